Background: an optimization exercise with open tools, aiming at small area. Do not read the settings as production practice. Where RTL was checked, it was by simulation tests only, not by an equivalence proof against the original. Order is by start time. A run may have started before the one above it ended, and the first run may already hold edits. Some runs may be left out. An edit can pass the tests and still lose a function that they never use. No functional check of the RTL was part of run 6. The clock cells of runs 10 to 17 come from the design's own scripts or RTL, not from TritonCTS. The clock port is modelled as an ideal driver, which makes a skipped or thinned clock tree look cheaper than it is; a real chip needs a root buffer or a tree. Power is estimated from default activity; no workload was simulated.

[flow/design.v]
`timescale 1ns / 1ps
module shifternew(
    input rstn,
    input [31:0] in0,
    input pclk,
    input fifo_empty,
    output reg tx,
    output reg fifo_rd_en,
    output reg [1:0] curState,
    output reg [6:0] reqcounter,
    output reg reqcounter_trig,
    output reg trig_out,
    output reg [8:0] bitcounter
    );
    parameter IDLE = 2'b00;
    parameter SYNC = 2'b01;
    parameter SEND = 2'b10;
    parameter WAIT = 2'b11;
    reg [7:0] counter;
    reg [35:0] curData;
    reg [1:0] nxtState;
    reg requested;
    reg data_req;
    reg [3:0] parity_bits;
    always@(posedge pclk) begin
        if(rstn == 1'b0) begin
            trig_out <= 1'b0;
            counter <= 8'b0;
        end else begin
            if(counter == 8'd49) begin 
                trig_out <= 1'b1;
                counter <= 8'b0;
            end else begin 
                trig_out <= 1'b0;
                counter <= counter + 1;
            end
        end
    end
    always@(posedge pclk) begin
        if(rstn == 1'b0) begin 
            bitcounter <= 9'b0;
        end else begin 
            if((trig_out == 1'b1) && (curState != IDLE)) begin
                if(bitcounter == 9'd344) begin 
                    bitcounter <= 9'b0;
                end else begin 
                    bitcounter <= bitcounter + 1;
                end
            end
        end
    end
    always@(posedge pclk) begin
        if(rstn == 1'b0) begin 
            reqcounter <= 7'b0;
        end else begin 
            if(curState == IDLE)
                reqcounter <= 7'b0;
            if((trig_out == 1'b1) && (curState != IDLE)) begin
                if(reqcounter == 7'h2d) begin 
                    reqcounter <= 7'h0a;
                    reqcounter_trig <= 7'b1;
                end else begin 
                    reqcounter <= reqcounter + 1;
                    reqcounter_trig <= 1'b0;
                end
            end
        end
    end
    always@(posedge pclk) begin
        if(curState == SYNC) begin
            curData[35:28] <= in0[31:24];
            curData[27] <= parity_bits[3];
            curData[26:19] <= in0[23:16];
            curData[18] <= parity_bits[2];
            curData[17:10] <= in0[15:8];
            curData[9] <= parity_bits[1];
            curData[8:1] <= in0[7:0];
            curData[0] <= parity_bits[0];
        end else begin
            if(trig_out == 1'b1) begin
                if(reqcounter == 7'h2d) begin 
                    curData[35:28] <= in0[31:24];
                    curData[27] <= parity_bits[3];
                    curData[26:19] <= in0[23:16];
                    curData[18] <= parity_bits[2];
                    curData[17:10] <= in0[15:8];
                    curData[9] <= parity_bits[1];
                    curData[8:1] <= in0[7:0];
                    curData[0] <= parity_bits[0];
                end else begin
                    if(curState == SEND)
                        curData <= {curData[34:0], 1'b0};
                end
            end
        end
    end
    always@(posedge pclk) begin
        curState <= IDLE;
        if(rstn == 1'b0) begin
            curState <= IDLE;
        end else begin
            if(trig_out == 1'b1)
                curState <= nxtState;
            else
                curState <= curState;
        end
    end
    always@(posedge pclk) begin
        if(rstn == 1'b0) begin
            fifo_rd_en <= 1'b1;
            requested <= 1'b0;
        end else begin
            if(curState == IDLE) begin 
                if(fifo_empty == 1'b1)
                    fifo_rd_en <= 1'b1;
                else
                    fifo_rd_en <= 1'b0;
            end else begin
                if(data_req == 1'b1) begin
                    if(requested == 1'b0) begin
                        fifo_rd_en <= 1'b1;
                        requested <= 1'b1;
                    end else begin
                        fifo_rd_en <= 1'b0;
                        requested <= 1'b1;
                    end
                end else begin
                    fifo_rd_en <= 1'b0;
                    requested <= 1'b0;
                end
            end
        end
    end
    reg buffer;    
    always@(posedge pclk) begin
        data_req <= 1'b0;
        if(rstn == 1'b0) begin
            data_req <= 1'b0;
            tx <= 1'b0;
            buffer <= 1'b0;
        end else begin
            case(curState)
                IDLE: begin
                    data_req <= 1'b0;
                    if(fifo_empty == 1'b0)
                        buffer <= 1'b1;
                    if(trig_out == 1'b1)
                        tx <= ~tx;
                end
                SYNC: begin
                    buffer <= 1'b0;
                    if(bitcounter < 9'd5) begin
                        tx <= 1'b1;
                    end else begin
                        if(bitcounter < 9'd10)
                            tx <= 1'b0;
                    end
                end
                SEND: begin
                    tx <= curData[35];
                    if(reqcounter == 7'h2a)
                        data_req <= 1'b1;
                    else
                        data_req <= 1'b0;
                end
                WAIT: begin
                    tx <= 1'b0;
                    data_req <= 1'b0;
                end
                default: begin
                    tx <= 1'b0;
                    data_req <= 1'b0;
                end
            endcase
        end
    end       
    always@(*) begin
        nxtState <= curState;
        case(curState)
            IDLE: begin
                if(buffer == 1'b1)
                    nxtState <= SYNC;
            end
            SYNC: begin
                if(bitcounter == 9'd9)
                    nxtState <= SEND;
            end
            SEND: begin
                if((bitcounter[4:0] == 5'b00111) && (fifo_empty == 1'b1))
                    nxtState <= IDLE;
                if(bitcounter == 9'd334)
                    nxtState <= WAIT;
            end
            WAIT: begin
                if(bitcounter == 9'd344)
                    nxtState <= IDLE;
            end
            default: begin
                nxtState <= IDLE;
            end
        endcase
    end
    function [3:0] paritygen;
        input [31:0] in0;
        integer i;
        integer j;
        reg[3:0] parityreg;
        begin
            parityreg = 4'b1111;
            for(i=0;i<4;i=i+1) begin 
                for(j=0; j<8; j=j+1) begin
                    parityreg[i] = parityreg[i] ^ in0[i*8 + j];
                end
            end 
            paritygen = parityreg;
        end 
    endfunction
    always@(*) begin
        parity_bits = paritygen(in0);
    end
endmodule
`timescale 1ns / 1ps
module vppm_module(
    input pclk,
    input rstn,
    input [1:0] dim,
    input [1:0] state,
    input [1:0] state_buf,
    input tx_in,
    output reg tx_out,
    output reg led_check
    );
    parameter IDLE = 2'b00;
    parameter SYNC = 2'b01;
    parameter SEND = 2'b10;
    parameter LOW = 2'b00;
    parameter MID = 2'b01;
    parameter HIGH = 2'b10;
    reg [5:0] counter;
    reg [7:0] forevercounter;
    always@(posedge pclk) begin
        if(rstn == 1'b0) begin
            counter <= 6'b0;
        end else if(state == SEND) begin
            if(counter == 6'd49)
                counter <= 6'd0;
            else
                counter <= counter + 1;
        end else begin
            counter <= 6'b0;
        end
    end
    always@(posedge pclk) begin
        if(rstn == 1'b0) begin
            forevercounter <= 8'b0;
        end else if(state == IDLE) begin
            if(forevercounter == 8'd249)
                forevercounter <= 8'd50;
            else
                forevercounter <= forevercounter + 1;
        end else
            forevercounter <= 8'b0;
    end  
    always@(posedge pclk) begin
        led_check <= 1'b0;
        if(rstn == 1'b0) begin
            tx_out <= 1'b0;
        end else
        case(state)
            SEND: begin
                if((counter > 6'd20) && (counter < 6'd31)) begin
                    if(counter < 6'd26) begin    
                        if(dim == HIGH) begin
                            tx_out <= 1'b1;
                        end else begin
                            if(dim == LOW) begin
                                tx_out <= 1'b0;
                            end else begin
                                tx_out <= tx_in ^ 1'b1;
                            end
                        end
                    end else begin
                        if(dim == HIGH) begin
                            tx_out <= 1'b1;
                        end else begin
                            if(dim == LOW) begin
                                tx_out <= 1'b0;
                            end else begin
                                tx_out <= tx_in;
                            end
                        end
                    end
                end else begin
                    if(counter < 6'd21)
                       tx_out <= tx_in ^ 1'b1;
                    else begin
                          tx_out <= tx_in ^ 1'b0;
                    end
                end
            end
            IDLE: begin
                    if(dim == HIGH) begin
                        led_check <= 1'b0;
                        if(forevercounter < 8'd130)
                            tx_out <= 1'b0;
                        else
                            tx_out <= 1'b1;
                    end else begin
                        if(dim == MID) begin
                            led_check <= 1'b1;
                            if(forevercounter < 8'd150)
                                tx_out <= 1'b0;
                            else
                                tx_out <= 1'b1;
                        end
                        else begin
                            led_check <= 1'b0;
                            if(forevercounter < 8'd170)
                                tx_out <= 1'b0;
                            else
                                tx_out <= 1'b1;
                        end
                    end
                end
            SYNC: begin
                tx_out <= tx_in;
            end
            default: begin
                tx_out <= 1'b0;
            end
        endcase
    end                        
endmodule
`timescale 1ns / 1ps
module vlc_tx(
    input pclk,
    input resetn,
    input [31:0] fifo_data,
    input fifo_empty,
    input [1:0] dim,
    output fifo_rd_en,
    output tx_out,
    output led_check
);
    wire tx;
    wire [1:0] state;
    reg [1:0] state_buf;
    shifternew uut(
        .rstn(resetn),
        .in0(fifo_data),
        .pclk(pclk),
        .fifo_empty(fifo_empty),
        .tx(tx),
        .fifo_rd_en(fifo_rd_en),
        .curState(state)
        );
    vppm_module vppm0 (
        .pclk(pclk),
        .rstn(resetn),
        .dim(dim),
        .state(state_buf),
        .state_buf(state),
        .tx_in(tx),
        .tx_out(tx_out),
        .led_check(led_check)
        );
    always@(posedge pclk) begin
        if(resetn == 1'b0)
            state_buf <= 2'b00;
        else
            state_buf <= state;
    end
endmodule
[flow/run.sh]
#!/bin/bash
# synth_recipe.tcl (not shown) runs the flow's synth.tcl, then flattens the netlist and writes it again
# the make line also repeats each setting of config.mk as NAME=value (left out here)
make -C /OpenROAD-flow-scripts/flow DESIGN_CONFIG=/design/flow/config.mk WORK_HOME=/design/flow/orfs CLKGATE_MAP_FILE= SYNTH_SCRIPT=/design/flow/synth_recipe.tcl finish
[flow/constraint.sdc]
create_clock -name core_clock -period 10.0 [get_ports {pclk}]
set_input_delay 2.0000 -clock core_clock [delete_from_list [all_inputs] [get_ports {pclk}]]
set_output_delay 2.0000 -clock core_clock [all_outputs]
set_load 0.01 [all_outputs]
[flow/config.mk]
export PLATFORM = sky130hd
export DESIGN_NAME = vlc_tx
export DESIGN_NICKNAME = vlc_tx
export VERILOG_FILES = /design/flow/design.v
export SDC_FILE = /design/flow/constraint.sdc
export NUM_CORES = 4
export LEC_CHECK = 0
export CAP_MARGIN = 20
export CORE_MARGIN = 2
export CORE_UTILIZATION = 40
export SLEW_MARGIN = 20
==> results of run 1 <==
## cell type report
| class | instances | area (um2) |
|---|---|---|
| flip-flops and latches | 86 | 2080 |
| multi-input cells | 291 | 2050 |
| clock buffers | 11 | 141 |
| fillers | 1013 | 5430 |
| clock inverters | 5 | 25.0 |
| inverters | 19 | 71.3 |
| repair buffers | 40 | 398 |
| well taps | 136 | 170 |
## layer usage
| layer | up-vias | track usage |
|---|---|---|
| met5 | - | 0 |
| met4 | 0 | 0.0495 |
| met3 | 11 | 0.0605 |
| met2 | 58 | 0.239 |
| met1 | 1352 | 0.169 |
| li1 | 1494 | - |
## critical path: cells and delay by family
kind	cells	cell delay (ns)
buffers and inverters	2	0.86
and+or+nand+nor	3	0.88
## flip-flops by register name, summed over array words and instances, names as in the netlist
name                  count
uut.fifo_rd_en            1
state_buf                 2
uut.requested             1
vppm0.forevercounter      8
uut.curData              36
uut.curState              2
uut.tx                    1
vppm0.tx_out              1
uut.reqcounter            7
uut.bitcounter            9
vppm0.led_check           1
uut.data_req              1
vppm0.counter             6
uut.counter               8
uut.trig_out              1
uut.buffer                1
## per-stage QoR
stage / setup slack (ns) / power [W] / util / area [um2] / hold WS [ns]
after floorplan: 6.95 / 0.000402 / - / 4270 / 0.433
after global placement: 6.24 / 0.000423 / 0.461 / 4780 / 0.450
after detailed placement: 6.19 / 0.000423 / 0.461 / 4780 / 0.471
after CTS: 6.59 / 0.000645 / 0.477 / 4940 / 0.488
after global routing: 6.48 / 0.000663 / 0.477 / 4940 / 0.510
final: 6.57 / 0.000633 / 0.477 / 4940 / 0.485
## Yosys cell counts (2+ instances only)
| library cell | number |
|---|---|
| o22ai_1 | 2 |
| nor2b_1 | 3 |
| or2_2 | 2 |
| buf_4 | 2 |
| a21oi_1 | 13 |
| buf_6 | 3 |
| nor2_1 | 50 |
| nand2_1 | 29 |
| nor3_1 | 2 |
| nand3_1 | 17 |
| nand4_1 | 5 |
| and4b_1 | 2 |
| and4_1 | 2 |
| xnor2_1 | 31 |
| or3_1 | 6 |
| nand2b_1 | 3 |
| a2111oi_0 | 2 |
| buf_2 | 2 |
| inv_1 | 18 |
| mux2i_1 | 3 |
| clkbuf_1 | 4 |
| and4bb_1 | 2 |
| o21ai_0 | 17 |
| nor4_1 | 3 |
| mux2_2 | 33 |
| xor2_1 | 19 |
| and3_1 | 4 |
| edfxtp_1 | 36 |
| and2_1 | 3 |
| ha_1 | 18 |
| dfxtp_1 | 50 |
## final timing paths
| check | start | to | cells after the start |
|---|---|---|---|
| hold reg to reg | uut.reqcounter[5] | uut.reqcounter[5] | 2 |
| setup reg to reg | uut.reqcounter[1] | uut.curData[3] | 5 |
| hold / removal | uut.reqcounter[5] | uut.reqcounter[5] | 2 |
| setup / recovery | resetn | vppm0.forevercounter[3] | 5 |
## power breakdown
| group | switching, W | internal, W | total (W) |
|---|---|---|---|
| Combinational | 0.0000181 | 0.0000285 | 0.0000467 |
| Clock | 0.000124 | 0.0000947 | 0.000219 |
| Sequential | 0.00000309 | 0.000365 | 0.000368 |
| Total | 0.000145 | 0.000488 | 0.000633 |
## cell families after synthesis
| group | Yosys count |
|---|---|
| compound gates | 49 |
| buf+inv | 30 |
| xor+xnor | 50 |
| fa+ha+maj | 18 |
| mux | 36 |
| simple gates | 138 |
| flops | 86 |
==> flow_summary.toml, run 1 <==
[synth]
postSynthCellCount = 407
ys_ff_latch = 86
synth.area.mux_share = 0.0940
synth_top_cell_by_area = "edfxtp_1"
synthXorXnorAreaFrac = 0.102
synth_nets = 462
synth_top_cell_area_share = 0.253
synthAdderAreaFrac = 0.0527
ys_types = 52
synth_flop_cell = "dfxtp_1"
syn_area_um2 = 4270
synth_top_family_by_area = "simple AND/OR/NAND/NOR gates"
synth-compound-area-share = 0.0711
synthArstFlopShare = 0
synth_area_leaders = "edfxtp_1 (25%), dfxtp_1 (23%), mux2_2 (8.7%), xnor2_1 (6.4%), ha_1 (5.3%)"
yosys.area_share.simple = 0.159
synth.yosys.warnings = 3
syn_avg_cell_area_um2 = 10.5
synth_edf_count = 36
ys_seq_area_frac = 0.487

[setup_path]
crit_path_top_delay_cell = "clkdlybuf4s50_1"
critical_path_class = "input pin to flop"
critPathMaxFanout = 10
critPathCaptureType = "flop"
cp.required_ns = 10.30
critPathMaxStageDelay_ns = 0.69
critical_path.cell_chain = "clkdlybuf4s50_1 > inv_2 > or3_1 > or2_1 > nor2_1"
start_kind = "input pin"
arrival_ns = 3.74
r2r_slack_ns = 7.64

[die]
die_h_um = 107
num_rows = 37
core_um2 = 10400
fp.dieW_um = 107
start_util = 0.412
io_pins = 40
die_area_um2 = 11500

[global_route]
gr-total-overflow = 0
grt_max_degree = 40
track_usage = 0.145
grt_pass1_wl_um = 13100
antenna_found_initial = 0
grt_pass1_vias = 2892

[route]
wl_met1_um = 3400
met2_length_um = 3600
dr.pass1.iters = 4
drt_iter0_markers = 171
met3WireLength_um = 502
totalWireLength_um = 7610
top_layer_used = "met4"
wl_per_cell_um = 12.9
via_count = 2915
vias_per_cell = 4.96
drc = 0
ant_nets = 0

[clock_network]
cts_root_buf = "clkbuf_8"
cts_buffer_depth = 2
cts_tree = "done"
cts_buffers = 9
post-cts-setup-buffers = 0
cts.clk_slew.worst_paths_ns = 0.08
post_cts_resized = 0
hold_buffers = 0
htree_num_levels = 3
cts_sinks = 86
clk-insertion-delay-late_ns = 0.36

[sta]
tightest_slew_ns = 1.00
finalCriticalPeriod_ns = 3.43
slew_headroom = 0.329
finalSetupViolCount = 0
hold_viol_final = 0
finalMaxSlewViolations = 0
tns_ns = 0
fin_crit_sh = 0.343
rsz0062_at_grt = "no"
skew_ns = 0.00939
max_freq_mhz = 291

[final_layout]
syn_to_final_growth_pct = 15.6
layout.cells.non_filler = 588
drive_above_1_share = 0.117
diodes = 0
final_nets = 502
layout_common_cells = "dfxtp_1 (50), nor2_1 (49), clkdlybuf4s50_1 (39), edfxtp_1 (36), mux2_2 (33)"
final_common_cell = "dfxtp_1"

[outcome]
status = "timing/DRC/antenna clean"

[placed_design]
gp_congestion = 0.884
dp_hpwl_um = 5350
io_buffers = 39
place_inst = 572

[power_and_ir_drop]
ir_drop_mv = 0.0911
leakagePower_nw = 1.76
p_per_area_nw_per_um2 = 128

[flow_run]
maxCapViolCount = 0

[min_path]
hold_path_class = "flop to flop"
==> run 2: changes to the inputs <==
==> flow/design.v (replaced) <==
`timescale 1ns / 1ps
module vlc_tx(
    input pclk,
    input resetn,
    input [31:0] fifo_data,
    input fifo_empty,
    input [1:0] dim,
    output reg fifo_rd_en,
    output reg tx_out,
    output reg led_check
);
    localparam IDLE = 2'b00;
    localparam SYNC = 2'b01;
    localparam SEND = 2'b10;
    localparam WAIT = 2'b11;
    reg [5:0] cnt;
    wire trig = (cnt == 6'd49);
    wire c_first = (cnt == 6'd0);        
    reg [1:0] state;
    reg idle_d;                          
    reg [8:0] bitcnt;
    reg [5:0] wpos;                      
    reg [5:0] n;                         
    reg txb;                             
    reg [2:0] look;                      
    reg par;                             
    reg buffer;
    wire [1:0] nbyte = n[5:4];
    wire [3:0] nbit = n[3:0];
    wire [4:0] sel = ~{nbyte, nbit[2:0]};
    wire fetched = nbit[3] ? par : fifo_data[sel];
    always @(posedge pclk) begin
        if (!resetn)
            cnt <= 6'd63;
        else if (trig)
            cnt <= 6'd0;
        else
            cnt <= cnt + 6'd1;
    end
    reg [1:0] nxt;
    always @(*) begin
        nxt = state;
        case (state)
            IDLE: if (buffer) nxt = SYNC;
            SYNC: if (bitcnt == 9'd9) nxt = SEND;
            SEND: begin
                if (bitcnt[4:0] == 5'd7 && fifo_empty) nxt = IDLE;
                if (bitcnt == 9'd334) nxt = WAIT;
            end
            WAIT: if (bitcnt == 9'd344) nxt = IDLE;
        endcase
    end
    always @(posedge pclk) begin
        if (!resetn) begin
            state <= IDLE;
            idle_d <= 1'b1;
            bitcnt <= 9'd0;
            buffer <= 1'b0;
        end else begin
            idle_d <= (state == IDLE);
            if (trig) begin
                state <= nxt;
                if (state != IDLE)
                    bitcnt <= (bitcnt == 9'd344) ? 9'd0 : bitcnt + 9'd1;
            end
            if (state == IDLE) begin
                if (!fifo_empty) buffer <= 1'b1;
            end else if (state == SYNC)
                buffer <= 1'b0;
        end
    end
    always @(posedge pclk) begin
        if (state == IDLE)
            wpos <= 6'd26;
        else if (trig)
            wpos <= (wpos == 6'd35) ? 6'd0 : wpos + 6'd1;
    end
    wire r = n[3];
    wire [2:0] q = n[2:0];
    wire q_step = r ? (cnt == 6'd48) : c_first;
    wire [2:0] q_next = q_step ? ((q == 3'd4) ? 3'd1 : q + 3'd1) : q;
    wire load = (state == SYNC) || (state == SEND && trig && wpos == 6'd35);
    always @(posedge pclk) begin
        if (!resetn) begin
            n <= 6'b001000;
        end else if (load) begin
            n <= 6'd3;
            look <= {fifo_data[29], fifo_data[30], fifo_data[31]};
            par <= ~(fifo_data[31] ^ fifo_data[30] ^ fifo_data[29]);
        end else if (state == SEND) begin
            if (c_first) begin
                look <= {fetched, look[2:1]};
                par <= nbit[3] ? 1'b1 : par ^ fetched;
                n <= nbit[3] ? {nbyte + 2'd1, 4'd0} : n + 6'd1;
            end
        end else if (state == IDLE) begin
            n <= idle_d ? {2'b00, r, q_next} : 6'd0;
        end
    end
    always @(posedge pclk) begin
        case (state)
            IDLE: if (trig) txb <= ~txb;
            SYNC: begin
                if (bitcnt < 9'd5) txb <= 1'b1;
                else if (bitcnt < 9'd10) txb <= 1'b0;
            end
            SEND: if (c_first) txb <= look[0];
            WAIT: txb <= 1'b0;
        endcase
    end
    always @(posedge pclk) begin
        if (!resetn)
            fifo_rd_en <= 1'b1;
        else
            fifo_rd_en <= (state == IDLE) ? fifo_empty :
                          (state == SEND && wpos == 6'd32 && cnt == 6'd1);
    end
    wire f30 = r ? (cnt >= 6'd29 && cnt <= 6'd48) : (cnt >= 6'd31 && cnt <= 6'd49) || c_first;
    wire f20 = r ? (cnt >= 6'd19 && cnt <= 6'd48) : (cnt >= 6'd21 && cnt <= 6'd49) || c_first;
    reg pattern;
    always @(*) begin
        case (dim)
            2'd2: pattern = (q >= 3'd3) || (q == 3'd2 && f30);
            2'd1: pattern = (q >= 3'd3);
            default: pattern = (q == 3'd4) || (q == 3'd3 && f20);
        endcase
    end
    reg shaped;
    always @(*) begin
        shaped = txb;
        if (state == SEND) begin
            if (cnt >= 6'd1 && cnt <= 6'd21)
                shaped = ~txb;
            else if (cnt >= 6'd22 && cnt <= 6'd31) begin
                if (dim == 2'd2) shaped = 1'b1;
                else if (dim == 2'd0) shaped = 1'b0;
                else if (cnt <= 6'd26) shaped = ~txb;
            end
        end
    end
    always @(posedge pclk) begin
        if (!resetn) begin
            tx_out <= 1'b0;
            led_check <= 1'b0;
        end else begin
            tx_out <= idle_d ? pattern : shaped;
            led_check <= idle_d && (dim == 2'd1);
        end
    end
endmodule
==> flow_summary.toml, run 2 <==
[route]
dr.pass1.iters = 4
via_count = 2425
wl_per_cell_um = 15.1
totalWireLength_um = 6560
vias_per_cell = 5.56
drt_iter0_markers = 118
drc = 0
ant_nets = 0

[clock_network]
post_cts_resized = 0
cts_sinks = 39
htree_num_levels = 2
cts_root_buf = "clkbuf_8"
cts_buffers = 5
post-cts-setup-buffers = 0
clk-insertion-delay-late_ns = 0.30
cts.clk_slew.worst_paths_ns = 0.07
cts_buffer_depth = 2
hold_buffers = 0
cts_tree = "done"

[global_route]
use_met1 = 0.234
gr-total-overflow = 0
grt_max_degree = 21
met3_usage = 0.0514
track_usage = 0.179
met2_usage = 0.288
antenna_found_initial = 0
grt_pass1_vias = 2263
grt_pass1_wl_um = 10800
grt.busiest_layer = "met2"

[sta]
finalMaxSlewViolations = 0
hold_viol_final = 0
fin_ws_ns = 6.42
finalSetupViolCount = 0
max_freq_mhz = 279
timing.hold.ws_ns = 0.499
skew_ns = 0.0110
finalCriticalPeriod_ns = 3.58
tns_ns = 0
rsz0062_at_grt = "no"
tightest_slew_ns = 0.909
fin_crit_sh = 0.358
slew_headroom = 0.394

[setup_path]
critPathCaptureType = "flop"
critPathMaxStageDelay_ns = 0.48
arrival_ns = 3.58
critical_path.cell_chain = "clkdlybuf4s50_1 > mux4_2 > o21a_1 > a32oi_1 > a22oi_1 > xnor2_1 > a31oi_1"
r2r-start = "cnt[1]"
crit_start = "fifo_data[10]"
crit_path_top_delay_cell = "mux4_2"
path_delay_family = "compound AO/OA/AOI/OAI gates"
critPathMaxFanout = 2
cp.required_ns = 10.00
crit_buf_inv = 1
start_kind = "input pin"
critical_path_class = "input pin to flop"

[placed_design]
place_ws_ns = 6.13
dp_hpwl_um = 4900
io_buffers = 39
gp_congestion = 0.786
post_dp_cell_area_um2 = 3150

[die]
start_util = 0.407
fp.dieW_um = 86.7
die_h_um = 86.7
num_rows = 30
io_pins = 40
die_area_um2 = 7520
core_um2 = 6720

[synth]
synthAdderAreaFrac = 0.0732
synth.yosys.warnings = 1
synth_top_cell_by_area = "dfxtp_1"
yosys.area_share.simple = 0.235
synth_top_family_by_area = "simple AND/OR/NAND/NOR gates"
syn_avg_cell_area_um2 = 8.42
synth_most_common_cell = "nor2_1"
synth_flop_cell = "dfxtp_1"
syn_area_um2 = 2740
synthArstFlopShare = 0
synthXorXnorAreaFrac = 0.0512
synth_nets = 378
ys_types = 57
synth.area.mux_share = 0.0864
postSynthCellCount = 325
synth_edf_count = 5
ys_ff_latch = 39
synth-compound-area-share = 0.199
synthTopCellsByCount = "nor2_1 (37), dfxtp_1 (34), nand2_1 (29)"
synth_top_cell_area_share = 0.249
synth_area_leaders = "dfxtp_1 (25%), ha_1 (7.3%), edfxtp_1 (5.5%), nor2_1 (5.1%), mux4_2 (4.1%)"
ys_seq_area_frac = 0.304

[power_and_ir_drop]
total_power_w = 0.000365
ir_drop_mv = 0.0762
leakagePower_nw = 1.21
p_per_area_nw_per_um2 = 112

[final_layout]
syn_to_final_growth_pct = 18.5
final_common_cell = "clkdlybuf4s50_1"
finish.instance_area_um2 = 3240
layout_common_cells = "clkdlybuf4s50_1 (39), nor2_1 (37), dfxtp_1 (34), nand2_1 (29), o21ai_0 (19)"
final_nets = 409
diodes = 0
num-fill-cells = 652
drive_above_1_share = 0.0674
largest_reg_flops = 9
top_register = "bitcnt"

[min_path]
hold_path_class = "flop to flop"
holdCritStartpoint = "n[5]"

[outcome]
status = "timing/DRC/antenna clean"

[flow_run]
maxCapViolCount = 0
[run 2: changes by cell type in the layout (fill, tap and decap cells not counted), moves of 5 or more]
cell and change:
o221ai_1 +5, mux2_2 -31, nand3_1 -7, edfxtp_1 -31
mux2i_1 +6, xnor2_1 -20, a31oi_1 +8, dfxtp_1 -16
nor2_1 -12, mux4_2 +5, xor2_1 -14, or3_1 -6
[run 2: worst min-delay path, stage by stage (launching register included)]
cell and delay [ns]:
dfxtp_1 0.34, nand2_1 0.06, a21oi_1 0.05
[run 2: area by class of cell]
| class | count | area (um2) | share of cell area |
|---|---|---|---|
| clock buffers | 6 | 82.6 | 0.0255 |
| clock inverters | 1 | 5.00 | 0.00154 |
| inverters | 18 | 67.6 | 0.0208 |
| multi-input cells | 253 | 1770 | 0.545 |
| flip-flops and latches | 39 | 831 | 0.256 |
| well taps | 80 | 100 | 0.0309 |
| repair buffers | 39 | 390 | 0.120 |
[run 2: worst paths after layout]
kind	endpoint	slack, ns	depth (start not counted)
worst min-delay path	n[5]	0.50	2
worst max register to register	look[0]	7.30	6
worst min register to register	n[5]	0.50	2
worst max-delay path	par	6.42	7
[run 2: routing by layer]
| layer | up-vias | share of wire |
|---|---|---|
| met5 | - | 0 |
| met2 | 66 | 0.44 |
| met1 | 1113 | 0.48 |
| li1 | 1241 | - |
| met3 | 5 | 0.067 |
| met4 | 0 | 0.0075 |
[run 2: cell families after synthesis]
group | Yosys count
simple gates | 125
compound gates | 79
flops | 39
buf+inv | 33
mux | 17
xor+xnor | 16
fa+ha+maj | 16
[run 2: through the flow]
stage / util / std cells
finish: 0.482 / 436
global route: 0.482 / 436
CTS: 0.482 / 436
detailed placement: 0.469 / 429
global placement: 0.469 / 429
floorplan: - / 325
[run 2: where the power goes]
part | total, W | internal [W] | leakage, nW | switching (W)
sequential | 0.000179 | 0.000164 | 0.321 | 0.0000154
combinational | 0.0000739 | 0.0000384 | 0.840 | 0.0000355
clock | 0.000111 | 0.0000542 | 0.0470 | 0.0000572
==> run 3: changes to the inputs <==
==> flow/flow/run.sh (new file) <==
#!/bin/bash
set -euo pipefail
WORK=$(pwd)
rm -rf "$WORK/scripts_own"
cp -r "$FLOW_HOME/scripts" "$WORK/scripts_own"
cp "$WORK/flow/abc_area.script" "$WORK/scripts_own/abc_speed.script"
bash "$WORK/standard.sh" \
  SCRIPTS_DIR="$WORK/scripts_own" \
  BUFFER_PORTS_ARGS="-buffer_cell sky130_fd_sc_hd__buf_1" \
  finish > "$WORK/flow_make.log" 2>&1
==> flow/flow/abc_area.script (new file) <==
strash
&get -n
&fraig -x
&put
scorr
dc2
dretime
strash
&get -n
&dch -f
&nf -a -p
&put
==> flow/standard.sh (new file) <==
#!/bin/bash
# synth_recipe.tcl (not shown) runs the flow's synth.tcl, then flattens the netlist and writes it again
# the make line also repeats each setting of config.mk as NAME=value (left out here)
make -C /OpenROAD-flow-scripts/flow DESIGN_CONFIG=/design/flow/config.mk WORK_HOME=/design/flow/orfs CLKGATE_MAP_FILE= SYNTH_SCRIPT=/design/flow/synth_recipe.tcl "${@:-finish}"
removed: flow/run.sh
==> flow_summary.toml, run 3 <==
[outcome]
status = "timing/DRC/antenna clean"

[synth]
synth_area_leaders = "dfxtp_1 (28%), mux4_2 (8.2%), ha_1 (8.1%), edfxtp_1 (6.1%), nand2_1 (4.4%)"
synth_top_cell_by_area = "dfxtp_1"
postSynthCellCount = 282
synthArstFlopShare = 0
ys_types = 47
synth_top_family_by_area = "simple AND/OR/NAND/NOR gates"
synthXorXnorAreaFrac = 0.0355
synth_flop_cell = "dfxtp_1"
synthTopCellsByCount = "dfxtp_1 (34), nand2_1 (29), nor2_1 (27)"
yosys.area_share.simple = 0.225
synth-compound-area-share = 0.204
syn_avg_cell_area_um2 = 8.75
synth_edf_count = 5
synth.area.mux_share = 0.0994
synth_most_common_cell = "dfxtp_1"
synth.yosys.warnings = 1
synth_top_cell_area_share = 0.276
ys_ff_latch = 39
ys_seq_area_frac = 0.337
synthAdderAreaFrac = 0.0811
synth_nets = 335
syn_area_um2 = 2470

[clock_network]
clk-insertion-delay-late_ns = 0.29
hold_buffers = 0
post_cts_resized = 0
cts_buffer_depth = 2
cts_tree = "done"
cts_buffers = 5
post-cts-setup-buffers = 0
cts_sinks = 39
htree_num_levels = 2
cts.clk_slew.worst_paths_ns = 0.07
cts_root_buf = "clkbuf_8"

[placed_design]
io_buffers = 39
dp_hpwl_um = 4270
gp_congestion = 0.814
place_inst = 397

[route]
drt_iter0_markers = 189
drc = 0
wl_per_cell_um = 14.1
dr.pass1.iters = 4
via_count = 2262
vias_per_cell = 5.59
totalWireLength_um = 5700
ant_nets = 0

[die]
fp.dieW_um = 82.5
die_area_um2 = 6810
num_rows = 28
start_util = 0.414
die_h_um = 82.5
core_um2 = 5960
io_pins = 40

[power_and_ir_drop]
leakagePower_nw = 0.982
total_power_w = 0.000350
ir_drop_mv = 0.0867
p_per_area_nw_per_um2 = 125

[final_layout]
layout_common_cells = "buf_1 (39), dfxtp_1 (34), nand2_1 (29), nor2_1 (27), a21oi_1 (20)"
drive_above_1_share = 0.0485
final_common_cell = "buf_1"
layout.cells.non_filler = 405
top_register = "bitcnt"
syn_to_final_growth_pct = 13.3
final_nets = 382
diodes = 0
largest_reg_flops = 9

[sta]
tns_ns = 0
finalMaxSlewViolations = 0
skew_ns = 0.00609
hold_viol_final = 0
finalSetupViolCount = 0
max_freq_mhz = 279
rsz0062_at_grt = "no"
tightest_slew_ns = 0.981
fin_crit_sh = 0.359
finalCriticalPeriod_ns = 3.59
slew_headroom = 0.339

[global_route]
grt_max_degree = 20
grt_pass1_vias = 2029
antenna_found_initial = 0
track_usage = 0.181
gr-total-overflow = 0
grt_pass1_wl_um = 9450

[flow_run]
maxCapViolCount = 0

[setup_path]
critPathCaptureType = "flop"
critPathMaxFanout = 3
arrival_ns = 3.59
critical_path_class = "input pin to flop"
start_kind = "input pin"
cp.required_ns = 10.00

[min_path]
hold_path_class = "flop to flop"
-- run 3: cell count changes in the layout (fill, tap and decap cells not counted), moves of 7 or more --
cell             change
a21oi_1              +7
nor2_1              -10
mux2i_1              -7
clkinv_1            +12
buf_1               +39
inv_1               -18
nor3_1               +9
clkdlybuf4s50_1     -39
-- run 3: path summary, 6_finish.rpt --
kind                       from         to  slack (ns)  cells after the start
setup / recovery  fifo_data[29]        par        6.41                      7
hold / removal           buffer     buffer        0.50                      1
setup reg to reg         cnt[1]  bitcnt[8]        7.06                      9
hold reg to reg          buffer     buffer        0.50                      1
-- run 3: cell type report --
cell class                 instances  area (um2)
clock buffer                       7        76.3
clock inverter                     1        5.00
fill                             581        3160
inverter                          12        45.0
multi-input combinational        231        1590
sequential                        39         831
tap                               75        93.8
timing repair buffer              40         154
-- run 3: power by group --
part	switching, W	total [W]	internal (W)	leakage, nW
registers	0.0000162	0.000181	0.000165	0.321
logic	0.0000332	0.0000639	0.0000307	0.619
clock network	0.0000562	0.000105	0.0000490	0.0422
-- run 3: critical path: stages --
cell	delay, ns
buf_1	0.11
mux4_2	0.45
mux4_2	0.46
o21ai_0	0.27
xnor2_1	0.11
nor3_1	0.13
a21oi_1	0.06
-- run 3: per-stage QoR --
stage / worst slack, ns / area, um2 / hold WS [ns] / utilization
after floorplan: 6.32 / 2470 / 0.467 / -
after global placement: 6.17 / 2720 / 0.475 / 0.456
after detailed placement: 6.12 / 2720 / 0.486 / 0.456
after CTS: 6.44 / 2800 / 0.505 / 0.470
after global routing: 6.25 / 2800 / 0.527 / 0.470
final: 6.41 / 2800 / 0.500 / 0.470
-- run 3: metal layers --
layer  share of wire  wire, um  GRT usage
met1            0.49      2800      0.255
met2            0.46      2600      0.273
met3           0.043       246     0.0467
met4          0.0084        48     0.0475
met5               0         0          0
-- run 3: cell families (layout without fill, tap and decap cells) --
family / after synthesis / in the layout
simple gates: 113 / 113
compound gates: 79 / 79
flops: 39 / 39
fa+ha+maj: 16 / 16
mux: 13 / 13
buf+inv: 12 / 60
xor+xnor: 10 / 10
==> run 4: changes to the inputs <==
==> flow/run.sh (new file) <==
#!/bin/bash
# synth_recipe.tcl (not shown) runs the flow's synth.tcl, then flattens the netlist and writes it again
# the make line also repeats each setting of config.mk as NAME=value (left out here)
make -C /OpenROAD-flow-scripts/flow DESIGN_CONFIG=/design/flow/config.mk WORK_HOME=/design/flow/orfs CLKGATE_MAP_FILE= SYNTH_SCRIPT=/design/flow/synth_recipe.tcl finish
--- a/flow/config.mk
+++ b/flow/config.mk
@@ -8,4 +8,6 @@
 export CAP_MARGIN = 20
 export CORE_MARGIN = 2
 export CORE_UTILIZATION = 40
+export CTS_BUF_LIST = sky130_fd_sc_hd__clkbuf_4
+export CTS_CLUSTER_SIZE = 40
 export SLEW_MARGIN = 20
removed: flow/flow/run.sh
removed: flow/flow/abc_area.script
removed: flow/standard.sh
==> flow_summary.toml, run 4 <==
[final_layout]
largest_reg_flops = 9
final_common_cell = "clkdlybuf4s50_1"
regArea_um2 = 831
final_nets = 409
num-fill-cells = 657
multi_input_area_um2 = 1770
top_register = "bitcnt"
finish.instance_area_um2 = 3200
diodes = 0
layout_common_cells = "clkdlybuf4s50_1 (39), nor2_1 (37), dfxtp_1 (34), nand2_1 (29), o21ai_0 (19)"
layout.cells.non_filler = 436
syn_to_final_growth_pct = 17.0
drive_above_1_share = 0.0646

[placed_design]
gp_congestion = 0.786
dp_hpwl_um = 4900
place_inst = 429
place_ws_ns = 6.13
post_dp_cell_area_um2 = 3150
io_buffers = 39

[synth]
synth_edf_count = 5
synth_nets = 378
synth.yosys.warnings = 1
syn_avg_cell_area_um2 = 8.42
postSynthCellCount = 325
synth_top_cell_by_area = "dfxtp_1"
synthArstFlopShare = 0
synthTopCellsByCount = "nor2_1 (37), dfxtp_1 (34), nand2_1 (29)"
synth_flop_cell = "dfxtp_1"
synth_most_common_cell = "nor2_1"
synth_top_cell_area_share = 0.249
synth_area_leaders = "dfxtp_1 (25%), ha_1 (7.3%), edfxtp_1 (5.5%), nor2_1 (5.1%), mux4_2 (4.1%)"
ys_seq_area_frac = 0.304
ys_ff_latch = 39
syn_area_um2 = 2740
ys_types = 57

[sta]
fin_ws_ns = 6.46
max_freq_mhz = 282
finalMaxSlewViolations = 0
tightest_slew_ns = 0.909
skew_ns = 0.0189
rsz0062_at_grt = "no"
slew_headroom = 0.394
fin_crit_sh = 0.354
finalCriticalPeriod_ns = 3.54
hold_viol_final = 0
tns_ns = 0
finalSetupViolCount = 0

[setup_path]
arrival_ns = 3.58
cp.required_ns = 10.04
start_kind = "input pin"
critPathCaptureType = "flop"
critPathMaxFanout = 2
critical_path_class = "input pin to flop"
r2r_slack_ns = 7.29

[clock_network]
cts_tree = "done"
post_cts_resized = 0
hold_buffers = 0
cts_buffer_depth = 2
cts_root_buf = "clkbuf_4"
cts.clk_slew.worst_paths_ns = 0.10
cts_buffers = 5
cts_sinks = 39
clk-insertion-delay-late_ns = 0.34
post-cts-setup-buffers = 0
htree_num_levels = 2

[outcome]
status = "timing/DRC/antenna clean"

[route]
dr.pass1.iters = 4
drc = 0
wl_per_cell_um = 14.9
totalWireLength_um = 6510
via_count = 2407
vias_per_cell = 5.52
drt_iter0_markers = 122
ant_nets = 0

[global_route]
gr-total-overflow = 0
use_met1 = 0.234
met2_usage = 0.290
track_usage = 0.178
grt_pass1_vias = 2284
met3_usage = 0.0400
antenna_found_initial = 0
grt_pass1_wl_um = 10800
grt.busiest_layer = "met2"
grt_max_degree = 21

[power_and_ir_drop]
seq_power_share = 0.545
p_per_area_nw_per_um2 = 103
p_int_w = 0.000227
p_switching_w = 0.000102
ir_drop_mv = 0.0506
power_frac_comb = 0.224
p_sw_frac = 0.310
leakagePower_nw = 1.19
clockPowerShare = 0.231

[die]
die_h_um = 86.7
fp.dieW_um = 86.7
start_util = 0.407
die_area_um2 = 7520
io_pins = 40
core_um2 = 6720
num_rows = 30

[min_path]
hold_path_class = "flop to flop"

[flow_run]
maxCapViolCount = 0
run 4: cell count changes after synthesis, sizes merged, moves of 6 or more:
cell    previous run  this run
a21oi             20        13
clkinv            12         0
buf                0         6
clkbuf             0         9
nor3              14         6
nor2              27        38
inv                0        18
mux2i              2         9
run 4: worst paths after layout:
kind,depth (start not counted),startpoint,end
worst max-delay path,7,fifo_data[10],par
worst min-delay path,2,n[5],n[5]
worst max register to register,6,cnt[1],look[0]
worst min register to register,2,n[5],n[5]
run 4: per-stage QoR:
stage	util	hold slack (ns)	power, W
final	0.476	0.500	0.000329
after global routing	0.476	0.522	0.000353
after CTS	0.476	0.504	0.000334
after detailed placement	0.469	0.490	0.000256
after global placement	0.469	0.487	0.000256
after floorplan	-	0.462	0.000229
run 4: power by group through the flow:
| stage | clock, W | sequential [W] | combinational, W |
|---|---|---|---|
| after global placement | 0 | 0.000183 | 0.0000737 |
| final | 0.0000760 | 0.000179 | 0.0000739 |
| after CTS | 0.0000814 | 0.000179 | 0.0000740 |
| after floorplan | 0 | 0.000172 | 0.0000567 |
| after global routing | 0.0000885 | 0.000182 | 0.0000832 |
| after detailed placement | 0 | 0.000183 | 0.0000733 |
run 4: critical path: stages:
cell and delay, ns:
clkdlybuf4s50_1 0.40, mux4_2 0.48, o21a_1 0.18, a32oi_1 0.14, a22oi_1 0.12, xnor2_1 0.16, a31oi_1 0.10
run 4: final cells by class:
class | count | area share
flip-flops and latches | 39 | 0.260
clock inverters | 2 | 0.00274
clock buffers | 5 | 0.0117
multi-input cells | 253 | 0.552
well taps | 80 | 0.0313
inverters | 18 | 0.0211
repair buffers | 39 | 0.122
run 4: per-layer routing:
layer | wire [um] | up-vias
met5 | 0 | -
met4 | 33 | 0
met3 | 404 | 2
met2 | 2920 | 61
met1 | 3150 | 1103
li1 | - | 1241
run 4: logic make-up after synthesis:
kind of cell,share of synthesized area
AND/OR/NAND/NOR,0.235
AO/OA/AOI/OAI,0.199
flip-flops,0.304
buffers and inverters,0.0512
multiplexers,0.0864
XOR/XNOR,0.0512
adder cells (fa/ha/maj),0.0732
==> run 5: changes to the inputs <==
==> flow/design.v (replaced) <==
`timescale 1ns / 1ps
module vlc_tx(
    input pclk,
    input resetn,
    input [31:0] fifo_data,
    input fifo_empty,
    input [1:0] dim,
    output reg fifo_rd_en,
    output reg tx_out,
    output reg led_check
);
    localparam IDLE = 2'b00;
    localparam SYNC = 2'b01;
    localparam SEND = 2'b10;
    localparam WAIT = 2'b11;
    reg [5:0] cnt;
    wire trig = cnt[5] & cnt[4] & ~cnt[1] & cnt[0];           
    wire c_first = (cnt == 6'd0);
    reg [1:0] state;
    reg idle_d;                          
    reg [8:0] bitcnt;                    
    reg [1:0] wbyte;                     
    reg [3:0] wbit;
    reg [1:0] nbyte;                     
    reg [3:0] nbit;                      
    reg txb;                             
    reg [2:0] look;                      
    reg par;                             
    reg buffer;
    wire in_idle = (state == IDLE);
    wire in_sync = (state == SYNC);
    wire in_send = (state == SEND);
    reg [7:0] bytesel;
    integer k;
    always @(*) begin
        for (k = 0; k < 8; k = k + 1) begin
            case (nbyte)
                2'b00: bytesel[k] = fifo_data[31 - k];
                2'b01: bytesel[k] = fifo_data[23 - k];
                2'b11: bytesel[k] = fifo_data[15 - k];
                default: bytesel[k] = fifo_data[7 - k];
            endcase
        end
    end
    wire fetched = nbit[3] ? par : bytesel[nbit[2:0]];
    always @(posedge pclk) begin
        if (!resetn)
            cnt <= 6'd63;
        else if (trig)
            cnt <= 6'd0;
        else
            cnt <= cnt + 6'd1;
    end
    wire bc_344 = bitcnt[8] & bitcnt[6] & bitcnt[4] & bitcnt[3];
    wire bc_lo = (bitcnt[8:4] == 5'd0);
    wire bc_9 = bc_lo & (bitcnt[3:0] == 4'd9);
    wire bc_0 = bc_lo & (bitcnt[3:0] == 4'd0);
    wire bc_5 = bc_lo & (bitcnt[3:0] == 4'd5);
    wire bc_334 = bitcnt[8] & bitcnt[6] & bitcnt[3] & bitcnt[2] & bitcnt[1];
    wire bc_m7 = (bitcnt[4:0] == 5'd7);
    reg [1:0] nxt;
    always @(*) begin
        nxt = state;
        case (state)
            IDLE: if (buffer) nxt = SYNC;
            SYNC: if (bc_9) nxt = SEND;
            SEND: begin
                if (bc_m7 && fifo_empty) nxt = IDLE;
                if (bc_334) nxt = WAIT;
            end
            WAIT: if (bc_344) nxt = IDLE;
        endcase
    end
    always @(posedge pclk) begin
        if (!resetn) begin
            state <= IDLE;
            idle_d <= 1'b1;
            bitcnt <= 9'd0;
            buffer <= 1'b0;
        end else begin
            idle_d <= in_idle;
            if (trig) begin
                state <= nxt;
                if (!in_idle)
                    bitcnt <= bc_344 ? 9'd0 : bitcnt + 9'd1;
            end
            if (in_idle) begin
                if (!fifo_empty) buffer <= 1'b1;
            end else if (in_sync)
                buffer <= 1'b0;
        end
    end
    wire w_32 = (wbyte == 2'b10) & (wbit == 4'd5);
    wire w_35 = (wbyte == 2'b10) & wbit[3];
    always @(posedge pclk) begin
        if (in_idle) begin
            wbyte <= 2'b11;
            wbit <= 4'd8;
        end else if (trig) begin
            if (wbit[3]) begin
                wbit <= 4'd0;
                wbyte <= {wbyte[0], ~wbyte[1]};
            end else
                wbit <= wbit + 4'd1;
        end
    end
    wire r = nbit[3];
    wire [2:0] q = nbit[2:0];
    wire q_step = r ? (cnt[5] & cnt[4] & ~cnt[1] & ~cnt[0]) : c_first;    
    wire load = in_sync || (in_send && trig && w_35);
    always @(posedge pclk) begin
        if (!resetn) begin
            nbyte <= 2'b00;
            nbit <= 4'b1000;
        end else if (load) begin
            nbyte <= 2'b00;
            nbit <= 4'd3;
            look <= {fifo_data[29], fifo_data[30], fifo_data[31]};
            par <= ~(fifo_data[31] ^ fifo_data[30] ^ fifo_data[29]);
        end else if (in_send) begin
            if (c_first) begin
                look <= {fetched, look[2:1]};
                par <= nbit[3] ? 1'b1 : par ^ fetched;
                if (nbit[3]) begin
                    nbit <= 4'd0;
                    nbyte <= {nbyte[0], ~nbyte[1]};
                end else
                    nbit <= nbit + 4'd1;
            end
        end else if (in_idle) begin
            if (!idle_d)
                nbit <= 4'd0;
            else if (q_step)
                nbit <= {r, q[1], q[0], ~q[1]};
        end
    end
    always @(posedge pclk) begin
        case (state)
            IDLE: if (trig) txb <= ~txb;
            SYNC: begin
                if (bc_0) txb <= 1'b1;
                else if (bc_5) txb <= 1'b0;
            end
            SEND: if (c_first) txb <= look[0];
            WAIT: txb <= 1'b0;
        endcase
    end
    always @(posedge pclk) begin
        if (!resetn)
            fifo_rd_en <= 1'b1;
        else
            fifo_rd_en <= in_idle ? fifo_empty : (in_send && w_32 && cnt == 6'd1);
    end
    wire f30 = r ? (cnt >= 6'd29 && cnt <= 6'd48) : (cnt >= 6'd31 || c_first);
    wire f20 = r ? (cnt >= 6'd19 && cnt <= 6'd48) : (cnt >= 6'd21 || c_first);
    reg pattern;
    always @(*) begin
        case (dim)
            2'd2: pattern = q[2] | (q[1] & f30);
            2'd1: pattern = q[2];
            default: pattern = q[2] & (~q[1] | f20);
        endcase
    end
    reg shaped;
    always @(*) begin
        shaped = txb;
        if (in_send) begin
            if (cnt >= 6'd1 && cnt <= 6'd21)
                shaped = ~txb;
            else if (cnt >= 6'd22 && cnt <= 6'd31) begin
                if (dim == 2'd2) shaped = 1'b1;
                else if (dim == 2'd0) shaped = 1'b0;
                else if (cnt <= 6'd26) shaped = ~txb;
            end
        end
    end
    always @(posedge pclk) begin
        if (!resetn) begin
            tx_out <= 1'b0;
            led_check <= 1'b0;
        end else begin
            tx_out <= idle_d ? pattern : shaped;
            led_check <= idle_d && (dim == 2'd1);
        end
    end
endmodule
==> flow/flow/run.sh (new file) <==
#!/bin/bash
set -euo pipefail
WORK=$(pwd)
rm -rf "$WORK/scripts_own"
cp -r "$FLOW_HOME/scripts" "$WORK/scripts_own"
cp "$WORK/flow/abc_area.script" "$WORK/scripts_own/abc_speed.script"
bash "$WORK/standard.sh" \
  SCRIPTS_DIR="$WORK/scripts_own" \
  BUFFER_PORTS_ARGS="-buffer_cell sky130_fd_sc_hd__buf_1" \
  finish > "$WORK/flow_make.log" 2>&1
==> flow/flow/abc_area.script (new file) <==
strash
&get -n
&fraig -x
&put
scorr
dc2
dretime
strash
&get -n
&dch -f
&nf -a -p
&put
==> flow/standard.sh (new file) <==
#!/bin/bash
# synth_recipe.tcl (not shown) runs the flow's synth.tcl, then flattens the netlist and writes it again
# the make line also repeats each setting of config.mk as NAME=value (left out here)
make -C /OpenROAD-flow-scripts/flow DESIGN_CONFIG=/design/flow/config.mk WORK_HOME=/design/flow/orfs CLKGATE_MAP_FILE= SYNTH_SCRIPT=/design/flow/synth_recipe.tcl "${@:-finish}"
--- a/flow/config.mk
+++ b/flow/config.mk
@@ -8,6 +8,4 @@
 export CAP_MARGIN = 20
 export CORE_MARGIN = 2
 export CORE_UTILIZATION = 40
-export CTS_BUF_LIST = sky130_fd_sc_hd__clkbuf_4
-export CTS_CLUSTER_SIZE = 40
 export SLEW_MARGIN = 20
removed: flow/run.sh
==> flow_summary.toml, run 5 <==
[final_layout]
top_register = "bitcnt"
multi_input_area_um2 = 1540
num-fill-cells = 617
final_common_cell = "buf_1"
largest_reg_flops = 9
regArea_um2 = 831
final_nets = 395
diodes = 0
syn_to_final_growth_pct = 14.3
fin_util = 0.471
layout_common_cells = "buf_1 (39), nand2_1 (34), dfxtp_1 (34), a21oi_1 (28), nor2_1 (24)"
reg_top3 = "bitcnt (9), cnt (6)"
drive_above_1_share = 0.0204

[synth]
synth_area_leaders = "dfxtp_1 (28%), ha_1 (8.2%), edfxtp_1 (6.2%), a21oi_1 (5.8%), nand2_1 (5.3%)"
syn_area_um2 = 2430
synth.yosys.warnings = 1
synthArstFlopShare = 0
synth_top_cell_area_share = 0.280
synth_top_cell_by_area = "dfxtp_1"
synth_flop_cell = "dfxtp_1"
syn_avg_cell_area_um2 = 8.20
postSynthCellCount = 296
ys_seq_area_frac = 0.342
synth_nets = 349
ys_ff_latch = 39
ys_types = 49
synth_edf_count = 5
synthTopCellsByCount = "dfxtp_1 (34), nand2_1 (34), a21oi_1 (28)"

[outcome]
status = "timing/DRC/antenna clean"

[placed_design]
gp_congestion = 0.773
io_buffers = 39
place_ws_ns = 6.43
dp_hpwl_um = 4020

[sta]
finalSetupViolCount = 0
tns_ns = 0
hold_viol_final = 0
rsz0062_at_grt = "no"
max_freq_mhz = 305
finalCriticalPeriod_ns = 3.28
fin_ws_ns = 6.72
fin_crit_sh = 0.328
slew_headroom = 0.310
timing.hold.ws_ns = 0.460
skew_ns = 0.0117
tightest_slew_ns = 1.03
finalMaxSlewViolations = 0

[clock_network]
post_cts_resized = 0
hold_buffers = 0
cts_tree = "done"
htree_num_levels = 2
post-cts-setup-buffers = 0
cts.clk_slew.worst_paths_ns = 0.08
clk-insertion-delay-late_ns = 0.30
cts_buffers = 5
cts_sinks = 39
cts_buffer_depth = 2
cts_root_buf = "clkbuf_8"

[route]
totalWireLength_um = 5650
drt_iter0_markers = 108
vias_per_cell = 5.59
wl_per_cell_um = 13.5
ant_nets = 0
drc = 0
dr.pass1.iters = 4
via_count = 2338

[global_route]
grt_max_degree = 20
grt_pass1_vias = 2152
grt_pass1_wl_um = 9560
gr-total-overflow = 0
track_usage = 0.181
antenna_found_initial = 0

[setup_path]
critPathMaxFanout = 2
start_kind = "input pin"
path_delay_family = "compound AO/OA/AOI/OAI gates"
path_depth = 7
critical_path_class = "input pin to flop"
cp.required_ns = 10.05
critPathCaptureType = "flop"
arrival_ns = 3.33
critical_path.cell_chain = "buf_1 > mux4_2 > or2_0 > a31oi_1 > a41o_1 > a21oi_1 > a22o_1"
critPathMaxStageDelay_ns = 0.45
crit_buf_inv = 1
reg2reg_depth = 7
crit_path_top_delay_cell = "mux4_2"

[die]
io_pins = 40
start_util = 0.412
fp.dieW_um = 81.9
die_h_um = 81.9
num_rows = 28
core_um2 = 5890
die_area_um2 = 6710

[power_and_ir_drop]
leakagePower_nw = 1.06
ir_drop_mv = 0.0918
p_per_area_nw_per_um2 = 159

[flow_run]
maxCapViolCount = 0

[min_path]
holdPathStages = 2
hold_path_class = "flop to flop"
[run 5: cell types whose count changed after synthesis, moves of 8 or more]
cell,delta
inv_1,-18
xnor2_1,-8
nor2_1,-13
clkbuf_1,-9
a21oi_1,+15
nor3_1,+9
clkinv_1,+15
[run 5: worst register-to-register path, delay by kind of cell (launching register included)]
kind,cells,cell delay [ns]
AOI/OAI and AO/OA,2,0.65
and+or+nand+nor,4,1.60
DFF,1,0.51
buffers and inverters,1,0.15
[run 5: where the power goes]
group	total (W)	leakage [nW]	switching (W)	internal, W
sequential	0.000201	0.322	0.0000293	0.000172
combinational	0.000109	0.684	0.0000592	0.0000498
clock	0.000131	0.0524	0.0000567	0.0000747
total	0.000441	1.06	0.000145	0.000296
[run 5: metrics by stage]
step	total power, W	area (um2)	cells
finish	0.000441	2770	418
global route	0.000470	2770	418
CTS	0.000444	2770	418
detailed placement	0.000311	2670	410
global placement	0.000311	2670	410
floorplan	0.000279	2430	296
[run 5: layout make-up]
class	count	area share
multi-input cells	242	0.555
flip-flops and latches	39	0.300
repair buffers	39	0.0528
well taps	75	0.0338
clock buffers	7	0.0275
inverters	15	0.0203
clock inverters	1	0.0108
[run 5: layer usage]
metal / up-vias / part of all wire / GRT usage
li1: 1212 / - / -
met1: 1083 / 0.49 / 0.231
met2: 31 / 0.46 / 0.293
met3: 12 / 0.035 / 0.0396
met4: 0 / 0.022 / 0.0800
met5: - / 0 / 0
[run 5: logic make-up after synthesis]
logic type | Yosys count | share of synthesized area
XOR/XNOR | 7 | 0.0253
flip-flops | 39 | 0.342
buffers and inverters | 15 | 0.0232
AO/OA/AOI/OAI | 94 | 0.255
AND/OR/NAND/NOR | 120 | 0.246
multiplexers | 5 | 0.0258
adder cells (fa/ha/maj) | 16 | 0.0825
[run 5: final timing paths]
check	startpoint	endpoint	slack (ns)
worst max-delay path	fifo_data[4]	look[2]	6.72
worst min-delay path	wbyte[0]	wbyte[1]	0.46
worst max register to register	cnt[0]	nbit[3]	7.04
worst min register to register	wbyte[0]	wbyte[1]	0.46
==> run 6: changes to the inputs <==
--- a/flow/design.v
+++ b/flow/design.v
@@ -26,7 +26,6 @@
     reg txb;                             
     reg [2:0] look;                      
     reg par;                             
-    reg buffer;
     wire in_idle = (state == IDLE);
     wire in_sync = (state == SYNC);
     wire in_send = (state == SEND);
@@ -62,7 +61,7 @@
     always @(*) begin
         nxt = state;
         case (state)
-            IDLE: if (buffer) nxt = SYNC;
+            IDLE: if (par) nxt = SYNC;
             SYNC: if (bc_9) nxt = SEND;
             SEND: begin
                 if (bc_m7 && fifo_empty) nxt = IDLE;
@@ -76,7 +75,6 @@
             state <= IDLE;
             idle_d <= 1'b1;
             bitcnt <= 9'd0;
-            buffer <= 1'b0;
         end else begin
             idle_d <= in_idle;
             if (trig) begin
@@ -84,10 +82,6 @@
                 if (!in_idle)
                     bitcnt <= bc_344 ? 9'd0 : bitcnt + 9'd1;
             end
-            if (in_idle) begin
-                if (!fifo_empty) buffer <= 1'b1;
-            end else if (in_sync)
-                buffer <= 1'b0;
         end
     end
     wire w_32 = (wbyte == 2'b10) & (wbit == 4'd5);
@@ -112,6 +106,7 @@
         if (!resetn) begin
             nbyte <= 2'b00;
             nbit <= 4'b1000;
+            par <= 1'b0;
         end else if (load) begin
             nbyte <= 2'b00;
             nbit <= 4'd3;
@@ -128,6 +123,7 @@
                     nbit <= nbit + 4'd1;
             end
         end else if (in_idle) begin
+            par <= ~fifo_empty | (idle_d & par);
             if (!idle_d)
                 nbit <= 4'd0;
             else if (q_step)
==> flow_summary.toml, run 6 <==
[synth]
synth_edf_count = 4
synth.yosys.warnings = 1
synth_top_cell_area_share = 0.277
ys_ff_latch = 38
synth_nets = 345
postSynthCellCount = 292
syn_avg_cell_area_um2 = 8.42
ys_types = 50
synth_top_cell_by_area = "dfxtp_1"
synthArstFlopShare = 0
synthTopCellsByCount = "dfxtp_1 (34), a21oi_1 (29), nand2_1 (25)"
syn_area_um2 = 2460
synth_flop_cell = "dfxtp_1"
synth_most_common_cell = "dfxtp_1"
synth_area_leaders = "dfxtp_1 (28%), ha_1 (8.1%), a21oi_1 (5.9%), edfxtp_1 (4.9%), nand2_1 (3.8%)"
ys_seq_area_frac = 0.326

[global_route]
track_usage = 0.183
grt_pass1_wl_um = 9680
grt_max_degree = 24
grt_pass1_vias = 2122
gr-total-overflow = 0
antenna_found_initial = 0

[outcome]
status = "timing/DRC/antenna clean"

[final_layout]
final_common_cell = "buf_1"
fin_util = 0.479
drive_above_1_share = 0.0380
layout_common_cells = "buf_1 (39), dfxtp_1 (34), a21oi_1 (29), nand2_1 (25), nor2_1 (22)"
top_register = "bitcnt"
final_nets = 394
reg_top3 = "bitcnt (9), cnt (6)"
layout.cells.non_filler = 417
largest_reg_flops = 9
syn_to_final_growth_pct = 15.3
diodes = 0

[sta]
fin_crit_sh = 0.359
skew_ns = 0.0129
slew_headroom = 0.354
timing.hold.ws_ns = 0.488
hold_viol_final = 0
finalSetupViolCount = 0
finalCriticalPeriod_ns = 3.59
finalMaxSlewViolations = 0
rsz0062_at_grt = "no"
tns_ns = 0
max_freq_mhz = 278
tightest_slew_ns = 0.958

[route]
via_count = 2362
totalWireLength_um = 5830
drt_iter0_markers = 157
wl_per_cell_um = 14.0
drc = 0
vias_per_cell = 5.66
dr.pass1.iters = 4
ant_nets = 0

[die]
io_pins = 40
die_area_um2 = 6790
core_um2 = 5920
start_util = 0.415
num_rows = 28
fp.dieW_um = 82.4
die_h_um = 82.4

[setup_path]
critical_path.cell_chain = "buf_1 > or3b_1 > a31oi_1 > a221oi_1 > a211oi_1 > nor3b_1 > o31ai_1 > a31oi_1 > o21a_1"
critPathCaptureType = "flop"
critical_path_class = "input pin to flop"
critPathMaxFanout = 3
arrival_ns = 3.78
cp.required_ns = 10.19
start_kind = "input pin"
path_common_cell = "a31oi_1"
critPathMaxStageDelay_ns = 0.39
crit_path_top_delay_cell = "a211oi_1"

[clock_network]
cts_tree = "done"
cts_buffers = 5
cts_root_buf = "clkbuf_8"
post_cts_resized = 0
cts_sinks = 38
cts_buffer_depth = 2
clk-insertion-delay-late_ns = 0.30
cts.clk_slew.worst_paths_ns = 0.09
post-cts-setup-buffers = 0
hold_buffers = 0
htree_num_levels = 2

[flow_run]
maxCapViolCount = 0

[power_and_ir_drop]
p_per_area_nw_per_um2 = 157
leakagePower_nw = 1.04
ir_drop_mv = 0.0828
total_power_w = 0.000445

[placed_design]
place_inst = 409
dp_hpwl_um = 4190
io_buffers = 39
gp_congestion = 0.812

[min_path]
hold_path_class = "flop to flop"
[run 6: changes by cell type after synthesis, moves of 4 or more]
cell      change
nand2_1       -9
a211oi_1      +4
nand3_1       -4
nor2b_1       +4
nor3_1        -4
o21ai_0       +4
o21bai_1      -4
or3b_1        +4
[run 6: critical path: cells and delay by family]
| kind | cells | cell delay (ns) |
|---|---|---|
| AND/OR/NAND/NOR | 2 | 0.44 |
| AO/OA/AOI/OAI | 6 | 1.20 |
| buffers and inverters | 1 | 0.13 |
[run 6: logic make-up after synthesis]
logic type	synth area share
AND/OR/NAND/NOR	0.255
AO/OA/AOI/OAI	0.270
flip-flops	0.326
adder cells (fa/ha/maj)	0.0814
buffers and inverters	0.0183
multiplexers	0.0356
XOR/XNOR	0.0143
[run 6: power breakdown]
part           internal, W  switching (W)
Clock            0.0000742      0.0000594
Combinational    0.0000543      0.0000591
Sequential        0.000167      0.0000309
Total             0.000295       0.000149
[run 6: area by class of cell]
type	instances	area, um2
well taps	75	93.8
clock inverters	3	45.0
flip-flops and latches	38	801
clock buffers	5	68.8
multi-input cells	242	1610
inverters	12	45.0
fillers	597	3090
repair buffers	42	169
[run 6: routing by layer]
metal,track usage,part of all wire,up-vias
li1,-,-,1243
met1,0.258,0.50,1068
met2,0.279,0.44,46
met3,0.0467,0.048,5
met4,0.0433,0.0065,0
met5,0,0,-
[run 6: worst paths after layout]
path	depth (start not counted)	start	slack, ns	to
min reg2reg	1	wbyte[1]	0.49	wbyte[0]
min	1	wbyte[1]	0.49	wbyte[0]
max reg2reg	6	cnt[0]	7.41	bitcnt[1]
max	9	fifo_data[31]	6.41	par
[run 6: through the flow]
stage                     instance area, um2  setup slack (ns)
after floorplan                         2460              6.35
after global placement                  2720              6.17
after detailed placement                2720              6.13
after CTS                               2840              6.42
after global routing                    2840              6.21
final                                   2840              6.41
==> run 7: changes to the inputs <==
--- a/flow/design.v
+++ b/flow/design.v
@@ -18,7 +18,8 @@
     wire c_first = (cnt == 6'd0);
     reg [1:0] state;
     reg idle_d;                          
-    reg [8:0] bitcnt;                    
+    reg [4:0] blo;                       
+    reg [3:0] bhi;                       
     reg [1:0] wbyte;                     
     reg [3:0] wbit;
     reg [1:0] nbyte;                     
@@ -29,6 +30,14 @@
     wire in_idle = (state == IDLE);
     wire in_sync = (state == SYNC);
     wire in_send = (state == SEND);
+    function [3:0] bit_step;
+        input [3:0] s;
+        bit_step = {s[2:0], s[0] ^ s[2] ^ ~(s[0] | s[3])};
+    endfunction
+    function bit_par;                    
+        input [3:0] s;
+        bit_par = ~s[3] & ~s[2] & ~s[0];
+    endfunction
     reg [7:0] bytesel;
     integer k;
     always @(*) begin
@@ -41,7 +50,10 @@
             endcase
         end
     end
-    wire fetched = nbit[3] ? par : bytesel[nbit[2:0]];
+    wire [7:0] bitsel = {bytesel[2], bytesel[3], bytesel[4], bytesel[6],
+                         bytesel[1], bytesel[5], bytesel[0], bytesel[7]};
+    wire n_par = bit_par(nbit);
+    wire fetched = n_par ? par : bitsel[nbit[2:0]];
     always @(posedge pclk) begin
         if (!resetn)
             cnt <= 6'd63;
@@ -50,13 +62,15 @@
         else
             cnt <= cnt + 6'd1;
     end
-    wire bc_344 = bitcnt[8] & bitcnt[6] & bitcnt[4] & bitcnt[3];
-    wire bc_lo = (bitcnt[8:4] == 5'd0);
-    wire bc_9 = bc_lo & (bitcnt[3:0] == 4'd9);
-    wire bc_0 = bc_lo & (bitcnt[3:0] == 4'd0);
-    wire bc_5 = bc_lo & (bitcnt[3:0] == 4'd5);
-    wire bc_334 = bitcnt[8] & bitcnt[6] & bitcnt[3] & bitcnt[2] & bitcnt[1];
-    wire bc_m7 = (bitcnt[4:0] == 5'd7);
+    wire hi_0 = ~bhi[2] & ~bhi[1] & ~bhi[0];
+    wire hi_10 = bhi[3] & bhi[1] & bhi[0];
+    wire lo_carry = (blo == 5'd16);
+    wire bc_344 = hi_10 & (blo == 5'd14);
+    wire bc_334 = hi_10 & (blo == 5'd31);
+    wire bc_9 = hi_0 & (blo == 5'd12);
+    wire bc_0 = hi_0 & (blo == 5'd0);
+    wire bc_5 = hi_0 & (blo == 5'd18);
+    wire bc_m7 = (blo == 5'd11);
     reg [1:0] nxt;
     always @(*) begin
         nxt = state;
@@ -74,28 +88,35 @@
         if (!resetn) begin
             state <= IDLE;
             idle_d <= 1'b1;
-            bitcnt <= 9'd0;
+            blo <= 5'd0;
+            bhi <= 4'd0;
         end else begin
             idle_d <= in_idle;
             if (trig) begin
                 state <= nxt;
-                if (!in_idle)
-                    bitcnt <= bc_344 ? 9'd0 : bitcnt + 9'd1;
-            end
-        end
-    end
-    wire w_32 = (wbyte == 2'b10) & (wbit == 4'd5);
-    wire w_35 = (wbyte == 2'b10) & wbit[3];
+                if (!in_idle) begin
+                    if (bc_344) begin
+                        blo <= 5'd0;
+                        bhi <= 4'd0;
+                    end else begin
+                        blo <= {blo[3:0], blo[4] ^ blo[2] ^ (blo[3:0] == 4'd0)};
+                        if (lo_carry)
+                            bhi <= {bhi[2:0], ~(bhi[0] ^ bhi[3])};
+                    end
+                end
+            end
+        end
+    end
+    wire w_32 = (wbyte == 2'b10) & wbit[3] & ~wbit[2] & wbit[1];    
+    wire w_35 = (wbyte == 2'b10) & bit_par(wbit);
     always @(posedge pclk) begin
         if (in_idle) begin
             wbyte <= 2'b11;
-            wbit <= 4'd8;
+            wbit <= 4'd0;
         end else if (trig) begin
-            if (wbit[3]) begin
-                wbit <= 4'd0;
+            wbit <= bit_step(wbit);
+            if (bit_par(wbit))
                 wbyte <= {wbyte[0], ~wbyte[1]};
-            end else
-                wbit <= wbit + 4'd1;
         end
     end
     wire r = nbit[3];
@@ -109,18 +130,16 @@
             par <= 1'b0;
         end else if (load) begin
             nbyte <= 2'b00;
-            nbit <= 4'd3;
+            nbit <= 4'd14;               
             look <= {fifo_data[29], fifo_data[30], fifo_data[31]};
             par <= ~(fifo_data[31] ^ fifo_data[30] ^ fifo_data[29]);
         end else if (in_send) begin
             if (c_first) begin
                 look <= {fetched, look[2:1]};
-                par <= nbit[3] ? 1'b1 : par ^ fetched;
-                if (nbit[3]) begin
-                    nbit <= 4'd0;
+                par <= n_par ? 1'b1 : par ^ fetched;
+                nbit <= bit_step(nbit);
+                if (n_par)
                     nbyte <= {nbyte[0], ~nbyte[1]};
-                end else
-                    nbit <= nbit + 4'd1;
             end
         end else if (in_idle) begin
             par <= ~fifo_empty | (idle_d & par);
==> flow_summary.toml, run 7 <==
[global_route]
met2_usage = 0.333
grt_max_degree = 21
grt_pass1_wl_um = 9910
antenna_found_initial = 0
track_usage = 0.193
gr-total-overflow = 0
met3_usage = 0.0393
grt_pass1_vias = 2191
use_met1 = 0.239
grt.busiest_layer = "met2"

[sta]
tns_ns = 0
finalMaxSlewViolations = 0
finalCriticalPeriod_ns = 3.40
slew_headroom = 0.326
hold_viol_final = 0
skew_ns = 0.0111
fin_crit_sh = 0.340
fin_ws_ns = 6.60
finalSetupViolCount = 0
tightest_slew_ns = 1.01
rsz0062_at_grt = "no"
max_freq_mhz = 295

[synth]
synth.yosys.warnings = 1
synthArstFlopShare = 0
synth_edf_count = 4
syn_area_um2 = 2350
ys_seq_area_frac = 0.340
synthTopCellsByCount = "nand2_1 (44), nor2_1 (42), dfxtp_1 (34)"
synth_flop_cell = "dfxtp_1"
synth_most_common_cell = "nand2_1"
synth_area_leaders = "dfxtp_1 (29%), nand2_1 (7.0%), nor2_1 (6.7%), ha_1 (5.3%), edfxtp_1 (5.1%)"
ys_types = 50
synth_nets = 349
synth_top_cell_area_share = 0.289
syn_avg_cell_area_um2 = 7.79
synth_top_cell_by_area = "dfxtp_1"
postSynthCellCount = 302
ys_ff_latch = 38

[route]
via_count = 2356
wl_per_cell_um = 14.0
totalWireLength_um = 5910
drt_iter0_markers = 164
ant_nets = 0
vias_per_cell = 5.58
drc = 0
dr.pass1.iters = 4

[final_layout]
num-fill-cells = 566
multi_input_area_um2 = 1490
layout_common_cells = "nand2_1 (44), nor2_1 (42), buf_1 (39), dfxtp_1 (34), a21oi_1 (22)"
top_register = "cnt"
final_common_cell = "nand2_1"
syn_to_final_growth_pct = 14.0
drive_above_1_share = 0.0286
reg_top3 = "cnt (6), blo (5)"
fin_util = 0.478
diodes = 0
regArea_um2 = 801
largest_reg_flops = 6
final_nets = 396

[setup_path]
cp.required_ns = 10.19
r2r-end = "nbit[1]"
r2r-start = "cnt[0]"
reg2reg_depth = 7
critPathMaxFanout = 2
arrival_ns = 3.58
start_kind = "input pin"
critPathCaptureType = "flop"
r2r_slack_ns = 7.16
critical_path_class = "input pin to flop"

[die]
fp.dieW_um = 80.7
die_h_um = 80.7
die_area_um2 = 6510
core_um2 = 5610
io_pins = 40
start_util = 0.419
num_rows = 27

[power_and_ir_drop]
p_switching_w = 0.000144
p_per_area_nw_per_um2 = 151
seq_power_share = 0.472
clockPowerShare = 0.267
power_frac_comb = 0.262
leakagePower_nw = 0.984
ir_drop_mv = 0.0549
p_sw_frac = 0.354
p_int_w = 0.000262

[clock_network]
cts_tree = "done"
cts_root_buf = "clkbuf_8"
post-cts-setup-buffers = 0
cts_buffer_depth = 2
hold_buffers = 0
post_cts_resized = 0
cts_buffers = 5
cts_sinks = 38
cts.clk_slew.worst_paths_ns = 0.08
htree_num_levels = 2
clk-insertion-delay-late_ns = 0.30

[min_path]
min_to = "wbit[2]"
holdPathStages = 2
holdCritStartpoint = "wbit[1]"
hold_path_class = "flop to flop"

[placed_design]
gp_congestion = 0.858
place_ws_ns = 6.32
io_buffers = 39
dp_hpwl_um = 4280

[outcome]
status = "timing/DRC/antenna clean"

[flow_run]
maxCapViolCount = 0
-- run 7: cell count changes after synthesis, moves of 5 or more --
cell / before / now
and3_1: 8 / 3
ha_1: 16 / 10
a31oi_1: 10 / 4
nand2_1: 25 / 44
a21oi_1: 29 / 22
nor2_1: 22 / 42
-- run 7: worst max-delay path, cell delays in order --
cell      delay (ns)
buf_1           0.06
nor3b_1         0.12
a211oi_1        0.23
a311oi_1        0.08
o32a_1          0.35
a21oi_1         0.21
nor2b_1         0.22
a21oi_1         0.09
o221a_1         0.22
-- run 7: how the worst max path moves through the flow --
| stage | start | end | cells past startpoint |
|---|---|---|---|
| 3_5_place_dp | fifo_data[24] | par | 9 |
| 2_1_floorplan | fifo_data[24] | par | 8 |
| 4_1_cts | fifo_data[24] | par | 9 |
| 6_report | fifo_data[24] | par | 9 |
| 5_1_grt | fifo_data[30] | par | 8 |
| 3_3_place_gp | fifo_data[24] | par | 9 |
-- run 7: power groups by stage --
stage / sequential, W / combinational, W / clock (W)
after floorplan: 0.000188 / 0.0000806 / 0
final: 0.000191 / 0.000106 / 0.000108
after CTS: 0.000191 / 0.000107 / 0.000110
after global placement: 0.000195 / 0.000105 / 0
after detailed placement: 0.000195 / 0.000106 / 0
after global routing: 0.000195 / 0.000121 / 0.000116
-- run 7: cell families (layout without fill, tap and decap cells) --
logic type,after synthesis,after routing,synth area share
xor+xnor,3,3,0.0112
fa+ha+maj,10,10,0.0532
mux,7,7,0.0415
simple gates,142,142,0.279
buf+inv,16,64,0.0255
flops,38,38,0.340
compound gates,86,86,0.249
-- run 7: metal layers --
layer / vias up / share of wire
met2: 43 / 0.47
met5: - / 0
met1: 1092 / 0.48
met3: 7 / 0.041
li1: 1214 / -
met4: 0 / 0.010
-- run 7: cell type report --
class                           count  area share
Sequential cell                    38       0.299
Clock inverter                      3     0.00607
Multi-Input combinational cell    248       0.556
Tap cell                           72      0.0336
Timing Repair Buffer               40      0.0574
Inverter                           16      0.0224
Clock buffer                        5      0.0257
-- run 7: stage by stage --
| stage | hold slack, ns | cells | area, um2 | power, W |
|---|---|---|---|---|
| after floorplan | 0.427 | 302 | 2350 | 0.000269 |
| final | 0.454 | 422 | 2680 | 0.000406 |
| after global routing | 0.495 | 422 | 2680 | 0.000432 |
| after global placement | 0.439 | 414 | 2600 | 0.000300 |
| after detailed placement | 0.446 | 414 | 2600 | 0.000301 |
| after CTS | 0.457 | 422 | 2680 | 0.000408 |
==> run 8: changes to the inputs <==
--- a/flow/design.v
+++ b/flow/design.v
@@ -108,7 +108,6 @@
         end
     end
     wire w_32 = (wbyte == 2'b10) & wbit[3] & ~wbit[2] & wbit[1];    
-    wire w_35 = (wbyte == 2'b10) & bit_par(wbit);
     always @(posedge pclk) begin
         if (in_idle) begin
             wbyte <= 2'b11;
@@ -122,24 +121,26 @@
     wire r = nbit[3];
     wire [2:0] q = nbit[2:0];
     wire q_step = r ? (cnt[5] & cnt[4] & ~cnt[1] & ~cnt[0]) : c_first;    
-    wire load = in_sync || (in_send && trig && w_35);
+    wire bc_789 = hi_0 & (blo == 5'd11 || blo == 5'd22 || blo == 5'd12);
+    wire restart = w_32 || (in_sync && !bc_789);
     always @(posedge pclk) begin
         if (!resetn) begin
             nbyte <= 2'b00;
             nbit <= 4'b1000;
             par <= 1'b0;
-        end else if (load) begin
-            nbyte <= 2'b00;
-            nbit <= 4'd14;               
-            look <= {fifo_data[29], fifo_data[30], fifo_data[31]};
-            par <= ~(fifo_data[31] ^ fifo_data[30] ^ fifo_data[29]);
-        end else if (in_send) begin
+        end else if (in_sync || in_send) begin
             if (c_first) begin
                 look <= {fetched, look[2:1]};
-                par <= n_par ? 1'b1 : par ^ fetched;
-                nbit <= bit_step(nbit);
-                if (n_par)
-                    nbyte <= {nbyte[0], ~nbyte[1]};
+                if (restart) begin
+                    nbyte <= 2'b00;
+                    nbit <= 4'd1;        
+                    par <= 1'b1;
+                end else begin
+                    par <= n_par ? 1'b1 : par ^ fetched;
+                    nbit <= bit_step(nbit);
+                    if (n_par)
+                        nbyte <= {nbyte[0], ~nbyte[1]};
+                end
             end
         end else if (in_idle) begin
             par <= ~fifo_empty | (idle_d & par);
--- a/flow/config.mk
+++ b/flow/config.mk
@@ -5,7 +5,9 @@
 export SDC_FILE = /design/flow/constraint.sdc
 export NUM_CORES = 4
 export LEC_CHECK = 0
-export CAP_MARGIN = 20
+export CAP_MARGIN = 0
 export CORE_MARGIN = 2
 export CORE_UTILIZATION = 40
-export SLEW_MARGIN = 20
+export CTS_BUF_LIST = sky130_fd_sc_hd__clkbuf_4
+export CTS_CLUSTER_SIZE = 10
+export SLEW_MARGIN = 0
==> flow_summary.toml, run 8 <==
[setup_path]
critPathMaxFanout = 16
cp.required_ns = 10.04
critical_path_class = "input pin to flop"
crit_start = "resetn"
start_kind = "input pin"
arrival_ns = 3.40
r2r_slack_ns = 7.62
reg2reg_depth = 7
critPathCaptureType = "flop"
r2r-end = "par"
crit_path_end = "look[2]"
r2r-start = "nbyte[1]"

[die]
core_um2 = 5610
fp.dieW_um = 80.7
io_pins = 40
die_h_um = 80.7
num_rows = 27
die_area_um2 = 6510
start_util = 0.420

[final_layout]
final_nets = 381
layout_common_cells = "buf_1 (39), dfxtp_1 (34), nor2_1 (33), nand2_1 (32), o21ai_0 (23)"
drive_above_1_share = 0.0269
largest_reg_flops = 6
final_common_cell = "buf_1"
num-fill-cells = 574
fin_util = 0.476
top_register = "cnt"
reg_top3 = "cnt (6), blo (5)"
syn_to_final_growth_pct = 13.4
diodes = 0

[sta]
finalSetupViolCount = 0
finalCriticalPeriod_ns = 3.37
rsz0062_at_grt = "no"
hold_viol_final = 0
tns_ns = 0
slew_headroom = 0.398
max_freq_mhz = 297
tightest_slew_ns = 0.895
fin_ws_ns = 6.63
finalMaxSlewViolations = 0
fin_crit_sh = 0.337
skew_ns = 0.0150

[synth]
synthTopCellsByCount = "dfxtp_1 (34), nor2_1 (33), nand2_1 (32)"
synth.yosys.warnings = 1
synth_area_leaders = "dfxtp_1 (29%), ha_1 (5.3%), nor2_1 (5.3%), edfxtp_1 (5.1%), nand2_1 (5.1%)"
ys_types = 52
ys_seq_area_frac = 0.340
synth_nets = 335
syn_area_um2 = 2350
synth_flop_cell = "dfxtp_1"
synth_edf_count = 4
synthArstFlopShare = 0
postSynthCellCount = 288
syn_avg_cell_area_um2 = 8.17
ys_ff_latch = 38
synth_most_common_cell = "dfxtp_1"
synth_top_cell_by_area = "dfxtp_1"
synth_top_cell_area_share = 0.289

[clock_network]
post_cts_resized = 0
cts_buffers = 5
hold_buffers = 0
post-cts-setup-buffers = 0
cts_sinks = 38
htree_num_levels = 2
clk-insertion-delay-late_ns = 0.35
cts_root_buf = "clkbuf_4"
cts.clk_slew.worst_paths_ns = 0.12
cts_tree = "done"
cts_buffer_depth = 2

[flow_run]
maxCapViolCount = 0

[route]
drt_iter0_markers = 133
wl_per_cell_um = 13.9
dr.pass1.iters = 4
totalWireLength_um = 5680
vias_per_cell = 5.68
via_count = 2310
drc = 0
ant_nets = 0

[power_and_ir_drop]
clockPowerShare = 0.244
leakagePower_nw = 0.924
seq_power_share = 0.460
p_sw_frac = 0.353
p_switching_w = 0.000155
p_int_w = 0.000285
ir_drop_mv = 0.0888
p_per_area_nw_per_um2 = 165
power_frac_comb = 0.297

[min_path]
holdPathStages = 0
hold_path_class = "flop to flop"

[global_route]
grt_pass1_wl_um = 9450
grt_max_degree = 25
antenna_found_initial = 0
grt_pass1_vias = 2111
track_usage = 0.183
gr-total-overflow = 0

[placed_design]
place_ws_ns = 6.24
dp_hpwl_um = 4140
gp_congestion = 0.823
io_buffers = 39

[outcome]
status = "timing/DRC/antenna clean"
-- run 8: critical path, cell delays in order --
cell and delay (ns):
buf_1 0.47, clkinv_1 0.57, nor2_1 0.36
-- run 8: cells by family after synthesis --
logic type | Yosys count | share of synthesized area
xor+xnor | 5 | 0.0186
fa+ha+maj | 10 | 0.0532
simple gates | 120 | 0.263
flops | 38 | 0.340
buf+inv | 16 | 0.0255
mux | 5 | 0.0324
compound gates | 94 | 0.267
-- run 8: per-layer routing --
layer | vias up | wire length (um) | track usage
met5 | - | 0 | 0
met4 | 0 | 54 | 0.0475
met2 | 60 | 2470 | 0.288
met3 | 6 | 302 | 0.0438
met1 | 1062 | 2850 | 0.251
li1 | 1182 | - | -
-- run 8: worst min path at each step --
stage	from	end	slack, ns
after CTS	look[1]	look[0]	0.42
after global placement	look[1]	look[0]	0.42
after global routing	look[2]	look[1]	0.45
final	look[1]	look[0]	0.43
after detailed placement	look[1]	look[0]	0.41
after floorplan	look[1]	look[0]	0.40
-- run 8: final cells by class --
class / count / area (um2) / area share
inverter: 16 / 60.1 / 0.0225
timing repair buffer: 39 / 146 / 0.0549
multi-input combinational: 234 / 1490 / 0.559
clock inverter: 2 / 33.8 / 0.0127
sequential: 38 / 801 / 0.300
clock buffer: 6 / 45.0 / 0.0169
tap: 72 / 90.1 / 0.0338
-- run 8: metrics by stage --
stage                     hold slack, ns  power, W  cells  instance area (um2)
after floorplan                    0.400  0.000298    288                 2350
after global placement             0.417  0.000336    399                 2590
after detailed placement           0.405  0.000335    399                 2590
after CTS                          0.425  0.000442    407                 2670
after global routing               0.453  0.000472    407                 2670
final                              0.431  0.000440    407                 2670
-- run 8: power groups by stage --
stage / logic, W / registers, W / clock network [W]
after floorplan: 0.000102 / 0.000196 / 0
after global placement: 0.000131 / 0.000206 / 0
after detailed placement: 0.000129 / 0.000206 / 0
after CTS: 0.000131 / 0.000202 / 0.000110
after global routing: 0.000150 / 0.000207 / 0.000115
final: 0.000131 / 0.000202 / 0.000107
==> run 9: changes to the inputs <==
==> flow/config.mk (replaced) <==
export PLATFORM = sky130hd
export DESIGN_NAME = vlc_tx
export DESIGN_NICKNAME = vlc_tx
export VERILOG_FILES = /design/flow/design.v
export SDC_FILE = /design/flow/constraint.sdc
export NUM_CORES = 4
export LEC_CHECK = 0
export CAP_MARGIN = 20
export CORE_MARGIN = 2
export CORE_UTILIZATION = 40
export SLEW_MARGIN = 20
==> flow_summary.toml, run 9 <==
[clock_network]
hold_buffers = 0
post-cts-setup-buffers = 0
cts.clk_slew.worst_paths_ns = 0.08
cts_tree = "done"
cts_sinks = 38
cts_buffer_depth = 2
cts_buffers = 5
clk-insertion-delay-late_ns = 0.30
post_cts_resized = 0
cts_root_buf = "clkbuf_8"
htree_num_levels = 2

[global_route]
gr-total-overflow = 0
grt_pass1_vias = 2107
antenna_found_initial = 0
grt_pass1_wl_um = 9500
grt_max_degree = 25
track_usage = 0.186

[placed_design]
gp_congestion = 0.823
dp_hpwl_um = 4140
io_buffers = 39
place_inst = 399

[setup_path]
crit_start = "resetn"
start_kind = "input pin"
arrival_ns = 3.42
critPathMaxFanout = 16
reg2reg_depth = 7
r2r-start = "nbyte[1]"
critPathCaptureType = "flop"
r2r-end = "par"
cp.required_ns = 9.97
critical_path_class = "input pin to flop"
r2r_slack_ns = 7.61
crit_path_end = "look[2]"

[sta]
slew_headroom = 0.372
tns_ns = 0
skew_ns = 0.0118
hold_viol_final = 0
fin_crit_sh = 0.344
max_freq_mhz = 291
tightest_slew_ns = 0.935
rsz0062_at_grt = "no"
finalSetupViolCount = 0
finalMaxSlewViolations = 0
finalCriticalPeriod_ns = 3.44
timing.hold.ws_ns = 0.426

[route]
dr.pass1.iters = 4
drc = 0
wl_per_cell_um = 13.9
wl_met1_um = 2870
via_count = 2289
totalWireLength_um = 5670
top_layer_used = "met4"
drt_iter0_markers = 95
met2_length_um = 2460
ant_nets = 0
vias_per_cell = 5.62
met3WireLength_um = 290

[synth]
synthArstFlopShare = 0
synth_edf_count = 4
synth_flop_cell = "dfxtp_1"
synthTopCellsByCount = "dfxtp_1 (34), nor2_1 (33), nand2_1 (32)"
synth_nets = 335
synth_top_cell_by_area = "dfxtp_1"
ys_ff_latch = 38
synth_most_common_cell = "dfxtp_1"
synth_area_leaders = "dfxtp_1 (29%), ha_1 (5.3%), nor2_1 (5.3%), edfxtp_1 (5.1%), nand2_1 (5.1%)"
ys_types = 52
postSynthCellCount = 288
synth_top_cell_area_share = 0.289
synth.yosys.warnings = 1
ys_seq_area_frac = 0.340
syn_avg_cell_area_um2 = 8.17
syn_area_um2 = 2350

[power_and_ir_drop]
power_frac_comb = 0.284
ir_drop_mv = 0.0867
clockPowerShare = 0.275
p_switching_w = 0.000158
p_int_w = 0.000301
p_sw_frac = 0.344
p_per_area_nw_per_um2 = 170
leakagePower_nw = 0.937
seq_power_share = 0.441

[final_layout]
final_nets = 381
final_common_cell = "buf_1"
reg_top3 = "cnt (6), blo (5)"
layout_common_cells = "buf_1 (39), dfxtp_1 (34), nor2_1 (33), nand2_1 (32), o21ai_0 (23)"
diodes = 0
layout.cells.non_filler = 407
drive_above_1_share = 0.0269
top_register = "cnt"
syn_to_final_growth_pct = 14.8
largest_reg_flops = 6

[min_path]
hold_path_class = "flop to flop"
holdCritStartpoint = "look[1]"

[die]
fp.dieW_um = 80.7
core_um2 = 5610
io_pins = 40
start_util = 0.420
die_area_um2 = 6510
num_rows = 27
die_h_um = 80.7

[outcome]
status = "timing/DRC/antenna clean"

[flow_run]
maxCapViolCount = 0
==> run 9: power groups by stage <==
stage          clock network, W  logic [W]  registers (W)
2_1_floorplan                 0   0.000102       0.000196
3_3_place_gp                  0   0.000131       0.000206
3_5_place_dp                  0   0.000129       0.000206
4_1_cts                0.000131   0.000131       0.000202
5_1_grt                0.000136   0.000150       0.000207
6_report               0.000126   0.000131       0.000203
==> run 9: kinds of logic (layout without fill, tap and decap cells) <==
| group | Yosys count | after routing | synth area share |
|---|---|---|---|
| AO/OA/AOI/OAI | 94 | 94 | 0.267 |
| AND/OR/NAND/NOR | 120 | 120 | 0.263 |
| XOR/XNOR | 5 | 5 | 0.0186 |
| buffers and inverters | 16 | 63 | 0.0255 |
| flip-flops | 38 | 38 | 0.340 |
| multiplexers | 5 | 5 | 0.0324 |
| adder cells (fa/ha/maj) | 10 | 10 | 0.0532 |
==> run 9: critical path: stages <==
cell	delay, ns
buf_1	0.48
clkinv_1	0.57
nor2_1	0.36
==> run 9: area by class of cell <==
type / instances / area (um2)
well taps: 72 / 90.1
inverters: 16 / 60.1
fillers: 572 / 2910
multi-input cells: 234 / 1490
flip-flops and latches: 38 / 801
repair buffers: 39 / 146
clock buffers: 8 / 111
==> run 9: worst min-delay path by stage <==
stage | endpoint | slack (ns) | cells after the start
after CTS | look[0] | 0.42 | 0
final | look[0] | 0.43 | 0
after global placement | look[0] | 0.42 | 0
after detailed placement | look[0] | 0.41 | 0
after floorplan | look[0] | 0.40 | 0
after global routing | look[1] | 0.44 | 0
==> run 9: layer usage <==
metal / vias to the layer above / GRT usage
met5: - / 0
met4: 0 / 0.0475
met3: 7 / 0.0539
met2: 43 / 0.294
met1: 1054 / 0.249
li1: 1185 / -
==> run 9: metrics by stage <==
step / cell area, um2 / power [W] / utilization / setup slack (ns)
floorplan: 2350 / 0.000298 / - / 6.53
global placement: 2590 / 0.000336 / 0.462 / 6.32
detailed placement: 2590 / 0.000335 / 0.462 / 6.24
CTS: 2700 / 0.000464 / 0.482 / 6.56
global route: 2700 / 0.000494 / 0.482 / 6.42
finish: 2700 / 0.000460 / 0.482 / 6.56
==> run 10: changes to the inputs <==
==> flow/flow/run.sh (replaced) <==
#!/bin/bash
# Own layout flow: the standard ORFS flow (standard.sh) with these changes to how
# the layout is made:
#  - ABC maps the logic with an area-oriented script (flow/abc_area.script) instead
#    of ORFS's delay-oriented one; synthesis is otherwise ORFS's and the standard flow's own;
#  - port buffers are sky130_fd_sc_hd__buf_1 instead of the larger cell buffer_ports picks;
#  - if flow/clock.txt exists ("CELL N"), the clock is buffered by flow/clock_buffer.tcl
#    with N buffers of type CELL driven by the clock port, instead of clock_tree_synthesis;
set -euo pipefail
WORK=$(pwd)
rm -rf "$WORK/scripts_own"
cp -r "$FLOW_HOME/scripts" "$WORK/scripts_own"
cp "$WORK/flow/abc_area.script" "$WORK/scripts_own/abc_speed.script"
if [[ -f "$WORK/flow/clock.txt" ]]; then
  read -r OWN_CLK_BUF OWN_CLK_NBUF < "$WORK/flow/clock.txt"
  export OWN_CLK_BUF OWN_CLK_NBUF
  grep -q '^log_cmd clock_tree_synthesis {\*}$cts_args$' "$WORK/scripts_own/cts.tcl"
  sed -i "s|^log_cmd clock_tree_synthesis {\*}\$cts_args\$|source $WORK/flow/clock_buffer.tcl|" "$WORK/scripts_own/cts.tcl"
fi
bash "$WORK/standard.sh" \
  SCRIPTS_DIR="$WORK/scripts_own" \
  BUFFER_PORTS_ARGS="-buffer_cell sky130_fd_sc_hd__buf_1" \
  finish > "$WORK/flow_make.log" 2>&1
==> flow/flow/clock.txt (new file) <==
sky130_fd_sc_hd__clkbuf_8 2
==> flow/flow/clock_buffer.tcl (new file) <==
# Clock buffering in place of clock_tree_synthesis (sourced by cts.tcl).
# The clock port drives OWN_CLK_NBUF buffers of type OWN_CLK_BUF; the clock
# pins are split between them by position (sorted by x, then y in each half),
# each buffer placed at the centre of its sinks. All registers get the same
# buffer type and the same kind of wiring, so no register's clock is made
# early or late on purpose.
set block [ord::get_db_block]
set db [ord::get_db]
set master [$db findMaster $::env(OWN_CLK_BUF)]
set nbuf $::env(OWN_CLK_NBUF)
set clk_port_name [get_full_name [lindex [get_property [lindex [all_clocks] 0] sources] 0]]
set clk_net [[$block findBTerm $clk_port_name] getNet]
set clk_net_name [$clk_net getName]
set sinks {}
foreach it [$clk_net getITerms] {
  set inst [$it getInst]
  set loc [$inst getLocation]
  lappend sinks [list $it [lindex $loc 0] [lindex $loc 1]]
}
set sinks [lsort -integer -index 1 $sinks]
set n [llength $sinks]
puts "own clock buffering: $n sinks on $clk_net_name, $nbuf x $::env(OWN_CLK_BUF)"
# split into groups of nearly equal size: columns by x, and for 4 groups also rows by y
proc split_groups {lst k idx} {
  set out {}
  set n [llength $lst]
  for {set g 0} {$g < $k} {incr g} {
    set a [expr {($g * $n) / $k}]
    set b [expr {(($g + 1) * $n) / $k - 1}]
    lappend out [lrange $lst $a $b]
  }
  return $out
}
if {$nbuf == 4} {
  set groups {}
  foreach half [split_groups $sinks 2 1] {
    set half [lsort -integer -index 2 $half]
    foreach q [split_groups $half 2 2] { lappend groups $q }
  }
} else {
  set groups [split_groups $sinks $nbuf 1]
}
set i 0
foreach grp $groups {
  set sx 0; set sy 0
  foreach s $grp { incr sx [lindex $s 1]; incr sy [lindex $s 2] }
  set cx [expr {$sx / [llength $grp]}]
  set cy [expr {$sy / [llength $grp]}]
  set inst [odb::dbInst_create $block $master "clkbuf_own_$i"]
  set net [odb::dbNet_create $block "clknet_own_$i"]
  $net setSigType CLOCK
  foreach s $grp {
    set it [lindex $s 0]
    $it disconnect
    $it connect $net
  }
  [$inst findITerm A] connect $clk_net
  [$inst findITerm X] connect $net
  $inst setLocation $cx $cy
  $inst setPlacementStatus PLACED
  puts "  clkbuf_own_$i: [llength $grp] sinks at ($cx, $cy)"
  incr i
}
set_propagated_clock [all_clocks]
==> flow_summary.toml, run 10 <==
[outcome]
status = "timing/DRC/antenna clean"

[final_layout]
top_register = "cnt"
reg_top3 = "cnt (6), blo (5)"
largest_reg_flops = 6
final_nets = 378
final_common_cell = "buf_1"
diodes = 0
drive_above_1_share = 0.0122
layout_common_cells = "buf_1 (39), dfxtp_1 (34), nor2_1 (33), nand2_1 (32), o21ai_0 (23)"
syn_to_final_growth_pct = 11.2
regArea_um2 = 801
fin_util = 0.467
num-fill-cells = 587
multi_input_area_um2 = 1490

[setup_path]
reg2reg_depth = 7
start_kind = "input pin"
arrival_ns = 3.45
r2r-start = "nbyte[1]"
r2r_slack_ns = 7.61
cp.required_ns = 9.87
r2r-end = "par"
critPathCaptureType = "flop"
critPathMaxFanout = 16
critical_path_class = "input pin to flop"

[synth]
ys_types = 52
synth_top_cell_by_area = "dfxtp_1"
synth_nets = 335
synth.yosys.warnings = 1
ys_seq_area_frac = 0.340
ys_ff_latch = 38
synth_flop_cell = "dfxtp_1"
postSynthCellCount = 288
synth_top_cell_area_share = 0.289
synth_area_leaders = "dfxtp_1 (29%), ha_1 (5.3%), nor2_1 (5.3%), edfxtp_1 (5.1%), nand2_1 (5.1%)"
syn_area_um2 = 2350
syn_avg_cell_area_um2 = 8.17
synthTopCellsByCount = "dfxtp_1 (34), nor2_1 (33), nand2_1 (32)"
synth_most_common_cell = "dfxtp_1"
synth_edf_count = 4
synthArstFlopShare = 0

[flow_run]
maxCapViolCount = 0

[sta]
finalSetupViolCount = 0
hold_viol_final = 0
rsz0062_at_grt = "no"
tightest_slew_ns = 0.931
slew_headroom = 0.375
fin_crit_sh = 0.358
max_freq_mhz = 279
tns_ns = 0
skew_ns = 0.00508
finalCriticalPeriod_ns = 3.58
finalMaxSlewViolations = 0

[global_route]
grt_pass1_vias = 2070
grt_max_degree = 25
track_usage = 0.171
gr-total-overflow = 0
antenna_found_initial = 0
grt_pass1_wl_um = 9310

[route]
drt_iter0_markers = 115
wl_per_cell_um = 13.9
drc = 0
dr.pass1.iters = 4
vias_per_cell = 5.62
totalWireLength_um = 5560
ant_nets = 0
via_count = 2255

[power_and_ir_drop]
leakagePower_nw = 0.895
ir_drop_mv = 0.0931
total_power_w = 0.000390
p_per_area_nw_per_um2 = 149

[clock_network]
hold_buffers = 0
post-cts-setup-buffers = 0
clk-insertion-delay-late_ns = 0.17
post_cts_resized = 0
cts.clk_slew.worst_paths_ns = 0.11

[die]
io_pins = 40
die_area_um2 = 6510
fp.dieW_um = 80.7
die_h_um = 80.7
num_rows = 27
core_um2 = 5610
start_util = 0.420

[min_path]
holdCritStartpoint = "look[2]"
holdPathStages = 0
min_to = "look[1]"
hold_path_class = "flop to flop"

[placed_design]
dp_hpwl_um = 4140
io_buffers = 39
gp_congestion = 0.823
-- run 10: how the worst max path moves through the flow --
stage | startpoint | endpoint | depth (start not counted)
2_1_floorplan | fifo_data[27] | par | 7
3_3_place_gp | resetn | look[0] | 3
3_5_place_dp | resetn | look[2] | 3
4_1_cts | resetn | look[0] | 3
5_1_grt | resetn | look[0] | 3
6_report | resetn | look[0] | 3
-- run 10: area by class of cell --
cell class	instances	share of cell area
multi-input cells	234	0.570
flip-flops and latches	38	0.306
well taps	72	0.0344
plain buffers	2	0.0105
repair buffers	39	0.0559
inverters	16	0.0229
-- run 10: metrics by stage --
stage                     cell area [um2]  cells  setup WS, ns  hold slack (ns)
after global placement               2590    399          6.32            0.417
after detailed placement             2590    399          6.24            0.405
after floorplan                      2350    288          6.53            0.400
after CTS                            2620    401          6.45            0.457
final                                2620    401          6.42            0.448
after global routing                 2620    401          6.32            0.459
-- run 10: power by group --
group / internal (W) / total [W] / switching (W) / leakage [nW]
logic: 0.0000602 / 0.000131 / 0.0000703 / 0.567
registers: 0.000170 / 0.000202 / 0.0000324 / 0.313
clock network: 0.0000188 / 0.0000574 / 0.0000386 / 0.0144
total: 0.000249 / 0.000390 / 0.000141 / 0.895
-- run 10: logic make-up (layout without fill, tap and decap cells) --
kind of cell | after synthesis | count (layout) | synth area share
fa+ha+maj | 10 | 10 | 0.0532
simple gates | 120 | 120 | 0.263
compound gates | 94 | 94 | 0.267
mux | 5 | 5 | 0.0324
flops | 38 | 38 | 0.340
buf+inv | 16 | 57 | 0.0255
xor+xnor | 5 | 5 | 0.0186
-- run 10: worst max-delay path, stage by stage --
cell      delay, ns
buf_1          0.49
clkinv_1       0.59
nor2_1         0.36
-- run 10: layer usage --
| metal | up-vias | GRT usage | wire [um] |
|---|---|---|---|
| met4 | 0 | 0.00847 | 22 |
| met1 | 1040 | 0.251 | 2900 |
| met5 | - | 0 | 0 |
| li1 | 1174 | - | - |
| met3 | 2 | 0.0146 | 237 |
| met2 | 39 | 0.288 | 2390 |
==> run 11: changes to the inputs <==
==> flow/flow/run.sh (replaced) <==
#!/bin/bash
# Own layout flow: the standard ORFS flow (standard.sh) with these changes to how
# the layout is made:
#  - logic mapping: synthesis (ORFS's and the standard flow's own, synth_recipe.tcl) is run once with
#    each ABC script flow/abc_*.script in place of ORFS's delay-oriented abc_speed.script,
#    and the layout uses the script whose netlist has the smallest cell area (ties: the
#    first in name order);
#  - port buffers are sky130_fd_sc_hd__buf_1 instead of the larger cell buffer_ports picks;
#  - if flow/clock.txt exists ("CELL N"), the clock is buffered by flow/clock_buffer.tcl
#    with N buffers of type CELL driven by the clock port, in place of clock_tree_synthesis;
set -euo pipefail
WORK=$(pwd)
rm -rf "$WORK/scripts_own" "$WORK/trials"
mkdir -p "$WORK/trials"
cp -r "$FLOW_HOME/scripts" "$WORK/scripts_own"
if [[ -f "$WORK/flow/clock.txt" ]]; then
  read -r OWN_CLK_BUF OWN_CLK_NBUF < "$WORK/flow/clock.txt"
  export OWN_CLK_BUF OWN_CLK_NBUF
  grep -q '^log_cmd clock_tree_synthesis {\*}$cts_args$' "$WORK/scripts_own/cts.tcl"
  sed -i "s|^log_cmd clock_tree_synthesis {\*}\$cts_args\$|source $WORK/flow/clock_buffer.tcl|" "$WORK/scripts_own/cts.tcl"
fi
STAT=orfs/reports/$FLOW_PLATFORM/vlc_tx/base/synth_stat.txt
best=""; best_area=""
for s in "$WORK"/flow/abc_*.script; do
  name=$(basename "$s" .script)
  cp "$s" "$WORK/scripts_own/abc_speed.script"
  rm -rf "$WORK/orfs"
  if bash "$WORK/standard.sh" SCRIPTS_DIR="$WORK/scripts_own" synth > "$WORK/trials/$name.log" 2>&1; then
    area=$(grep -E "Chip area for (top )?module" "$WORK/$STAT" | tail -1 | awk '{print $NF}')
    echo "$name $area" >> "$WORK/trials/areas.txt"
    if [[ -z "$best" ]] || awk -v a="$area" -v b="$best_area" 'BEGIN{exit !(a < b)}'; then
      best=$s; best_area=$area
    fi
  else
    echo "$name failed" >> "$WORK/trials/areas.txt"
  fi
  mkdir -p "$WORK/trials/$name"
  cp -r "$WORK/orfs/logs" "$WORK/trials/$name/" 2>/dev/null || true
done
echo "chosen $(basename "$best" .script) $best_area" >> "$WORK/trials/areas.txt"
cp "$best" "$WORK/scripts_own/abc_speed.script"
rm -rf "$WORK/orfs"
bash "$WORK/standard.sh" \
  SCRIPTS_DIR="$WORK/scripts_own" \
  BUFFER_PORTS_ARGS="-buffer_cell sky130_fd_sc_hd__buf_1" \
  finish > "$WORK/flow_make.log" 2>&1
==> flow/flow/abc_s4.script (new file) <==
strash
&get -n
&fraig -x
&put
scorr
dc2
dretime
strash
&get -n
&dch -f
&nf -a -p
&put
==> flow/flow/abc_t2.script (new file) <==
strash
&get -n
&fraig -x
&put
scorr
dc2
dc2
dc2
strash
&get -n
&dch -f
&nf -a -p
&put
==> flow/flow/abc_t4.script (new file) <==
strash
&get -n
&fraig -x
&put
scorr
dc2
dretime
strash
&get -n
&dch -f
&nf -a -p -R 1000
&put
==> flow/flow/abc_u1.script (new file) <==
strash
&get -n
&fraig -x
&put
scorr
dc2
dc2
dc2
dc2
strash
&get -n
&dch -f
&nf -a -p
&put
==> flow/flow/abc_u3.script (new file) <==
strash
&get -n
&fraig -x
&put
scorr
dc2
dc2
dc2
strash
&get -n
&dch
&nf -a -p
&put
==> flow/flow/abc_u6.script (new file) <==
strash
&get -n
&fraig -x
&put
scorr
dc2
dc2
dc2
strash
&get -n
&dch -f
&nf -a -p -F 8 -A 4
&put
==> flow/flow/abc_u7.script (new file) <==
strash
dc2
dc2
dc2
strash
&get -n
&dch -f
&nf -a -p
&put
==> flow/flow/clock.txt (replaced) <==
sky130_fd_sc_hd__buf_4 4
removed: flow/flow/abc_area.script
==> flow_summary.toml, run 11 <==
[die]
die_h_um = 78.9
core_um2 = 5470
num_rows = 27
io_pins = 40
die_area_um2 = 6220
fp.dieW_um = 78.9
start_util = 0.410

[route]
via_count = 2247
drt_iter0_markers = 88
ant_nets = 0
drc = 0
wl_per_cell_um = 13.6
vias_per_cell = 5.67
dr.pass1.iters = 4
totalWireLength_um = 5400

[setup_path]
critPathCaptureType = "flop"
start_kind = "input pin"
r2r-start = "cnt[0]"
critPathMaxStageDelay_ns = 0.55
crit_path_top_delay_cell = "buf_1"
arrival_ns = 3.47
reg2reg_depth = 7
r2r_slack_ns = 7.49
critPathMaxFanout = 18
critical_path_class = "input pin to flop"
critical_path.cell_chain = "buf_1 > clkinv_1 > nor2_1"
r2r-end = "state[1]"
cp.required_ns = 9.82

[min_path]
holdPathStages = 0
hold_path_class = "flop to flop"
min_to = "look[0]"
holdCritStartpoint = "look[1]"

[synth]
postSynthCellCount = 281
ys_types = 42
ys_ff_latch = 38
syn_area_um2 = 2240
synth.yosys.warnings = 1
synth_area_leaders = "dfxtp_1 (30%), nand2_1 (6.5%), ha_1 (5.6%), nor2_1 (5.5%), a21oi_1 (5.4%)"
synth_top_cell_area_share = 0.303
syn_avg_cell_area_um2 = 7.98
synthArstFlopShare = 0
ys_seq_area_frac = 0.357
synth_most_common_cell = "nand2_1"
synthTopCellsByCount = "nand2_1 (39), dfxtp_1 (34), nor2_1 (33)"
synth_flop_cell = "dfxtp_1"
synth_edf_count = 4
synth_nets = 328
synth_top_cell_by_area = "dfxtp_1"

[power_and_ir_drop]
p_sw_frac = 0.348
leakagePower_nw = 0.877
p_int_w = 0.000240
total_power_w = 0.000368
p_switching_w = 0.000128
seq_power_share = 0.535
clockPowerShare = 0.162
p_per_area_nw_per_um2 = 147
ir_drop_mv = 0.0720
power_frac_comb = 0.303

[clock_network]
cts.clk_slew.worst_paths_ns = 0.09
post_cts_resized = 0
hold_buffers = 0
post-cts-setup-buffers = 0
clk-insertion-delay-late_ns = 0.13

[sta]
skew_ns = 0.00486
tightest_slew_ns = 0.984
finalSetupViolCount = 0
max_freq_mhz = 274
slew_headroom = 0.339
hold_viol_final = 0
tns_ns = 0
finalMaxSlewViolations = 0
rsz0062_at_grt = "no"
finalCriticalPeriod_ns = 3.65
fin_crit_sh = 0.365
timing.hold.ws_ns = 0.427

[final_layout]
diodes = 0
num-fill-cells = 571
syn_to_final_growth_pct = 11.9
multi_input_area_um2 = 1390
drive_above_1_share = 0.0185
reg_top3 = "cnt (6), blo (5)"
final_nets = 373
largest_reg_flops = 6
regArea_um2 = 801
top_register = "cnt"
layout_common_cells = "nand2_1 (39), buf_1 (39), dfxtp_1 (34), nor2_1 (33), a21oi_1 (24)"

[flow_run]
maxCapViolCount = 0

[global_route]
grt_max_degree = 19
gr-total-overflow = 0
track_usage = 0.176
antenna_found_initial = 0
grt_pass1_wl_um = 9350
grt_pass1_vias = 2048

[placed_design]
io_buffers = 39
dp_hpwl_um = 4030
gp_congestion = 0.832

[outcome]
status = "timing/DRC/antenna clean"
-- run 11: cell types whose count changed after synthesis, moves of 3 or more --
cell	delta
a221oi_1	+6
a31oi_1	+3
a41oi_1	-4
nand2_1	+7
nand2b_1	+4
nand3b_1	-7
nor3b_1	-6
or3b_1	-5
-- run 11: power groups by stage --
stage	Combinational [W]	Sequential [W]	Clock, W
4_1_cts	0.000112	0.000196	0.0000622
6_report	0.000112	0.000197	0.0000596
5_1_grt	0.000128	0.000200	0.0000695
2_1_floorplan	0.0000875	0.000191	0
3_3_place_gp	0.000111	0.000200	0
3_5_place_dp	0.000112	0.000200	0
-- run 11: cells by family (layout without fill, tap and decap cells) --
| group | after synthesis | in the layout | synth area share |
|---|---|---|---|
| simple gates | 113 | 113 | 0.234 |
| compound gates | 98 | 98 | 0.289 |
| flops | 38 | 38 | 0.357 |
| buf+inv | 15 | 58 | 0.0251 |
| fa+ha+maj | 10 | 10 | 0.0558 |
| xor+xnor | 5 | 5 | 0.0195 |
| mux | 2 | 2 | 0.0201 |
-- run 11: stage by stage --
| step | cells | instance area, um2 | setup slack (ns) | utilization |
|---|---|---|---|---|
| floorplan | 281 | 2240 | 6.60 | - |
| global route | 396 | 2510 | 6.12 | 0.459 |
| global placement | 392 | 2480 | 6.21 | 0.453 |
| finish | 396 | 2510 | 6.35 | 0.459 |
| CTS | 396 | 2510 | 6.33 | 0.459 |
| detailed placement | 392 | 2480 | 6.17 | 0.453 |
-- run 11: how the worst max path moves through the flow --
stage                              from       to  slack (ns)
after floorplan           fifo_data[14]      par        6.60
after global placement           resetn  look[1]        6.21
after detailed placement         resetn  look[1]        6.17
after CTS                        resetn  look[1]        6.33
after global routing             resetn  look[0]        6.12
final                            resetn  look[1]        6.35
-- run 11: metal layers --
layer	part of all wire	track usage
met1	0.49	0.266
met2	0.45	0.284
met3	0.039	0.00909
met4	0.015	0.0259
met5	0	0
-- run 11: layout make-up --
| class | instances | share of cell area |
|---|---|---|
| repair buffers | 39 | 0.0583 |
| well taps | 72 | 0.0359 |
| multi-input cells | 228 | 0.552 |
| inverters | 15 | 0.0224 |
| flip-flops and latches | 38 | 0.319 |
| plain buffers | 4 | 0.0120 |
-- run 11: critical path: cells and delay by family --
family / cells / cell delay [ns]
AND/OR/NAND/NOR: 1 / 0.36
buffers and inverters: 2 / 1.10
==> run 12: changes to the inputs <==
--- a/flow/design.v
+++ b/flow/design.v
@@ -14,8 +14,10 @@
     localparam SEND = 2'b10;
     localparam WAIT = 2'b11;
     reg [5:0] cnt;
-    wire trig = cnt[5] & cnt[4] & ~cnt[1] & cnt[0];           
-    wire c_first = (cnt == 6'd0);
+    wire trig = (~cnt[5] & cnt[4] & ~cnt[2]);
+    wire c_first = (~cnt[5] & cnt[4] & cnt[0]);
+    wire c_2 = (cnt[5] & ~cnt[4] & ~cnt[3] & ~cnt[2] & ~cnt[1] & ~cnt[0]);                 
+    wire c_49 = (~cnt[5] & ~cnt[4] & cnt[3] & cnt[2] & cnt[1] & cnt[0]);                
     reg [1:0] state;
     reg idle_d;                          
     reg [4:0] blo;                       
@@ -56,9 +58,9 @@
     wire fetched = n_par ? par : bitsel[nbit[2:0]];
     always @(posedge pclk) begin
         if (!resetn)
-            cnt <= 6'd63;
+            cnt <= 6'd30;
         else if (trig)
-            cnt <= 6'd0;
+            cnt <= 6'd31;
         else
             cnt <= cnt + 6'd1;
     end
@@ -120,12 +122,11 @@
     end
     wire r = nbit[3];
     wire [2:0] q = nbit[2:0];
-    wire q_step = r ? (cnt[5] & cnt[4] & ~cnt[1] & ~cnt[0]) : c_first;    
+    wire q_step = r ? c_49 : c_first;
     wire bc_789 = hi_0 & (blo == 5'd11 || blo == 5'd22 || blo == 5'd12);
     wire restart = w_32 || (in_sync && !bc_789);
     always @(posedge pclk) begin
         if (!resetn) begin
-            nbyte <= 2'b00;
             nbit <= 4'b1000;
             par <= 1'b0;
         end else if (in_sync || in_send) begin
@@ -165,10 +166,14 @@
         if (!resetn)
             fifo_rd_en <= 1'b1;
         else
-            fifo_rd_en <= in_idle ? fifo_empty : (in_send && w_32 && cnt == 6'd1);
+            fifo_rd_en <= in_idle ? fifo_empty : (in_send && w_32 && c_2);
     end
-    wire f30 = r ? (cnt >= 6'd29 && cnt <= 6'd48) : (cnt >= 6'd31 || c_first);
-    wire f20 = r ? (cnt >= 6'd19 && cnt <= 6'd48) : (cnt >= 6'd21 || c_first);
+    wire f30n = (~cnt[5]) | (cnt[4] & cnt[3] & cnt[2] & cnt[1]);
+    wire f20n = (~cnt[5]) | (cnt[4] & cnt[2]) | (cnt[4] & cnt[3]);
+    wire f30r = (~cnt[5] & ~cnt[4]) | (cnt[5] & cnt[4] & cnt[3] & cnt[2]);
+    wire f20r = (~cnt[5] & ~cnt[4]) | (cnt[5] & cnt[4] & cnt[2]) | (cnt[4] & cnt[3] & ~cnt[2]) | (cnt[4] & ~cnt[3] & cnt[1]);
+    wire f30 = r ? f30r : f30n;
+    wire f20 = r ? f20r : f20n;
     reg pattern;
     always @(*) begin
         case (dim)
@@ -177,19 +182,11 @@
             default: pattern = q[2] & (~q[1] | f20);
         endcase
     end
-    reg shaped;
-    always @(*) begin
-        shaped = txb;
-        if (in_send) begin
-            if (cnt >= 6'd1 && cnt <= 6'd21)
-                shaped = ~txb;
-            else if (cnt >= 6'd22 && cnt <= 6'd31) begin
-                if (dim == 2'd2) shaped = 1'b1;
-                else if (dim == 2'd0) shaped = 1'b0;
-                else if (cnt <= 6'd26) shaped = ~txb;
-            end
-        end
-    end
+    wire sh_win_inv = (cnt[5] & ~cnt[3]) | (cnt[5] & ~cnt[4]) | (cnt[5] & ~cnt[2] & ~cnt[1]);      
+    wire sh_win_force = (cnt[4] & cnt[3] & ~cnt[1]) | (cnt[4] & cnt[3] & ~cnt[2]) | (cnt[4] & ~cnt[3] & cnt[2] & cnt[0]) | (cnt[5] & cnt[4] & cnt[2] & cnt[1] & ~cnt[0]);    
+    wire sh_inv = in_send && sh_win_inv;
+    wire sh_force = in_send && sh_win_force && !dim[0];
+    wire shaped = sh_force ? dim[1] : txb ^ sh_inv;
     always @(posedge pclk) begin
         if (!resetn) begin
             tx_out <= 1'b0;
==> flow_summary.toml, run 12 <==
[final_layout]
top_register = "cnt"
num-fill-cells = 532
reg_top3 = "cnt (6), blo (5)"
diodes = 0
largest_reg_flops = 6
drive_above_1_share = 0.0233
final_nets = 346
layout_common_cells = "buf_1 (39), dfxtp_1 (32), nor2_1 (30), nand2_1 (30), a21oi_1 (27)"
layout.cells.non_filler = 370
syn_to_final_growth_pct = 12.8
finish.instance_area_um2 = 2390
final_common_cell = "buf_1"

[placed_design]
post_dp_cell_area_um2 = 2360
gp_congestion = 0.865
place_inst = 366
io_buffers = 39
dp_hpwl_um = 3700
place_ws_ns = 6.04

[min_path]
hold_path_class = "flop to flop"
holdCritStartpoint = "look[2]"
holdPathStages = 0
min_to = "look[1]"

[global_route]
grt_max_degree = 15
gr-total-overflow = 0
grt_pass1_vias = 1972
grt_pass1_wl_um = 8740
track_usage = 0.171
antenna_found_initial = 0

[route]
ant_nets = 0
vias_per_cell = 5.64
totalWireLength_um = 4990
dr.pass1.iters = 4
drc = 0
wl_per_cell_um = 13.5
drt_iter0_markers = 83
via_count = 2088

[setup_path]
arrival_ns = 3.60
r2r_slack_ns = 7.45
critPathCaptureType = "flop"
crit_start = "resetn"
r2r-end = "bhi[0]"
start_kind = "input pin"
cp.required_ns = 9.81
r2r-start = "cnt[4]"
critPathMaxFanout = 14
critical_path_class = "input pin to flop"
reg2reg_depth = 7

[clock_network]
hold_buffers = 0
cts.clk_slew.worst_paths_ns = 0.09
post_cts_resized = 0
post-cts-setup-buffers = 0
clk-insertion-delay-late_ns = 0.14

[synth]
synth_top_cell_by_area = "dfxtp_1"
synthArstFlopShare = 0
syn_area_um2 = 2120
synth_most_common_cell = "dfxtp_1"
ys_types = 41
synth.yosys.warnings = 1
synthTopCellsByCount = "dfxtp_1 (32), nand2_1 (30), nor2_1 (30)"
ys_ff_latch = 38
ys_seq_area_frac = 0.387
synth_flop_cell = "dfxtp_1"
postSynthCellCount = 256
synth_area_leaders = "dfxtp_1 (30%), edfxtp_1 (8.5%), a21oi_1 (6.4%), nand2_1 (5.3%), nor2_1 (5.3%)"
synth_edf_count = 6
synth_top_cell_area_share = 0.302
syn_avg_cell_area_um2 = 8.29
synth_nets = 300

[sta]
finalMaxSlewViolations = 0
tns_ns = 0
rsz0062_at_grt = "no"
slew_headroom = 0.614
fin_ws_ns = 6.21
fin_crit_sh = 0.379
hold_viol_final = 0
skew_ns = 0.0176
tightest_slew_ns = 0.579
finalCriticalPeriod_ns = 3.79
finalSetupViolCount = 0
max_freq_mhz = 264

[die]
core_um2 = 5110
die_area_um2 = 5910
num_rows = 26
start_util = 0.416
io_pins = 40
die_h_um = 76.9
fp.dieW_um = 76.9

[flow_run]
maxCapViolCount = 0

[power_and_ir_drop]
leakagePower_nw = 0.790
ir_drop_mv = 0.0666
p_per_area_nw_per_um2 = 179

[outcome]
status = "timing/DRC/antenna clean"
run 12: cell count changes after synthesis, moves of 4 or more:
cell / before / now
a211oi_1: 4 / 0
nand2_1: 39 / 30
nand3_1: 5 / 10
o21ai_0: 21 / 14
run 12: kinds of logic (layout without fill, tap and decap cells):
logic type | after synthesis | in the layout | synth area share
buffers and inverters | 12 | 56 | 0.0212
muxes | 4 | 4 | 0.0306
AOI/OAI and AO/OA | 84 | 84 | 0.263
adders and majority gates | 7 | 7 | 0.0412
and+or+nand+nor | 105 | 105 | 0.233
DFF | 38 | 38 | 0.387
xor gates and xnor gates | 6 | 6 | 0.0247
run 12: final cells by class:
class | count | area (um2) | area share
tap | 70 | 87.6 | 0.0366
multi-input combinational | 206 | 1260 | 0.525
timing repair buffer | 40 | 154 | 0.0643
sequential | 38 | 821 | 0.343
inverter | 12 | 45.0 | 0.0188
buffer | 4 | 30.0 | 0.0125
run 12: how the worst max path moves through the flow:
stage / endpoint / cells past startpoint
6_report: nbyte[0] / 4
2_1_floorplan: par / 7
3_5_place_dp: nbyte[0] / 4
4_1_cts: nbyte[0] / 4
5_1_grt: nbyte[0] / 4
3_3_place_gp: nbyte[0] / 4
run 12: critical path: stages:
cell and delay (ns):
buf_1 0.44, clkinv_1 0.46, nor2_1 0.37, a21boi_0 0.32
run 12: layer usage:
metal	wire length [um]	global-route usage	part of all wire
met5	0	0	0
met2	2190	0.289	0.44
met3	236	0.0141	0.047
met1	2460	0.242	0.49
met4	97	0.0273	0.019
run 12: report_power, final:
part | leakage (nW) | switching (W) | internal (W)
clock network | 0.0192 | 0.0000386 | 0.0000210
logic | 0.456 | 0.0000783 | 0.0000722
registers | 0.315 | 0.0000411 | 0.000177
run 12: metrics by stage:
step,hold WS [ns],power (W),utilization
floorplan,0.400,0.000329,-
global placement,0.419,0.000372,0.463
detailed placement,0.408,0.000371,0.463
CTS,0.432,0.000431,0.469
global route,0.455,0.000466,0.469
finish,0.422,0.000428,0.469
==> run 13: changes to the inputs <==
--- a/flow/design.v
+++ b/flow/design.v
@@ -9,10 +9,10 @@
     output reg tx_out,
     output reg led_check
 );
-    localparam IDLE = 2'b00;
-    localparam SYNC = 2'b01;
-    localparam SEND = 2'b10;
-    localparam WAIT = 2'b11;
+    localparam IDLE = 2'd1;
+    localparam SYNC = 2'd3;
+    localparam SEND = 2'd2;
+    localparam WAIT = 2'd0;
     reg [5:0] cnt;
     wire trig = (~cnt[5] & cnt[4] & ~cnt[2]);
     wire c_first = (~cnt[5] & cnt[4] & cnt[0]);
@@ -64,15 +64,13 @@
         else
             cnt <= cnt + 6'd1;
     end
-    wire hi_0 = ~bhi[2] & ~bhi[1] & ~bhi[0];
-    wire hi_10 = bhi[3] & bhi[1] & bhi[0];
-    wire lo_carry = (blo == 5'd16);
-    wire bc_344 = hi_10 & (blo == 5'd14);
-    wire bc_334 = hi_10 & (blo == 5'd31);
-    wire bc_9 = hi_0 & (blo == 5'd12);
-    wire bc_0 = hi_0 & (blo == 5'd0);
-    wire bc_5 = hi_0 & (blo == 5'd18);
-    wire bc_m7 = (blo == 5'd11);
+    wire lo_carry = (blo[4] & ~blo[3] & ~blo[2] & ~blo[1] & ~blo[0]);
+    wire bc_344 = (bhi[3] & bhi[1] & bhi[0] & ~blo[4] & blo[3] & blo[1] & ~blo[0]);
+    wire bc_334 = (bhi[3] & bhi[1] & bhi[0] & blo[4] & blo[3] & blo[2]);
+    wire bc_9 = (~bhi[2] & ~bhi[1] & ~bhi[0] & blo[3] & ~blo[0]);
+    wire bc_0 = (~bhi[2] & ~bhi[1] & ~bhi[0] & ~blo[2] & ~blo[1] & ~blo[0]);
+    wire bc_5 = (~bhi[2] & ~bhi[1] & ~bhi[0] & blo[4] & ~blo[2]);
+    wire bc_m7 = (~blo[4] & blo[3] & ~blo[2] & blo[1] & blo[0]);
     reg [1:0] nxt;
     always @(*) begin
         nxt = state;
@@ -123,7 +121,7 @@
     wire r = nbit[3];
     wire [2:0] q = nbit[2:0];
     wire q_step = r ? c_49 : c_first;
-    wire bc_789 = hi_0 & (blo == 5'd11 || blo == 5'd22 || blo == 5'd12);
+    wire bc_789 = (~bhi[2] & ~bhi[1] & ~bhi[0] & blo[2] & blo[1]) | (~bhi[2] & ~bhi[1] & ~bhi[0] & blo[3] & ~blo[0]) | (~bhi[2] & ~bhi[1] & ~bhi[0] & blo[1] & blo[0]);
     wire restart = w_32 || (in_sync && !bc_789);
     always @(posedge pclk) begin
         if (!resetn) begin
==> flow_summary.toml, run 13 <==
[final_layout]
num-fill-cells = 563
drive_above_1_share = 0.0234
syn_to_final_growth_pct = 13.3
layout_common_cells = "nand2_1 (42), buf_1 (39), nor2_1 (32), dfxtp_1 (32), o21ai_0 (22)"
largest_reg_flops = 6
regArea_um2 = 821
diodes = 0
final_common_cell = "nand2_1"
final_nets = 341
multi_input_area_um2 = 1200
top_register = "cnt"
reg_top3 = "cnt (6), blo (5)"

[power_and_ir_drop]
p_sw_frac = 0.358
p_int_w = 0.000253
seq_power_share = 0.535
leakagePower_nw = 0.835
clockPowerShare = 0.151
p_switching_w = 0.000141
power_frac_comb = 0.314
p_per_area_nw_per_um2 = 170
ir_drop_mv = 0.0834

[synth]
synthTopCellsByCount = "nand2_1 (42), dfxtp_1 (32), nor2_1 (32)"
synth_top_cell_area_share = 0.313
syn_area_um2 = 2050
synth_top_cell_by_area = "dfxtp_1"
postSynthCellCount = 255
synth_area_leaders = "dfxtp_1 (31%), edfxtp_1 (8.8%), nand2_1 (7.7%), nor2_1 (5.9%), o21ai_0 (5.4%)"
synth_edf_count = 6
syn_avg_cell_area_um2 = 8.03
synth_nets = 295
synthArstFlopShare = 0
synth_flop_cell = "dfxtp_1"
ys_ff_latch = 38
synth.yosys.warnings = 1
ys_seq_area_frac = 0.401
synth_most_common_cell = "nand2_1"
ys_types = 42

[global_route]
track_usage = 0.164
grt_max_degree = 20
gr-total-overflow = 0
grt_pass1_wl_um = 7730
grt_pass1_vias = 1742
antenna_found_initial = 0

[placed_design]
io_buffers = 39
gp_congestion = 0.773
dp_hpwl_um = 3510
place_ws_ns = 6.27

[route]
totalWireLength_um = 4710
wl_per_cell_um = 12.8
drt_iter0_markers = 67
ant_nets = 0
drc = 0
vias_per_cell = 5.46
dr.pass1.iters = 4
via_count = 2015

[die]
core_um2 = 5010
num_rows = 26
io_pins = 40
die_h_um = 75.6
start_util = 0.409
fp.dieW_um = 75.6
die_area_um2 = 5710

[setup_path]
crit_start = "fifo_data[8]"
crit_path_end = "par"
arrival_ns = 3.61
critPathCaptureType = "flop"
critPathMaxFanout = 2
r2r-end = "par"
start_kind = "input pin"
r2r-start = "nbyte[1]"
reg2reg_depth = 11
r2r_slack_ns = 7.53
critical_path_class = "input pin to flop"
cp.required_ns = 10.03

[outcome]
status = "timing/DRC/antenna clean"

[sta]
slew_headroom = 0.509
hold_viol_final = 0
fin_crit_sh = 0.358
skew_ns = 0.0142
finalMaxSlewViolations = 0
max_freq_mhz = 279
finalCriticalPeriod_ns = 3.58
fin_ws_ns = 6.42
rsz0062_at_grt = "no"
tightest_slew_ns = 0.735
tns_ns = 0
finalSetupViolCount = 0

[min_path]
hold_path_class = "flop to flop"

[clock_network]
post_cts_resized = 0
post-cts-setup-buffers = 0
hold_buffers = 0
clk-insertion-delay-late_ns = 0.14
cts.clk_slew.worst_paths_ns = 0.09

[flow_run]
maxCapViolCount = 0
run 13: cell count changes after synthesis, moves of 6 or more:
cell,previous run,this run
o21ai_0,14,22
nand2_1,30,42
a21oi_1,27,17
clkinv_1,12,6
run 13: metal layers:
layer	GRT usage	up-vias	wire length, um
li1	-	1041	-
met4	0.0409	0	127
met2	0.271	36	2120
met5	0	-	0
met3	0.0106	10	162
met1	0.236	928	2300
run 13: logic make-up (layout without fill, tap and decap cells):
logic type | count (synthesis) | after routing | share of synthesized area
and+or+nand+nor | 125 | 125 | 0.280
adders and majority gates | 3 | 3 | 0.0183
xor gates and xnor gates | 8 | 8 | 0.0342
AOI/OAI and AO/OA | 70 | 70 | 0.219
DFF | 38 | 38 | 0.401
muxes | 5 | 5 | 0.0373
buffers and inverters | 6 | 50 | 0.0110
run 13: power by group through the flow:
stage	registers (W)	clock network (W)	logic (W)
detailed placement	0.000215	0	0.000124
CTS	0.000211	0.0000621	0.000125
global placement	0.000214	0	0.000123
floorplan	0.000203	0	0.0000988
finish	0.000211	0.0000596	0.000124
global route	0.000215	0.0000667	0.000143
run 13: stage by stage:
| stage | util | total power [W] | hold WS [ns] | instances | cell area (um2) |
|---|---|---|---|---|---|
| CTS | 0.463 | 0.000398 | 0.448 | 369 | 2320 |
| detailed placement | 0.457 | 0.000338 | 0.413 | 365 | 2290 |
| finish | 0.463 | 0.000394 | 0.436 | 369 | 2320 |
| global placement | 0.457 | 0.000337 | 0.420 | 365 | 2290 |
| global route | 0.463 | 0.000425 | 0.454 | 369 | 2320 |
| floorplan | - | 0.000302 | 0.400 | 255 | 2050 |
run 13: worst max-delay path: stages:
cell and delay [ns]:
buf_1 0.07, a221o_1 0.33, a21oi_1 0.12, a311oi_1 0.06
a311o_1 0.35, nand3_1 0.08, o21ai_0 0.14, xnor2_1 0.16
nand3_1 0.09, a22oi_1 0.15, nor2b_1 0.07
run 13: how the worst min path moves through the flow:
stage               slack [ns]  startpoint  cells past startpoint       to
floorplan                 0.40     look[1]                      0  look[0]
global placement          0.42     look[1]                      0  look[0]
detailed placement        0.41     look[1]                      0  look[0]
CTS                       0.45     look[1]                      0  look[0]
global route              0.45     look[1]                      0  look[0]
finish                    0.44     look[1]                      0  look[0]
run 13: area by class of cell:
cell class | count | share of cell area
Inverter | 6 | 0.00971
Multi-Input combinational cell | 211 | 0.519
Sequential cell | 38 | 0.354
Timing Repair Buffer | 40 | 0.0663
Tap cell | 70 | 0.0378
Buffer | 4 | 0.0129
==> run 14: changes to the inputs <==
==> flow/flow/run.sh (replaced) <==
#!/bin/bash
# Own layout flow: the standard ORFS flow (standard.sh) with these changes to how
# the layout is made:
#  - logic mapping: synthesis (ORFS's and the standard flow's own, synth_recipe.tcl) is run once with
#    each ABC script flow/abc_*.script in place of ORFS's delay-oriented abc_speed.script
#    (up to NUM_CORES at a time, each in trials/<script>/), and the layout continues from
#    the synthesis whose netlist has the smallest cell area (ties: first in name order).
#    The abc_z* scripts run ABC's &deepsyn with a time limit, so their results can vary
#    from run to run; the netlist chosen is the one the layout is made from;
#  - port buffers are sky130_fd_sc_hd__buf_1 instead of the larger cell buffer_ports picks;
#  - if flow/clock.txt exists ("CELL N"), the clock is buffered by flow/clock_buffer.tcl
#    with N buffers of type CELL driven by the clock port, in place of clock_tree_synthesis;
set -euo pipefail
WORK=$(pwd)
rm -rf "$WORK/scripts_base" "$WORK/trials" "$WORK/orfs"
mkdir -p "$WORK/trials"
cp -r "$FLOW_HOME/scripts" "$WORK/scripts_base"
if [[ -f "$WORK/flow/clock.txt" ]]; then
  read -r OWN_CLK_BUF OWN_CLK_NBUF < "$WORK/flow/clock.txt"
  export OWN_CLK_BUF OWN_CLK_NBUF
  grep -q '^log_cmd clock_tree_synthesis {\*}$cts_args$' "$WORK/scripts_base/cts.tcl"
  sed -i "s|^log_cmd clock_tree_synthesis {\*}\$cts_args\$|source $WORK/flow/clock_buffer.tcl|" "$WORK/scripts_base/cts.tcl"
fi
STAT_REL="orfs/reports/$FLOW_PLATFORM/vlc_tx/base/synth_stat.txt"

run_trial() {
  local name=$1 script=$2
  local d="$WORK/trials/$name"
  mkdir -p "$d"
  cp -r "$WORK/scripts_base" "$d/scripts"
  cp "$script" "$d/scripts/abc_speed.script"
  sed "s|$WORK/orfs|$d/orfs|g" "$WORK/standard.sh" > "$d/std.sh"
  if timeout 900 bash "$d/std.sh" SCRIPTS_DIR="$d/scripts" synth > "$d/make.log" 2>&1; then
    grep -E "Chip area for (top )?module" "$d/$STAT_REL" | tail -1 | awk '{print $NF}' > "$d/area.txt"
  fi
}

jobs_max=${NUM_CORES:-4}
for s in "$WORK"/flow/abc_*.script; do
  while [[ $(jobs -rp | wc -l) -ge $jobs_max ]]; do sleep 1; done
  run_trial "$(basename "$s" .script)" "$s" &
done
wait

best=""; best_area=""
for s in "$WORK"/flow/abc_*.script; do
  name=$(basename "$s" .script)
  a=$(cat "$WORK/trials/$name/area.txt" 2>/dev/null || true)
  echo "$name ${a:-failed}" >> "$WORK/trials/areas.txt"
  [[ -n "$a" ]] || continue
  if [[ -z "$best" ]] || awk -v a="$a" -v b="$best_area" 'BEGIN{exit !(a < b)}'; then
    best=$name; best_area=$a
  fi
done
echo "chosen $best $best_area" >> "$WORK/trials/areas.txt"
mv "$WORK/trials/$best/orfs" "$WORK/orfs"
bash "$WORK/standard.sh" \
  SCRIPTS_DIR="$WORK/trials/$best/scripts" \
  BUFFER_PORTS_ARGS="-buffer_cell sky130_fd_sc_hd__buf_1" \
  finish > "$WORK/flow_make.log" 2>&1
==> flow/flow/abc_w3.script (new file) <==
strash
&get -n
&fraig -x
&put
scorr
dc2
dc2
strash
&get -n
&dch -f
&nf -a -p -R 1000
&put
==> flow/flow/abc_w4.script (new file) <==
strash
&get -n
&fraig -x
&put
scorr
dc2
dretime
strash
&get -n
&dch -f
&nf -a -p -R 1000
&put
&get -n
&st
&dch -f
&nf -a -p -R 1000
&put
==> flow/flow/abc_z1.script (new file) <==
strash
&get -n
&fraig -x
&put
scorr
dc2
strash
&get -n
&deepsyn -T 30 -S 1
&dch -f
&nf -a -p -R 1000
&put
==> flow/flow/abc_z2.script (new file) <==
strash
&get -n
&fraig -x
&put
scorr
dc2
strash
&get -n
&deepsyn -T 30 -S 2
&dch -f
&nf -a -p -R 1000
&put
==> flow/flow/abc_z3.script (new file) <==
strash
&get -n
&fraig -x
&put
scorr
dc2
strash
&get -n
&deepsyn -T 30 -S 3
&dch -f
&nf -a -p -R 1000
&put
==> flow/flow/abc_z4.script (new file) <==
strash
&get -n
&fraig -x
&put
scorr
dc2
strash
&get -n
&deepsyn -T 30 -S 4
&dch -f
&nf -a -p -R 1000
&put
==> flow/flow/abc_z5.script (new file) <==
strash
&get -n
&fraig -x
&put
scorr
dc2
strash
&get -n
&deepsyn -T 30 -S 5
&dch -f
&nf -a -p -R 1000
&put
==> flow/flow/abc_z6.script (new file) <==
strash
&get -n
&fraig -x
&put
scorr
dc2
strash
&get -n
&deepsyn -T 30 -S 6
&dch -f
&nf -a -p -R 1000
&put
==> flow/flow/abc_z7.script (new file) <==
strash
&get -n
&fraig -x
&put
scorr
dc2
strash
&get -n
&deepsyn -T 30 -S 7
&dch -f
&nf -a -p -R 1000
&put
==> flow/flow/abc_z8.script (new file) <==
strash
&get -n
&fraig -x
&put
scorr
dc2
strash
&get -n
&deepsyn -T 30 -S 8
&dch -f
&nf -a -p -R 1000
&put
==> flow_summary.toml, run 14 <==
[final_layout]
num-fill-cells = 483
top_register = "cnt"
diodes = 0
layout.cells.non_filler = 344
final_common_cell = "buf_1"
largest_reg_flops = 6
reg_top3 = "cnt (6), blo (5)"
syn_to_final_growth_pct = 13.6
fin_util = 0.473
layout_common_cells = "buf_1 (39), nand2_1 (36), dfxtp_1 (32), nor2_1 (19), a21oi_1 (17)"
final_nets = 319
drive_above_1_share = 0.0181

[placed_design]
io_buffers = 39
place_inst = 340
dp_hpwl_um = 3300
gp_congestion = 0.800

[setup_path]
path_delay_family = "compound AO/OA/AOI/OAI gates"
crit_buf_inv = 2
cp.required_ns = 10.08
critical_path_class = "input pin to flop"
critPathMaxStageDelay_ns = 0.54
arrival_ns = 3.48
critPathMaxFanout = 22
critical_path.cell_chain = "buf_1 > buf_4 > nand2_1 > a311oi_1 > a21oi_1 > nor2_1 > a22o_1"
start_kind = "input pin"
crit_path_top_delay_cell = "a311oi_1"
critPathCaptureType = "flop"

[route]
via_count = 1898
vias_per_cell = 5.52
ant_nets = 0
drt_iter0_markers = 155
dr.pass1.iters = 4
drc = 0
totalWireLength_um = 4370
wl_per_cell_um = 12.7

[min_path]
hold_path_class = "flop to flop"

[sta]
fin_crit_sh = 0.340
timing.hold.ws_ns = 0.427
rsz0062_at_grt = "no"
skew_ns = 0.00448
max_freq_mhz = 294
finalSetupViolCount = 0
slew_headroom = 0.553
hold_viol_final = 0
finalCriticalPeriod_ns = 3.40
tightest_slew_ns = 0.664
tns_ns = 0
finalMaxSlewViolations = 0

[synth]
synthTopCellsByCount = "nand2_1 (36), dfxtp_1 (32), nor2_1 (19)"
synth-compound-area-share = 0.256
yosys.area_share.simple = 0.269
synthXorXnorAreaFrac = 0.0223
synth.area.mux_share = 0.00509
synth_top_cell_area_share = 0.326
synth_top_family_by_area = "simple AND/OR/NAND/NOR gates"
synth.yosys.warnings = 1
ys_types = 40
synth_nets = 273
synth_flop_cell = "dfxtp_1"
synthArstFlopShare = 0
synthAdderAreaFrac = 0.0191
syn_avg_cell_area_um2 = 8.44
syn_area_um2 = 1970
synth_most_common_cell = "nand2_1"
ys_seq_area_frac = 0.417
synth_top_cell_by_area = "dfxtp_1"
synth_edf_count = 6
ys_ff_latch = 38
postSynthCellCount = 233
synth_area_leaders = "dfxtp_1 (33%), edfxtp_1 (9.2%), nand2_1 (6.9%), a21oi_1 (4.3%), nor2_1 (3.6%)"

[die]
die_h_um = 74.1
die_area_um2 = 5490
core_um2 = 4720
fp.dieW_um = 74.1
num_rows = 25
start_util = 0.416
io_pins = 40

[global_route]
track_usage = 0.160
grt_pass1_wl_um = 7400
gr-total-overflow = 0
grt_max_degree = 23
antenna_found_initial = 0
grt_pass1_vias = 1676

[outcome]
status = "timing/DRC/antenna clean"

[clock_network]
post-cts-setup-buffers = 0
hold_buffers = 0
cts.clk_slew.worst_paths_ns = 0.09
clk-insertion-delay-late_ns = 0.13
post_cts_resized = 0

[power_and_ir_drop]
p_per_area_nw_per_um2 = 142
ir_drop_mv = 0.0895
leakagePower_nw = 0.773
total_power_w = 0.000317

[flow_run]
maxCapViolCount = 0
## run 14: changes by cell type in the layout (fill, tap and decap cells not counted), moves of 4 or more
| cell | before | now |
|---|---|---|
| nor2b_1 | 6 | 10 |
| o211ai_1 | 3 | 8 |
| a22o_1 | 1 | 7 |
| o21ai_0 | 22 | 10 |
| nor2_1 | 32 | 19 |
| a222oi_1 | 0 | 6 |
| nand2_1 | 42 | 36 |
| o22ai_1 | 0 | 4 |
## run 14: path summary, 6_finish.rpt
| path | slack [ns] | to | startpoint | cells after the start |
|---|---|---|---|---|
| worst max-delay path | 6.60 | bhi[3] | resetn | 7 |
| worst min-delay path | 0.43 | look[1] | look[2] | 0 |
| worst max register to register | 7.25 | bhi[0] | cnt[4] | 9 |
| worst min register to register | 0.43 | look[1] | look[2] | 0 |
## run 14: power breakdown
group / internal, W / leakage [nW] / switching (W)
clock network: 0.0000210 / 0.0192 / 0.0000374
registers: 0.000167 / 0.315 / 0.0000191
logic: 0.0000328 / 0.439 / 0.0000390
total: 0.000221 / 0.773 / 0.0000955
## run 14: cells by family (layout without fill, tap and decap cells)
kind of cell             count (synthesis)  after routing
multiplexers                             1              1
flip-flops                              38             38
AND/OR/NAND/NOR                        108            108
buffers and inverters                    6             50
AO/OA/AOI/OAI                           72             72
adder cells (fa/ha/maj)                  3              3
XOR/XNOR                                 5              5
## run 14: layer usage
layer / routed length [um] / global-route usage / vias to the layer above
li1: - / - / 982
met1: 2240 / 0.236 / 887
met2: 1970 / 0.265 / 25
met3: 127 / 0.0122 / 4
met4: 39 / 0.0182 / 0
met5: 0 / 0 / -
## run 14: final cells by class
| cell class | count | area (um2) | share of cell area |
|---|---|---|---|
| inverters | 6 | 22.5 | 0.0101 |
| well taps | 67 | 83.8 | 0.0375 |
| flip-flops and latches | 38 | 821 | 0.367 |
| multi-input cells | 189 | 1120 | 0.503 |
| repair buffers | 40 | 154 | 0.0689 |
| plain buffers | 4 | 30.0 | 0.0134 |
## run 14: through the flow
stage / worst slack, ns / cell area, um2
after floorplan: 6.79 / 1970
after global placement: 6.52 / 2200
after detailed placement: 6.47 / 2200
after CTS: 6.63 / 2230
after global routing: 6.41 / 2230
final: 6.60 / 2230
## run 14: worst register-to-register path: cells and delay by family, from the launching register on
family / cells / cell delay, ns
XOR/XNOR: 1 / 0.14
flip-flops: 1 / 0.53
AO/OA/AOI/OAI: 2 / 0.35
AND/OR/NAND/NOR: 6 / 1.63
==> run 15: changes to the inputs <==
--- a/flow/flow/run.sh
+++ b/flow/flow/run.sh
@@ -52,9 +52,14 @@
     best=$name; best_area=$a
   fi
 done
-echo "chosen $best $best_area" >> "$WORK/trials/areas.txt"
-mv "$WORK/trials/$best/orfs" "$WORK/orfs"
+echo "chosen ${best:-none} $best_area" >> "$WORK/trials/areas.txt"
+if [[ -n "$best" ]]; then
+  mv "$WORK/trials/$best/orfs" "$WORK/orfs"
+  scripts="$WORK/trials/$best/scripts"
+else
+  scripts="$WORK/scripts_base"
+fi
 bash "$WORK/standard.sh" \
-  SCRIPTS_DIR="$WORK/trials/$best/scripts" \
+  SCRIPTS_DIR="$scripts" \
   BUFFER_PORTS_ARGS="-buffer_cell sky130_fd_sc_hd__buf_1" \
   finish > "$WORK/flow_make.log" 2>&1
==> flow/flow/abc_z10.script (new file) <==
strash
&get -n
&fraig -x
&put
scorr
dc2
strash
&get -n
&deepsyn -T 30 -S 10
&dch -f
&nf -a -p -R 1000
&put
==> flow/flow/abc_z11.script (new file) <==
strash
&get -n
&fraig -x
&put
scorr
dc2
strash
&get -n
&deepsyn -T 30 -S 11
&dch -f
&nf -a -p -R 1000
&put
==> flow/flow/abc_z12.script (new file) <==
strash
&get -n
&fraig -x
&put
scorr
dc2
strash
&get -n
&deepsyn -T 30 -S 12
&dch -f
&nf -a -p -R 1000
&put
==> flow/flow/abc_z13.script (new file) <==
strash
&get -n
&fraig -x
&put
scorr
dc2
strash
&get -n
&deepsyn -T 30 -S 13
&dch -f
&nf -a -p -R 1000
&put
==> flow/flow/abc_z14.script (new file) <==
strash
&get -n
&fraig -x
&put
scorr
dc2
strash
&get -n
&deepsyn -T 30 -S 14
&dch -f
&nf -a -p -R 1000
&put
==> flow/flow/abc_z15.script (new file) <==
strash
&get -n
&fraig -x
&put
scorr
dc2
strash
&get -n
&deepsyn -T 30 -S 15
&dch -f
&nf -a -p -R 1000
&put
==> flow/flow/abc_z16.script (new file) <==
strash
&get -n
&fraig -x
&put
scorr
dc2
strash
&get -n
&deepsyn -T 30 -S 16
&dch -f
&nf -a -p -R 1000
&put
==> flow/flow/abc_z9.script (new file) <==
strash
&get -n
&fraig -x
&put
scorr
dc2
strash
&get -n
&deepsyn -T 30 -S 9
&dch -f
&nf -a -p -R 1000
&put
--- a/flow/config.mk
+++ b/flow/config.mk
@@ -8,4 +8,5 @@
 export CAP_MARGIN = 20
 export CORE_MARGIN = 2
 export CORE_UTILIZATION = 40
+export GPL_TIMING_DRIVEN = 0
 export SLEW_MARGIN = 20
==> flow_summary.toml, run 15 <==
[synth]
ys_ff_latch = 38
ys_types = 41
synth_area_leaders = "dfxtp_1 (33%), edfxtp_1 (9.1%), nor2_1 (6.1%), a22o_1 (4.4%), nand3_1 (4.1%)"
synth_top_cell_by_area = "dfxtp_1"
synth_edf_count = 6
synthArstFlopShare = 0
synth.yosys.warnings = 1
syn_area_um2 = 1970
syn_avg_cell_area_um2 = 8.46
postSynthCellCount = 233
synthTopCellsByCount = "dfxtp_1 (32), nor2_1 (32), nand2_1 (19)"
synth_flop_cell = "dfxtp_1"
synth_top_cell_area_share = 0.325
synth_nets = 273
ys_seq_area_frac = 0.417

[die]
start_util = 0.417
die_h_um = 74.2
io_pins = 40
fp.dieW_um = 74.2
core_um2 = 4720
num_rows = 25
die_area_um2 = 5500

[route]
totalWireLength_um = 4500
vias_per_cell = 5.37
via_count = 1842
drt_iter0_markers = 59
drc = 0
dr.pass1.iters = 4
ant_nets = 0
wl_per_cell_um = 13.1

[final_layout]
final_common_cell = "buf_1"
reg_top3 = "cnt (6), blo (5)"
drive_above_1_share = 0.0145
layout_common_cells = "buf_1 (39), nor2_1 (32), dfxtp_1 (32), nand2_1 (19), nand3_1 (16)"
regArea_um2 = 821
largest_reg_flops = 6
multi_input_area_um2 = 1120
top_register = "cnt"
syn_to_final_growth_pct = 13.2
diodes = 0
num-fill-cells = 466
final_nets = 318

[sta]
fin_crit_sh = 0.387
slew_headroom = 0.519
tightest_slew_ns = 0.716
rsz0062_at_grt = "no"
finalMaxSlewViolations = 0
finalCriticalPeriod_ns = 3.87
tns_ns = 0
fin_ws_ns = 6.13
finalSetupViolCount = 0
hold_viol_final = 0
skew_ns = 0.0140
max_freq_mhz = 258

[global_route]
grt_pass1_vias = 1562
gr-total-overflow = 0
track_usage = 0.160
antenna_found_initial = 0
grt_pass1_wl_um = 7290
grt_max_degree = 18

[setup_path]
critPathMaxFanout = 17
path_common_cell = "nor2_1"
critPathMaxStageDelay_ns = 0.64
critPathCaptureType = "flop"
arrival_ns = 3.87
critical_path_class = "input pin to flop"
crit_path_top_delay_cell = "nor3_1"
r2r-start = "cnt[4]"
critical_path.cell_chain = "buf_1 > nand2_1 > nor3_1 > nor2_1 > a21oi_1 > nor2_1 > nor2_1 > a31oi_1"
crit_start = "resetn"
cp.required_ns = 10.00
start_kind = "input pin"

[min_path]
hold_path_class = "flop to flop"
holdCritStartpoint = "look[2]"

[clock_network]
cts.clk_slew.worst_paths_ns = 0.10
post-cts-setup-buffers = 0
hold_buffers = 0
post_cts_resized = 0
clk-insertion-delay-late_ns = 0.14

[flow_run]
maxCapViolCount = 0

[power_and_ir_drop]
leakagePower_nw = 0.769
p_per_area_nw_per_um2 = 143
ir_drop_mv = 0.0866

[outcome]
status = "timing/DRC/antenna clean"

[placed_design]
place_ws_ns = 5.98
dp_hpwl_um = 3290
io_buffers = 39
gp_congestion = 0.762
==> run 15: cell types whose count changed in the layout (fill, tap and decap cells not counted), sizes merged, moves of 3 or more <==
cell	delta
a21oi	-6
a222oi	-5
a22o	+3
a22oi	+4
nand2	-17
nand3	+5
nor2	+13
o211ai	-4
o21ai	+4
o221ai	+4
==> run 15: critical path: cells and delay by family <==
| kind | cells | cell delay [ns] |
|---|---|---|
| compound gates | 2 | 0.20 |
| buf+inv | 1 | 0.51 |
| simple gates | 5 | 1.15 |
==> run 15: path summary, 6_finish.rpt <==
check	to	slack (ns)	depth (start not counted)
max	state[0]	6.13	8
min	look[1]	0.41	0
max reg2reg	state[0]	7.67	8
min reg2reg	look[1]	0.41	0
==> run 15: area by class of cell <==
cell class,instances,area share
well taps,67,0.0376
flip-flops and latches,38,0.368
repair buffers,39,0.0656
plain buffers,4,0.0135
inverters,7,0.0118
multi-input cells,188,0.504
==> run 15: metal layers <==
layer / wire length [um] / vias up / part of all wire / track usage
met1: 2300 / 844 / 0.51 / 0.239
met3: 169 / 3 / 0.038 / 0.0136
met2: 1990 / 31 / 0.44 / 0.263
met4: 40 / 0 / 0.0089 / 0.0141
met5: 0 / - / 0 / 0
li1: - / 964 / - / -
==> run 15: where the power goes <==
part           switching (W)  leakage (nW)  internal [W]
clock network      0.0000387        0.0192     0.0000210
logic              0.0000396         0.435     0.0000326
registers          0.0000188         0.315      0.000168
total              0.0000971         0.769      0.000221
==> run 15: cells by family after synthesis <==
group                      share of synthesized area
muxes                                         0.0108
AOI/OAI and AO/OA                              0.244
adders and majority gates                     0.0190
and+or+nand+nor                                0.270
buffers and inverters                         0.0133
xor gates and xnor gates                      0.0267
DFF                                            0.417
==> run 15: stage by stage <==
stage,cell area [um2],hold slack [ns],cells,utilization,total power [W]
after CTS,2230,0.425,343,0.472,0.000321
after detailed placement,2200,0.407,339,0.466,0.000262
after global placement,2200,0.403,339,0.466,0.000261
after global routing,2230,0.436,343,0.472,0.000340
final,2230,0.414,343,0.472,0.000318
after floorplan,1970,0.400,233,-,0.000239
==> run 16: changes to the inputs <==
--- a/flow/design.v
+++ b/flow/design.v
@@ -121,15 +121,14 @@
     wire r = nbit[3];
     wire [2:0] q = nbit[2:0];
     wire q_step = r ? c_49 : c_first;
-    wire bc_789 = (~bhi[2] & ~bhi[1] & ~bhi[0] & blo[2] & blo[1]) | (~bhi[2] & ~bhi[1] & ~bhi[0] & blo[3] & ~blo[0]) | (~bhi[2] & ~bhi[1] & ~bhi[0] & blo[1] & blo[0]);
-    wire restart = w_32 || (in_sync && !bc_789);
+    wire bc_6 = (~bhi[2] & ~bhi[1] & ~bhi[0] & blo[2] & blo[0]);
+    wire restart = w_32 || (in_sync && bc_6);
     always @(posedge pclk) begin
         if (!resetn) begin
             nbit <= 4'b1000;
             par <= 1'b0;
         end else if (in_sync || in_send) begin
             if (c_first) begin
-                look <= {fetched, look[2:1]};
                 if (restart) begin
                     nbyte <= 2'b00;
                     nbit <= 4'd1;        
@@ -149,6 +148,9 @@
                 nbit <= {r, q[1], q[0], ~q[1]};
         end
     end
+    always @(posedge pclk)
+        if (c_first)
+            look <= {fetched, look[2:1]};
     always @(posedge pclk) begin
         case (state)
             IDLE: if (trig) txb <= ~txb;
--- a/flow/flow/run.sh
+++ b/flow/flow/run.sh
@@ -5,14 +5,15 @@
 #    each ABC script flow/abc_*.script in place of ORFS's delay-oriented abc_speed.script
 #    (up to NUM_CORES at a time, each in trials/<script>/), and the layout continues from
 #    the synthesis whose netlist has the smallest cell area (ties: first in name order).
-#    The abc_z* scripts run ABC's &deepsyn with a time limit, so their results can vary
-#    from run to run; the netlist chosen is the one the layout is made from;
+#    Besides flow/abc_*.script, 24 scripts made from flow/deepsyn.template run ABC's
+#    &deepsyn (seeds 1..24) with a time limit, so their results can vary from run to
+#    run; the netlist chosen is the one the layout is made from;
 #  - port buffers are sky130_fd_sc_hd__buf_1 instead of the larger cell buffer_ports picks;
 #  - if flow/clock.txt exists ("CELL N"), the clock is buffered by flow/clock_buffer.tcl
 #    with N buffers of type CELL driven by the clock port, in place of clock_tree_synthesis;
 set -euo pipefail
 WORK=$(pwd)
-rm -rf "$WORK/scripts_base" "$WORK/trials" "$WORK/orfs"
+rm -rf "$WORK/scripts_base" "$WORK/trials" "$WORK/orfs" "$WORK/abc_gen"
 mkdir -p "$WORK/trials"
 cp -r "$FLOW_HOME/scripts" "$WORK/scripts_base"
 if [[ -f "$WORK/flow/clock.txt" ]]; then
@@ -35,15 +36,26 @@
   fi
 }
 
+# the &deepsyn scripts: flow/deepsyn.template with seeds 1..24, half of them with more
+# area-flow rounds in the mapper
+mkdir -p "$WORK/abc_gen"
+for seed in $(seq 1 24); do
+  nf=""
+  if (( seed > 12 )); then nf="-F 8 -A 8"; fi
+  sed -e "s|@SEED@|$seed|" -e "s|@NF@|$nf|" "$WORK/flow/deepsyn.template" \
+    > "$WORK/abc_gen/abc_z$(printf %02d "$seed").script"
+done
+SCRIPTS=("$WORK"/flow/abc_*.script "$WORK"/abc_gen/abc_z*.script)
+
 jobs_max=${NUM_CORES:-4}
-for s in "$WORK"/flow/abc_*.script; do
+for s in "${SCRIPTS[@]}"; do
   while [[ $(jobs -rp | wc -l) -ge $jobs_max ]]; do sleep 1; done
   run_trial "$(basename "$s" .script)" "$s" &
 done
 wait
 
 best=""; best_area=""
-for s in "$WORK"/flow/abc_*.script; do
+for s in "${SCRIPTS[@]}"; do
   name=$(basename "$s" .script)
   a=$(cat "$WORK/trials/$name/area.txt" 2>/dev/null || true)
   echo "$name ${a:-failed}" >> "$WORK/trials/areas.txt"
==> flow/flow/deepsyn.template (new file) <==
strash
&get -n
&fraig -x
&put
scorr
dc2
strash
&get -n
&deepsyn -T 30 -S @SEED@
&dch -f
&nf -a -p -R 1000 @NF@
&put
removed: flow/flow/abc_z1.script
removed: flow/flow/abc_z10.script
removed: flow/flow/abc_z11.script
removed: flow/flow/abc_z12.script
removed: flow/flow/abc_z13.script
removed: flow/flow/abc_z14.script
removed: flow/flow/abc_z15.script
removed: flow/flow/abc_z16.script
removed: flow/flow/abc_z2.script
removed: flow/flow/abc_z3.script
removed: flow/flow/abc_z4.script
removed: flow/flow/abc_z5.script
removed: flow/flow/abc_z6.script
removed: flow/flow/abc_z7.script
removed: flow/flow/abc_z8.script
removed: flow/flow/abc_z9.script
==> flow_summary.toml, run 16 <==
[placed_design]
io_buffers = 39
place_inst = 329
gp_congestion = 0.796
dp_hpwl_um = 3310

[route]
totalWireLength_um = 4510
drt_iter0_markers = 120
vias_per_cell = 5.58
wl_per_cell_um = 13.5
dr.pass1.iters = 4
via_count = 1857
ant_nets = 0
drc = 0

[synth]
synth_top_cell_area_share = 0.328
postSynthCellCount = 223
syn_area_um2 = 1950
synthArstFlopShare = 0
synth_edf_count = 6
synth_top_cell_by_area = "dfxtp_1"
syn_avg_cell_area_um2 = 8.75
synth.yosys.warnings = 1
ys_seq_area_frac = 0.421
ys_types = 41
synth_flop_cell = "dfxtp_1"
synth_area_leaders = "dfxtp_1 (33%), edfxtp_1 (9.2%), nand2_1 (5.0%), o21ai_0 (4.9%), a21oi_1 (4.6%)"
synth_most_common_cell = "dfxtp_1"
ys_ff_latch = 38
synthTopCellsByCount = "dfxtp_1 (32), nand2_1 (26), nor2_1 (23)"
synth_nets = 263

[die]
die_h_um = 73.8
num_rows = 25
io_pins = 40
core_um2 = 4720
die_area_um2 = 5450
start_util = 0.413
fp.dieW_um = 73.8

[sta]
slew_headroom = 0.470
skew_ns = 0.0216
max_freq_mhz = 282
fin_crit_sh = 0.355
tightest_slew_ns = 0.794
rsz0062_at_grt = "no"
finalCriticalPeriod_ns = 3.55
finalMaxSlewViolations = 0
finalSetupViolCount = 0
tns_ns = 0
hold_viol_final = 0

[final_layout]
final_common_cell = "buf_1"
drive_above_1_share = 0.0226
reg_top3 = "cnt (6), blo (5)"
top_register = "cnt"
fin_util = 0.468
largest_reg_flops = 6
layout_common_cells = "buf_1 (39), dfxtp_1 (32), nand2_1 (26), nor2_1 (23), o21ai_0 (19)"
diodes = 0
layout.cells.non_filler = 333
final_nets = 308
syn_to_final_growth_pct = 13.3
num-fill-cells = 503

[setup_path]
arrival_ns = 3.42
crit_path_top_delay_cell = "mux4_2"
critical_path.cell_chain = "buf_1 > mux4_2 > o21ai_0 > a31oi_1 > a211oi_1 > a21oi_1 > mux2_1"
cp.required_ns = 9.87
r2r-end = "look[2]"
reg2reg_depth = 6
r2r-start = "nbit[1]"
start_kind = "input pin"
critical_path_class = "input pin to flop"
critPathMaxFanout = 3
r2r_slack_ns = 7.69
critPathCaptureType = "flop"
critPathMaxStageDelay_ns = 0.46

[clock_network]
post-cts-setup-buffers = 0
hold_buffers = 0
cts.clk_slew.worst_paths_ns = 0.10
clk-insertion-delay-late_ns = 0.14
post_cts_resized = 0

[outcome]
status = "timing/DRC/antenna clean"

[power_and_ir_drop]
total_power_w = 0.000308
leakagePower_nw = 0.770
ir_drop_mv = 0.0755
p_per_area_nw_per_um2 = 139

[global_route]
gr-total-overflow = 0
antenna_found_initial = 0
track_usage = 0.170
grt_max_degree = 15
grt_pass1_wl_um = 7580
grt_pass1_vias = 1683

[flow_run]
maxCapViolCount = 0

[min_path]
holdPathStages = 0
hold_path_class = "flop to flop"
holdCritStartpoint = "look[1]"
min_to = "look[0]"
-- run 16: area by class of cell --
cell class              count  area (um2)  share of cell area
plain buffers               4        30.0              0.0136
inverters                   4        15.0             0.00679
multi-input cells         181        1110               0.504
flip-flops and latches     38         821               0.371
well taps                  67        83.8              0.0379
repair buffers             39         146              0.0662
-- run 16: stage by stage --
stage                     instance area [um2]  hold WS, ns  setup slack (ns)
final                                    2210        0.403              6.45
after global routing                     2210        0.426              6.29
after CTS                                2210        0.408              6.47
after detailed placement                 2180        0.407              6.34
after global placement                   2180        0.403              6.34
after floorplan                          1950        0.400              6.55
-- run 16: logic make-up after synthesis --
family | count (synthesis) | synth area share
fa+ha+maj | 3 | 0.0192
compound gates | 79 | 0.270
mux | 4 | 0.0340
xor+xnor | 4 | 0.0180
simple gates | 91 | 0.230
buf+inv | 4 | 0.00769
flops | 38 | 0.421
-- run 16: per-layer routing --
metal	global-route usage	up-vias	share of wire
met4	0.0263	0	0.016
met1	0.246	872	0.49
met2	0.281	30	0.46
met5	0	-	0
met3	0.0137	6	0.033
li1	-	949	-
-- run 16: how the worst max path moves through the flow --
stage	slack, ns	to	cells after the start	start
floorplan	6.55	look[2]	6	fifo_data[22]
global placement	6.34	state[0]	7	resetn
detailed placement	6.34	look[2]	7	fifo_data[22]
CTS	6.47	look[2]	7	fifo_data[22]
global route	6.29	state[0]	7	resetn
finish	6.45	look[2]	7	fifo_data[22]
-- run 16: report_power, final --
group / leakage (nW) / internal [W] / switching (W)
logic: 0.435 / 0.0000284 / 0.0000351
clock network: 0.0192 / 0.0000210 / 0.0000384
registers: 0.316 / 0.000167 / 0.0000178
-- run 16: worst max-delay path, delay by kind of cell --
kind	cells	cell delay (ns)
AOI/OAI and AO/OA	4	0.60
muxes	2	0.76
buffers and inverters	1	0.07
==> run 17: changes to the inputs <==
--- a/flow/design.v
+++ b/flow/design.v
@@ -14,8 +14,8 @@
     localparam SEND = 2'd2;
     localparam WAIT = 2'd0;
     reg [5:0] cnt;
-    wire trig = (~cnt[5] & cnt[4] & ~cnt[2]);
-    wire c_first = (~cnt[5] & cnt[4] & cnt[0]);
+    wire trig = (~cnt[5] & cnt[4] & ~cnt[2]);                                          
+    wire c_first = (~cnt[5] & cnt[4] & cnt[0]);                                        
     wire c_2 = (cnt[5] & ~cnt[4] & ~cnt[3] & ~cnt[2] & ~cnt[1] & ~cnt[0]);                 
     wire c_49 = (~cnt[5] & ~cnt[4] & cnt[3] & cnt[2] & cnt[1] & cnt[0]);                
     reg [1:0] state;
--- a/flow/flow/run.sh
+++ b/flow/flow/run.sh
@@ -5,8 +5,8 @@
 #    each ABC script flow/abc_*.script in place of ORFS's delay-oriented abc_speed.script
 #    (up to NUM_CORES at a time, each in trials/<script>/), and the layout continues from
 #    the synthesis whose netlist has the smallest cell area (ties: first in name order).
-#    Besides flow/abc_*.script, 24 scripts made from flow/deepsyn.template run ABC's
-#    &deepsyn (seeds 1..24) with a time limit, so their results can vary from run to
+#    Besides flow/abc_*.script, 40 scripts made from flow/deepsyn.template run ABC's
+#    &deepsyn (seeds 1..40) with a time limit, so their results can vary from run to
 #    run; the netlist chosen is the one the layout is made from;
 #  - port buffers are sky130_fd_sc_hd__buf_1 instead of the larger cell buffer_ports picks;
 #  - if flow/clock.txt exists ("CELL N"), the clock is buffered by flow/clock_buffer.tcl
@@ -36,12 +36,12 @@
   fi
 }
 
-# the &deepsyn scripts: flow/deepsyn.template with seeds 1..24, half of them with more
+# the &deepsyn scripts: flow/deepsyn.template with seeds 1..40, half of them with more
 # area-flow rounds in the mapper
 mkdir -p "$WORK/abc_gen"
-for seed in $(seq 1 24); do
+for seed in $(seq 1 40); do
   nf=""
-  if (( seed > 12 )); then nf="-F 8 -A 8"; fi
+  if (( seed > 20 )); then nf="-F 8 -A 8"; fi
   sed -e "s|@SEED@|$seed|" -e "s|@NF@|$nf|" "$WORK/flow/deepsyn.template" \
     > "$WORK/abc_gen/abc_z$(printf %02d "$seed").script"
 done
==> flow_summary.toml, run 17 <==
[min_path]
holdPathStages = 0
hold_path_class = "flop to flop"

[power_and_ir_drop]
p_per_area_nw_per_um2 = 145
ir_drop_mv = 0.0903
total_power_w = 0.000317
p_switching_w = 0.0000964
p_sw_frac = 0.304
p_int_w = 0.000221
leakagePower_nw = 0.750
power_frac_comb = 0.215
clockPowerShare = 0.187
seq_power_share = 0.598

[clock_network]
clk-insertion-delay-late_ns = 0.14
post-cts-setup-buffers = 0
post_cts_resized = 0
cts.clk_slew.worst_paths_ns = 0.08
hold_buffers = 0

[synth]
synth_nets = 276
synth_top_cell_by_area = "dfxtp_1"
ys_seq_area_frac = 0.423
synth_top_cell_area_share = 0.330
ys_ff_latch = 38
synth.yosys.warnings = 1
synth_flop_cell = "dfxtp_1"
syn_area_um2 = 1940
synthTopCellsByCount = "nand2_1 (35), dfxtp_1 (32), nor2_1 (28)"
postSynthCellCount = 236
synth_edf_count = 6
synthArstFlopShare = 0
syn_avg_cell_area_um2 = 8.22
ys_types = 45
synth_most_common_cell = "nand2_1"
synth_area_leaders = "dfxtp_1 (33%), edfxtp_1 (9.3%), nand2_1 (6.8%), nor2_1 (5.4%), a21oi_1 (5.2%)"

[sta]
finalSetupViolCount = 0
tns_ns = 0
skew_ns = 0.0176
fin_crit_sh = 0.351
rsz0062_at_grt = "no"
tightest_slew_ns = 0.729
slew_headroom = 0.514
timing.hold.ws_ns = 0.426
hold_viol_final = 0
finalMaxSlewViolations = 0
max_freq_mhz = 285
finalCriticalPeriod_ns = 3.51

[route]
wl_per_cell_um = 13.3
dr.pass1.iters = 4
totalWireLength_um = 4440
via_count = 1866
vias_per_cell = 5.60
drc = 0
drt_iter0_markers = 103
ant_nets = 0

[setup_path]
r2r-end = "par"
arrival_ns = 3.53
crit_start = "fifo_data[9]"
critPathCaptureType = "flop"
r2r-start = "nbit[2]"
critical_path_class = "input pin to flop"
cp.required_ns = 10.02
reg2reg_depth = 11
crit_path_end = "par"
critPathMaxFanout = 2
start_kind = "input pin"
r2r_slack_ns = 7.36

[global_route]
gr-total-overflow = 0
track_usage = 0.169
antenna_found_initial = 0
grt_pass1_wl_um = 7690
grt_pass1_vias = 1697
grt_max_degree = 19

[final_layout]
final_common_cell = "buf_1"
reg_top3 = "cnt (6), blo (5)"
diodes = 0
layout.cells.non_filler = 333
drive_above_1_share = 0.0143
layout_common_cells = "buf_1 (39), nand2_1 (35), dfxtp_1 (32), nor2_1 (28), a21oi_1 (20)"
final_nets = 321
top_register = "cnt"
finish.instance_area_um2 = 2180
syn_to_final_growth_pct = 12.6
largest_reg_flops = 6

[placed_design]
post_dp_cell_area_um2 = 2150
io_buffers = 39
place_inst = 329
dp_hpwl_um = 3280
gp_congestion = 0.830

[flow_run]
maxCapViolCount = 0

[die]
io_pins = 40
core_um2 = 4690
die_h_um = 73.6
start_util = 0.413
num_rows = 25
fp.dieW_um = 73.6
die_area_um2 = 5420

[outcome]
status = "timing/DRC/antenna clean"
[run 17: changes by cell type after synthesis, sizes merged, moves of 3 or more]
cell    delta
nand2      +9
clkinv     +5
nor2       +5
a211oi     -4
nand2b     -4
a222oi     -3
nand3      +3
nor2b      -3
[run 17: final cells by class]
cell class                      count  area, um2
Sequential cell                    38        821
Buffer                              4       30.0
Fill cell                         497       2510
Timing Repair Buffer               39        146
Inverter                            9       33.8
Multi-Input combinational cell    189       1080
Tap cell                           54       67.6
[run 17: cells by family after synthesis]
family,Yosys count,share of synthesized area
and+or+nand+nor,102,0.250
AOI/OAI and AO/OA,80,0.271
DFF,38,0.423
buffers and inverters,9,0.0174
xor gates and xnor gates,3,0.0136
adders and majority gates,3,0.0194
muxes,1,0.00516
[run 17: metrics by stage]
step                worst slack (ns)  utilization
floorplan                       6.57            -
global placement                6.34        0.459
detailed placement              6.32        0.459
CTS                             6.46        0.465
global route                    6.33        0.465
finish                          6.49        0.465
[run 17: routing by layer]
layer	up-vias	share of wire	global-route usage	wire length [um]
met1	822	0.50	0.253	2210
met2	53	0.43	0.272	1890
met5	-	0	0	0
met4	0	0.0088	0.0182	39
met3	5	0.066	0.0178	291
li1	986	-	-	-
[run 17: worst min path at each step]
| stage | start | slack (ns) | to |
|---|---|---|---|
| after floorplan | look[1] | 0.40 | look[0] |
| after detailed placement | look[1] | 0.42 | look[0] |
| final | look[2] | 0.43 | look[1] |
| after global placement | look[1] | 0.40 | look[0] |
| after CTS | look[1] | 0.43 | look[0] |
| after global routing | look[2] | 0.46 | look[1] |
[run 17: critical path, cell delays in order]
cell and delay [ns]:
buf_1 0.07, a222oi_1 0.29, nand3_1 0.11, a21oi_1 0.16, a2111oi_0 0.08, a31oi_1 0.20, nor3_1 0.08, xnor2_1 0.15
nor2_1 0.06, a311o_1 0.32
[run 17: power by group through the flow]
| stage | registers, W | logic (W) | clock network, W |
|---|---|---|---|
| detailed placement | 0.000193 | 0.0000678 | 0 |
| global placement | 0.000193 | 0.0000672 | 0 |
| finish | 0.000190 | 0.0000682 | 0.0000593 |
| CTS | 0.000189 | 0.0000684 | 0.0000627 |
| floorplan | 0.000187 | 0.0000505 | 0 |
| global route | 0.000193 | 0.0000786 | 0.0000669 |

-- what the ideal ports hide --
In the flow no input, the clock included, has a driving cell. The finished layouts below were timed again as built, in two steps. Step 1: set_driving_cell puts a clkbuf_16 on pclk and a buf_2 on each other input, an assumption about the parent block. Step 2 moves the port delays by t, midway between the first and last clock arrival at a register: inputs arrive t later, outputs are due t later. That takes back most of the time a late clock gives input paths. a / b / c = no drivers / after step 1 / after step 2; a / b = the first two.
| run | shift t [ns] | setup WS [ns] | worst setup path after step 2 | slew at the worst register clock pin (ns) | pins driven straight from the clock port |
|---|---|---|---|---|---|
| run 1 | 0.394 | 6.567 / 6.558 / 6.164 | input to register | 0.09 / 0.09 | 1 |
| run 2 | 0.322 | 6.417 / 6.419 / 6.098 | input to register | 0.08 / 0.08 | 1 |
| run 3 | 0.320 | 6.415 / 6.416 / 6.096 | input to register | 0.08 / 0.08 | 1 |
| run 4 | 0.359 | 6.460 / 6.462 / 6.102 | input to register | 0.12 / 0.12 | 1 |
| run 5 | 0.323 | 6.724 / 6.731 / 6.408 | input to register | 0.08 / 0.08 | 1 |
| run 6 | 0.318 | 6.407 / 6.412 / 6.095 | input to register | 0.09 / 0.09 | 1 |
| run 7 | 0.324 | 6.605 / 6.611 / 6.287 | input to register | 0.09 / 0.09 | 1 |
| run 8 | 0.369 | 6.635 / 6.633 / 6.263 | input to register | 0.12 / 0.12 | 1 |
| run 9 | 0.317 | 6.558 / 6.557 / 6.240 | input to register | 0.08 / 0.08 | 1 |
| run 10 | 0.201 | 6.416 / 6.423 / 6.223 | input to register | 0.11 / 0.11 | 2 |
| run 11 | 0.184 | 6.351 / 6.374 / 6.189 | input to register | 0.09 / 0.09 | 4 |
| run 12 | 0.180 | 6.211 / 6.235 / 6.055 | input to register | 0.10 / 0.10 | 4 |
| run 13 | 0.182 | 6.419 / 6.450 / 6.267 | input to register | 0.10 / 0.10 | 4 |
| run 14 | 0.173 | 6.604 / 6.624 / 6.450 | input to register | 0.09 / 0.09 | 4 |
| run 15 | 0.181 | 6.128 / 6.146 / 5.965 | input to register | 0.10 / 0.10 | 4 |
| run 16 | 0.182 | 6.451 / 6.481 / 6.299 | input to register | 0.10 / 0.10 | 4 |
| run 17 | 0.180 | 6.490 / 6.519 / 6.339 | input to register | 0.10 / 0.10 | 4 |
After both steps setup and hold are still met in every run listed. For run 1, which loses most, drivers alone change the setup slack by -0.009 ns; drivers and shift together by -0.403 ns.
